Context: an optimization exercise on an open-source flow, tuned for a short achievable clock period and few clock cycles. The choices shown serve that exercise and are no tape-out recipe.
At most, simulation tests tie the RTL to the original design; equivalence was not proved.
The runs stand in the order in which they began. Some may have run side by side, so a run need not build on the results above it, and the first need not be the original design.
Not every run is shown, and edits may drop behaviour that the tests do not exercise.
Function not checked in runs 12 to 15: the RTL went through the layout flow alone.
No driver is modelled on the clock port, so clocking that relies on it looks cheaper here than on a real chip.
Power is estimated from default activity; no workload was simulated.

==> flow/design.v <==
module constant_value #(parameter W=8, V=0) (A);
	output [W-1:0] A;  
	assign A = V;
endmodule
module register_WE #(parameter W = 8) (A,B,clk,rst,enb);
		input [W-1:0] A;
		input clk,rst,enb;
		output reg [W-1:0] B;
		always@(posedge clk)
		begin
		if(rst == 1) begin
			B <= 0;
		end
		else begin
			if(enb == 1) begin
				B <= A;
			end
		end		
		end
endmodule
module my_2mux #(parameter W=4) (A,B,C,D);
	input [W-1:0] A,B;
	input C;
	output reg [W-1:0] D;
	always@* 
	begin
		if ( C == 0 )
			D = A;
		else
			D = B;
	end
endmodule
module my_4mux #(parameter W=4) (A,B,C,D,E,F);
	input [W-1:0] A,B,C,D;
	input [1:0] E;
	output reg [W-1:0] F;
	always@* 
	begin
		if ( E == 2'b00  )
			F = A;
		else if ( E == 2'b01 )
			F = B;
		else if ( E == 2'b10  )
			F = C;
		else
			F = D;
	end
endmodule
module shifter #(parameter W=8) (data, sh, sh_data);
input [W-1:0] data;  
input [2:0] sh;  
output reg [W-1:0] sh_data;  
always@* begin
	case(sh)
		3'b001: sh_data = 0;  
		3'b010: sh_data = {data[W-2:0],data[W-1]};  
		3'b011: sh_data = {data[0],data[W-1:1]};  
		3'b100: sh_data = {data[W-2:0],1'b0};  
		3'b101: sh_data = {data[W-1],data[W-1:1]};  
		3'b110: sh_data = {1'b0,data[W-1:1]};  
		default: sh_data = data;  
	endcase
end
endmodule
module register_file #(parameter W=8) (din1,Rn,Rm,Rd,wrt,R7Write,rst,clk,dout1,dout2);
	input [W-1:0] din1;
	input [2:0] Rn,Rm,Rd;
	input rst,wrt,R7Write,clk;
	output [W-1:0] dout1,dout2;
	reg [W-1:0] regs [0:7];
	integer i;
	always@(posedge clk)
	begin
		if(rst == 1) begin
			for(i=0;i<8;i=i+1) regs[i] <= 0;
		end
		else begin
			if(wrt == 1) regs[Rd] <= din1;
			if(R7Write == 1) regs[7] <= din1;
		end
	end
	assign dout1 = (R7Write && Rn == 3'd7) ? din1 : regs[Rn];
	assign dout2 = (R7Write && Rm == 3'd7) ? din1 : regs[Rm];
endmodule
module alu #(parameter W=4) (clk,rst,enb,updateFlags,A,B,C,CONTROL,CO,OVF,N,Z);
	input clk,rst,enb;
	input updateFlags;
	input [W-1:0] A,B;
	input [2:0] CONTROL;
	output reg CO,OVF,N,Z;  
	output reg [W-1:0] C;
	reg nCO,nOVF,nN,nZ;  
	reg setFlags;  
	always@*
	begin
	nCO = 0;
	nOVF = 0;
	setFlags = 0;
	C = 0;
	if ( CONTROL == 3'b000)
	begin
		{nCO,C} = A + B;  
		if ( (A[W-1] == B[W-1] ) && (A[W-1] != C[W-1] ))  
			nOVF = 1;  
		setFlags = 1;
	end
	else if ( CONTROL == 3'b001)
	begin
		{nCO,C} = A + {1'b0,~B} + 1'b1;  
		if ( (A[W-1] != B[W-1] ) && (A[W-1] != C[W-1] ))  
			nOVF = 1;
		setFlags = 1;
	end
	else if ( CONTROL == 3'b010)
	begin
		{nCO,C} = B + {1'b0,~A} + 1'b1;  
		if ( (A[W-1] != B[W-1] ) && (B[W-1] != C[W-1] ))  
			nOVF = 1;
		setFlags = 1;
	end
	else if ( CONTROL == 3'b011)
	begin
		C = A ^ B; 			 
		setFlags = 1;
	end
	else if ( CONTROL == 3'b100)
	begin
		C = A & B; 			 
		setFlags = 1;
	end
	else if ( CONTROL == 3'b101)
	begin
		C = A | B;			 
		setFlags = 1;
	end
	else if ( CONTROL == 3'b110)
	begin
		C = B; 			 
	end
	else
	begin
		C = A;			 
	end
	nN = C[W-1];  
	nZ = ( C == 0);  
	end
	always@(posedge clk)
	begin
		if(rst == 1) begin
			CO <= 0;
			OVF <= 0;
			N <= 0;
			Z <= 0;
		end
		else if(enb && updateFlags && setFlags) begin
			CO <= nCO;
			OVF <= nOVF;
			N <= nN;
			Z <= nZ;
		end
	end
endmodule
module datapath(
	PCWrite,
	CLK,
	RST,
	AdrSrc,
	MemW,
	IRWrite,
	RA1Src,
	RegWrite,
	R7Write,
	ALUSrcA,
	updateFlags,
	reg_enb,
	ALUControl,
	ALUSrcB,
	RA2Src,
	RA3Src,
	ResultSrc,
	shift,
	WD3Src,
	C,
	V,
	N,
	Z,
	ALUA,
	ALUB,
	alures,
	counter,
	instruction,
	mem,
	rd2,
	result,
	shiftd,
	mem_addr,
	mem_rdata,
	mem_wdata,
	mem_we
);
input wire	PCWrite;
input wire	CLK;
input wire	RST;
input wire	AdrSrc;
input wire	MemW;
input wire	IRWrite;
input wire	RA1Src;
input wire	RegWrite;
input wire	R7Write;
input wire	ALUSrcA;
input wire	updateFlags;
input wire	reg_enb;
input wire	[2:0] ALUControl;
input wire	[1:0] ALUSrcB;
input wire	[1:0] RA2Src;
input wire	[1:0] RA3Src;
input wire	[1:0] ResultSrc;
input wire	[2:0] shift;
input wire	[1:0] WD3Src;
output wire	C;
output wire	V;
output wire	N;
output wire	Z;
output wire	[7:0] ALUA;
output wire	[7:0] ALUB;
output wire	[7:0] alures;
output wire	[7:0] counter;
output wire	[15:0] instruction;
output wire	[15:0] mem;
output wire	[7:0] rd2;
output wire	[7:0] result;
output wire	[7:0] shiftd;
output wire	[7:0] mem_addr;
input wire	[15:0] mem_rdata;
output wire	[7:0] mem_wdata;
output wire	mem_we;
wire	[7:0] ALUOut;
wire	[7:0] ALUResult;
wire	[7:0] DATA;
wire	enb;
wire	[15:0] INSTR;
wire	[15:0] MEM_ALTERA_SYNTHESIZED;
wire	[7:0] ONE;
wire	[7:0] PC;
wire	[2:0] RA1;
wire	[2:0] RA2;
wire	[2:0] RA3;
wire	[7:0] RD_ALTERA_SYNTHESIZED2;
wire	[7:0] Result_ALTERA_SYNTHESIZED;
wire	[2:0] SEVEN;
wire	[7:0] shifted;
wire	[2:0] SIX;
wire	[7:0] WD3;
wire	[7:0] SYNTHESIZED_WIRE_0;
wire	[7:0] SYNTHESIZED_WIRE_1;
wire	[7:0] SYNTHESIZED_WIRE_2;
wire	[7:0] SYNTHESIZED_WIRE_3;
wire	[7:0] SYNTHESIZED_WIRE_4;
wire	SYNTHESIZED_WIRE_5;
wire	[7:0] SYNTHESIZED_WIRE_6;
assign	ALUA = SYNTHESIZED_WIRE_0;
assign	ALUB = SYNTHESIZED_WIRE_1;
assign	SYNTHESIZED_WIRE_5 = 1;
register_WE	b2v_inst(
	.clk(CLK),
	.rst(RST),
	.enb(PCWrite),
	.A(Result_ALTERA_SYNTHESIZED),
	.B(PC));
	defparam	b2v_inst.W = 8;
alu	b2v_inst1(
	.clk(CLK),
	.rst(RST),
	.enb(enb),
	.updateFlags(updateFlags),
	.A(SYNTHESIZED_WIRE_0),
	.B(SYNTHESIZED_WIRE_1),
	.CONTROL(ALUControl),
	.CO(C),
	.OVF(V),
	.N(N),
	.Z(Z),
	.C(ALUResult));
	defparam	b2v_inst1.W = 8;
constant_value	b2v_inst10(
	.A(SIX));
	defparam	b2v_inst10.V = 6;
	defparam	b2v_inst10.W = 3;
my_2mux	b2v_inst11(
	.C(RA1Src),
	.A(INSTR[5:3]),
	.B(SEVEN),
	.D(RA1));
	defparam	b2v_inst11.W = 3;
constant_value	b2v_inst12(
	.A(SEVEN));
	defparam	b2v_inst12.V = 7;
	defparam	b2v_inst12.W = 3;
register_file	b2v_inst13(
	.wrt(RegWrite),
	.rst(RST),
	.clk(CLK),
	.R7Write(R7Write),
	.din1(WD3),
	.Rd(RA3),
	.Rm(RA2),
	.Rn(RA1),
	.dout1(SYNTHESIZED_WIRE_2),
	.dout2(SYNTHESIZED_WIRE_3));
	defparam	b2v_inst13.W = 8;
register_WE	b2v_inst14(
	.clk(CLK),
	.rst(RST),
	.enb(enb),
	.A(SYNTHESIZED_WIRE_2),
	.B(SYNTHESIZED_WIRE_4));
	defparam	b2v_inst14.W = 8;
register_WE	b2v_inst15(
	.clk(CLK),
	.rst(RST),
	.enb(enb),
	.A(SYNTHESIZED_WIRE_3),
	.B(RD_ALTERA_SYNTHESIZED2));
	defparam	b2v_inst15.W = 8;
shifter	b2v_inst19(
	.data(RD_ALTERA_SYNTHESIZED2),
	.sh(shift),
	.sh_data(shifted));
	defparam	b2v_inst19.W = 8;
my_2mux	b2v_inst2(
	.C(AdrSrc),
	.A(PC),
	.B(Result_ALTERA_SYNTHESIZED),
	.D(SYNTHESIZED_WIRE_6));
	defparam	b2v_inst2.W = 8;
my_2mux	b2v_inst20(
	.C(ALUSrcA),
	.A(SYNTHESIZED_WIRE_4),
	.B(PC),
	.D(SYNTHESIZED_WIRE_0));
	defparam	b2v_inst20.W = 8;
my_4mux	b2v_inst21(
	.A(shifted),
	.B(INSTR[7:0]),
	.C(ONE),
	.D(8'b0),
	.E(ALUSrcB),
	.F(SYNTHESIZED_WIRE_1));
	defparam	b2v_inst21.W = 8;
constant_value	b2v_inst22(
	.A(ONE));
	defparam	b2v_inst22.V = 1;
	defparam	b2v_inst22.W = 8;
register_WE	b2v_inst28(
	.clk(CLK),
	.rst(RST),
	.enb(enb),
	.A(ALUResult),
	.B(ALUOut));
	defparam	b2v_inst28.W = 8;
my_4mux	b2v_inst31(
	.A(ALUOut),
	.B(DATA),
	.C(ALUResult),
	.D(8'b0),
	.E(ResultSrc),
	.F(Result_ALTERA_SYNTHESIZED));
	defparam	b2v_inst31.W = 8;
assign	mem_addr = SYNTHESIZED_WIRE_6;
assign	mem_we = MemW;
assign	mem_wdata = RD_ALTERA_SYNTHESIZED2;
assign	MEM_ALTERA_SYNTHESIZED = mem_rdata;
register_WE	b2v_inst4(
	.clk(CLK),
	.rst(RST),
	.enb(IRWrite),
	.A(MEM_ALTERA_SYNTHESIZED),
	.B(INSTR));
	defparam	b2v_inst4.W = 16;
register_WE	b2v_inst5(
	.clk(CLK),
	.rst(RST),
	.enb(enb),
	.A(MEM_ALTERA_SYNTHESIZED[7:0]),
	.B(DATA));
	defparam	b2v_inst5.W = 8;
my_4mux	b2v_inst7(
	.A(DATA),
	.B(Result_ALTERA_SYNTHESIZED),
	.C(PC),
	.D(8'b0),
	.E(WD3Src),
	.F(WD3));
	defparam	b2v_inst7.W = 8;
my_4mux	b2v_inst8(
	.A(INSTR[8:6]),
	.B(INSTR[10:8]),
	.C(SIX),
	.D(3'b0),
	.E(RA3Src),
	.F(RA3));
	defparam	b2v_inst8.W = 3;
my_4mux	b2v_inst9(
	.A(INSTR[2:0]),
	.B(INSTR[8:6]),
	.C(SIX),
	.D(INSTR[10:8]),
	.E(RA2Src),
	.F(RA2));
	defparam	b2v_inst9.W = 3;
assign	enb = reg_enb;
assign	alures = ALUResult;
assign	counter = PC;
assign	instruction = INSTR;
assign	mem = MEM_ALTERA_SYNTHESIZED;
assign	rd2 = RD_ALTERA_SYNTHESIZED2;
assign	result = Result_ALTERA_SYNTHESIZED;
assign	shiftd = shifted;
endmodule
module controller(rst,instr,clk,PCWrite,AdrSrc,MemW,IRWrite,RA1Src,RA2Src,RA3Src,WD3Src,RegWrite,R7Write,Shift,ALUSrcA,ALUSrcB,ALUControl,ResultSrc,updateFlags,Z,N,V,C,RUN);
input [15:0] instr;
input clk,rst,RUN;
input Z,N,V,C;
output reg PCWrite,AdrSrc,MemW,IRWrite,RA1Src,RegWrite,R7Write,ALUSrcA,updateFlags;
output reg [1:0] RA2Src,RA3Src,WD3Src,ALUSrcB,ResultSrc;
output reg [2:0] Shift,ALUControl;
reg [3:0] state;
reg dRA1Src;
reg [1:0] dRA2Src,dRA3Src;
always@(posedge clk)
begin
	if(rst == 1) state <= 4'b0000;  
	else if (RUN == 1) begin
		if(state == 4'b0000) state <= 4'b0001;  
		else if(state == 4'b0001) begin
			if(instr[15:14] == 2'b00) begin
				state <= 4'b0010 ; 
			end
			else if(instr[15:14] == 2'b01) begin
				if(instr[13:12] == 2'b00) begin
					state <= 4'b0011 ; 
				end
				else if(instr[13:12] == 2'b01) begin
					state <= 4'b1011 ; 
				end
				else if(instr[13:12] == 2'b10) begin
					state <= 4'b0011 ; 
				end
			end
			else if(instr[15:14] == 2'b10) begin
				if(instr[13:11] == 3'b000) begin
					state <= 4'b1000 ; 
				end
				else if(instr[13:11] == 3'b001) begin
					state <= 4'b1010 ; 
				end
				else if(instr[13:11] == 3'b010) begin
					state <= 4'b1001 ; 
				end
				else if(instr[13:11] == 3'b011) begin
					if(Z == 1) state <= 4'b1000 ; 
					else state <= 4'b0000;  
				end
				else if(instr[13:11] == 3'b100) begin
					if(Z == 0) state <= 4'b1000 ; 
					else state <= 4'b0000;  
				end
				else if(instr[13:11] == 3'b101) begin
					if(C == 1) state <= 4'b1000 ; 
					else state <= 4'b0000;  
				end
				else if(instr[13:11] == 3'b110) begin
					if(C == 0) state <= 4'b1000 ; 
					else state <= 4'b0000;  
				end
			end
		end
		else if(state == 4'b0011) begin
			if(instr[13:12] == 2'b00) state <= 4'b0101;  
			else if(instr[13:12] == 2'b10) state <= 4'b0100;  
		end
		else if(state == 4'b0010) state <= 4'b0111;  
		else if(state == 4'b1011) state <= 4'b0000;  
		else if(state == 4'b0111) state <= 4'b0000;  
		else if(state == 4'b0100) state <= 4'b0000;  
		else if(state == 4'b0101) state <= 4'b0110;  
		else if(state == 4'b0110) state <= 4'b0000;  
		else if(state == 4'b1000) state <= 4'b0000;  
		else if(state == 4'b1001) state <= 4'b0000;  
		else if(state == 4'b1010) state <= 4'b0000;  
	end
end
always@(*)
	begin
	if(instr[15:14] == 2'b10) dRA1Src = 1;  
	else dRA1Src = 0;
	if(instr[15:9] == 7'b00000 || instr[15:9] == 7'b00001 || instr[15:9] == 7'b00010 
			|| instr[15:9] == 7'b00011 || instr[15:9] == 7'b00100)  dRA2Src = 2'b00;  
	else if(instr[15:9] == 7'b00101 || instr[15:9] == 7'b00110 || instr[15:9] == 7'b00111 
			|| instr[15:9] == 7'b01000 || instr[15:9] == 7'b01001 || instr[15:9] == 7'b01010) dRA2Src = 2'b01;  
	else if(instr[15:14] == 2'b01 && instr[13:12] == 2'b10) dRA2Src = 2'b01;  
	else if(instr[15:14] == 2'b10 && instr[13:11] == 3'b010) dRA2Src = 2'b11;  
	else dRA2Src = 2'b00;
	if(instr[15:14] == 2'b00 || (instr[15:14] == 2'b01 && instr[13:12] == 2'b00)) dRA3Src = 2'b00;  
	else if(instr[15:14] == 2'b01 && instr[13:12] == 2'b01) dRA3Src = 2'b01;  
	else if(instr[15:14] == 2'b10 && instr[13:11] == 3'b001) dRA3Src = 2'b10;  
	else dRA3Src = 2'b00;
	end
always@(*)
	begin
	PCWrite = 0;
	AdrSrc = 0;
	MemW = 0;
	IRWrite = 0;
	RegWrite = 0;
	R7Write = 0;
	Shift = 3'b000;
	ALUSrcA = 0;
	ALUSrcB = 2'b00;
	ALUControl = 3'b000;
	ResultSrc = 2'b00;
	updateFlags = 0;
	RA1Src = dRA1Src;
	RA2Src = dRA2Src;
	RA3Src = dRA3Src;
	WD3Src = 2'b01;
	if(state == 4'b0000) begin
		PCWrite = 1;
		AdrSrc = 0;
		MemW = 0;
		IRWrite = 1;
		RegWrite = 0;
		R7Write = 0;
		Shift = 3'b000;
		ALUSrcA = 1;
		ALUSrcB = 2'b10;
		ALUControl = 3'b000;
		ResultSrc = 2'b10;
		updateFlags = 0;
	end
	else if(state == 4'b0001) begin
		PCWrite = 0;
		AdrSrc = 0;
		MemW = 0;
		IRWrite = 0;
		WD3Src = 2'b01;
		RegWrite = 0;
		R7Write = 1;
		Shift = 3'b000;
		ALUSrcA = 1;
		ALUSrcB = 2'b10;
		ALUControl = 3'b000;
		ResultSrc = 2'b10;
		updateFlags = 0;
	end
	else if(state == 4'b0101) begin
		PCWrite = 0;
		AdrSrc = 1;
		MemW = 0;
		IRWrite = 0;
		RegWrite = 0;
		R7Write = 0;
		Shift = 3'b000;
		ALUSrcA = 0;
		ALUSrcB = 2'b00;
		ALUControl = 3'b000;
		ResultSrc = 2'b00;
		updateFlags = 0;
	end
	else if(state == 4'b1011) begin
		PCWrite = 0;
		AdrSrc = 0;
		MemW = 0;
		IRWrite = 0;
		RegWrite = 1;
		R7Write = 0;
		Shift = 3'b000;
		ALUSrcA = 0;
		ALUSrcB = 2'b01;
		ALUControl = 3'b110;
		ResultSrc = 2'b10;
		updateFlags = 0;
	end
	else if(state == 4'b0010) begin
		PCWrite = 0;
		AdrSrc = 0;
		MemW = 0;
		IRWrite = 0;
		RegWrite = 0;
		R7Write = 0;
		if(instr[13:9] == 5'b00101) 		Shift = 3'b001;  
		else if(instr[13:9] == 5'b00110) Shift = 3'b010;  
		else if(instr[13:9] == 5'b00111) Shift = 3'b011;  
		else if(instr[13:9] == 5'b01000)	Shift = 3'b100;  
		else if(instr[13:9] == 5'b01001)	Shift = 3'b101;  
		else if(instr[13:9] == 5'b01010) Shift = 3'b110;  
		ALUSrcA = 0;
		ALUSrcB = 2'b00;
		if(instr[13:9] == 5'b00000) ALUControl = 3'b000;  
		else if(instr[13:9] == 5'b00001) ALUControl = 3'b001;  
		else if(instr[13:9] == 5'b00010) ALUControl = 3'b100;  
		else if(instr[13:9] == 5'b00011) ALUControl = 3'b101;  
		else if(instr[13:9] == 5'b00100) ALUControl = 3'b011;  
		else if(instr[13:9] == 5'b00101) ALUControl = 3'b110;  
		else if(instr[13:9] == 5'b00110) ALUControl = 3'b110;  
		else if(instr[13:9] == 5'b00111) ALUControl = 3'b110;  
		else if(instr[13:9] == 5'b01000) ALUControl = 3'b110;  
		else if(instr[13:9] == 5'b01001) ALUControl = 3'b110;  
		else if(instr[13:9] == 5'b01010) ALUControl = 3'b110;  
		ResultSrc = 2'b00;
		updateFlags = 1;
	end
	else if(state == 4'b0011) begin
		PCWrite = 0;
		AdrSrc = 0;
		MemW = 0;
		IRWrite = 0;
		RegWrite = 0;
		R7Write = 0;
		Shift = 3'b000;
		ALUSrcA = 0;
		ALUSrcB = 2'b00;
		ALUControl = 3'b111;
		ResultSrc = 2'b00;
		updateFlags = 0;
	end
	else if(state == 4'b0100) begin
		PCWrite = 0;
		AdrSrc = 1;
		MemW = 1;
		IRWrite = 0;
		RegWrite = 0;
		R7Write = 0;
		Shift = 3'b000;
		ALUSrcA = 0;
		ALUSrcB = 2'b00;
		ALUControl = 3'b000;
		ResultSrc = 2'b00;
		updateFlags = 0;
	end
	else if(state == 4'b1000) begin
		WD3Src = 2'b01;
		PCWrite = 1;
		AdrSrc = 0;
		MemW = 0;
		IRWrite = 0;
		RegWrite = 0;
		R7Write = 1;
		Shift = 3'b000;
		ALUSrcA = 0;
		ALUSrcB = 2'b01;
		ALUControl = 3'b000;
		ResultSrc = 2'b10;
		updateFlags = 0;
	end
	else if(state == 4'b1010) begin
		WD3Src = 2'b10;
		PCWrite = 1;
		AdrSrc = 0;
		MemW = 0;
		IRWrite = 0;
		RegWrite = 1;
		R7Write = 1;
		Shift = 3'b000;
		ALUSrcA = 0;
		ALUSrcB = 2'b01;
		ALUControl = 3'b000;
		ResultSrc = 2'b10;
		updateFlags = 0;
	end
	else if(state == 4'b1001) begin
		WD3Src = 2'b01;
		PCWrite = 1;
		AdrSrc = 0;
		MemW = 0;
		IRWrite = 0;
		RegWrite = 0;
		R7Write = 1;
		Shift = 3'b000;
		ALUSrcA = 0;
		ALUSrcB = 2'b00;
		ALUControl = 3'b110;
		ResultSrc = 2'b10;
		updateFlags = 0;
	end
	else if(state == 4'b0110) begin
		WD3Src = 2'b00;
		PCWrite = 0;
		AdrSrc = 0;
		MemW = 0;
		IRWrite = 0;
		RegWrite = 1;
		R7Write = 0;
		Shift = 3'b000;
		ALUSrcA = 0;
		ALUSrcB = 2'b00;
		ALUControl = 3'b000;
		ResultSrc = 2'b00;
		updateFlags = 0;
	end
	else if(state == 4'b0111) begin
		RA3Src = 2'b00;
		WD3Src = 2'b01;
		PCWrite = 0;
		AdrSrc = 0;
		MemW = 0;
		IRWrite = 0;
		RegWrite = 1;
		R7Write = 0;
		Shift = 3'b000;
		ALUSrcA = 0;
		ALUSrcB = 2'b00;
		ALUControl = 3'b000;
		ResultSrc = 2'b00;
		updateFlags = 0;
	end
end
endmodule
module msprocessor(clk,RESET,RUN,MemAddr,MemRData,MemWE,MemWData);
input clk, RESET, RUN;
output [7:0] MemAddr;     
input [15:0] MemRData;    
output MemWE;             
output [7:0] MemWData;
wire [15:0] inst;
wire C,Z,N,V;
wire PCWrite,AdrSrc,MemW,IRWrite,RA1Src,RegWrite,R7Write,ALUSrcA,updateFlags;
wire [1:0] RA2Src,RA3Src,WD3Src,ALUSrcB,ResultSrc;
wire [2:0] Shift,ALUControl;
datapath dpt(.CLK(clk),.RST(RESET),.PCWrite(PCWrite&RUN),.AdrSrc(AdrSrc),.MemW(MemW&RUN),.IRWrite(IRWrite&RUN),
				.RA1Src(RA1Src),.RA2Src(RA2Src),.RA3Src(RA3Src),.WD3Src(WD3Src),
					.RegWrite(RegWrite&RUN),.R7Write(R7Write&RUN),.shift(Shift),.ALUSrcA(ALUSrcA),
						.ALUSrcB(ALUSrcB),.ALUControl(ALUControl),.ResultSrc(ResultSrc),.C(C),.Z(Z),
							.N(N),.V(V),.counter(),.alures(),.result(),.shiftd(),
								.mem(),.updateFlags(updateFlags),.ALUB(),.ALUA(),.reg_enb(RUN),.instruction(inst),.rd2(),
									.mem_addr(MemAddr),.mem_rdata(MemRData),.mem_wdata(MemWData),.mem_we(MemWE));
controller cont(.rst(RESET),.clk(clk),.PCWrite(PCWrite),.AdrSrc(AdrSrc),.MemW(MemW),.IRWrite(IRWrite),
				.RA1Src(RA1Src),.RA2Src(RA2Src),.RA3Src(RA3Src),.WD3Src(WD3Src),
					.RegWrite(RegWrite),.R7Write(R7Write),.Shift(Shift),.ALUSrcA(ALUSrcA),
						.ALUSrcB(ALUSrcB),.ALUControl(ALUControl),.ResultSrc(ResultSrc),.updateFlags(updateFlags),.instr(inst),
							.C(C),.Z(Z),.N(N),.V(V),.RUN(RUN));
endmodule
==> flow/run.sh <==
#!/bin/bash
# synth_recipe.tcl (not shown) runs the flow's synth.tcl, then flattens the netlist and writes it again
# the make line also repeats each setting of config.mk as NAME=value (left out here)
make -C /OpenROAD-flow-scripts/flow DESIGN_CONFIG=/design/flow/config.mk WORK_HOME=/design/flow/orfs CLKGATE_MAP_FILE= SYNTH_SCRIPT=/design/flow/synth_recipe.tcl finish
==> flow/config.mk <==
export PLATFORM = sky130hd
export DESIGN_NAME = msprocessor
export DESIGN_NICKNAME = msprocessor
export VERILOG_FILES = /design/flow/design.v
export SDC_FILE = /design/flow/constraint.sdc
export NUM_CORES = 4
export LEC_CHECK = 0
export CAP_MARGIN = 20
export CORE_MARGIN = 2
export CORE_UTILIZATION = 40
export PLACE_DENSITY = 0.6
export SLEW_MARGIN = 20
==> flow/constraint.sdc <==
create_clock -name core_clock -period 7.5 [get_ports {clk}]
set_input_delay 1.5000 -clock core_clock [delete_from_list [all_inputs] [get_ports {clk}]]
set_output_delay 1.5000 -clock core_clock [all_outputs]
set_load 0.01 [all_outputs]
==> flow_metrics.py, run 1 <==
metrics = {
    "place": {
        "gp_congestion": 0.9336,
        "io_buffers": 35,
        "dp_hpwl_um": 21570,
        "pre_cts_ws_ns": 2.253,
    },
    "power": {
        "p_per_area_nw_per_um2": 215.1,
        "p_int_mw": 1.441,
        "combPwrFrac": 0.274,
        "swShare": 0.3423,
        "vdd_ir_drop_max_uv": 160.4,
        "clkPwrFrac": 0.350,
        "p_leak_nw": 3.981,
        "pwr-share-seq": 0.376,
        "power_switching_uw": 749.9,
    },
    "layout": {
        "layout_common_cells": "157 x nor2_1, 114 x nand2_1, 72 x a21oi_1",
        "final_common_cell": "nor2_1",
        "areaGrowthSynthToFinish_pct": 11.42,
        "regArea_um2": 3163,
        "n_antenna_cell": 0,
        "multiInputGateArea_um2": 5527,
        "final_nets": 1121,
        "drive_gt1_frac": 0.1066,
        "fillers": 2185,
    },
    "critical_path": {
        "crit_path_start_kind": "flip-flop",
        "end_kind": "flip-flop",
        "crit_slowest_cell": "a31oi_2",
        "path_class": "flip-flop to flip-flop",
        "critical_path.cell_chain": "buf_4 -> nor2b_1 -> nor2b_1 -> a2111oi_0 -> o21ai_1 -> ha_1 -> inv_1 -> fa_1 -> o21bai_1 -> a21oi_1 -> o31a_1 -> nand2_1 -> nand2_1 -> a22oi_1 -> a22oi_1 -> a31oi_2 -> nor2_1",
        "worstPathRequired_ns": 7.64,
        "crit_fanout": 19,
        "cp_num_buf_inv": 2,
        "critPathMaxStageDelay_ns": 0.63,
        "cpLargestDelayFamily": "compound AO/OA/AOI/OAI gates",
        "cp.arrival_ns": 5.53,
    },
    "global_route": {
        "antenna_found_initial": 0,
        "grt_usage": 0.2532,
        "grt_pass1_vias": 8184,
        "grt.overflow.total": 0,
        "grt_max_degree": 75,
        "grt_pass1_wl_um": 47000,
    },
    "clock_network": {
        "worstSkewPairLatency_ns": 0.42,
        "cts_buffers": 17,
        "cts_tree": "yes",
        "cts_sinks": 126,
        "cts_root_buffer": "clkbuf_16",
        "post-cts-setup-buffers": 0,
        "cts_buffer_depth": 2,
        "cts_hold_buf": 0,
        "clkSlewWorstSetupHoldPaths_ns": 0.06,
        "h-tree-depth": 4,
        "post_cts_resized": 0,
    },
    "run_status": {
        "outcome": "timing/DRC/antenna clean",
    },
    "drt": {
        "vias": 8348,
        "routed_via_density": 6.120,
        "dr.pass1.iters": 5,
        "routed_wl_um": 29940,
        "drtIter0Drc": 797,
        "routedWlPerCell_um": 21.95,
        "post-route-drc-count": 0,
        "drtAntennaViolNets": 0,
    },
    "die": {
        "dieArea_um2": 24070,
        "start_util": 0.4062,
        "core_um2": 22500,
        "fp-row-count": 55,
        "die-width_um": 155.2,
        "die_y_um": 155.2,
        "io_pins": 36,
    },
    "timing": {
        "tightest_slew_ns": 1.057,
        "grt_setup_unrepaired": "false",
        "slew_headroom": 0.2925,
        "skew_ns": 0.01177,
        "fin_crit_ns": 5.389,
        "tns_ns": 0,
        "hold_viol": 0,
        "setup_viol": 0,
        "postLayoutSetupSlackWorst_ns": 2.111,
        "timing.fmax_ghz": 0.1856,
        "drv_slew": 0,
        "min_period_over_period": 0.7185,
    },
    "logic_synthesis": {
        "synthesis.area_um2": 9140,
        "synth_edf_count": 64,
        "synth_top_family_by_area": "compound AO/OA/AOI/OAI gates",
        "synth_mux_area_frac": 0.1068,
        "yosys-top-cells-area": "edfxtp_1 21%, dfxtp_1 14%, nor2_1 6.4%",
        "synth_area_per_cell_um2": 8.542,
        "synth_warnings": 10,
        "ys_seq_area_frac": 0.3461,
        "synth_compound_area_frac": 0.2449,
        "synth.ff_latch_count": 126,
        "yosysUniqueCellTypes": 89,
        "yosys.area_share.simple": 0.1958,
        "ys_async_sr_fraction": 0,
        "synthXorXnorAreaFrac": 0.003833,
        "synth_top_area_cell": "edfxtp_1",
        "synth_top_area_share": 0.2103,
        "yosys.area_share.adder": 0.05092,
        "synth_nets": 1125,
        "synth_top_flop_cell": "edfxtp_1",
        "netlist_instances": 1070,
    },
    "job": {
        "drv_cap": 0,
    },
    "worst_hold_path": {
        "hp-class": "flip-flop to flip-flop",
    },
}
-- layer usage --
layer	vias to the layer above	global-route usage	part of all wire
li1	3926	-	-
met1	4035	0.3306	0.43
met2	309	0.4193	0.47
met3	78	0.02869	0.054
met4	0	0.1217	0.045
met5	-	0	0
-- synthesized netlist by cell type, types with 4 or more instances --
master	count
o211a_1	5
a31oi_1	7
nand3_1	16
o22ai_1	18
a221o_1	4
or3_1	5
o21ai_1	5
nand2b_1	16
buf_2	18
inv_1	37
ha_1	34
dfxtp_1	62
nor3b_1	7
o22a_1	4
nand2_1	114
mux2_2	28
mux2i_1	57
a21oi_1	72
a221oi_1	9
mux4_2	4
a2bb2oi_1	5
a21o_1	6
a22oi_1	17
buf_1	6
and3_1	7
edfxtp_1	64
o211ai_1	13
o21ai_0	60
o21bai_1	7
or2_2	5
o221ai_1	8
a22o_1	5
nor3_1	21
a211oi_1	16
o31ai_1	5
clkbuf_1	43
nor2_1	157
nor2b_1	17
-- registers in the layout, summed over array words and instances (netlist names) --
name,flops
cont.state,4
dpt.b2v_inst.B,8
dpt.b2v_inst1.CO,1
dpt.b2v_inst1.Z,1
dpt.b2v_inst13.regs,64
dpt.b2v_inst14.B,8
dpt.b2v_inst15.B,8
dpt.b2v_inst28.B,8
dpt.b2v_inst4.B,16
dpt.b2v_inst5.B,8
-- metrics by stage --
stage          total power, mW  cell area [um2]  instances  hold slack (ns)  utilization
2_1_floorplan            1.228             9140       1070           0.4286            -
3_3_place_gp             1.425             9635       1332           0.4761       0.4282
3_5_place_dp             1.427             9635       1332           0.4889       0.4282
4_1_cts                  2.192            10180       1364           0.4965       0.4523
5_1_grt                  2.289            10180       1364           0.5279       0.4525
6_report                 2.190            10180       1364           0.4928       0.4525
-- path summary, 6_finish.rpt --
check / from / end / slack, ns / depth (start not counted)
hold / removal: dpt.b2v_inst14.B[3] / dpt.b2v_inst14.B[3] / 0.49 / 2
setup reg to reg: cont.state[3] / dpt.b2v_inst13.regs[7][6] / 2.11 / 17
setup / recovery: cont.state[3] / dpt.b2v_inst13.regs[7][6] / 2.11 / 17
hold reg to reg: dpt.b2v_inst14.B[3] / dpt.b2v_inst14.B[3] / 0.49 / 2
-- cells by family (layout without fill, tap and decap cells) --
logic type               after synthesis  after routing
AND/OR/NAND/NOR                      388            388
XOR/XNOR                               4              4
multiplexers                          89             89
adder cells (fa/ha/maj)               36             36
AO/OA/AOI/OAI                        315            315
flip-flops                           126            126
buffers and inverters                112            121
-- worst register-to-register path: stages (launching register included) --
cell and delay [ns]:
dfxtp_1 0.52, buf_4 0.30, nor2b_1 0.49, nor2b_1 0.61, a2111oi_0 0.14, o21ai_1 0.33, ha_1 0.27, inv_1 0.07
fa_1 0.41, o21bai_1 0.19, a21oi_1 0.15, o31a_1 0.34, nand2_1 0.09, nand2_1 0.06, a22oi_1 0.18, a22oi_1 0.21
a31oi_2 0.63, nor2_1 0.12
-- cell type report --
class	instances	share of cell area
clock inverter	10	0.006143
inverter	40	0.01474
timing repair buffer	49	0.04374
multi-input combinational	832	0.5427
clock buffer	22	0.04706
sequential	126	0.3106
tap	285	0.03502
-- power by group through the flow --
stage	clock, mW	sequential, mW	combinational (mW)
2_1_floorplan	0	0.804	0.424
3_3_place_gp	0	0.836	0.589
3_5_place_dp	0	0.837	0.590
4_1_cts	0.776	0.823	0.593
5_1_grt	0.803	0.830	0.656
6_report	0.767	0.824	0.599
Testbench counts, summed over its fixed seeds: cycles 44,472.
==> inputs of run 2 (changes only) <==
--- a/flow/design.v
+++ b/flow/design.v
@@ -723,20 +723,138 @@
 output MemWE;             
 output [7:0] MemWData;
-wire [15:0] inst;
-wire C,Z,N,V;
-wire PCWrite,AdrSrc,MemW,IRWrite,RA1Src,RegWrite,R7Write,ALUSrcA,updateFlags;
-wire [1:0] RA2Src,RA3Src,WD3Src,ALUSrcB,ResultSrc;
-wire [2:0] Shift,ALUControl;
-datapath dpt(.CLK(clk),.RST(RESET),.PCWrite(PCWrite&RUN),.AdrSrc(AdrSrc),.MemW(MemW&RUN),.IRWrite(IRWrite&RUN),
-				.RA1Src(RA1Src),.RA2Src(RA2Src),.RA3Src(RA3Src),.WD3Src(WD3Src),
-					.RegWrite(RegWrite&RUN),.R7Write(R7Write&RUN),.shift(Shift),.ALUSrcA(ALUSrcA),
-						.ALUSrcB(ALUSrcB),.ALUControl(ALUControl),.ResultSrc(ResultSrc),.C(C),.Z(Z),
-							.N(N),.V(V),.counter(),.alures(),.result(),.shiftd(),
-								.mem(),.updateFlags(updateFlags),.ALUB(),.ALUA(),.reg_enb(RUN),.instruction(inst),.rd2(),
-									.mem_addr(MemAddr),.mem_rdata(MemRData),.mem_wdata(MemWData),.mem_we(MemWE));
-controller cont(.rst(RESET),.clk(clk),.PCWrite(PCWrite),.AdrSrc(AdrSrc),.MemW(MemW),.IRWrite(IRWrite),
-				.RA1Src(RA1Src),.RA2Src(RA2Src),.RA3Src(RA3Src),.WD3Src(WD3Src),
-					.RegWrite(RegWrite),.R7Write(R7Write),.Shift(Shift),.ALUSrcA(ALUSrcA),
-						.ALUSrcB(ALUSrcB),.ALUControl(ALUControl),.ResultSrc(ResultSrc),.updateFlags(updateFlags),.instr(inst),
-							.C(C),.Z(Z),.N(N),.V(V),.RUN(RUN));
+reg [7:0] A;         
+reg [7:0] pc;        
+reg dmode;           
+reg st;              
+reg ld_we;           
+reg [2:0] ld_rd;     
+reg [7:0] wd;        
+reg halted;
+reg Zf, Cf;
+reg [7:0] R [0:6];   
+reg ev;              
+reg [15:0] eir;      
+reg [7:0] epc2;      
+reg [7:0] elink;     
+assign MemAddr = A;
+assign MemWData = wd;
+assign MemWE = st & RUN;
+wire [4:0] e_op = eir[13:9];
+wire [2:0] e_rd = eir[8:6];
+wire [2:0] e_rn = eir[5:3];
+wire [2:0] e_rm = eir[2:0];
+wire e_isdp  = ev && eir[15:14] == 2'b00 && e_op <= 5'd10;
+wire e_isldi = ev && eir[15:12] == 4'b0101;
+wire e_isbl  = ev && eir[15:11] == 5'b10001;
+wire e_setf  = e_isdp && e_op <= 5'd4;
+wire [7:0] ea = (e_rn == 3'd7) ? epc2 : R[e_rn];
+wire [7:0] eb = (e_rm == 3'd7) ? epc2 : R[e_rm];
+wire [7:0] es = (e_rd == 3'd7) ? epc2 : R[e_rd];
+reg [7:0] e_res;
+reg e_c;
+always @* begin
+	e_c = 1'b0;
+	case (e_op)
+		5'd0: {e_c, e_res} = {1'b0, ea} + {1'b0, eb};
+		5'd1: {e_c, e_res} = {1'b0, ea} + {1'b0, ~eb} + 9'd1;
+		5'd2: e_res = ea & eb;
+		5'd3: e_res = ea | eb;
+		5'd4: e_res = ea ^ eb;
+		5'd6: e_res = {es[6:0], es[7]};
+		5'd7: e_res = {es[0], es[7:1]};
+		5'd8: e_res = {es[6:0], 1'b0};
+		5'd9: e_res = {es[7], es[7:1]};
+		5'd10: e_res = {1'b0, es[7:1]};
+		default: e_res = 8'h00;
+	endcase
+end
+wire [2:0] e_wreg = e_isldi ? eir[10:8] : e_isbl ? 3'd6 : e_rd;
+wire e_we = (e_isdp || e_isldi || e_isbl) && e_wreg != 3'd7;
+wire [7:0] e_wshort = e_isldi ? eir[7:0] : elink;
+wire [7:0] e_wdata = e_isdp ? e_res : e_wshort;
+wire Zn = e_setf ? (e_res == 8'h00) : Zf;
+wire Cn = e_setf ? e_c : Cf;
+wire [15:0] I = MemRData;
+wire f_dp   = I[15:14] == 2'b00;
+wire f_mem  = I[15:14] == 2'b01;
+wire f_br   = I[15:14] == 2'b10;
+wire f_halt = I[15:14] == 2'b11;
+wire f_ldr  = f_mem && I[13:12] == 2'b00;
+wire f_ldi  = f_mem && I[13:12] == 2'b01;
+wire f_str  = f_mem && I[13:12] == 2'b10;
+wire [2:0] cond = I[13:11];
+wire f_bl   = f_br && cond == 3'b001;
+wire f_bx   = f_br && cond == 3'b010;
+wire [7:0] pc1 = pc + 8'd1;
+wire [7:0] pc2 = pc + 8'd2;
+wire [2:0] f_in = I[5:3];    
+wire [2:0] f_im = I[8:6];    
+wire [2:0] f_ix = I[10:8];   
+wire e_fwd = e_we && !e_isdp;
+wire [7:0] f_rn = (f_in == 3'd7) ? pc2 : (e_fwd && e_wreg == f_in) ? e_wshort : R[f_in];
+wire [7:0] f_rm = (f_im == 3'd7) ? pc2 : (e_fwd && e_wreg == f_im) ? e_wshort : R[f_im];
+wire [7:0] f_rx = (f_ix == 3'd7) ? pc2 : (e_fwd && e_wreg == f_ix) ? e_wshort : R[f_ix];
+wire hazard = e_isdp && e_we &&
+	(((f_ldr || f_str) && e_rd == I[5:3]) || (f_str && e_rd == I[8:6]) || (f_bx && e_rd == I[10:8]));
+reg taken;
+always @* begin
+	case (cond)
+		3'b000: taken = 1'b1;
+		3'b001: taken = 1'b1;
+		3'b011: taken = Zn;
+		3'b100: taken = !Zn;
+		3'b101: taken = Cn;
+		3'b110: taken = !Cn;
+		default: taken = 1'b0;
+	endcase
+end
+wire [7:0] target = pc2 + I[7:0];
+wire [7:0] nxt = f_bx ? f_rx : (f_br && taken) ? target : pc1;
+integer i;
+always @(posedge clk) begin
+	if (RESET) begin
+		A <= 8'h00;
+		pc <= 8'h00;
+		dmode <= 1'b0;
+		st <= 1'b0;
+		halted <= 1'b0;
+		ev <= 1'b0;
+		Zf <= 1'b0;
+		Cf <= 1'b0;
+		for (i = 0; i < 7; i = i + 1) R[i] <= 8'h00;
+	end else if (RUN) begin
+		if (dmode) begin
+			if (ld_we) R[ld_rd] <= MemRData[7:0];
+			dmode <= 1'b0;
+			st <= 1'b0;
+			A <= pc;
+		end else begin
+			if (e_we) R[e_wreg] <= e_wdata;
+			if (e_setf) begin
+				Zf <= Zn;
+				Cf <= Cn;
+			end
+			ev <= 1'b0;
+			if (halted || hazard) begin
+			end else if (f_halt) begin
+				halted <= 1'b1;
+			end else if (f_ldr || f_str) begin
+				dmode <= 1'b1;
+				st <= f_str;
+				ld_we <= f_ldr && I[8:6] != 3'd7;
+				ld_rd <= I[8:6];
+				wd <= f_rm;
+				A <= f_rn;
+				pc <= pc1;
+			end else begin
+				ev <= f_dp || f_ldi || f_bl;
+				eir <= I;
+				epc2 <= pc2;
+				elink <= pc1;
+				A <= nxt;
+				pc <= nxt;
+			end
+		end
+	end
+end
 endmodule
==> run 2 against run 1 <==
Effect of this change: still clean; register-to-register slack better by 0.12 ns; worst hold slack got worse by 0.023 ns; final cell count grew 13%; fmax increased by 2.4%; count of clock-buffer cells in the layout decreased by 4; critical path type unchanged; largest cell class unchanged.
==> flow_metrics.py, run 2 <==
metrics = {
    "timing": {
        "timing.fmax_ghz": 0.1899,
        "hold_viol": 0,
        "tns_ns": 0,
        "min_period_over_period": 0.7020,
        "finalHoldWorstSlack_ns": 0.4696,
        "slew_headroom": 0.2481,
        "drv_slew": 0,
        "setup_viol": 0,
        "tightest_slew_ns": 1.128,
        "fin_crit_ns": 5.265,
        "postLayoutSetupSlackWorst_ns": 2.235,
        "skew_ns": 0.01152,
        "grt_setup_unrepaired": "false",
    },
    "drt": {
        "drtAntennaViolNets": 0,
        "routedWlPerCell_um": 26.50,
        "post-route-drc-count": 0,
        "routed.top_layer": "met4",
        "vias": 10140,
        "routed_via_density": 6.607,
        "routed_wl_um": 40680,
        "dr_wl_met3_um": 4430,
        "dr.pass1.iters": 8,
        "met2_length_um": 17250,
        "drtIter0Drc": 1586,
        "met1_length_um": 17410,
    },
    "clock_network": {
        "h-tree-depth": 4,
        "cts_buffers": 17,
        "cts_sinks": 139,
        "cts_root_buffer": "clkbuf_16",
        "clkSlewWorstSetupHoldPaths_ns": 0.07,
        "cts_hold_buf": 0,
        "cts_tree": "yes",
        "worstSkewPairLatency_ns": 0.44,
        "cts_buffer_depth": 2,
        "post_cts_resized": 0,
        "post-cts-setup-buffers": 0,
    },
    "global_route": {
        "grt_max_degree": 43,
        "antenna_found_initial": 0,
        "grt.overflow.total": 0,
        "grt_pass1_vias": 9537,
        "grt_pass1_wl_um": 61510,
        "grt_usage": 0.2678,
    },
    "layout": {
        "areaGrowthSynthToFinish_pct": 9.683,
        "final_nets": 1194,
        "layout_common_cells": "121 x nand2_1, 116 x nor2_1, 100 x edfxtp_1",
        "n_antenna_cell": 0,
        "largest_reg_flops": 64,
        "drive_gt1_frac": 0.1564,
        "final_cell_area_um2": 12770,
        "fillers": 2785,
        "final_common_cell": "nand2_1",
    },
    "place": {
        "gp_congestion": 0.9881,
        "io_buffers": 35,
        "dp_hpwl_um": 29640,
        "placed_area_um2": 12180,
        "pre_cts_ws_ns": 1.906,
    },
    "die": {
        "die_y_um": 174.6,
        "dieArea_um2": 30490,
        "fp-row-count": 62,
        "io_pins": 36,
        "die-width_um": 174.6,
        "core_um2": 28700,
        "start_util": 0.4056,
    },
    "logic_synthesis": {
        "synth.most_common_cell": "nand2_1",
        "yosys-top-cells-area": "edfxtp_1 26%, mux4_2 16%, dfxtp_1 6.7%",
        "synth_top_area_share": 0.2579,
        "synth_edf_count": 100,
        "synth.ff_latch_count": 139,
        "yosysUniqueCellTypes": 91,
        "synthesis.area_um2": 11640,
        "synth_top_area_cell": "edfxtp_1",
        "synth_nets": 1209,
        "ys_seq_area_frac": 0.3250,
        "ys_async_sr_fraction": 0,
        "synth_area_per_cell_um2": 10.10,
        "synth_top_flop_cell": "edfxtp_1",
        "synth_commonest_cells": "121 x nand2_1, 116 x nor2_1, 100 x edfxtp_1",
        "synth_warnings": 1,
        "netlist_instances": 1153,
    },
    "power": {
        "p_total_mw": 2.326,
        "vdd_ir_drop_max_uv": 146.2,
        "p_leak_nw": 4.866,
        "p_per_area_nw_per_um2": 182.1,
    },
    "critical_path": {
        "crit_path_start_kind": "flip-flop",
        "worstPathRequired_ns": 7.88,
        "rrSetupSlack_ns": 2.24,
        "crit_slowest_cell": "dfxtp_2",
        "timing.rr.end": "A[1]",
        "critPathMaxStageDelay_ns": 0.69,
        "rr_worst_depth": 17,
        "cp.arrival_ns": 5.65,
        "crit_fanout": 16,
        "critical_path.cell_chain": "mux4_2 -> mux2i_1 -> a21o_1 -> inv_1 -> ha_1 -> fa_1 -> a21o_1 -> a31o_1 -> a21oi_1 -> xnor2_1 -> a221oi_2 -> nand4b_4 -> o311ai_2 -> nand3_1 -> mux2i_1 -> a2111oi_0 -> a221o_1",
        "path_class": "flip-flop to flip-flop",
        "end_kind": "flip-flop",
    },
    "worst_hold_path": {
        "min_from": "A[3]",
        "whs_endpoint": "A[3]",
        "hp-class": "flip-flop to flip-flop",
        "hold_depth": 2,
    },
    "run_status": {
        "outcome": "timing/DRC/antenna clean",
    },
    "job": {
        "drv_cap": 0,
    },
}
## run 2: cell types whose count changed after synthesis, moves of 17 or more
cell,change
a21oi_1,-27
nand3_1,+17
dfxtp_1,-23
mux4_2,+79
nand4_1,+17
xnor2_1,+23
edfxtp_1,+36
nor2_1,-41
## run 2: worst max-delay path, delay by kind of cell, from the launching register on
family                   cells  cell delay, ns
buffers and inverters        1            0.07
multiplexers                 3            0.92
flip-flops                   1            0.69
XOR/XNOR                     1            0.12
AND/OR/NAND/NOR              2            0.45
AO/OA/AOI/OAI                8            2.22
adder cells (fa/ha/maj)      2            0.72
## run 2: how the worst max path moves through the flow
| stage | to | startpoint | depth (start not counted) | slack, ns |
|---|---|---|---|---|
| after global placement | A[3] | flip-flop | 17 | 2.00 |
| final | A[1] | flip-flop | 17 | 2.24 |
| after global routing | A[1] | flip-flop | 17 | 1.83 |
| after floorplan | A[4] | flip-flop | 19 | 2.33 |
| after detailed placement | A[1] | flip-flop | 17 | 1.91 |
| after CTS | A[1] | flip-flop | 17 | 1.88 |
## run 2: area by class of cell
cell class,instances,area (um2),share of cell area
Sequential cell,139,3785,0.2964
Multi-Input combinational cell,882,7276,0.5698
Clock inverter,14,161.4,0.01264
Timing Repair Buffer,50,457.9,0.03586
Inverter,48,180.2,0.01411
Clock buffer,18,429.2,0.03361
Tap cell,384,480.5,0.03763
## run 2: logic make-up after synthesis
logic type	share of synthesized area
simple gates	0.1609
compound gates	0.1500
mux	0.2452
flops	0.3250
buf+inv	0.05008
fa+ha+maj	0.04170
xor+xnor	0.02708
## run 2: power by group
group | leakage (nW) | internal, mW | total [mW] | switching (mW)
Sequential | 1.29 | 0.851 | 0.908 | 0.0568
Combinational | 3.29 | 0.232 | 0.533 | 0.302
Clock | 0.284 | 0.498 | 0.884 | 0.386
## run 2: metrics by stage
step	instances	util
floorplan	1153	-
global placement	1503	0.4243
detailed placement	1503	0.4243
CTS	1535	0.4449
global route	1535	0.4449
finish	1535	0.4449
## run 2: per-layer routing
layer / global-route usage / vias to the layer above
met5: 0 / -
met1: 0.4008 / 4975
met2: 0.3841 / 722
met3: 0.04743 / 91
li1: - / 4354
met4: 0.1049 / 0
Testbench counts for the RTL of run 2, summed over its fixed seeds: cycles 14,335.
==> inputs of run 3 (changes only) <==
--- a/flow/design.v
+++ b/flow/design.v
@@ -733,46 +733,31 @@
 reg Zf, Cf;
 reg [7:0] R [0:6];   
-reg ev;              
-reg [15:0] eir;      
-reg [7:0] epc2;      
-reg [7:0] elink;     
+reg [7:0] opA;       
+reg [7:0] opB;       
+reg [7:0] opS;       
+reg e_cin;           
+reg e_we;            
+reg [2:0] e_wreg;
+reg e_setf;          
+reg e_arith, e_and, e_or, e_xor, e_rol, e_ror, e_shl, e_asr, e_lsr, e_pass;
 assign MemAddr = A;
 assign MemWData = wd;
 assign MemWE = st & RUN;
-wire [4:0] e_op = eir[13:9];
-wire [2:0] e_rd = eir[8:6];
-wire [2:0] e_rn = eir[5:3];
-wire [2:0] e_rm = eir[2:0];
-wire e_isdp  = ev && eir[15:14] == 2'b00 && e_op <= 5'd10;
-wire e_isldi = ev && eir[15:12] == 4'b0101;
-wire e_isbl  = ev && eir[15:11] == 5'b10001;
-wire e_setf  = e_isdp && e_op <= 5'd4;
-wire [7:0] ea = (e_rn == 3'd7) ? epc2 : R[e_rn];
-wire [7:0] eb = (e_rm == 3'd7) ? epc2 : R[e_rm];
-wire [7:0] es = (e_rd == 3'd7) ? epc2 : R[e_rd];
-reg [7:0] e_res;
-reg e_c;
-always @* begin
-	e_c = 1'b0;
-	case (e_op)
-		5'd0: {e_c, e_res} = {1'b0, ea} + {1'b0, eb};
-		5'd1: {e_c, e_res} = {1'b0, ea} + {1'b0, ~eb} + 9'd1;
-		5'd2: e_res = ea & eb;
-		5'd3: e_res = ea | eb;
-		5'd4: e_res = ea ^ eb;
-		5'd6: e_res = {es[6:0], es[7]};
-		5'd7: e_res = {es[0], es[7:1]};
-		5'd8: e_res = {es[6:0], 1'b0};
-		5'd9: e_res = {es[7], es[7:1]};
-		5'd10: e_res = {1'b0, es[7:1]};
-		default: e_res = 8'h00;
-	endcase
-end
-wire [2:0] e_wreg = e_isldi ? eir[10:8] : e_isbl ? 3'd6 : e_rd;
-wire e_we = (e_isdp || e_isldi || e_isbl) && e_wreg != 3'd7;
-wire [7:0] e_wshort = e_isldi ? eir[7:0] : elink;
-wire [7:0] e_wdata = e_isdp ? e_res : e_wshort;
-wire Zn = e_setf ? (e_res == 8'h00) : Zf;
-wire Cn = e_setf ? e_c : Cf;
+wire [8:0] e_sum = {1'b0, opA} + {1'b0, opB} + {8'b0, e_cin};
+wire [7:0] e_res =
+	  ({8{e_arith}} & e_sum[7:0])
+	| ({8{e_and}} & (opA & opB))
+	| ({8{e_or}}  & (opA | opB))
+	| ({8{e_xor}} & (opA ^ opB))
+	| ({8{e_rol}} & {opS[6:0], opS[7]})
+	| ({8{e_ror}} & {opS[0], opS[7:1]})
+	| ({8{e_shl}} & {opS[6:0], 1'b0})
+	| ({8{e_asr}} & {opS[7], opS[7:1]})
+	| ({8{e_lsr}} & {1'b0, opS[7:1]})
+	| ({8{e_pass}} & opB);
+wire e_zarith = &(~((opA ^ opB) ^ {opA[6:0] | opB[6:0], e_cin}));
+wire e_zlogic = ~|(({8{e_and}} & (opA & opB)) | ({8{e_or}} & (opA | opB)) | ({8{e_xor}} & (opA ^ opB)));
+wire Zn = e_setf ? (e_arith ? e_zarith : e_zlogic) : Zf;
+wire Cn = e_setf ? (e_arith & e_sum[8]) : Cf;
 wire [15:0] I = MemRData;
 wire f_dp   = I[15:14] == 2'b00;
@@ -786,15 +771,16 @@
 wire f_bl   = f_br && cond == 3'b001;
 wire f_bx   = f_br && cond == 3'b010;
+wire [4:0] op = I[13:9];
+wire f_dpv  = f_dp && op <= 5'd10;
 wire [7:0] pc1 = pc + 8'd1;
 wire [7:0] pc2 = pc + 8'd2;
-wire [2:0] f_in = I[5:3];    
-wire [2:0] f_im = I[8:6];    
-wire [2:0] f_ix = I[10:8];   
-wire e_fwd = e_we && !e_isdp;
-wire [7:0] f_rn = (f_in == 3'd7) ? pc2 : (e_fwd && e_wreg == f_in) ? e_wshort : R[f_in];
-wire [7:0] f_rm = (f_im == 3'd7) ? pc2 : (e_fwd && e_wreg == f_im) ? e_wshort : R[f_im];
-wire [7:0] f_rx = (f_ix == 3'd7) ? pc2 : (e_fwd && e_wreg == f_ix) ? e_wshort : R[f_ix];
-wire hazard = e_isdp && e_we &&
-	(((f_ldr || f_str) && e_rd == I[5:3]) || (f_str && e_rd == I[8:6]) || (f_bx && e_rd == I[10:8]));
+wire [2:0] i_n = I[5:3];
+wire [2:0] i_m = I[2:0];
+wire [2:0] i_d = I[8:6];
+wire [2:0] i_x = I[10:8];
+wire [7:0] r_n = (i_n == 3'd7) ? pc2 : (e_we && e_wreg == i_n) ? e_res : R[i_n];
+wire [7:0] r_m = (i_m == 3'd7) ? pc2 : (e_we && e_wreg == i_m) ? e_res : R[i_m];
+wire [7:0] r_d = (i_d == 3'd7) ? pc2 : (e_we && e_wreg == i_d) ? e_res : R[i_d];
+wire [7:0] r_x = (i_x == 3'd7) ? pc2 : (e_we && e_wreg == i_x) ? e_res : R[i_x];
 reg taken;
 always @* begin
@@ -810,5 +796,6 @@
 end
 wire [7:0] target = pc2 + I[7:0];
-wire [7:0] nxt = f_bx ? f_rx : (f_br && taken) ? target : pc1;
+wire [7:0] nxt = f_bx ? r_x : (f_br && taken) ? target : pc1;
+wire f_sub = op == 5'd1;
 integer i;
 always @(posedge clk) begin
@@ -819,5 +806,6 @@
 		st <= 1'b0;
 		halted <= 1'b0;
-		ev <= 1'b0;
+		e_we <= 1'b0;
+		e_setf <= 1'b0;
 		Zf <= 1'b0;
 		Cf <= 1'b0;
@@ -830,11 +818,12 @@
 			A <= pc;
 		end else begin
-			if (e_we) R[e_wreg] <= e_wdata;
+			if (e_we) R[e_wreg] <= e_res;
 			if (e_setf) begin
 				Zf <= Zn;
 				Cf <= Cn;
 			end
-			ev <= 1'b0;
-			if (halted || hazard) begin
+			e_we <= 1'b0;
+			e_setf <= 1'b0;
+			if (halted) begin
 			end else if (f_halt) begin
 				halted <= 1'b1;
@@ -842,14 +831,27 @@
 				dmode <= 1'b1;
 				st <= f_str;
-				ld_we <= f_ldr && I[8:6] != 3'd7;
-				ld_rd <= I[8:6];
-				wd <= f_rm;
-				A <= f_rn;
+				ld_we <= f_ldr && i_d != 3'd7;
+				ld_rd <= i_d;
+				wd <= r_d;
+				A <= r_n;
 				pc <= pc1;
 			end else begin
-				ev <= f_dp || f_ldi || f_bl;
-				eir <= I;
-				epc2 <= pc2;
-				elink <= pc1;
+				e_we <= (f_dpv && i_d != 3'd7) || (f_ldi && i_x != 3'd7) || f_bl;
+				e_setf <= f_dp && op <= 5'd4;
+				e_wreg <= f_ldi ? i_x : f_bl ? 3'd6 : i_d;
+				opA <= r_n;
+				opB <= f_ldi ? I[7:0] : f_bl ? pc1 : f_sub ? ~r_m : r_m;
+				opS <= r_d;
+				e_cin <= f_sub;
+				e_arith <= f_dp && (op == 5'd0 || op == 5'd1);
+				e_and <= f_dp && op == 5'd2;
+				e_or  <= f_dp && op == 5'd3;
+				e_xor <= f_dp && op == 5'd4;
+				e_rol <= f_dp && op == 5'd6;
+				e_ror <= f_dp && op == 5'd7;
+				e_shl <= f_dp && op == 5'd8;
+				e_asr <= f_dp && op == 5'd9;
+				e_lsr <= f_dp && op == 5'd10;
+				e_pass <= f_ldi || f_bl;
 				A <= nxt;
 				pc <= nxt;
==> run 3 against run 2 <==
Effect of this change: still clean on timing, DRC and antenna; synthesized cell count shrank 16%; utilization grew 0.67 points; non-clock buffer count shrank 2; total power shrank 9.9%.
==> flow_metrics.py, run 3 <==
metrics = {
    "place": {
        "pre_cts_ws_ns": 2.543,
        "gp_congestion": 0.9602,
        "placed_area_um2": 10340,
        "dp_hpwl_um": 23410,
        "io_buffers": 35,
    },
    "drt": {
        "vias": 8231,
        "routed_wl_um": 32420,
        "routedWlPerCell_um": 24.92,
        "drtAntennaViolNets": 0,
        "drtIter0Drc": 1017,
        "routed_via_density": 6.327,
        "dr.pass1.iters": 6,
        "post-route-drc-count": 0,
    },
    "layout": {
        "fillers": 2282,
        "final_nets": 1011,
        "final_cell_area_um2": 10920,
        "final_util": 0.4516,
        "final_common_cell": "nor2_1",
        "drive_gt1_frac": 0.1320,
        "areaGrowthSynthToFinish_pct": 11.29,
        "layout_common_cells": "108 x nor2_1, 106 x edfxtp_1, 84 x nand2_1",
        "largest_reg_flops": 64,
        "n_antenna_cell": 0,
    },
    "critical_path": {
        "cp_num_buf_inv": 3,
        "timing.rr.end": "A[3]",
        "cp.depth": 7,
        "rr_worst_depth": 10,
        "critical_path.cell_chain": "clkdlybuf4s50_1 -> nand3_1 -> nor2_1 -> a22oi_1 -> inv_1 -> nor3_1 -> buf_4",
        "path_class": "input pin to flip-flop",
        "rrSetupSlack_ns": 3.68,
        "cp.arrival_ns": 4.61,
        "crit_slowest_cell": "nor3_1",
        "r2r_start": "opA[0]",
        "end_kind": "flip-flop",
        "cpLargestDelayFamily": "simple AND/OR/NAND/NOR gates",
        "critPathMaxStageDelay_ns": 0.95,
        "crit_fanout": 9,
        "crit_path_start_kind": "input pin",
        "worstPathRequired_ns": 7.64,
    },
    "timing": {
        "tns_ns": 0,
        "grt_setup_unrepaired": "false",
        "hold_viol": 0,
        "slew_headroom": 0.2325,
        "skew_ns": 0.01118,
        "tightest_slew_ns": 1.142,
        "postLayoutSetupSlackWorst_ns": 3.021,
        "min_period_over_period": 0.5972,
        "fin_crit_ns": 4.479,
        "timing.fmax_ghz": 0.2233,
        "drv_slew": 0,
        "setup_viol": 0,
    },
    "worst_hold_path": {
        "min_from": "st",
        "whs_endpoint": "st",
        "hp-class": "flip-flop to flip-flop",
        "hold_depth": 2,
    },
    "logic_synthesis": {
        "synthesis.area_um2": 9811,
        "synth.most_common_cell": "nor2_1",
        "synth_area_per_cell_um2": 10.13,
        "synth_top_flop_cell": "edfxtp_1",
        "netlist_instances": 968,
        "ys_seq_area_frac": 0.3877,
        "synth.ff_latch_count": 137,
        "yosysUniqueCellTypes": 69,
        "yosys-top-cells-area": "edfxtp_1 32%, mux4_2 14%, dfxtp_1 6.3%",
        "synth_edf_count": 106,
        "synth_top_area_cell": "edfxtp_1",
        "synth_commonest_cells": "109 x nor2_1, 106 x edfxtp_1, 84 x nand2_1",
        "synth_warnings": 1,
        "synth_nets": 1015,
        "synth_top_area_share": 0.3244,
        "ys_async_sr_fraction": 0,
    },
    "power": {
        "p_leak_nw": 3.909,
        "p_per_area_nw_per_um2": 192.0,
        "vdd_ir_drop_max_uv": 123.6,
        "p_total_mw": 2.096,
    },
    "global_route": {
        "grt_pass1_vias": 7849,
        "grt_max_degree": 39,
        "antenna_found_initial": 0,
        "grt_usage": 0.2552,
        "grt_pass1_wl_um": 49420,
        "grt.overflow.total": 0,
    },
    "die": {
        "fp-row-count": 57,
        "io_pins": 36,
        "die-width_um": 160.6,
        "core_um2": 24180,
        "die_y_um": 160.6,
        "start_util": 0.4058,
        "dieArea_um2": 25800,
    },
    "clock_network": {
        "cts_buffer_depth": 2,
        "cts_sinks": 137,
        "cts_buffers": 17,
        "clkSlewWorstSetupHoldPaths_ns": 0.07,
        "cts_hold_buf": 0,
        "cts_root_buffer": "clkbuf_16",
        "cts_tree": "yes",
        "post_cts_resized": 0,
        "h-tree-depth": 4,
        "worstSkewPairLatency_ns": 0.44,
        "post-cts-setup-buffers": 0,
    },
    "run_status": {
        "outcome": "timing/DRC/antenna clean",
    },
    "job": {
        "drv_cap": 0,
    },
}
run 3: changes by cell type after synthesis, sizes merged, moves of 10 or more:
cell	previous run	this run
a21o	22	8
o211ai	8	32
mux2i	70	22
nand4	18	6
o22ai	4	14
mux4	83	60
mux2	25	10
nand2	121	85
run 3: report_power, final:
group / switching [mW] / leakage, nW / internal [mW]
Clock: 0.347 / 0.286 / 0.462
Combinational: 0.237 / 2.33 / 0.165
Sequential: 0.0356 / 1.29 / 0.850
Total: 0.619 / 3.91 / 1.48
run 3: worst min-delay path, cell delays in order (launching register included):
cell and delay [ns]:
dfxtp_1 0.31, o21ai_0 0.06, a21oi_1 0.06
run 3: cell type report:
cell class | instances | area [um2] | share of cell area
Multi-Input combinational cell | 717 | 5545 | 0.5079
Timing Repair Buffer | 48 | 450.4 | 0.04126
Clock inverter | 11 | 66.31 | 0.006074
Sequential cell | 137 | 3804 | 0.3484
Inverter | 43 | 161.4 | 0.01478
Clock buffer | 21 | 485.5 | 0.04446
Tap cell | 324 | 405.4 | 0.03713
run 3: worst max-delay path by stage:
stage / start / to / slack [ns]
after floorplan: MemRData[12] / e_and / 3.40
after detailed placement: MemRData[3] / A[2] / 2.54
after global routing: MemRData[3] / A[2] / 2.67
after global placement: MemRData[3] / A[2] / 2.55
after CTS: MemRData[3] / A[2] / 2.99
final: RUN / R[5][2] / 3.02
run 3: logic make-up after synthesis:
kind of cell / Yosys count / synth area share
and+or+nand+nor: 305 / 0.1435
AOI/OAI and AO/OA: 248 / 0.1704
DFF: 137 / 0.3877
buffers and inverters: 114 / 0.04948
muxes: 92 / 0.1717
xor gates and xnor gates: 44 / 0.03928
adders and majority gates: 28 / 0.03801
run 3: per-stage QoR:
stage | hold WS (ns) | std cells
finish | 0.4803 | 1301
global route | 0.5395 | 1301
CTS | 0.4871 | 1300
detailed placement | 0.4769 | 1268
global placement | 0.4667 | 1268
floorplan | 0.4489 | 968
run 3: routing by layer:
metal	global-route usage	vias up	part of all wire
met5	0	-	0
met4	0.1061	0	0.041
met3	0.04545	85	0.085
met2	0.4001	439	0.46
met1	0.3510	4031	0.41
li1	-	3676	-
Testbench counts for the RTL of run 3, summed over its fixed seeds: cycles 14,335.
==> inputs of run 4 (changes only) <==
--- a/flow/config.mk
+++ b/flow/config.mk
@@ -6,7 +6,9 @@
 export NUM_CORES = 4
 export LEC_CHECK = 0
+export ABC_CLOCK_PERIOD_IN_PS = 3000
 export CAP_MARGIN = 20
 export CORE_MARGIN = 2
 export CORE_UTILIZATION = 40
 export PLACE_DENSITY = 0.6
+export SETUP_SLACK_MARGIN = 4.4
 export SLEW_MARGIN = 20
==> run 4 against run 3 <==
Effect of this change: first-iteration DRC count rose by 9.9%; largest power group unchanged; largest cell class unchanged; non-clock buffer count rose by 113; clock skew rose by 0.0027 ns.
==> flow_metrics.py, run 4 <==
metrics = {
    "power": {
        "power_switching_uw": 704.9,
        "vdd_ir_drop_max_uv": 111.1,
        "p_leak_nw": 4.816,
        "pwr-share-seq": 0.390,
        "p_per_area_nw_per_um2": 174.3,
        "clkPwrFrac": 0.365,
        "combPwrFrac": 0.246,
        "p_int_mw": 1.572,
        "swShare": 0.3095,
    },
    "job": {
        "drv_cap": 0,
    },
    "logic_synthesis": {
        "synth_nets": 1015,
        "synth.most_common_cell": "nor2_1",
        "synth_edf_count": 106,
        "netlist_instances": 968,
        "synth_warnings": 1,
        "yosysUniqueCellTypes": 69,
        "ys_seq_area_frac": 0.3877,
        "synth_top_flop_cell": "edfxtp_1",
        "synth_top_area_cell": "edfxtp_1",
        "synth.ff_latch_count": 137,
        "ys_async_sr_fraction": 0,
        "synth_top_area_share": 0.3244,
        "synth_area_per_cell_um2": 10.13,
        "yosys-top-cells-area": "edfxtp_1 32%, mux4_2 14%, dfxtp_1 6.3%",
        "synthesis.area_um2": 9811,
        "synth_commonest_cells": "109 x nor2_1, 106 x edfxtp_1, 84 x nand2_1",
    },
    "worst_hold_path": {
        "hp-class": "flip-flop to flip-flop",
        "min_from": "st",
    },
    "global_route": {
        "grt.overflow.total": 0,
        "grt_usage": 0.2830,
        "grt_pass1_wl_um": 54810,
        "grt_pass1_vias": 8783,
        "grt_max_degree": 28,
        "antenna_found_initial": 0,
    },
    "layout": {
        "final_nets": 1125,
        "fillers": 2019,
        "drive_gt1_frac": 0.3382,
        "largest_reg_flops": 64,
        "layout_common_cells": "106 x edfxtp_1, 104 x nor2_1, 89 x buf_4",
        "areaGrowthSynthToFinish_pct": 33.15,
        "n_antenna_cell": 0,
        "final_common_cell": "edfxtp_1",
    },
    "drt": {
        "routed_via_density": 6.563,
        "dr.pass1.iters": 6,
        "vias": 9286,
        "drtAntennaViolNets": 0,
        "post-route-drc-count": 0,
        "routed_wl_um": 37690,
        "routedWlPerCell_um": 26.63,
        "drtIter0Drc": 1118,
    },
    "place": {
        "pre_cts_ws_ns": 2.891,
        "io_buffers": 35,
        "dp_hpwl_um": 24150,
        "gp_congestion": 0.9301,
    },
    "timing": {
        "tns_ns": 0,
        "drv_slew": 0,
        "slew_headroom": 0.3052,
        "setup_viol": 0,
        "grt_setup_unrepaired": "true",
        "fin_crit_ns": 3.326,
        "hold_viol": 0,
        "tightest_slew_ns": 1.035,
        "timing.fmax_ghz": 0.3007,
        "min_period_over_period": 0.4435,
        "postLayoutSetupSlackWorst_ns": 4.174,
        "skew_ns": 0.01390,
    },
    "critical_path": {
        "cp.arrival_ns": 1.83,
        "worstPathRequired_ns": 6.00,
        "end_kind": "output port",
        "rr_worst_depth": 10,
        "path_class": "input pin to output port",
        "r2r_start": "opB[0]",
        "timing.rr.end": "A[3]",
        "critPathLaunch": "RUN",
        "crit_fanout": 2,
        "endpoint": "MemWE",
        "rrSetupSlack_ns": 4.33,
        "crit_path_start_kind": "input pin",
    },
    "clock_network": {
        "cts_sinks": 137,
        "h-tree-depth": 4,
        "cts_hold_buf": 0,
        "cts_tree": "yes",
        "cts_buffers": 17,
        "worstSkewPairLatency_ns": 0.44,
        "cts_root_buffer": "clkbuf_16",
        "cts_buffer_depth": 2,
        "clkSlewWorstSetupHoldPaths_ns": 0.07,
    },
    "die": {
        "io_pins": 36,
        "dieArea_um2": 25800,
        "start_util": 0.4058,
        "die-width_um": 160.6,
        "die_y_um": 160.6,
        "fp-row-count": 57,
        "core_um2": 24180,
    },
    "run_status": {
        "outcome": "timing/DRC/antenna clean",
    },
}
## run 4: cell counts after synthesis
No cell type changed its count.
## run 4: cell type report
| class | instances | area [um2] | area share |
|---|---|---|---|
| clock inverter | 15 | 143.9 | 0.01102 |
| tap | 324 | 405.4 | 0.03103 |
| clock buffer | 17 | 425.4 | 0.03257 |
| inverter | 43 | 161.4 | 0.01236 |
| multi-input combinational | 718 | 6350 | 0.4861 |
| timing repair buffer | 161 | 1772 | 0.1356 |
| sequential | 137 | 3805 | 0.2913 |
## run 4: worst min path at each step
stage	depth (start not counted)	endpoint	slack [ns]
6_report	2	st	0.50
5_1_grt	2	st	0.53
4_1_cts	2	A[1]	0.51
3_5_place_dp	2	st	0.49
3_3_place_gp	2	st	0.49
2_1_floorplan	2	st	0.45
## run 4: logic make-up after synthesis
logic type / after synthesis / synth area share
flops: 137 / 0.3877
buf+inv: 114 / 0.04948
xor+xnor: 44 / 0.03928
compound gates: 248 / 0.1704
mux: 92 / 0.1717
fa+ha+maj: 28 / 0.03801
simple gates: 305 / 0.1435
## run 4: power by group through the flow
| stage | Sequential (mW) | Clock, mW | Combinational (mW) |
|---|---|---|---|
| floorplan | 0.883 | 0 | 0.291 |
| global placement | 0.901 | 0 | 0.402 |
| detailed placement | 0.901 | 0 | 0.402 |
| CTS | 0.885 | 0.831 | 0.496 |
| global route | 0.890 | 0.865 | 0.584 |
| finish | 0.887 | 0.831 | 0.559 |
## run 4: layer usage
layer | routed length (um) | track usage
met5 | 0 | 0
met4 | 2323 | 0.1314
met2 | 17490 | 0.4579
met3 | 3789 | 0.06173
met1 | 14090 | 0.3639
## run 4: timing repair
| item | in CTS | in global routing |
|---|---|---|
| endpoints found under the setup margin | 209 | 156 |
| gates cloned | 8 | 2 |
| resized for setup | 189 | 77 |
| buffers inserted | 72 | 30 |
| pin swaps | 48 | 43 |
## run 4: worst max-delay path, stage by stage
cell and delay [ns]:
buf_8 0.09, and2_4 0.12, buf_6 0.11
## run 4: through the flow
stage	hold WS [ns]	utilization	instance area [um2]	total power [mW]	std cells
3_3_place_gp	0.4941	0.4343	10500	1.303	1271
4_1_cts	0.5110	0.5148	12450	2.212	1383
3_5_place_dp	0.4901	0.4343	10500	1.303	1271
5_1_grt	0.5275	0.5403	13060	2.339	1415
6_report	0.5039	0.5403	13060	2.277	1415
2_1_floorplan	0.4543	-	10110	1.175	968
==> inputs of run 5 (changes only) <==
--- a/flow/design.v
+++ b/flow/design.v
@@ -727,6 +727,4 @@
 reg dmode;           
 reg st;              
-reg ld_we;           
-reg [2:0] ld_rd;     
 reg [7:0] wd;        
 reg halted;
@@ -741,4 +739,10 @@
 reg e_setf;          
 reg e_arith, e_and, e_or, e_xor, e_rol, e_ror, e_shl, e_asr, e_lsr, e_pass;
+reg [15:0] cdat [0:3];
+reg [5:0] ctag [0:3];
+reg [3:0] cv;
+reg fill;            
+reg [15:0] cw;       
+reg chit;            
 assign MemAddr = A;
 assign MemWData = wd;
@@ -760,5 +764,6 @@
 wire Zn = e_setf ? (e_arith ? e_zarith : e_zlogic) : Zf;
 wire Cn = e_setf ? (e_arith & e_sum[8]) : Cf;
-wire [15:0] I = MemRData;
+wire f_go = !dmode || chit;
+wire [15:0] I = dmode ? cw : MemRData;
 wire f_dp   = I[15:14] == 2'b00;
 wire f_mem  = I[15:14] == 2'b01;
@@ -775,12 +780,13 @@
 wire [7:0] pc1 = pc + 8'd1;
 wire [7:0] pc2 = pc + 8'd2;
+wire [7:0] w_data = dmode ? MemRData[7:0] : e_res;
 wire [2:0] i_n = I[5:3];
 wire [2:0] i_m = I[2:0];
 wire [2:0] i_d = I[8:6];
 wire [2:0] i_x = I[10:8];
-wire [7:0] r_n = (i_n == 3'd7) ? pc2 : (e_we && e_wreg == i_n) ? e_res : R[i_n];
-wire [7:0] r_m = (i_m == 3'd7) ? pc2 : (e_we && e_wreg == i_m) ? e_res : R[i_m];
-wire [7:0] r_d = (i_d == 3'd7) ? pc2 : (e_we && e_wreg == i_d) ? e_res : R[i_d];
-wire [7:0] r_x = (i_x == 3'd7) ? pc2 : (e_we && e_wreg == i_x) ? e_res : R[i_x];
+wire [7:0] r_n = (i_n == 3'd7) ? pc2 : (e_we && e_wreg == i_n) ? w_data : R[i_n];
+wire [7:0] r_m = (i_m == 3'd7) ? pc2 : (e_we && e_wreg == i_m) ? w_data : R[i_m];
+wire [7:0] r_d = (i_d == 3'd7) ? pc2 : (e_we && e_wreg == i_d) ? w_data : R[i_d];
+wire [7:0] r_x = (i_x == 3'd7) ? pc2 : (e_we && e_wreg == i_x) ? w_data : R[i_x];
 reg taken;
 always @* begin
@@ -798,4 +804,6 @@
 wire [7:0] nxt = f_bx ? r_x : (f_br && taken) ? target : pc1;
 wire f_sub = op == 5'd1;
+wire [1:0] lk = pc1[1:0];
+wire lhit = cv[lk] && ctag[lk] == pc1[7:2] && !(dmode && st && A == pc1);
 integer i;
 always @(posedge clk) begin
@@ -810,51 +818,60 @@
 		Zf <= 1'b0;
 		Cf <= 1'b0;
+		fill <= 1'b0;
+		cv <= 4'b0000;
 		for (i = 0; i < 7; i = i + 1) R[i] <= 8'h00;
 	end else if (RUN) begin
-		if (dmode) begin
-			if (ld_we) R[ld_rd] <= MemRData[7:0];
-			dmode <= 1'b0;
-			st <= 1'b0;
+		if (e_we) R[e_wreg] <= w_data;
+		if (e_setf) begin
+			Zf <= Zn;
+			Cf <= Cn;
+		end
+		if (fill) begin
+			cdat[pc[1:0]] <= MemRData;
+			ctag[pc[1:0]] <= pc[7:2];
+			cv[pc[1:0]] <= 1'b1;
+		end
+		if (dmode && st && ctag[A[1:0]] == A[7:2]) cv[A[1:0]] <= 1'b0;
+		e_we <= 1'b0;
+		e_setf <= 1'b0;
+		dmode <= 1'b0;
+		st <= 1'b0;
+		fill <= 1'b0;
+		if (halted) begin
+		end else if (!f_go) begin
 			A <= pc;
+			fill <= 1'b1;
+		end else if (f_halt) begin
+			halted <= 1'b1;
+		end else if (f_ldr || f_str) begin
+			dmode <= 1'b1;
+			st <= f_str;
+			e_we <= f_ldr && i_d != 3'd7;
+			e_wreg <= i_d;
+			wd <= r_d;
+			A <= r_n;
+			pc <= pc1;
+			cw <= cdat[lk];
+			chit <= lhit;
 		end else begin
-			if (e_we) R[e_wreg] <= e_res;
-			if (e_setf) begin
-				Zf <= Zn;
-				Cf <= Cn;
-			end
-			e_we <= 1'b0;
-			e_setf <= 1'b0;
-			if (halted) begin
-			end else if (f_halt) begin
-				halted <= 1'b1;
-			end else if (f_ldr || f_str) begin
-				dmode <= 1'b1;
-				st <= f_str;
-				ld_we <= f_ldr && i_d != 3'd7;
-				ld_rd <= i_d;
-				wd <= r_d;
-				A <= r_n;
-				pc <= pc1;
-			end else begin
-				e_we <= (f_dpv && i_d != 3'd7) || (f_ldi && i_x != 3'd7) || f_bl;
-				e_setf <= f_dp && op <= 5'd4;
-				e_wreg <= f_ldi ? i_x : f_bl ? 3'd6 : i_d;
-				opA <= r_n;
-				opB <= f_ldi ? I[7:0] : f_bl ? pc1 : f_sub ? ~r_m : r_m;
-				opS <= r_d;
-				e_cin <= f_sub;
-				e_arith <= f_dp && (op == 5'd0 || op == 5'd1);
-				e_and <= f_dp && op == 5'd2;
-				e_or  <= f_dp && op == 5'd3;
-				e_xor <= f_dp && op == 5'd4;
-				e_rol <= f_dp && op == 5'd6;
-				e_ror <= f_dp && op == 5'd7;
-				e_shl <= f_dp && op == 5'd8;
-				e_asr <= f_dp && op == 5'd9;
-				e_lsr <= f_dp && op == 5'd10;
-				e_pass <= f_ldi || f_bl;
-				A <= nxt;
-				pc <= nxt;
-			end
+			e_we <= (f_dpv && i_d != 3'd7) || (f_ldi && i_x != 3'd7) || f_bl;
+			e_setf <= f_dp && op <= 5'd4;
+			e_wreg <= f_ldi ? i_x : f_bl ? 3'd6 : i_d;
+			opA <= r_n;
+			opB <= f_ldi ? I[7:0] : f_bl ? pc1 : f_sub ? ~r_m : r_m;
+			opS <= r_d;
+			e_cin <= f_sub;
+			e_arith <= f_dp && (op == 5'd0 || op == 5'd1);
+			e_and <= f_dp && op == 5'd2;
+			e_or  <= f_dp && op == 5'd3;
+			e_xor <= f_dp && op == 5'd4;
+			e_rol <= f_dp && op == 5'd6;
+			e_ror <= f_dp && op == 5'd7;
+			e_shl <= f_dp && op == 5'd8;
+			e_asr <= f_dp && op == 5'd9;
+			e_lsr <= f_dp && op == 5'd10;
+			e_pass <= f_ldi || f_bl;
+			A <= nxt;
+			pc <= nxt;
 		end
 	end
==> run 5 against run 4 <==
Effect of this change: final area is 44% higher; sequential share of layout area is 8.0 points higher; utilization is 1.4 points lower; still clean on timing, DRC and antenna; non-clock buffer count is 25 higher; clock skew is 0.0042 ns higher; via count is 39% higher; sequential power is 77% higher.
==> flow_metrics.py, run 5 <==
metrics = {
    "critical_path": {
        "cpLargestDelayFamily": "compound AO/OA/AOI/OAI gates",
        "crit_path_start_kind": "flip-flop",
        "critical_path.cell_chain": "buf_4 -> inv_1 -> ha_1 -> o211ai_1 -> nor4_2 -> a21oi_2 -> mux2i_2 -> a21o_4 -> o22ai_2 -> o311ai_2 -> a221oi_2",
        "critPathMaxStageDelay_ns": 0.65,
        "path_class": "flip-flop to flip-flop",
        "crit_fanout": 8,
        "rrSetupSlack_ns": 4.11,
        "timing.rr.end": "A[6]",
        "rr_worst_depth": 11,
        "r2r_start": "opA[0]",
        "end_kind": "flip-flop",
        "critPathLaunch": "opA[0]",
        "cp.arrival_ns": 3.83,
        "cp_num_buf_inv": 2,
        "worstPathRequired_ns": 7.94,
        "cp.depth": 11,
        "crit_slowest_cell": "o211ai_1",
    },
    "timing": {
        "timing.fmax_ghz": 0.2954,
        "drv_slew": 0,
        "setup_viol": 0,
        "grt_setup_unrepaired": "true",
        "fin_crit_ns": 3.386,
        "postLayoutSetupSlackWorst_ns": 4.114,
        "min_period_over_period": 0.4514,
        "slew_headroom": 0.3970,
        "skew_ns": 0.01813,
        "hold_viol": 0,
        "tns_ns": 0,
        "tightest_slew_ns": 0.8980,
    },
    "drt": {
        "routedWlPerCell_um": 27.03,
        "routed_wl_um": 54880,
        "drtIter0Drc": 1555,
        "post-route-drc-count": 0,
        "routed_via_density": 6.339,
        "drtAntennaViolNets": 0,
        "vias": 12870,
        "dr.pass1.iters": 7,
    },
    "layout": {
        "multiInputGateArea_um2": 8055,
        "final_common_cell": "edfxtp_1",
        "fillers": 3111,
        "drive_gt1_frac": 0.2734,
        "final_cell_area_um2": 18820,
        "n_antenna_cell": 0,
        "layout_common_cells": "207 x edfxtp_1, 205 x nand2_1, 108 x buf_4",
        "regArea_um2": 6990,
        "final_nets": 1598,
        "areaGrowthSynthToFinish_pct": 28.99,
        "final_util": 0.5266,
    },
    "die": {
        "start_util": 0.4083,
        "die_y_um": 195,
        "die-width_um": 195,
        "io_pins": 36,
        "core_um2": 35740,
        "fp-row-count": 69,
        "dieArea_um2": 38030,
    },
    "power": {
        "swShare": 0.2760,
        "power_switching_mw": 1.047,
        "pwr-share-seq": 0.413,
        "p_int_mw": 2.746,
        "p_per_area_nw_per_um2": 201.5,
        "clkPwrFrac": 0.389,
        "p_leak_nw": 6.809,
        "vdd_ir_drop_max_uv": 204.2,
        "combPwrFrac": 0.197,
    },
    "logic_synthesis": {
        "synth.most_common_cell": "nand2_1",
        "synth_top_family_by_area": "simple AND/OR/NAND/NOR gates",
        "synth_commonest_cells": "216 x nand2_1, 207 x edfxtp_1, 110 x nor2_1",
        "synth_top_area_share": 0.4260,
        "synth_compound_area_frac": 0.1374,
        "yosys-top-cells-area": "edfxtp_1 43%, nand2_1 5.6%, mux4_2 5.4%",
        "synth.ff_latch_count": 245,
        "synth_top_flop_cell": "edfxtp_1",
        "synth_top_area_cell": "edfxtp_1",
        "synth_area_per_cell_um2": 10.29,
        "synthXorXnorAreaFrac": 0.03721,
        "synth_warnings": 1,
        "synth_nets": 1468,
        "yosysUniqueCellTypes": 73,
        "ys_async_sr_fraction": 0,
        "netlist_instances": 1418,
        "yosys.area_share.simple": 0.1657,
        "synth_mux_area_frac": 0.1135,
        "ys_seq_area_frac": 0.4781,
        "yosys.area_share.adder": 0.02812,
        "synthesis.area_um2": 14590,
        "synth_edf_count": 207,
    },
    "clock_network": {
        "clkSlewWorstSetupHoldPaths_ns": 0.07,
        "cts_sinks": 245,
        "h-tree-depth": 1,
        "cts_root_buffer": "clkbuf_16",
        "worstSkewPairLatency_ns": 0.57,
        "cts_buffers": 27,
        "cts_tree": "yes",
        "cts_buffer_depth": 3,
    },
    "place": {
        "pre_cts_ws_ns": 2.077,
        "placed_area_um2": 15470,
        "gp_congestion": 0.9488,
        "io_buffers": 35,
        "dp_hpwl_um": 34100,
    },
    "worst_hold_path": {
        "whs_endpoint": "halted",
        "hold_depth": 2,
        "min_from": "halted",
        "hp-class": "flip-flop to flip-flop",
    },
    "global_route": {
        "grt_usage": 0.2825,
        "grt_pass1_vias": 12500,
        "grt_pass1_wl_um": 80560,
        "antenna_found_initial": 0,
        "grt.overflow.total": 0,
        "grt_max_degree": 36,
    },
    "run_status": {
        "outcome": "timing/DRC/antenna clean",
    },
    "job": {
        "drv_cap": 0,
    },
}
==> run 5: cell count changes after synthesis, sizes merged, moves of 11 or more <==
cell,before,now
a211oi,24,36
a21oi,37,63
a311oi,5,23
a31oi,8,19
and3,7,35
clkbuf,42,55
edfxtp,106,207
mux2i,22,69
mux4,60,35
nand2,85,216
nand3,29,50
o211ai,32,8
o21ai,57,69
xor2,15,29
==> run 5: worst max-delay path by stage <==
stage,endpoint
6_report,A[6]
5_1_grt,A[6]
4_1_cts,MemWE
3_5_place_dp,A[7]
3_3_place_gp,A[7]
2_1_floorplan,A[6]
==> run 5: metal layers <==
metal | up-vias | share of wire | global-route usage
li1 | 5542 | - | -
met1 | 6235 | 0.39 | 0.3832
met2 | 859 | 0.43 | 0.4257
met3 | 232 | 0.12 | 0.06200
met4 | 0 | 0.060 | 0.1465
met5 | - | 0 | 0
==> run 5: cells by family after synthesis <==
group	count (synthesis)
compound gates	298
fa+ha+maj	31
flops	245
buf+inv	143
mux	115
simple gates	524
xor+xnor	62
==> run 5: metrics by stage <==
step,hold slack (ns),total power [mW],cells
6_report,0.4778,3.793,2030
5_1_grt,0.5299,3.891,2030
4_1_cts,0.4719,3.726,2001
3_5_place_dp,0.4570,2.138,1852
3_3_place_gp,0.4413,2.136,1852
2_1_floorplan,0.4280,1.953,1418
==> run 5: final cells by class <==
| type | instances | area share |
|---|---|---|
| repair buffers | 186 | 0.1048 |
| flip-flops and latches | 245 | 0.3714 |
| clock buffers | 31 | 0.03669 |
| inverters | 53 | 0.01243 |
| well taps | 461 | 0.03064 |
| multi-input cells | 1033 | 0.4279 |
| clock inverters | 19 | 0.01529 |
| repair inverters | 2 | 0.0007977 |
==> run 5: what timing repair did <==
action                     in CTS  in global routing
pin swaps                      58                 51
gates cloned                   13                  0
setup endpoints to repair     338                 94
gates resized for setup       228                 84
hold buffers                    0                  0
buffers inserted               86                 29
==> run 5: worst min-delay path, cell delays in order (launching register included) <==
cell	delay, ns
dfxtp_1	0.32
a21oi_1	0.04
nor2_1	0.08
==> run 5: power by group through the flow <==
stage          combinational, mW  sequential (mW)  clock (mW)
3_3_place_gp               0.543             1.59           0
2_1_floorplan              0.385             1.57           0
6_report                   0.749             1.57        1.48
5_1_grt                    0.784             1.57        1.54
3_5_place_dp               0.544             1.59           0
4_1_cts                    0.676             1.56        1.49
Testbench counts for the RTL of run 5, summed over its fixed seeds: cycles 13,870.
==> inputs of run 6 (changes only) <==
--- a/flow/design.v
+++ b/flow/design.v
@@ -748,5 +748,6 @@
 assign MemWData = wd;
 assign MemWE = st & RUN;
-wire [8:0] e_sum = {1'b0, opA} + {1'b0, opB} + {8'b0, e_cin};
+wire [8:0] e_sum;
+ks_add8 e_add(.a(opA), .b(opB), .cin(e_cin), .s(e_sum[7:0]), .cout(e_sum[8]));
 wire [7:0] e_res =
 	  ({8{e_arith}} & e_sum[7:0])
@@ -778,6 +779,12 @@
 wire [4:0] op = I[13:9];
 wire f_dpv  = f_dp && op <= 5'd10;
-wire [7:0] pc1 = pc + 8'd1;
-wire [7:0] pc2 = pc + 8'd2;
+reg [7:0] pc1, pc2;
+integer b;
+always @* begin
+	for (b = 0; b < 8; b = b + 1) begin
+		pc1[b] = pc[b] ^ ((pc & ((8'd1 << b) - 8'd1)) == ((8'd1 << b) - 8'd1));
+		pc2[b] = (b == 0) ? pc[0] : pc[b] ^ ((pc & ((8'd1 << b) - 8'd2)) == ((8'd1 << b) - 8'd2));
+	end
+end
 wire [7:0] w_data = dmode ? MemRData[7:0] : e_res;
 wire [2:0] i_n = I[5:3];
@@ -801,5 +808,6 @@
 	endcase
 end
-wire [7:0] target = pc2 + I[7:0];
+wire [7:0] target;
+ks_add8 t_add(.a(pc2), .b(I[7:0]), .cin(1'b0), .s(target), .cout());
 wire [7:0] nxt = f_bx ? r_x : (f_br && taken) ? target : pc1;
 wire f_sub = op == 5'd1;
@@ -878,2 +886,44 @@
 end
 endmodule
+module ks_add8(a, b, cin, s, cout);
+input [7:0] a, b;
+input cin;
+output [7:0] s;
+output cout;
+wire [8:0] g0 = {a & b, cin};
+wire [8:0] p0 = {a ^ b, 1'b0};
+wire [8:0] g1, p1, g2, p2, g3, p3, g4;
+genvar j;
+generate
+	for (j = 0; j < 9; j = j + 1) begin : pre
+		if (j >= 1) begin
+			assign g1[j] = g0[j] | (p0[j] & g0[j-1]);
+			assign p1[j] = p0[j] & p0[j-1];
+		end else begin
+			assign g1[j] = g0[j];
+			assign p1[j] = p0[j];
+		end
+		if (j >= 2) begin
+			assign g2[j] = g1[j] | (p1[j] & g1[j-2]);
+			assign p2[j] = p1[j] & p1[j-2];
+		end else begin
+			assign g2[j] = g1[j];
+			assign p2[j] = p1[j];
+		end
+		if (j >= 4) begin
+			assign g3[j] = g2[j] | (p2[j] & g2[j-4]);
+			assign p3[j] = p2[j] & p2[j-4];
+		end else begin
+			assign g3[j] = g2[j];
+			assign p3[j] = p2[j];
+		end
+		if (j >= 8) begin
+			assign g4[j] = g3[j] | (p3[j] & g3[j-8]);
+		end else begin
+			assign g4[j] = g3[j];
+		end
+	end
+endgenerate
+assign s = p0[8:1] ^ g4[7:0];
+assign cout = g4[8];
+endmodule
==> run 6 against run 5 <==
Effect of this change: setup slack got worse by 0.046 ns; fmax fell by 1.4%; clock skew rose by 0.034 ns; utilization fell by 1.6 points; critical path type is now input pin to output port; highest routed layer unchanged.
==> flow_metrics.py, run 6 <==
metrics = {
    "job": {
        "drv_cap": 0,
    },
    "logic_synthesis": {
        "yosys-top-cells-area": "edfxtp_1 41%, mux2i_1 6.5%, dfxtp_1 5.0%",
        "synthesis.area_um2": 15330,
        "synth_top_area_cell": "edfxtp_1",
        "synth_warnings": 1,
        "synth_area_per_cell_um2": 10.61,
        "synth_commonest_cells": "207 x edfxtp_1, 167 x nand2_1, 103 x nor2_1",
        "synth_top_flop_cell": "edfxtp_1",
        "netlist_instances": 1445,
        "yosysUniqueCellTypes": 99,
        "synth.most_common_cell": "edfxtp_1",
        "ys_async_sr_fraction": 0,
        "synth_top_area_share": 0.4055,
        "synth_nets": 1498,
        "synth.ff_latch_count": 245,
        "synth_edf_count": 207,
        "ys_seq_area_frac": 0.4551,
    },
    "global_route": {
        "grt_pass1_wl_um": 82590,
        "antenna_found_initial": 0,
        "grt_max_degree": 37,
        "grt_pass1_vias": 12590,
        "grt_usage": 0.2818,
        "grt.overflow.total": 0,
    },
    "die": {
        "fp-row-count": 71,
        "die_y_um": 199.8,
        "core_um2": 37670,
        "die-width_um": 199.8,
        "start_util": 0.4070,
        "io_pins": 36,
        "dieArea_um2": 39910,
    },
    "power": {
        "p_leak_nw": 7.071,
        "vdd_ir_drop_max_uv": 182.3,
        "p_per_area_nw_per_um2": 189.9,
    },
    "drt": {
        "routedWlPerCell_um": 27.35,
        "routed_wl_um": 57220,
        "routed_via_density": 6.399,
        "drtIter0Drc": 1890,
        "post-route-drc-count": 0,
        "dr.pass1.iters": 8,
        "vias": 13390,
        "drtAntennaViolNets": 0,
    },
    "critical_path": {
        "cp.arrival_ns": 1.93,
        "path_class": "input pin to output port",
        "cpLargestDelayFamily": "buffers and inverters",
        "critical_path.cell_chain": "buf_6 -> buf_6 -> and2_4 -> buf_6",
        "crit_top_cell": "buf_6",
        "cp_num_buf_inv": 3,
        "crit_slowest_cell": "and2_4",
        "crit_path_start_kind": "input pin",
        "worstPathRequired_ns": 6.00,
        "crit_fanout": 2,
        "end_kind": "output port",
        "critPathMaxStageDelay_ns": 0.13,
    },
    "place": {
        "io_buffers": 35,
        "gp_congestion": 0.9878,
        "dp_hpwl_um": 36330,
    },
    "timing": {
        "tns_ns": 0,
        "timing.fmax_ghz": 0.2914,
        "slew_headroom": 0.2656,
        "setup_viol": 0,
        "finalHoldWorstSlack_ns": 0.4714,
        "skew_ns": 0.05258,
        "hold_viol": 0,
        "drv_slew": 0,
        "min_period_over_period": 0.4576,
        "tightest_slew_ns": 1.094,
        "fin_crit_ns": 3.432,
        "grt_setup_unrepaired": "true",
    },
    "clock_network": {
        "h-tree-depth": 1,
        "cts_tree": "yes",
        "cts_hold_buf": 0,
        "worstSkewPairLatency_ns": 0.60,
        "clkSlewWorstSetupHoldPaths_ns": 0.06,
        "cts_sinks": 245,
        "cts_root_buffer": "clkbuf_16",
        "cts_buffer_depth": 3,
        "cts_buffers": 28,
    },
    "run_status": {
        "outcome": "timing/DRC/antenna clean",
    },
    "layout": {
        "areaGrowthSynthToFinish_pct": 25.52,
        "final_common_cell": "edfxtp_1",
        "n_antenna_cell": 0,
        "final_nets": 1614,
        "fillers": 3296,
        "drive_gt1_frac": 0.2758,
        "layout_common_cells": "207 x edfxtp_1, 159 x nand2_1, 98 x nor2_1",
    },
    "worst_hold_path": {
        "hp-class": "flip-flop to flip-flop",
    },
}
run 6: cell families (layout without fill, tap and decap cells):
family                     Yosys count  in the layout  share of synthesized area
and+or+nand+nor                    478            479                     0.1484
AOI/OAI and AO/OA                  325            325                     0.1534
DFF                                245            245                     0.4551
buffers and inverters              156            288                    0.05175
muxes                              154            157                     0.1324
xor gates and xnor gates            53             53                    0.03028
adders and majority gates           34             34                    0.02873
run 6: stage by stage:
stage / worst slack (ns) / total power [mW] / cells / area, um2 / utilization
finish: 4.068 / 3.653 / 2092 / 19240 / 0.5109
global route: 4.064 / 3.746 / 2092 / 19240 / 0.5109
CTS: 4.073 / 3.579 / 2068 / 18560 / 0.4928
detailed placement: 2.412 / 2.153 / 1922 / 16220 / 0.4305
global placement: 2.385 / 2.146 / 1920 / 16150 / 0.4287
floorplan: 3.789 / 1.971 / 1445 / 15610 / -
run 6: where the power goes:
group	internal [mW]	leakage [nW]	total (mW)	switching, mW
registers	1.51	2.27	1.56	0.0481
logic	0.320	4.39	0.748	0.429
clock network	0.753	0.418	1.35	0.594
total	2.58	7.07	3.65	1.07
run 6: path summary, 6_finish.rpt:
path         startpoint      to  slack, ns  cells after the start
max                 RUN   MemWE       4.07                      4
min              halted  halted       0.47                      2
max reg2reg      opB[0]  opB[1]       4.39                      9
min reg2reg      halted  halted       0.47                      2
run 6: cell type report:
cell class | count | area (um2) | share of cell area
Timing Repair Buffer | 177 | 1917 | 0.09962
Inverter | 61 | 256.5 | 0.01333
Clock inverter | 21 | 190.2 | 0.009884
Sequential cell | 245 | 7002 | 0.3639
Clock buffer | 29 | 704.4 | 0.03661
Tap cell | 511 | 639.4 | 0.03323
Multi-Input combinational cell | 1048 | 8533 | 0.4435
run 6: timing repair:
item | CTS | global route
setup buffers | 86 | 22
pin swaps | 35 | 43
gates resized for setup | 176 | 110
setup endpoints to repair | 329 | 148
cloned | 10 | 2
run 6: layer usage:
| layer | share of wire | track usage | vias to the layer above |
|---|---|---|---|
| li1 | - | - | 5668 |
| met1 | 0.39 | 0.3842 | 6543 |
| met2 | 0.44 | 0.4306 | 931 |
| met3 | 0.12 | 0.06200 | 245 |
| met4 | 0.055 | 0.1273 | 0 |
| met5 | 0 | 0 | - |
run 6: worst register-to-register path, cell delays in order, from the launching register on:
cell and delay (ns):
edfxtp_1 0.40, inv_1 0.09, fa_1 0.42, nor2b_1 0.26
nor3_1 0.12, o32ai_2 0.88, mux2i_2 0.18, mux2i_1 0.19
a22oi_1 0.20, mux2i_1 0.11
Testbench counts for the RTL of run 6, summed over its fixed seeds: cycles 13,870.
==> inputs of run 7 (changes only) <==
--- a/flow/config.mk
+++ b/flow/config.mk
@@ -6,5 +6,5 @@
 export NUM_CORES = 4
 export LEC_CHECK = 0
-export ABC_CLOCK_PERIOD_IN_PS = 3000
+export ABC_CLOCK_PERIOD_IN_PS = 1000
 export CAP_MARGIN = 20
 export CORE_MARGIN = 2
==> run 7 against run 6 <==
Effect of this change: critical path depth did not move; setup slack did not move; non-clock buffer count did not move; final cell count did not move; utilization did not move; first-iteration DRC count did not move; sequential share of layout area did not move; flip-flop and latch count did not move; total power did not move; sequential power barely moved; combinational power barely moved; clock skew did not move; critical endpoint unchanged.
==> flow_metrics.py, run 7 <==
metrics = {
    "run_status": {
        "outcome": "timing/DRC/antenna clean",
    },
    "place": {
        "dp_cells": 1922,
        "gp_congestion": 0.9878,
        "io_buffers": 35,
        "dp_hpwl_um": 36330,
    },
    "layout": {
        "areaGrowthSynthToFinish_pct": 25.52,
        "final_nets": 1614,
        "fillers": 3296,
        "final_util": 0.5109,
        "layout_common_cells": "207 x edfxtp_1, 159 x nand2_1, 98 x nor2_1",
        "n_antenna_cell": 0,
        "drive_gt1_frac": 0.2758,
        "fin_cells": 2092,
        "final_common_cell": "edfxtp_1",
    },
    "clock_network": {
        "worstSkewPairLatency_ns": 0.60,
        "cts_buffers": 28,
        "cts_buffer_depth": 3,
        "h-tree-depth": 1,
        "clkSlewWorstSetupHoldPaths_ns": 0.06,
        "cts_root_buffer": "clkbuf_16",
        "cts_tree": "yes",
        "cts_sinks": 245,
    },
    "critical_path": {
        "crit_slowest_cell": "and2_4",
        "cp_num_buf_inv": 3,
        "crit_fanout": 2,
        "cp.arrival_ns": 1.93,
        "end_kind": "output port",
        "crit_top_cell": "buf_6",
        "worstPathRequired_ns": 6.00,
        "cpLargestDelayFamily": "buffers and inverters",
        "crit_path_start_kind": "input pin",
        "critical_path.cell_chain": "buf_6 -> buf_6 -> and2_4 -> buf_6",
        "path_class": "input pin to output port",
        "critPathMaxStageDelay_ns": 0.13,
    },
    "power": {
        "p_per_area_nw_per_um2": 189.9,
        "p_leak_nw": 7.071,
        "vdd_ir_drop_max_uv": 182.3,
    },
    "logic_synthesis": {
        "synth.most_common_cell": "edfxtp_1",
        "ys_seq_area_frac": 0.4551,
        "synth_edf_count": 207,
        "synth.ff_latch_count": 245,
        "netlist_instances": 1445,
        "synth_top_area_cell": "edfxtp_1",
        "synth_top_flop_cell": "edfxtp_1",
        "yosysUniqueCellTypes": 99,
        "ys_async_sr_fraction": 0,
        "synth_area_per_cell_um2": 10.61,
        "synth_top_area_share": 0.4055,
        "synth_warnings": 1,
        "synth_nets": 1498,
        "synth_commonest_cells": "207 x edfxtp_1, 167 x nand2_1, 103 x nor2_1",
        "synthesis.area_um2": 15330,
        "yosys-top-cells-area": "edfxtp_1 41%, mux2i_1 6.5%, dfxtp_1 5.0%",
    },
    "timing": {
        "grt_setup_unrepaired": "true",
        "tns_ns": 0,
        "timing.fmax_ghz": 0.2914,
        "min_period_over_period": 0.4576,
        "slew_headroom": 0.2656,
        "drv_slew": 0,
        "setup_viol": 0,
        "tightest_slew_ns": 1.094,
        "fin_crit_ns": 3.432,
        "hold_viol": 0,
        "skew_ns": 0.05258,
    },
    "drt": {
        "routedWlPerCell_um": 27.35,
        "routed_wl_um": 57220,
        "drtIter0Drc": 1890,
        "dr.pass1.iters": 8,
        "post-route-drc-count": 0,
        "drtAntennaViolNets": 0,
        "routed_via_density": 6.399,
        "vias": 13390,
    },
    "global_route": {
        "grt_pass1_wl_um": 82590,
        "grt_usage": 0.2818,
        "antenna_found_initial": 0,
        "grt.overflow.total": 0,
        "grt_max_degree": 37,
        "grt_pass1_vias": 12590,
    },
    "die": {
        "dieArea_um2": 39910,
        "io_pins": 36,
        "start_util": 0.4070,
        "fp-row-count": 71,
        "die-width_um": 199.8,
        "core_um2": 37670,
        "die_y_um": 199.8,
    },
    "worst_hold_path": {
        "hp-class": "flip-flop to flip-flop",
    },
    "job": {
        "drv_cap": 0,
    },
}
-- run 7: final cells by class --
| type | count | area [um2] | share of cell area |
|---|---|---|---|
| clock buffer | 29 | 704.4 | 0.03661 |
| inverter | 61 | 256.5 | 0.01333 |
| clock inverter | 21 | 190.2 | 0.009884 |
| sequential | 245 | 7002 | 0.3639 |
| multi-input combinational | 1048 | 8533 | 0.4435 |
| tap | 511 | 639.4 | 0.03323 |
| timing repair buffer | 177 | 1917 | 0.09962 |
-- run 7: timing repair --
item                       4_1_cts  5_1_grt
hold endpoints to repair         0        0
resized for setup              176      110
setup endpoints to repair      329      148
buffers inserted                86       22
hold buffers                     0        0
cloned                          10        2
pin swaps                       35       43
-- run 7: path summary, 6_finish.rpt --
check                              end   start  slack (ns)  cells after the start
worst min register to register  halted  halted        0.47                      2
worst max register to register  opB[1]  opB[0]        4.39                      9
worst min-delay path            halted  halted        0.47                      2
worst max-delay path             MemWE     RUN        4.07                      4
-- run 7: cells by family after synthesis --
logic type               count (synthesis)  share of synthesized area
AO/OA/AOI/OAI                          325                     0.1534
XOR/XNOR                                53                    0.03028
adder cells (fa/ha/maj)                 34                    0.02873
buffers and inverters                  156                    0.05175
flip-flops                             245                     0.4551
multiplexers                           154                     0.1324
AND/OR/NAND/NOR                        478                     0.1484
-- run 7: power by group --
| group | switching (mW) | internal [mW] |
|---|---|---|
| clock | 0.594 | 0.753 |
| combinational | 0.429 | 0.320 |
| sequential | 0.0481 | 1.51 |
-- run 7: metal layers --
metal / share of wire / track usage
met3: 0.12 / 0.06200
met2: 0.44 / 0.4306
met4: 0.055 / 0.1273
met1: 0.39 / 0.3842
met5: 0 / 0
-- run 7: worst register-to-register path, delay by kind of cell, from the launching register on --
| kind | cells | cell delay, ns |
|---|---|---|
| flip-flops | 1 | 0.40 |
| buffers and inverters | 1 | 0.09 |
| AO/OA/AOI/OAI | 2 | 1.08 |
| adder cells (fa/ha/maj) | 1 | 0.42 |
| AND/OR/NAND/NOR | 2 | 0.38 |
| multiplexers | 3 | 0.48 |
-- run 7: metrics by stage --
step | total power, mW | hold slack (ns) | area (um2) | setup slack (ns)
6_report | 3.653 | 0.4714 | 19240 | 4.068
3_3_place_gp | 2.146 | 0.4418 | 16150 | 2.385
3_5_place_dp | 2.153 | 0.4526 | 16220 | 2.412
5_1_grt | 3.746 | 0.5225 | 19240 | 4.064
4_1_cts | 3.579 | 0.4778 | 18560 | 4.073
2_1_floorplan | 1.971 | 0.4280 | 15610 | 3.789
==> inputs of run 8 (changes only) <==
--- a/flow/config.mk
+++ b/flow/config.mk
@@ -6,8 +6,8 @@
 export NUM_CORES = 4
 export LEC_CHECK = 0
-export ABC_CLOCK_PERIOD_IN_PS = 1000
 export CAP_MARGIN = 20
 export CORE_MARGIN = 2
 export CORE_UTILIZATION = 40
+export GPL_TIMING_DRIVEN = 0
 export PLACE_DENSITY = 0.6
 export SETUP_SLACK_MARGIN = 4.4
==> run 8 against run 7 <==
Effect of this change: still clean; setup slack got worse by 0.036 ns; fmax decreased by 1.0%; non-clock buffer count increased by 52; total power decreased by 0.70%; routed wire length decreased by 0.72%; synthesized cell count unchanged; sequential power about the same; register-to-register slack got worse by 0.11 ns; combinational power increased by 4.0%; utilization increased by 0.55 points; highest routed layer unchanged.
==> flow_metrics.py, run 8 <==
metrics = {
    "logic_synthesis": {
        "yosysUniqueCellTypes": 99,
        "synth_edf_count": 207,
        "synthesis.area_um2": 15330,
        "netlist_instances": 1445,
        "synth_top_area_share": 0.4055,
        "ys_async_sr_fraction": 0,
        "synth.most_common_cell": "edfxtp_1",
        "synth_nets": 1498,
        "ys_seq_area_frac": 0.4551,
        "synth_top_flop_cell": "edfxtp_1",
        "synth_warnings": 1,
        "synth.ff_latch_count": 245,
        "synth_top_area_cell": "edfxtp_1",
        "yosys-top-cells-area": "edfxtp_1 41%, mux2i_1 6.5%, dfxtp_1 5.0%",
        "synth_area_per_cell_um2": 10.61,
        "synth_commonest_cells": "207 x edfxtp_1, 167 x nand2_1, 103 x nor2_1",
    },
    "critical_path": {
        "crit_path_start_kind": "input pin",
        "cp.arrival_ns": 1.97,
        "critical_path.cell_chain": "buf_12 -> clkbuf_16 -> and2_4 -> buf_6",
        "worstPathRequired_ns": 6.00,
        "rrSetupSlack_ns": 4.28,
        "crit_slowest_cell": "clkbuf_16",
        "end_kind": "output port",
        "timing.rr.end": "A[5]",
        "crit_fanout": 2,
        "critPathMaxStageDelay_ns": 0.13,
        "path_class": "input pin to output port",
        "r2r_start": "opB[4]",
        "rr_worst_depth": 10,
        "cp_num_buf_inv": 3,
        "cpLargestDelayFamily": "buffers and inverters",
    },
    "layout": {
        "final_util": 0.5164,
        "final_common_cell": "edfxtp_1",
        "fin_cells": 2142,
        "regArea_um2": 6995,
        "areaGrowthSynthToFinish_pct": 26.89,
        "fillers": 3343,
        "n_antenna_cell": 0,
        "final_nets": 1662,
        "multiInputGateArea_um2": 8531,
        "drive_gt1_frac": 0.2992,
        "final_cell_area_um2": 19450,
        "layout_common_cells": "207 x edfxtp_1, 162 x nand2_1, 99 x nor2_1",
    },
    "die": {
        "dieArea_um2": 39910,
        "core_um2": 37670,
        "io_pins": 36,
        "start_util": 0.4070,
        "die-width_um": 199.8,
        "die_y_um": 199.8,
        "fp-row-count": 71,
    },
    "drt": {
        "routed_via_density": 6.151,
        "routedWlPerCell_um": 26.52,
        "post-route-drc-count": 0,
        "drtIter0Drc": 1599,
        "routed_wl_um": 56810,
        "vias": 13180,
        "dr.pass1.iters": 6,
        "drtAntennaViolNets": 0,
    },
    "timing": {
        "tightest_slew_ns": 0.9821,
        "hold_viol": 0,
        "drv_slew": 0,
        "timing.fmax_ghz": 0.2883,
        "skew_ns": 0.03397,
        "slew_headroom": 0.3406,
        "min_period_over_period": 0.4624,
        "grt_setup_unrepaired": "true",
        "setup_viol": 0,
        "fin_crit_ns": 3.468,
        "tns_ns": 0,
    },
    "power": {
        "combPwrFrac": 0.214,
        "p_per_area_nw_per_um2": 186.5,
        "swShare": 0.3012,
        "p_leak_nw": 7.164,
        "p_int_mw": 2.535,
        "vdd_ir_drop_max_uv": 190.5,
        "power_switching_mw": 1.093,
        "clkPwrFrac": 0.359,
        "pwr-share-seq": 0.426,
    },
    "global_route": {
        "grt_pass1_vias": 12540,
        "grt.overflow.total": 0,
        "grt_max_degree": 23,
        "grt_pass1_wl_um": 82190,
        "grt_usage": 0.2841,
        "antenna_found_initial": 0,
    },
    "run_status": {
        "outcome": "timing/DRC/antenna clean",
    },
    "clock_network": {
        "cts_sinks": 245,
        "cts_root_buffer": "clkbuf_16",
        "cts_tree": "yes",
        "clkSlewWorstSetupHoldPaths_ns": 0.07,
        "cts_buffers": 28,
        "cts_buffer_depth": 3,
        "h-tree-depth": 1,
        "worstSkewPairLatency_ns": 0.60,
    },
    "worst_hold_path": {
        "hold_depth": 2,
        "min_from": "halted",
        "whs_endpoint": "halted",
        "hp-class": "flip-flop to flip-flop",
    },
    "place": {
        "gp_congestion": 1.007,
        "io_buffers": 34,
        "placed_area_um2": 16650,
        "dp_cells": 1994,
        "dp_hpwl_um": 40930,
    },
    "job": {
        "drv_cap": 0,
    },
}
-- run 8: repair_timing --
item                                    CTS  global route
pin swaps                                46            47
gates resized for setup                 232           109
buffers inserted                         58            36
endpoints found under the setup margin  241           121
cloned                                    0             2
hold buffers                              0             0
-- run 8: per-stage QoR --
stage	setup WS [ns]	hold slack (ns)	power, mW
3_3_place_gp	2.626	0.4437	2.175
2_1_floorplan	3.789	0.4280	1.971
6_report	4.032	0.4724	3.628
3_5_place_dp	2.613	0.4634	2.182
4_1_cts	4.033	0.4793	3.560
5_1_grt	4.028	0.5378	3.732
-- run 8: power by group through the flow --
stage                     Clock [mW]  Sequential [mW]  Combinational, mW
after detailed placement           0             1.57              0.608
after floorplan                    0             1.56              0.412
after global placement             0             1.57              0.602
after global routing            1.37             1.55              0.811
after CTS                       1.32             1.55              0.695
final                           1.30             1.55              0.778
-- run 8: kinds of logic after synthesis --
logic type | Yosys count | share of synthesized area
compound gates | 325 | 0.1534
xor+xnor | 53 | 0.03028
fa+ha+maj | 34 | 0.02873
buf+inv | 156 | 0.05175
flops | 245 | 0.4551
mux | 154 | 0.1324
simple gates | 478 | 0.1484
-- run 8: final cells by class --
class | count | share of cell area
tap | 511 | 0.03287
inverter | 61 | 0.01248
clock inverter | 24 | 0.008877
buffer | 95 | 0.04393
clock buffer | 28 | 0.03602
multi-input combinational | 1044 | 0.4386
sequential | 245 | 0.3596
timing repair buffer | 134 | 0.06761
-- run 8: how the worst max path moves through the flow --
stage,startpoint,endpoint,cells past startpoint
finish,RUN,MemWE,4
global route,RUN,MemWE,4
CTS,RUN,MemWE,4
detailed placement,MemRData[0],pc[6],14
global placement,MemRData[0],pc[6],14
floorplan,MemRData[0],pc[6],13
-- run 8: tightest hold or removal path, delay by kind of cell, from the launching register on --
family	cells	cell delay, ns
AND/OR/NAND/NOR	1	0.07
flip-flops	1	0.32
AO/OA/AOI/OAI	1	0.04
-- run 8: per-layer routing --
metal / up-vias / part of all wire / GRT usage
li1: 5779 / - / -
met1: 6498 / 0.41 / 0.3836
met2: 742 / 0.45 / 0.4402
met3: 156 / 0.10 / 0.06418
met4: 0 / 0.043 / 0.1218
met5: - / 0 / 0
==> inputs of run 9 (changes only) <==
==> flow/flow/run.sh (new file) <==
#!/bin/bash
# The standard layout, with one step added after clock tree synthesis:
# flow/fix_io.tcl removes the buffers that placement left on the RUN -> MemWE
# path (between the port buffers). Everything else is the standard flow.
set -euo pipefail
export POST_CTS_TCL="$PWD/flow/fix_io.tcl"
bash standard.sh > standard.log 2>&1
==> flow/flow/fix_io.tcl (new file) <==
# Run after clock tree synthesis (POST_CTS_TCL). The only path from an input
# port to an output port is RUN -> MemWE (MemWE = store & RUN). Buffers that
# placement put between RUN's input buffer and the AND gate only add delay on
# it; remove them, keeping the port buffers at both ends.
set pe [find_timing_paths -from [get_ports RUN] -to [get_ports MemWE] -path_delay max]
set insts {}
foreach pt [get_property $pe points] {
  set pin [get_property $pt pin]
  set inst [get_cells -quiet -of_objects $pin]
  if { $inst eq "" } { continue }
  set name [get_full_name $inst]
  if { [lsearch -exact $insts $name] < 0 } { lappend insts $name }
}
puts "fix_io: RUN -> MemWE goes through $insts"
set extra {}
foreach name [lrange $insts 1 end-1] {
  set ref [get_property [get_cells $name] ref_name]
  if { [regexp {__(buf|clkbuf|dlygate|clkdlybuf)} $ref] } { lappend extra $name }
}
if { [llength $extra] > 0 } {
  puts "fix_io: removing $extra"
  remove_buffers [get_cells $extra]
}
report_checks -from [get_ports RUN] -to [get_ports MemWE]
==> flow/standard.sh (new file) <==
#!/bin/bash
# synth_recipe.tcl (not shown) runs the flow's synth.tcl, then flattens the netlist and writes it again
# the make line also repeats each setting of config.mk as NAME=value (left out here)
make -C /OpenROAD-flow-scripts/flow DESIGN_CONFIG=/design/flow/config.mk WORK_HOME=/design/flow/orfs CLKGATE_MAP_FILE= SYNTH_SCRIPT=/design/flow/synth_recipe.tcl "${@:-finish}"
--- a/flow/config.mk
+++ b/flow/config.mk
@@ -6,8 +6,8 @@
 export NUM_CORES = 4
 export LEC_CHECK = 0
+export ABC_CLOCK_PERIOD_IN_PS = 3000
 export CAP_MARGIN = 20
 export CORE_MARGIN = 2
 export CORE_UTILIZATION = 40
-export GPL_TIMING_DRIVEN = 0
 export PLACE_DENSITY = 0.6
 export SETUP_SLACK_MARGIN = 4.4
removed: flow/run.sh
==> run 9 against run 8 <==
Effect of this change: still clean; fmax increased by 4.3%; flip-flop and latch count unchanged; sequential power barely moved; die area unchanged; utilization is 0.70 points lower.
==> flow_metrics.py, run 9 <==
metrics = {
    "run_status": {
        "outcome": "timing/DRC/antenna clean",
    },
    "clock_network": {
        "cts_tree": "yes",
        "cts_sinks": 245,
        "worstSkewPairLatency_ns": 0.60,
        "clkSlewWorstSetupHoldPaths_ns": 0.06,
    },
    "global_route": {
        "use_met2": 0.4306,
        "grt_pass1_wl_um": 82590,
        "gr-max-usage-layer": "met2",
        "gr-usage-met1": 0.3842,
        "grt_pass1_vias": 12590,
        "grt.overflow.total": 0,
        "grt_use_met3": 0.06200,
        "grt_max_degree": 37,
        "grt_usage": 0.2818,
        "antenna_found_initial": 0,
    },
    "drt": {
        "vias": 13300,
        "drtIter0Drc": 1665,
        "routed_wl_um": 57010,
        "routed_via_density": 6.370,
        "routedWlPerCell_um": 27.30,
        "post-route-drc-count": 0,
        "drtAntennaViolNets": 0,
        "dr.pass1.iters": 10,
    },
    "critical_path": {
        "worstPathRequired_ns": 6.00,
        "end_kind": "output port",
        "cp.arrival_ns": 1.83,
        "crit_path_start_kind": "input pin",
        "crit_fanout": 2,
        "path_class": "input pin to output port",
    },
    "layout": {
        "final_common_cell": "edfxtp_1",
        "final_util": 0.5094,
        "final_nets": 1610,
        "n_antenna_cell": 0,
        "drive_gt1_frac": 0.2727,
        "layout_common_cells": "207 x edfxtp_1, 159 x nand2_1, 99 x nor2_1",
        "fin_cells": 2088,
        "fillers": 3307,
        "regArea_um2": 7002,
        "areaGrowthSynthToFinish_pct": 25.16,
        "multiInputGateArea_um2": 8531,
    },
    "timing": {
        "tightest_slew_ns": 1.117,
        "grt_setup_unrepaired": "true",
        "fin_crit_ns": 3.326,
        "setup_viol": 0,
        "hold_viol": 0,
        "timing.fmax_ghz": 0.3006,
        "tns_ns": 0,
        "postLayoutSetupSlackWorst_ns": 4.174,
        "slew_headroom": 0.2501,
        "drv_slew": 0,
        "skew_ns": 0.05192,
        "min_period_over_period": 0.4435,
    },
    "logic_synthesis": {
        "synth_top_area_share": 0.4055,
        "ys_async_sr_fraction": 0,
        "ys_seq_area_frac": 0.4551,
        "synth_edf_count": 207,
        "synth_top_area_cell": "edfxtp_1",
        "synth_area_per_cell_um2": 10.61,
        "synth.ff_latch_count": 245,
        "synth_commonest_cells": "207 x edfxtp_1, 167 x nand2_1, 103 x nor2_1",
        "synth_warnings": 1,
        "synth.most_common_cell": "edfxtp_1",
        "synth_nets": 1498,
        "yosys-top-cells-area": "edfxtp_1 41%, mux2i_1 6.5%, dfxtp_1 5.0%",
        "yosysUniqueCellTypes": 99,
        "synthesis.area_um2": 15330,
        "synth_top_flop_cell": "edfxtp_1",
        "netlist_instances": 1445,
    },
    "power": {
        "p_total_mw": 3.648,
        "vdd_ir_drop_max_uv": 184.2,
        "p_leak_nw": 7.046,
        "p_per_area_nw_per_um2": 190.2,
    },
    "place": {
        "gp_congestion": 0.9878,
        "dp_hpwl_um": 36330,
        "pre_cts_ws_ns": 2.412,
        "io_buffers": 35,
        "dp_cells": 1922,
    },
    "die": {
        "dieArea_um2": 39910,
        "io_pins": 36,
        "core_um2": 37670,
        "start_util": 0.4070,
        "die_y_um": 199.8,
        "fp-row-count": 71,
        "die-width_um": 199.8,
    },
    "worst_hold_path": {
        "hp-class": "flip-flop to flip-flop",
    },
    "job": {
        "drv_cap": 0,
    },
}
==> run 9: critical path, cell delays in order <==
cell,delay (ns)
buf_6,0.09
and2_4,0.12
buf_6,0.11
==> run 9: layer usage <==
| metal | vias to the layer above | part of all wire |
|---|---|---|
| met4 | 0 | 0.059 |
| li1 | 5671 | - |
| met5 | - | 0 |
| met1 | 6515 | 0.40 |
| met2 | 875 | 0.43 |
| met3 | 240 | 0.11 |
==> run 9: final cells by class <==
class	instances	area share
Clock inverter	21	0.009913
Tap cell	511	0.03332
Multi-Input combinational cell	1049	0.4446
Clock buffer	29	0.03672
Sequential cell	245	0.3649
Inverter	61	0.01337
Timing Repair Buffer	172	0.09710
==> run 9: power by group <==
group	switching, mW	internal [mW]	total (mW)
Clock	0.594	0.753	1.35
Combinational	0.426	0.317	0.743
Sequential	0.0480	1.51	1.56
Total	1.07	2.58	3.65
==> run 9: per-stage QoR <==
stage,instance area [um2],hold slack [ns]
6_report,19190,0.4710
5_1_grt,19190,0.5225
3_5_place_dp,16220,0.4526
3_3_place_gp,16150,0.4418
2_1_floorplan,15610,0.4280
==> run 9: path summary, 6_finish.rpt <==
path,start,endpoint,slack (ns),cells past startpoint
min reg2reg,halted,halted,0.47,2
min,halted,halted,0.47,2
max,RUN,MemWE,4.17,3
max reg2reg,pc[1],A[7],4.34,11
==> run 9: kinds of logic (layout without fill, tap and decap cells) <==
family / after synthesis / in the layout / share of synthesized area
AO/OA/AOI/OAI: 325 / 325 / 0.1534
XOR/XNOR: 53 / 53 / 0.03028
adder cells (fa/ha/maj): 34 / 34 / 0.02873
buffers and inverters: 156 / 283 / 0.05175
flip-flops: 245 / 245 / 0.4551
multiplexers: 154 / 157 / 0.1324
AND/OR/NAND/NOR: 478 / 480 / 0.1484
==> inputs of run 10 (changes only) <==
--- a/flow/design.v
+++ b/flow/design.v
@@ -739,10 +739,13 @@
 reg e_setf;          
 reg e_arith, e_and, e_or, e_xor, e_rol, e_ror, e_shl, e_asr, e_lsr, e_pass;
-reg [15:0] cdat [0:3];
-reg [5:0] ctag [0:3];
-reg [3:0] cv;
-reg fill;            
+localparam CB = 6;
+localparam NE = 1 << CB;
+localparam DIST = 32;            
+reg [15:0] cdat [0:NE-1];
+reg [7-CB:0] ctag [0:NE-1];
+reg [NE-1:0] cv;
 reg [15:0] cw;       
 reg chit;            
+reg [7:0] ppf;       
 assign MemAddr = A;
 assign MemWData = wd;
@@ -765,6 +768,6 @@
 wire Zn = e_setf ? (e_arith ? e_zarith : e_zlogic) : Zf;
 wire Cn = e_setf ? (e_arith & e_sum[8]) : Cf;
-wire f_go = !dmode || chit;
-wire [15:0] I = dmode ? cw : MemRData;
+wire f_go = chit || !dmode;
+wire [15:0] I = chit ? cw : MemRData;
 wire f_dp   = I[15:14] == 2'b00;
 wire f_mem  = I[15:14] == 2'b01;
@@ -812,6 +815,14 @@
 wire [7:0] nxt = f_bx ? r_x : (f_br && taken) ? target : pc1;
 wire f_sub = op == 5'd1;
-wire [1:0] lk = pc1[1:0];
-wire lhit = cv[lk] && ctag[lk] == pc1[7:2] && !(dmode && st && A == pc1);
+wire [CB-1:0] lk = pc1[CB-1:0];
+wire lhit = cv[lk] && ctag[lk] == pc1[7:CB] && !(dmode && st && A == pc1);
+wire [7:0] pc3 = pc2 + 8'd1;
+wire [7:0] ppf1 = ppf + 8'd1;
+wire [7:0] pd = ppf - pc1;
+wire prst = pd == 8'd0 || pd > DIST;
+wire h_pc2 = cv[pc2[CB-1:0]] && ctag[pc2[CB-1:0]] == pc2[7:CB];
+wire h_ppf = cv[ppf[CB-1:0]] && ctag[ppf[CB-1:0]] == ppf[7:CB];
+wire [7:0] pfa = prst ? (h_pc2 ? pc3 : pc2) : (h_ppf ? ppf1 : ppf);
+wire seq = !f_bx && !(f_br && taken);
 integer i;
 always @(posedge clk) begin
@@ -826,6 +837,7 @@
 		Zf <= 1'b0;
 		Cf <= 1'b0;
-		fill <= 1'b0;
-		cv <= 4'b0000;
+		chit <= 1'b0;
+		cv <= {NE{1'b0}};
+		ppf <= 8'h00;
 		for (i = 0; i < 7; i = i + 1) R[i] <= 8'h00;
 	end else if (RUN) begin
@@ -835,19 +847,18 @@
 			Cf <= Cn;
 		end
-		if (fill) begin
-			cdat[pc[1:0]] <= MemRData;
-			ctag[pc[1:0]] <= pc[7:2];
-			cv[pc[1:0]] <= 1'b1;
+		if (!dmode) begin
+			cdat[A[CB-1:0]] <= MemRData;
+			ctag[A[CB-1:0]] <= A[7:CB];
+			cv[A[CB-1:0]] <= 1'b1;
 		end
-		if (dmode && st && ctag[A[1:0]] == A[7:2]) cv[A[1:0]] <= 1'b0;
+		if (dmode && st && ctag[A[CB-1:0]] == A[7:CB]) cv[A[CB-1:0]] <= 1'b0;
 		e_we <= 1'b0;
 		e_setf <= 1'b0;
 		dmode <= 1'b0;
 		st <= 1'b0;
-		fill <= 1'b0;
 		if (halted) begin
 		end else if (!f_go) begin
 			A <= pc;
-			fill <= 1'b1;
+			chit <= 1'b0;
 		end else if (f_halt) begin
 			halted <= 1'b1;
@@ -880,6 +891,14 @@
 			e_lsr <= f_dp && op == 5'd10;
 			e_pass <= f_ldi || f_bl;
-			A <= nxt;
 			pc <= nxt;
+			cw <= cdat[lk];
+			if (seq && lhit) begin
+				chit <= 1'b1;
+				A <= pfa;
+				ppf <= pfa + 8'd1;
+			end else begin
+				chit <= 1'b0;
+				A <= nxt;
+			end
 		end
 	end
==> run 10 against run 9 <==
Effect of this change: global-route usage is 2.4 points lower; sequential power grew to 5.5 times the previous value; non-clock buffer count is 300 higher; final cell count grew to 3.1 times the previous value; synthesized cell count grew to 2.7 times the previous value; critical endpoint is now ppf[6].
==> flow_metrics.py, run 10 <==
metrics = {
    "critical_path": {
        "cpLargestDelayFamily": "multiplexers",
        "end_kind": "flip-flop",
        "rr_worst_depth": 13,
        "cp.arrival_ns": 4.90,
        "crit_slowest_cell": "mux4_2",
        "cp.depth": 13,
        "crit_path_start_kind": "flip-flop",
        "critPathLaunch": "pc[0]",
        "worstPathRequired_ns": 8.19,
        "critical_path.cell_chain": "buf_6 -> ha_4 -> buf_4 -> mux4_2 -> mux4_2 -> mux4_2 -> xnor2_1 -> a2111o_1 -> a21o_4 -> or3_4 -> inv_4 -> nand3_1 -> o311ai_1",
        "path_class": "flip-flop to flip-flop",
        "crit_fanout": 8,
        "cp_num_buf_inv": 3,
        "crit_top_cell": "mux4_2",
        "timing.rr.end": "ppf[6]",
        "r2r_start": "pc[0]",
        "rrSetupSlack_ns": 3.29,
        "critPathMaxStageDelay_ns": 0.54,
    },
    "clock_network": {
        "cts_sinks": 1386,
        "clkSlewWorstSetupHoldPaths_ns": 0.06,
        "cts_tree": "yes",
        "worstSkewPairLatency_ns": 0.79,
    },
    "timing": {
        "min_period_over_period": 0.5610,
        "fin_crit_ns": 4.208,
        "timing.fmax_ghz": 0.2377,
        "setup_viol": 0,
        "tns_ns": 0,
        "skew_ns": 0.03148,
        "slew_headroom": 0.2222,
        "postLayoutSetupSlackWorst_ns": 3.292,
        "drv_slew": 0,
        "grt_setup_unrepaired": "true",
        "tightest_slew_ns": 1.155,
        "hold_viol": 0,
    },
    "drt": {
        "vias": 41190,
        "routedWlPerCell_um": 32.98,
        "post-route-drc-count": 0,
        "drtIter0Drc": 5758,
        "routed_wl_um": 212300,
        "drtAntennaViolNets": 0,
        "dr.pass1.iters": 6,
        "routed_via_density": 6.398,
    },
    "logic_synthesis": {
        "ys_seq_area_frac": 0.6350,
        "yosysUniqueCellTypes": 81,
        "synth_warnings": 1,
        "synth_nets": 3939,
        "ys_async_sr_fraction": 0,
        "synth_top_flop_cell": "edfxtp_1",
        "synth_commonest_cells": "1,270 x edfxtp_1, 543 x mux4_2, 278 x nor2_1",
        "synth.ff_latch_count": 1386,
        "synth_top_area_cell": "edfxtp_1",
        "synth_edf_count": 1270,
        "synthesis.area_um2": 63720,
        "synth.most_common_cell": "edfxtp_1",
        "synth_top_area_share": 0.5985,
        "netlist_instances": 3874,
        "synth_area_per_cell_um2": 16.45,
        "yosys-top-cells-area": "edfxtp_1 60%, mux4_2 19%, dfxtp_1 3.6%",
    },
    "die": {
        "die-width_um": 403.1,
        "dieArea_um2": 162500,
        "fp-row-count": 146,
        "core_um2": 158400,
        "start_util": 0.4023,
        "die_y_um": 403.1,
        "io_pins": 36,
    },
    "place": {
        "gp_congestion": 0.9464,
        "pre_cts_ws_ns": 2.182,
        "io_buffers": 35,
        "placed_area_um2": 67160,
        "dp_hpwl_um": 120000,
    },
    "power": {
        "p_per_area_nw_per_um2": 241.6,
        "p_total_mw": 19.11,
        "clkPwrFrac": 0.385,
        "pwr-share-seq": 0.452,
        "combPwrFrac": 0.163,
        "p_int_mw": 14.19,
        "swShare": 0.2572,
        "power_switching_mw": 4.915,
        "p_leak_nw": 25.34,
        "vdd_ir_drop_max_uv": 258.1,
    },
    "global_route": {
        "antenna_found_initial": 5,
        "grt_max_degree": 88,
        "grt.overflow.total": 0,
        "grt_pass1_vias": 39310,
        "grt_usage": 0.2577,
        "grt_pass1_wl_um": 299100,
    },
    "layout": {
        "areaGrowthSynthToFinish_pct": 24.13,
        "final_cell_area_um2": 79090,
        "drive_gt1_frac": 0.3629,
        "final_common_cell": "edfxtp_1",
        "layout_common_cells": "1,270 x edfxtp_1, 543 x mux4_2, 263 x nand2_1",
        "largest_reg_flops": 1024,
        "final_nets": 4317,
    },
    "worst_hold_path": {
        "hold_depth": 2,
        "hp-class": "flip-flop to flip-flop",
        "whs_endpoint": "Cf",
        "min_from": "Cf",
    },
    "run_status": {
        "outcome": "timing/DRC/antenna clean",
    },
    "job": {
        "drv_cap": 0,
    },
}
==> run 10: cell types whose count changed in the layout (fill, tap and decap cells not counted), moves of 81 or more <==
cell       before   now
buf_12         16   110
nor2_4          1    82
edfxtp_1      207  1270
clkbuf_16      30   154
nand2_1       159   263
mux4_2         29   543
nor2_1         99   186
buf_4          90   203
==> run 10: cell type report <==
cell class,count,area (um2)
diodes,4,10.01
clock buffers,186,3920
clock inverters,74,899.6
fillers,12770,79290
inverters,70,361.6
multi-input cells,2172,24210
flip-flops and latches,1386,40510
well taps,2072,2592
repair buffers,472,6573
repair inverters,2,20.02
==> run 10: power by group through the flow <==
stage | combinational, mW | sequential (mW) | clock, mW
after floorplan | 1.64 | 8.74 | 0
after global placement | 2.28 | 8.80 | 0
after detailed placement | 2.29 | 8.80 | 0
after global routing | 3.22 | 8.63 | 7.77
final | 3.11 | 8.63 | 7.36
==> run 10: per-layer routing <==
metal	track usage	wire [um]	vias to the layer above
li1	-	-	16580
met5	0	10	-
met3	0.05436	22280	444
met4	0.07924	7405	2
met1	0.3672	84190	21550
met2	0.3989	98410	2611
==> run 10: cell families after synthesis <==
group	count (synthesis)	synth area share
simple gates	862	0.06152
xor+xnor	76	0.01045
fa+ha+maj	46	0.009268
mux	633	0.2063
flops	1386	0.6350
compound gates	552	0.05687
buf+inv	319	0.02062
==> run 10: tightest hold or removal path, cell delays in order, from the launching register on <==
cell and delay, ns:
dfxtp_1 0.31, nand2_1 0.05, a21oi_1 0.05
==> run 10: how the worst max path moves through the flow <==
stage | to
after global routing | ppf[2]
after floorplan | A[4]
after global placement | flip-flop
final | ppf[6]
after detailed placement | flip-flop
==> run 10: through the flow <==
step	cells	util	hold WS, ns
finish	6438	0.4994	0.4504
detailed placement	5805	0.4240	0.4456
floorplan	3874	-	0.4280
global placement	5804	0.4239	0.4391
global route	6434	0.4993	0.4850
Testbench counts for the RTL of run 10, summed over its fixed seeds: cycles 13,219.
==> inputs of run 11 (changes only) <==
--- a/flow/design.v
+++ b/flow/design.v
@@ -731,12 +731,12 @@
 reg Zf, Cf;
 reg [7:0] R [0:6];   
-reg [7:0] opA;       
-reg [7:0] opB;       
-reg [7:0] opS;       
-reg e_cin;           
-reg e_we;            
+reg [7:0] opA, opB, opS;         
+reg e_cin, e_we, e_setf;         
 reg [2:0] e_wreg;
-reg e_setf;          
-reg e_arith, e_and, e_or, e_xor, e_rol, e_ror, e_shl, e_asr, e_lsr, e_pass;
+reg [9:0] e_ctl;                 
+reg [7:0] opA2, opB2, opS2;
+reg e2_cin, e2_we, e2_setf;
+reg [2:0] e2_wreg;
+reg [9:0] e2_ctl;
 localparam CB = 6;
 localparam NE = 1 << CB;
@@ -745,27 +745,18 @@
 reg [7-CB:0] ctag [0:NE-1];
 reg [NE-1:0] cv;
-reg [15:0] cw;       
+reg [15:0] cw, cw2;  
 reg chit;            
+reg chit2;           
 reg [7:0] ppf;       
 assign MemAddr = A;
 assign MemWData = wd;
 assign MemWE = st & RUN;
-wire [8:0] e_sum;
-ks_add8 e_add(.a(opA), .b(opB), .cin(e_cin), .s(e_sum[7:0]), .cout(e_sum[8]));
-wire [7:0] e_res =
-	  ({8{e_arith}} & e_sum[7:0])
-	| ({8{e_and}} & (opA & opB))
-	| ({8{e_or}}  & (opA | opB))
-	| ({8{e_xor}} & (opA ^ opB))
-	| ({8{e_rol}} & {opS[6:0], opS[7]})
-	| ({8{e_ror}} & {opS[0], opS[7:1]})
-	| ({8{e_shl}} & {opS[6:0], 1'b0})
-	| ({8{e_asr}} & {opS[7], opS[7:1]})
-	| ({8{e_lsr}} & {1'b0, opS[7:1]})
-	| ({8{e_pass}} & opB);
-wire e_zarith = &(~((opA ^ opB) ^ {opA[6:0] | opB[6:0], e_cin}));
-wire e_zlogic = ~|(({8{e_and}} & (opA & opB)) | ({8{e_or}} & (opA | opB)) | ({8{e_xor}} & (opA ^ opB)));
-wire Zn = e_setf ? (e_arith ? e_zarith : e_zlogic) : Zf;
-wire Cn = e_setf ? (e_arith & e_sum[8]) : Cf;
+wire [7:0] e_res, e2_res;
+wire e_z, e_c, e2_z, e2_c;
+exu x1(.a(opA), .b(opB), .s(opS), .cin(e_cin), .ctl(e_ctl), .res(e_res), .z(e_z), .c(e_c));
+exu x2(.a(opA2), .b(opB2), .s(opS2), .cin(e2_cin), .ctl(e2_ctl), .res(e2_res), .z(e2_z), .c(e2_c));
+wire Zn = e2_setf ? e2_z : e_setf ? e_z : Zf;
+wire Cn = e2_setf ? e2_c : e_setf ? e_c : Cf;
+wire [7:0] w_data = dmode ? MemRData[7:0] : e_res;
 wire f_go = chit || !dmode;
 wire [15:0] I = chit ? cw : MemRData;
@@ -775,28 +766,27 @@
 wire f_halt = I[15:14] == 2'b11;
 wire f_ldr  = f_mem && I[13:12] == 2'b00;
-wire f_ldi  = f_mem && I[13:12] == 2'b01;
 wire f_str  = f_mem && I[13:12] == 2'b10;
 wire [2:0] cond = I[13:11];
-wire f_bl   = f_br && cond == 3'b001;
 wire f_bx   = f_br && cond == 3'b010;
-wire [4:0] op = I[13:9];
-wire f_dpv  = f_dp && op <= 5'd10;
-reg [7:0] pc1, pc2;
-integer b;
-always @* begin
-	for (b = 0; b < 8; b = b + 1) begin
-		pc1[b] = pc[b] ^ ((pc & ((8'd1 << b) - 8'd1)) == ((8'd1 << b) - 8'd1));
-		pc2[b] = (b == 0) ? pc[0] : pc[b] ^ ((pc & ((8'd1 << b) - 8'd2)) == ((8'd1 << b) - 8'd2));
-	end
-end
-wire [7:0] w_data = dmode ? MemRData[7:0] : e_res;
-wire [2:0] i_n = I[5:3];
-wire [2:0] i_m = I[2:0];
-wire [2:0] i_d = I[8:6];
-wire [2:0] i_x = I[10:8];
-wire [7:0] r_n = (i_n == 3'd7) ? pc2 : (e_we && e_wreg == i_n) ? w_data : R[i_n];
-wire [7:0] r_m = (i_m == 3'd7) ? pc2 : (e_we && e_wreg == i_m) ? w_data : R[i_m];
-wire [7:0] r_d = (i_d == 3'd7) ? pc2 : (e_we && e_wreg == i_d) ? w_data : R[i_d];
-wire [7:0] r_x = (i_x == 3'd7) ? pc2 : (e_we && e_wreg == i_x) ? w_data : R[i_x];
+wire [7:0] pc1, pc2, pc3, pc4;
+ks_add8 a1(.a(pc), .b(8'd1), .cin(1'b0), .s(pc1), .cout());
+ks_add8 a2(.a(pc), .b(8'd2), .cin(1'b0), .s(pc2), .cout());
+ks_add8 a3(.a(pc), .b(8'd3), .cin(1'b0), .s(pc3), .cout());
+ks_add8 a4(.a(pc), .b(8'd4), .cin(1'b0), .s(pc4), .cout());
+wire [55:0] rf = {R[6], R[5], R[4], R[3], R[2], R[1], R[0]};
+wire [7:0] r_n, r_m, r_d, r_x, r2_n, r2_m, r2_d;
+rsel s_n(.idx(I[5:3]),  .rf(rf), .r7(pc2), .we1(e_we), .wr1(e_wreg), .v1(w_data), .we2(e2_we), .wr2(e2_wreg), .v2(e2_res), .q(r_n));
+rsel s_m(.idx(I[2:0]),  .rf(rf), .r7(pc2), .we1(e_we), .wr1(e_wreg), .v1(w_data), .we2(e2_we), .wr2(e2_wreg), .v2(e2_res), .q(r_m));
+rsel s_d(.idx(I[8:6]),  .rf(rf), .r7(pc2), .we1(e_we), .wr1(e_wreg), .v1(w_data), .we2(e2_we), .wr2(e2_wreg), .v2(e2_res), .q(r_d));
+rsel s_x(.idx(I[10:8]), .rf(rf), .r7(pc2), .we1(e_we), .wr1(e_wreg), .v1(w_data), .we2(e2_we), .wr2(e2_wreg), .v2(e2_res), .q(r_x));
+rsel t_n(.idx(cw2[5:3]), .rf(rf), .r7(pc3), .we1(e_we), .wr1(e_wreg), .v1(w_data), .we2(e2_we), .wr2(e2_wreg), .v2(e2_res), .q(r2_n));
+rsel t_m(.idx(cw2[2:0]), .rf(rf), .r7(pc3), .we1(e_we), .wr1(e_wreg), .v1(w_data), .we2(e2_we), .wr2(e2_wreg), .v2(e2_res), .q(r2_m));
+rsel t_d(.idx(cw2[8:6]), .rf(rf), .r7(pc3), .we1(e_we), .wr1(e_wreg), .v1(w_data), .we2(e2_we), .wr2(e2_wreg), .v2(e2_res), .q(r2_d));
+wire d_we, d_setf, d_cin, d2_we, d2_setf, d2_cin;
+wire [2:0] d_wreg, d2_wreg;
+wire [9:0] d_ctl, d2_ctl;
+wire [7:0] d_b, d2_b;
+edec dc1(.w(I), .rm(r_m), .link(pc1), .we(d_we), .wreg(d_wreg), .setf(d_setf), .ctl(d_ctl), .b(d_b), .cin(d_cin));
+edec dc2(.w(cw2), .rm(r2_m), .link(pc2), .we(d2_we), .wreg(d2_wreg), .setf(d2_setf), .ctl(d2_ctl), .b(d2_b), .cin(d2_cin));
 reg taken;
 always @* begin
@@ -814,15 +804,25 @@
 ks_add8 t_add(.a(pc2), .b(I[7:0]), .cin(1'b0), .s(target), .cout());
 wire [7:0] nxt = f_bx ? r_x : (f_br && taken) ? target : pc1;
-wire f_sub = op == 5'd1;
-wire [CB-1:0] lk = pc1[CB-1:0];
-wire lhit = cv[lk] && ctag[lk] == pc1[7:CB] && !(dmode && st && A == pc1);
-wire [7:0] pc3 = pc2 + 8'd1;
+wire seq = !f_bx && !(f_br && taken);
+wire x_ok = (cw[15:14] == 2'b00 && cw[13:9] <= 5'd10) || cw[15:12] == 4'b0101;
+wire y_dp = cw2[15:14] == 2'b00 && cw2[13:9] <= 5'd10;
+wire y_ok = y_dp || cw2[15:12] == 4'b0101;
+wire [2:0] x_dst = cw[15:14] == 2'b00 ? cw[8:6] : cw[10:8];
+wire y_rnm = y_dp && cw2[13:9] <= 5'd4;      
+wire y_rd  = y_dp && cw2[13:9] >= 5'd6;      
+wire dep = x_dst != 3'd7 &&
+	((y_rnm && (cw2[5:3] == x_dst || cw2[2:0] == x_dst)) || (y_rd && cw2[8:6] == x_dst));
+wire pair = chit && chit2 && x_ok && y_ok && !dep;
+wire [7:0] np  = pair ? pc2 : pc1;
+wire [7:0] np1 = pair ? pc3 : pc2;
+wire [7:0] np2 = pair ? pc4 : pc3;
+wire stw = dmode && st;      
+wire h_np  = cv[np[CB-1:0]]  && ctag[np[CB-1:0]]  == np[7:CB]  && !(stw && A == np);
+wire h_np1 = cv[np1[CB-1:0]] && ctag[np1[CB-1:0]] == np1[7:CB] && !(stw && A == np1);
+wire h_ppf = cv[ppf[CB-1:0]] && ctag[ppf[CB-1:0]] == ppf[7:CB];
 wire [7:0] ppf1 = ppf + 8'd1;
-wire [7:0] pd = ppf - pc1;
+wire [7:0] pd = ppf - np;
 wire prst = pd == 8'd0 || pd > DIST;
-wire h_pc2 = cv[pc2[CB-1:0]] && ctag[pc2[CB-1:0]] == pc2[7:CB];
-wire h_ppf = cv[ppf[CB-1:0]] && ctag[ppf[CB-1:0]] == ppf[7:CB];
-wire [7:0] pfa = prst ? (h_pc2 ? pc3 : pc2) : (h_ppf ? ppf1 : ppf);
-wire seq = !f_bx && !(f_br && taken);
+wire [7:0] pfa = prst ? (h_np1 ? np2 : np1) : (h_ppf ? ppf1 : ppf);
 integer i;
 always @(posedge clk) begin
@@ -835,7 +835,10 @@
 		e_we <= 1'b0;
 		e_setf <= 1'b0;
+		e2_we <= 1'b0;
+		e2_setf <= 1'b0;
 		Zf <= 1'b0;
 		Cf <= 1'b0;
 		chit <= 1'b0;
+		chit2 <= 1'b0;
 		cv <= {NE{1'b0}};
 		ppf <= 8'h00;
@@ -843,5 +846,6 @@
 	end else if (RUN) begin
 		if (e_we) R[e_wreg] <= w_data;
-		if (e_setf) begin
+		if (e2_we) R[e2_wreg] <= e2_res;
+		if (e_setf || e2_setf) begin
 			Zf <= Zn;
 			Cf <= Cn;
@@ -852,7 +856,9 @@
 			cv[A[CB-1:0]] <= 1'b1;
 		end
-		if (dmode && st && ctag[A[CB-1:0]] == A[7:CB]) cv[A[CB-1:0]] <= 1'b0;
+		if (stw && ctag[A[CB-1:0]] == A[7:CB]) cv[A[CB-1:0]] <= 1'b0;
 		e_we <= 1'b0;
 		e_setf <= 1'b0;
+		e2_we <= 1'b0;
+		e2_setf <= 1'b0;
 		dmode <= 1'b0;
 		st <= 1'b0;
@@ -861,4 +867,5 @@
 			A <= pc;
 			chit <= 1'b0;
+			chit2 <= 1'b0;
 		end else if (f_halt) begin
 			halted <= 1'b1;
@@ -866,32 +873,37 @@
 			dmode <= 1'b1;
 			st <= f_str;
-			e_we <= f_ldr && i_d != 3'd7;
-			e_wreg <= i_d;
+			e_we <= f_ldr && I[8:6] != 3'd7;
+			e_wreg <= I[8:6];
 			wd <= r_d;
 			A <= r_n;
 			pc <= pc1;
-			cw <= cdat[lk];
-			chit <= lhit;
+			cw <= cdat[np[CB-1:0]];
+			cw2 <= cdat[np1[CB-1:0]];
+			chit <= h_np;
+			chit2 <= h_np1;
 		end else begin
-			e_we <= (f_dpv && i_d != 3'd7) || (f_ldi && i_x != 3'd7) || f_bl;
-			e_setf <= f_dp && op <= 5'd4;
-			e_wreg <= f_ldi ? i_x : f_bl ? 3'd6 : i_d;
+			e_we <= d_we;
+			e_setf <= d_setf;
+			e_wreg <= d_wreg;
+			e_ctl <= d_ctl;
+			e_cin <= d_cin;
 			opA <= r_n;
-			opB <= f_ldi ? I[7:0] : f_bl ? pc1 : f_sub ? ~r_m : r_m;
+			opB <= d_b;
 			opS <= r_d;
-			e_cin <= f_sub;
-			e_arith <= f_dp && (op == 5'd0 || op == 5'd1);
-			e_and <= f_dp && op == 5'd2;
-			e_or  <= f_dp && op == 5'd3;
-			e_xor <= f_dp && op == 5'd4;
-			e_rol <= f_dp && op == 5'd6;
-			e_ror <= f_dp && op == 5'd7;
-			e_shl <= f_dp && op == 5'd8;
-			e_asr <= f_dp && op == 5'd9;
-			e_lsr <= f_dp && op == 5'd10;
-			e_pass <= f_ldi || f_bl;
-			pc <= nxt;
-			cw <= cdat[lk];
-			if (seq && lhit) begin
+			if (pair) begin
+				e2_we <= d2_we;
+				e2_setf <= d2_setf;
+				e2_wreg <= d2_wreg;
+				e2_ctl <= d2_ctl;
+				e2_cin <= d2_cin;
+				opA2 <= r2_n;
+				opB2 <= d2_b;
+				opS2 <= r2_d;
+			end
+			pc <= pair ? pc2 : nxt;
+			cw <= cdat[np[CB-1:0]];
+			cw2 <= cdat[np1[CB-1:0]];
+			chit2 <= h_np1;
+			if (seq && h_np) begin
 				chit <= 1'b1;
 				A <= pfa;
@@ -899,5 +911,5 @@
 			end else begin
 				chit <= 1'b0;
-				A <= nxt;
+				A <= pair ? pc2 : nxt;
 			end
 		end
@@ -905,4 +917,62 @@
 end
 endmodule
+module exu(a, b, s, cin, ctl, res, z, c);
+input [7:0] a, b, s;
+input cin;
+input [9:0] ctl;     
+output [7:0] res;
+output z;            
+output c;
+wire [8:0] sum;
+ks_add8 add(.a(a), .b(b), .cin(cin), .s(sum[7:0]), .cout(sum[8]));
+wire [7:0] lg = ({8{ctl[1]}} & (a & b)) | ({8{ctl[2]}} & (a | b)) | ({8{ctl[3]}} & (a ^ b));
+assign res =
+	  ({8{ctl[0]}} & sum[7:0])
+	| lg
+	| ({8{ctl[4]}} & {s[6:0], s[7]})
+	| ({8{ctl[5]}} & {s[0], s[7:1]})
+	| ({8{ctl[6]}} & {s[6:0], 1'b0})
+	| ({8{ctl[7]}} & {s[7], s[7:1]})
+	| ({8{ctl[8]}} & {1'b0, s[7:1]})
+	| ({8{ctl[9]}} & b);
+wire zarith = &(~((a ^ b) ^ {a[6:0] | b[6:0], cin}));
+assign z = ctl[0] ? zarith : ~|lg;
+assign c = ctl[0] & sum[8];
+endmodule
+module edec(w, rm, link, we, wreg, setf, ctl, b, cin);
+input [15:0] w;
+input [7:0] rm;      
+input [7:0] link;    
+output we;
+output [2:0] wreg;
+output setf;
+output [9:0] ctl;
+output [7:0] b;
+output cin;
+wire [4:0] op = w[13:9];
+wire dp = w[15:14] == 2'b00;
+wire dpv = dp && op <= 5'd10;
+wire ldi = w[15:12] == 4'b0101;
+wire bl = w[15:11] == 5'b10001;
+wire sub = op == 5'd1;
+assign wreg = ldi ? w[10:8] : bl ? 3'd6 : w[8:6];
+assign we = (dpv || ldi || bl) && wreg != 3'd7;
+assign setf = dp && op <= 5'd4;
+assign cin = dp && sub;
+assign b = ldi ? w[7:0] : bl ? link : sub ? ~rm : rm;
+assign ctl = {ldi || bl, dp && op == 5'd10, dp && op == 5'd9, dp && op == 5'd8, dp && op == 5'd7,
+	dp && op == 5'd6, dp && op == 5'd4, dp && op == 5'd3, dp && op == 5'd2, dp && (op == 5'd0 || op == 5'd1)};
+endmodule
+module rsel(idx, rf, r7, we1, wr1, v1, we2, wr2, v2, q);
+input [2:0] idx;
+input [55:0] rf;     
+input [7:0] r7;      
+input we1, we2;
+input [2:0] wr1, wr2;
+input [7:0] v1, v2;
+output [7:0] q;
+wire [7:0] rv = rf[idx*8 +: 8];
+assign q = (idx == 3'd7) ? r7 : (we2 && wr2 == idx) ? v2 : (we1 && wr1 == idx) ? v1 : rv;
+endmodule
 module ks_add8(a, b, cin, s, cout);
 input [7:0] a, b;
==> run 11 against run 10 <==
Effect of this change: routed wire length increased by 88%; clock power up 8.3%; area after synthesis increased by 32%; flip-flop and latch count is 49 higher; die area grew 32%; synthesized cell count grew 130%; setup slack worse by 1.4 ns; sequential share of layout area shrank 11 points; count of clock-buffer cells in the layout rose by 22; utilization is 0.14 points higher; via count grew 97%; register-to-register slack worse by 1.4 ns; critical path type unchanged; critical endpoint is now ppf[7]; largest cell class is now multi-input gates.
==> flow_metrics.py, run 11 <==
metrics = {
    "worst_hold_path": {
        "hp-class": "flip-flop to flip-flop",
        "hold_depth": 2,
        "min_from": "chit2",
        "whs_endpoint": "chit2",
    },
    "timing": {
        "slew_headroom": 0.1498,
        "drv_slew": 0,
        "skew_ns": 0.08181,
        "tns_ns": 0,
        "timing.fmax_ghz": 0.1791,
        "min_period_over_period": 0.7443,
        "hold_viol": 0,
        "finalHoldWorstSlack_ns": 0.4917,
        "setup_viol": 0,
        "tightest_slew_ns": 1.275,
        "fin_crit_ns": 5.582,
        "grt_setup_unrepaired": "true",
    },
    "layout": {
        "final_cell_area_um2": 104900,
        "fin_cells": 12080,
        "final_nets": 9216,
        "areaGrowthSynthToFinish_pct": 24.48,
        "layout_common_cells": "2,495 x nand2_1, 1,324 x edfxtp_1, 1,188 x nand3_1",
        "final_common_cell": "nand2_1",
        "largest_reg_flops": 1024,
        "drive_gt1_frac": 0.2240,
    },
    "power": {
        "combPwrFrac": 0.310,
        "p_int_mw": 16.13,
        "clkPwrFrac": 0.322,
        "p_per_area_nw_per_um2": 235.7,
        "p_leak_nw": 36.96,
        "swShare": 0.3475,
        "p_total_mw": 24.72,
        "pwr-share-seq": 0.368,
        "vdd_ir_drop_max_uv": 238.2,
        "power_switching_mw": 8.589,
    },
    "logic_synthesis": {
        "synth_top_area_cell": "edfxtp_1",
        "synth_commonest_cells": "2,545 x nand2_1, 1,324 x edfxtp_1, 1,206 x nand3_1",
        "netlist_instances": 8924,
        "synth_area_per_cell_um2": 9.439,
        "synth.ff_latch_count": 1435,
        "synthesis.area_um2": 84240,
        "ys_seq_area_frac": 0.4984,
        "yosysUniqueCellTypes": 102,
        "synth_top_flop_cell": "edfxtp_1",
        "yosys-top-cells-area": "edfxtp_1 47%, nand2_1 11%, nand3_1 7.2%",
        "synth_edf_count": 1324,
        "synth.most_common_cell": "nand2_1",
        "ys_async_sr_fraction": 0,
        "synth_top_area_share": 0.4720,
        "synth_nets": 9003,
        "synth_warnings": 1,
    },
    "place": {
        "io_buffers": 35,
        "dp_cells": 11280,
        "placed_area_um2": 88010,
        "gp_congestion": 1.019,
        "dp_hpwl_um": 227700,
    },
    "critical_path": {
        "end_kind": "flip-flop",
        "cpLargestDelayFamily": "compound AO/OA/AOI/OAI gates",
        "path_class": "flip-flop to flip-flop",
        "crit_fanout": 6,
        "cp.arrival_ns": 6.27,
        "timing.rr.end": "ppf[7]",
        "r2r_start": "cw[6]",
        "rrSetupSlack_ns": 1.92,
        "cp_num_buf_inv": 6,
        "crit_top_cell": "buf_6",
        "critPathMaxStageDelay_ns": 0.52,
        "crit_path_start_kind": "flip-flop",
        "crit_slowest_cell": "o41ai_4",
        "rr_worst_depth": 26,
        "worstPathRequired_ns": 8.19,
    },
    "drt": {
        "vias": 81110,
        "drtAntennaViolNets": 0,
        "routed_via_density": 6.712,
        "dr.pass1.iters": 9,
        "post-route-drc-count": 0,
        "drtIter0Drc": 13410,
        "routed_wl_um": 399700,
        "routedWlPerCell_um": 33.08,
    },
    "die": {
        "dieArea_um2": 214300,
        "die-width_um": 462.9,
        "fp-row-count": 168,
        "start_util": 0.4023,
        "io_pins": 36,
        "core_um2": 209400,
        "die_y_um": 462.9,
    },
    "run_status": {
        "outcome": "timing/DRC/antenna clean",
    },
    "clock_network": {
        "cts_sinks": 1435,
        "clkSlewWorstSetupHoldPaths_ns": 0.06,
        "cts_tree": "yes",
        "worstSkewPairLatency_ns": 0.86,
    },
    "global_route": {
        "grt.overflow.total": 0,
        "grt_pass1_wl_um": 554100,
        "antenna_found_initial": 20,
        "grt_usage": 0.3561,
        "grt_max_degree": 99,
        "grt_pass1_vias": 75100,
    },
    "job": {
        "drv_cap": 0,
    },
}
## run 11: changes by cell type after synthesis, moves of 165 or more
| cell | previous run | this run |
|---|---|---|
| mux4_2 | 543 | 212 |
| a21oi_1 | 168 | 348 |
| clkbuf_1 | 186 | 579 |
| a311oi_1 | 39 | 261 |
| nand3_1 | 65 | 1206 |
| and3_1 | 41 | 206 |
| nand2_1 | 276 | 2545 |
## run 11: logic make-up after synthesis
| kind of cell | count (synthesis) | synth area share |
|---|---|---|
| multiplexers | 402 | 0.07979 |
| XOR/XNOR | 169 | 0.01757 |
| adder cells (fa/ha/maj) | 60 | 0.009179 |
| flip-flops | 1435 | 0.4984 |
| buffers and inverters | 857 | 0.04009 |
| AO/OA/AOI/OAI | 1425 | 0.1183 |
| AND/OR/NAND/NOR | 4576 | 0.2367 |
## run 11: per-stage QoR
step	utilization	setup slack (ns)
after floorplan	-	1.411
after global placement	0.4202	0.8222
after detailed placement	0.4204	0.8125
after global routing	0.5007	1.787
final	0.5008	1.918
## run 11: worst max-delay path by stage
stage	slack [ns]	startpoint	endpoint	cells after the start
final	1.92	cw[6]	ppf[7]	26
after global routing	1.79	cw[6]	ppf[7]	26
after detailed placement	0.81	cw[8]	cw2[3]	17
after global placement	0.82	cw[8]	cw2[3]	17
after floorplan	1.41	cw[14]	ppf[7]	29
## run 11: routing by layer
layer	routed length (um)	track usage
met5	449	0.005793
met4	30940	0.2222
met3	58760	0.1170
met2	170100	0.5282
met1	139400	0.4478
## run 11: worst reg2reg max path, cell delays in order, from the launching register on
cell	delay, ns
edfxtp_1	0.51
buf_6	0.18
nand2_1	0.09
mux2i_2	0.11
a21o_1	0.21
o41ai_4	0.52
buf_6	0.21
o21ai_1	0.08
and2_4	0.20
inv_6	0.06
ha_4	0.19
or4_4	0.49
nor2_4	0.12
o211ai_1	0.15
mux2_4	0.29
a221o_1	0.31
xnor2_1	0.15
o31ai_2	0.09
buf_6	0.20
inv_8	0.05
buf_6	0.12
a31o_4	0.20
o22ai_4	0.12
o211ai_1	0.15
or4_1	0.52
nand3_1	0.09
a21oi_1	0.06
## run 11: power by group through the flow
stage / logic (mW) / registers, mW / clock network, mW
after detailed placement: 5.43 / 9.28 / 0
after global routing: 7.83 / 9.10 / 8.29
after global placement: 5.38 / 9.28 / 0
final: 7.65 / 9.10 / 7.97
after floorplan: 3.48 / 9.15 / 0
## run 11: layout make-up
| class | instances | area (um2) |
|---|---|---|
| tap | 2805 | 3510 |
| clock inverter | 86 | 917.1 |
| antenna | 11 | 27.53 |
| clock buffer | 208 | 4318 |
| sequential | 1435 | 42020 |
| multi-input combinational | 6640 | 43640 |
| inverter | 94 | 467.9 |
| timing repair buffer | 801 | 9893 |
| timing repair inverter | 4 | 56.30 |
| fill | 18620 | 104500 |
Testbench counts for the RTL of run 11, summed over its fixed seeds: cycles 11,940.
==> inputs of run 12 (changes only) <==
--- a/flow/design.v
+++ b/flow/design.v
@@ -748,4 +748,7 @@
 reg chit;            
 reg chit2;           
+reg fh2, fh3;        
+reg seqd;            
+reg pmode;           
 reg [7:0] ppf;       
 assign MemAddr = A;
@@ -759,5 +762,5 @@
 wire Cn = e2_setf ? e2_c : e_setf ? e_c : Cf;
 wire [7:0] w_data = dmode ? MemRData[7:0] : e_res;
-wire f_go = chit || !dmode;
+wire f_go = chit || (!dmode && !pmode);
 wire [15:0] I = chit ? cw : MemRData;
 wire f_dp   = I[15:14] == 2'b00;
@@ -775,5 +778,5 @@
 ks_add8 a4(.a(pc), .b(8'd4), .cin(1'b0), .s(pc4), .cout());
 wire [55:0] rf = {R[6], R[5], R[4], R[3], R[2], R[1], R[0]};
-wire [7:0] r_n, r_m, r_d, r_x, r2_n, r2_m, r2_d;
+wire [7:0] r_n, r_m, r_d, r_x, r2_n, r2_m, r2_d, r2_x;
 rsel s_n(.idx(I[5:3]),  .rf(rf), .r7(pc2), .we1(e_we), .wr1(e_wreg), .v1(w_data), .we2(e2_we), .wr2(e2_wreg), .v2(e2_res), .q(r_n));
 rsel s_m(.idx(I[2:0]),  .rf(rf), .r7(pc2), .we1(e_we), .wr1(e_wreg), .v1(w_data), .we2(e2_we), .wr2(e2_wreg), .v2(e2_res), .q(r_m));
@@ -783,4 +786,5 @@
 rsel t_m(.idx(cw2[2:0]), .rf(rf), .r7(pc3), .we1(e_we), .wr1(e_wreg), .v1(w_data), .we2(e2_we), .wr2(e2_wreg), .v2(e2_res), .q(r2_m));
 rsel t_d(.idx(cw2[8:6]), .rf(rf), .r7(pc3), .we1(e_we), .wr1(e_wreg), .v1(w_data), .we2(e2_we), .wr2(e2_wreg), .v2(e2_res), .q(r2_d));
+rsel t_x(.idx(cw2[10:8]), .rf(rf), .r7(pc3), .we1(e_we), .wr1(e_wreg), .v1(w_data), .we2(e2_we), .wr2(e2_wreg), .v2(e2_res), .q(r2_x));
 wire d_we, d_setf, d_cin, d2_we, d2_setf, d2_cin;
 wire [2:0] d_wreg, d2_wreg;
@@ -789,16 +793,7 @@
 edec dc1(.w(I), .rm(r_m), .link(pc1), .we(d_we), .wreg(d_wreg), .setf(d_setf), .ctl(d_ctl), .b(d_b), .cin(d_cin));
 edec dc2(.w(cw2), .rm(r2_m), .link(pc2), .we(d2_we), .wreg(d2_wreg), .setf(d2_setf), .ctl(d2_ctl), .b(d2_b), .cin(d2_cin));
-reg taken;
-always @* begin
-	case (cond)
-		3'b000: taken = 1'b1;
-		3'b001: taken = 1'b1;
-		3'b011: taken = Zn;
-		3'b100: taken = !Zn;
-		3'b101: taken = Cn;
-		3'b110: taken = !Cn;
-		default: taken = 1'b0;
-	endcase
-end
+wire taken, y_taken;
+brc b1(.cond(cond), .z(Zn), .c(Cn), .taken(taken));
+brc b2(.cond(cw2[13:11]), .z(Zn), .c(Cn), .taken(y_taken));
 wire [7:0] target;
 ks_add8 t_add(.a(pc2), .b(I[7:0]), .cin(1'b0), .s(target), .cout());
@@ -806,23 +801,52 @@
 wire seq = !f_bx && !(f_br && taken);
 wire x_ok = (cw[15:14] == 2'b00 && cw[13:9] <= 5'd10) || cw[15:12] == 4'b0101;
+wire x_setf = cw[15:14] == 2'b00 && cw[13:9] <= 5'd4;
 wire y_dp = cw2[15:14] == 2'b00 && cw2[13:9] <= 5'd10;
-wire y_ok = y_dp || cw2[15:12] == 4'b0101;
+wire y_br = cw2[15:14] == 2'b10 && cw2[13:11] != 3'b111;
+wire y_bx = cw2[15:14] == 2'b10 && cw2[13:11] == 3'b010;
+wire y_bc = cw2[15:14] == 2'b10 && cw2[13:11] >= 3'b011;
+wire y_ok = y_dp || cw2[15:12] == 4'b0101 || (y_br && !(y_bc && x_setf));
 wire [2:0] x_dst = cw[15:14] == 2'b00 ? cw[8:6] : cw[10:8];
 wire y_rnm = y_dp && cw2[13:9] <= 5'd4;      
 wire y_rd  = y_dp && cw2[13:9] >= 5'd6;      
 wire dep = x_dst != 3'd7 &&
-	((y_rnm && (cw2[5:3] == x_dst || cw2[2:0] == x_dst)) || (y_rd && cw2[8:6] == x_dst));
-wire pair = chit && chit2 && x_ok && y_ok && !dep;
+	((y_rnm && (cw2[5:3] == x_dst || cw2[2:0] == x_dst)) || (y_rd && cw2[8:6] == x_dst) ||
+	 (y_bx && cw2[10:8] == x_dst));
+localparam DUAL = 0;        
+wire pair = DUAL && chit && chit2 && x_ok && y_ok && !dep;
+wire [7:0] y_target;
+ks_add8 y_add(.a(pc3), .b(cw2[7:0]), .cin(1'b0), .s(y_target), .cout());
+wire y_jump = y_br && y_taken;
+wire [7:0] y_nxt = y_bx ? r2_x : y_jump ? y_target : pc2;
 wire [7:0] np  = pair ? pc2 : pc1;
 wire [7:0] np1 = pair ? pc3 : pc2;
-wire [7:0] np2 = pair ? pc4 : pc3;
 wire stw = dmode && st;      
-wire h_np  = cv[np[CB-1:0]]  && ctag[np[CB-1:0]]  == np[7:CB]  && !(stw && A == np);
-wire h_np1 = cv[np1[CB-1:0]] && ctag[np1[CB-1:0]] == np1[7:CB] && !(stw && A == np1);
-wire h_ppf = cv[ppf[CB-1:0]] && ctag[ppf[CB-1:0]] == ppf[7:CB];
-wire [7:0] ppf1 = ppf + 8'd1;
-wire [7:0] pd = ppf - np;
-wire prst = pd == 8'd0 || pd > DIST;
-wire [7:0] pfa = prst ? (h_np1 ? np2 : np1) : (h_ppf ? ppf1 : ppf);
+wire fillw = !dmode;         
+wire [7:0] pk [1:4];
+assign pk[1] = pc1;
+assign pk[2] = pc2;
+assign pk[3] = pc3;
+assign pk[4] = pc4;
+wire [4:1] c_k, f_k, k_k;
+wire [15:0] w_k [1:4];
+genvar g;
+generate
+	for (g = 1; g <= 4; g = g + 1) begin : lk
+		assign c_k[g] = cv[pk[g][CB-1:0]] && ctag[pk[g][CB-1:0]] == pk[g][7:CB] && !(stw && A == pk[g]);
+		assign f_k[g] = fillw && A == pk[g];
+		assign k_k[g] = (c_k[g] && !(fillw && A[CB-1:0] == pk[g][CB-1:0])) || f_k[g];
+		assign w_k[g] = f_k[g] ? MemRData : cdat[pk[g][CB-1:0]];
+	end
+endgenerate
+wire h_np  = pair ? (c_k[2] || f_k[2]) : (c_k[1] || f_k[1]);
+wire h_np1 = pair ? (c_k[3] || f_k[3]) : (c_k[2] || f_k[2]);
+wire [15:0] w_np  = pair ? w_k[2] : w_k[1];
+wire [15:0] w_np1 = pair ? w_k[3] : w_k[2];
+wire k_np1 = pair ? k_k[3] : k_k[2];
+wire k_np2 = pair ? k_k[4] : k_k[3];
+wire h_fast = seqd && (pair ? fh3 && !(stw && A == pc2) : fh2 && !(stw && A == pc1));
+wire [7:0] pd = ppf - pc;
+wire prst = pd < 8'd2 || pd > DIST;
+wire [7:0] pfa = prst ? np1 : ppf;
 integer i;
 always @(posedge clk) begin
@@ -841,4 +865,8 @@
 		chit <= 1'b0;
 		chit2 <= 1'b0;
+		fh2 <= 1'b0;
+		fh3 <= 1'b0;
+		seqd <= 1'b0;
+		pmode <= 1'b0;
 		cv <= {NE{1'b0}};
 		ppf <= 8'h00;
@@ -863,4 +891,5 @@
 		dmode <= 1'b0;
 		st <= 1'b0;
+		pmode <= 1'b0;
 		if (halted) begin
 		end else if (!f_go) begin
@@ -868,4 +897,5 @@
 			chit <= 1'b0;
 			chit2 <= 1'b0;
+			seqd <= 1'b0;
 		end else if (f_halt) begin
 			halted <= 1'b1;
@@ -878,8 +908,11 @@
 			A <= r_n;
 			pc <= pc1;
-			cw <= cdat[np[CB-1:0]];
-			cw2 <= cdat[np1[CB-1:0]];
+			cw <= w_np;
+			cw2 <= w_np1;
 			chit <= h_np;
 			chit2 <= h_np1;
+			fh2 <= k_np1;
+			fh3 <= k_np2;
+			seqd <= 1'b1;
 		end else begin
 			e_we <= d_we;
@@ -901,15 +934,18 @@
 				opS2 <= r2_d;
 			end
-			pc <= pair ? pc2 : nxt;
-			cw <= cdat[np[CB-1:0]];
-			cw2 <= cdat[np1[CB-1:0]];
+			pc <= pair ? y_nxt : nxt;
+			cw <= w_np;
+			cw2 <= w_np1;
 			chit2 <= h_np1;
-			if (seq && h_np) begin
-				chit <= 1'b1;
+			fh2 <= k_np1;
+			fh3 <= k_np2;
+			chit <= (pair ? !y_jump : seq) && h_np;
+			seqd <= pair ? !y_jump : seq;
+			if ((pair ? !y_jump : seq) && h_fast) begin
+				pmode <= 1'b1;
 				A <= pfa;
 				ppf <= pfa + 8'd1;
 			end else begin
-				chit <= 1'b0;
-				A <= pair ? pc2 : nxt;
+				A <= pair ? y_nxt : nxt;
 			end
 		end
@@ -917,4 +953,21 @@
 end
 endmodule
+module brc(cond, z, c, taken);
+input [2:0] cond;
+input z, c;
+output reg taken;
+always @* begin
+	case (cond)
+		3'b000: taken = 1'b1;
+		3'b001: taken = 1'b1;
+		3'b010: taken = 1'b1;
+		3'b011: taken = z;
+		3'b100: taken = !z;
+		3'b101: taken = c;
+		3'b110: taken = !c;
+		default: taken = 1'b0;
+	endcase
+end
+endmodule
 module exu(a, b, s, cin, ctl, res, z, c);
 input [7:0] a, b, s;
==> run 12 against run 11 <==
Effect of this change: fmax increased by 57%; area after synthesis decreased by 27%; final area decreased by 26%; via count decreased by 51%; largest power group unchanged; synthesized cell count decreased by 58%.
==> flow_metrics.py, run 12 <==
metrics = {
    "layout": {
        "largest_reg_flops": 1024,
        "final_common_cell": "edfxtp_1",
        "layout_common_cells": "1,270 x edfxtp_1, 489 x mux4_2, 273 x nand2_1",
        "drive_gt1_frac": 0.3807,
        "areaGrowthSynthToFinish_pct": 25.54,
        "final_cell_area_um2": 77630,
        "final_nets": 4172,
    },
    "logic_synthesis": {
        "synth_commonest_cells": "1,270 x edfxtp_1, 489 x mux4_2, 284 x nand2_1",
        "synth_nets": 3785,
        "synth_warnings": 2,
        "synth_area_per_cell_um2": 16.60,
        "synthesis.area_um2": 61840,
        "ys_async_sr_fraction": 0,
        "synth.most_common_cell": "edfxtp_1",
        "netlist_instances": 3726,
        "ys_seq_area_frac": 0.6507,
        "synth_top_flop_cell": "edfxtp_1",
        "synth.ff_latch_count": 1375,
        "synth_top_area_share": 0.6167,
        "synth_top_area_cell": "edfxtp_1",
        "yosysUniqueCellTypes": 82,
        "yosys-top-cells-area": "edfxtp_1 62%, mux4_2 18%, dfxtp_1 3.4%",
        "synth_edf_count": 1270,
    },
    "global_route": {
        "grt_usage": 0.2608,
        "grt_max_degree": 72,
        "grt_pass1_wl_um": 291800,
        "antenna_found_initial": 9,
        "grt_pass1_vias": 38040,
        "grt.overflow.total": 0,
    },
    "die": {
        "core_um2": 153900,
        "fp-row-count": 144,
        "dieArea_um2": 157800,
        "io_pins": 36,
        "start_util": 0.4019,
        "die-width_um": 397.2,
        "die_y_um": 397.2,
    },
    "power": {
        "p_leak_nw": 24.77,
        "p_per_area_nw_per_um2": 254.0,
        "vdd_ir_drop_max_uv": 231.4,
    },
    "clock_network": {
        "cts_sinks": 1375,
        "worstSkewPairLatency_ns": 0.80,
        "clkSlewWorstSetupHoldPaths_ns": 0.07,
        "cts_tree": "yes",
    },
    "critical_path": {
        "critPathMaxStageDelay_ns": 0.60,
        "worstPathRequired_ns": 8.03,
        "rr_worst_depth": 12,
        "crit_path_start_kind": "flip-flop",
        "critical_path.cell_chain": "buf_4 -> buf_12 -> buf_8 -> ha_4 -> buf_12 -> buf_16 -> buf_12 -> buf_16 -> mux4_2 -> mux4_2 -> mux4_2 -> mux2_2",
        "crit_slowest_cell": "mux4_2",
        "end_kind": "flip-flop",
        "cp.arrival_ns": 4.09,
        "path_class": "flip-flop to flip-flop",
        "crit_fanout": 8,
        "rrSetupSlack_ns": 3.94,
    },
    "place": {
        "placed_area_um2": 65280,
        "dp_hpwl_um": 112200,
        "gp_congestion": 0.9661,
        "io_buffers": 35,
    },
    "drt": {
        "post-route-drc-count": 0,
        "met1_length_um": 82030,
        "routed.top_layer": "met5",
        "met2_length_um": 94310,
        "dr_wl_met3_um": 22080,
        "routed_wl_um": 207800,
        "dr.pass1.iters": 6,
        "vias": 39740,
        "drtAntennaViolNets": 0,
        "routedWlPerCell_um": 33.15,
        "routed_via_density": 6.339,
        "drtIter0Drc": 5706,
    },
    "worst_hold_path": {
        "hold_depth": 2,
        "hp-class": "flip-flop to flip-flop",
    },
    "timing": {
        "min_period_over_period": 0.4747,
        "setup_viol": 0,
        "hold_viol": 0,
        "slew_headroom": 0.2532,
        "finalHoldWorstSlack_ns": 0.4827,
        "drv_slew": 0,
        "skew_ns": 0.03548,
        "grt_setup_unrepaired": "true",
        "timing.fmax_ghz": 0.2809,
        "tns_ns": 0,
        "fin_crit_ns": 3.560,
        "tightest_slew_ns": 1.120,
    },
    "run_status": {
        "outcome": "timing/DRC/antenna clean",
    },
    "job": {
        "drv_cap": 0,
    },
}
[run 12: logic make-up after synthesis]
family | after synthesis | share of synthesized area
flip-flops | 1375 | 0.6507
AND/OR/NAND/NOR | 812 | 0.06024
multiplexers | 588 | 0.1950
AO/OA/AOI/OAI | 511 | 0.05400
buffers and inverters | 321 | 0.02015
XOR/XNOR | 79 | 0.01143
adder cells (fa/ha/maj) | 40 | 0.008458
[run 12: worst max-delay path, delay by kind of cell (launching register included)]
kind                       cells  cell delay [ns]
muxes                          4             1.68
buffers and inverters          7             0.92
adders and majority gates      1             0.31
DFF                            1             0.35
[run 12: worst paths after layout]
kind              startpoint      to
setup / recovery       pc[0]  cw[13]
hold / removal        halted  halted
setup reg to reg       pc[0]  cw[13]
hold reg to reg       halted  halted
[run 12: layer usage]
layer	vias to the layer above	track usage
li1	15890	-
met1	20850	0.3699
met2	2515	0.3943
met3	481	0.05455
met4	6	0.1046
met5	-	0
[run 12: where the power goes]
part / switching (mW) / total [mW] / internal (mW)
clock: 3.06 / 6.91 / 3.85
sequential: 0.115 / 8.60 / 8.49
combinational: 2.21 / 4.21 / 2.00
[run 12: layout make-up]
cell class                      instances  area [um2]
Tap cell                             2044        2557
Timing Repair Buffer                  478        6845
Timing Repair inverter                  2       13.76
Clock inverter                         81       784.5
Fill cell                           12410       76240
Clock buffer                          174        3726
Sequential cell                      1375       40290
Antenna cell                            1       2.502
Inverter                               80       371.6
Multi-Input combinational cell       2034       23030
[run 12: stage by stage]
| step | power (mW) | std cells | util | worst slack, ns |
|---|---|---|---|---|
| floorplan | 10.77 | 3726 | - | 3.709 |
| global placement | 11.75 | 5638 | 0.4242 | 2.482 |
| detailed placement | 11.76 | 5639 | 0.4242 | 2.517 |
| global route | 20.26 | 6268 | 0.5045 | 3.909 |
| finish | 19.72 | 6269 | 0.5045 | 3.940 |
==> inputs of run 13 (changes only) <==
--- a/flow/design.v
+++ b/flow/design.v
@@ -813,5 +813,5 @@
 	((y_rnm && (cw2[5:3] == x_dst || cw2[2:0] == x_dst)) || (y_rd && cw2[8:6] == x_dst) ||
 	 (y_bx && cw2[10:8] == x_dst));
-localparam DUAL = 0;        
+localparam DUAL = 1;        
 wire pair = DUAL && chit && chit2 && x_ok && y_ok && !dep;
 wire [7:0] y_target;
==> run 13 against run 12 <==
Effect of this change: sequential share of layout area decreased by 16 points; die area is 45% higher; combinational power grew 130%; critical path type unchanged; critical endpoint is now ppf[6]; first-iteration DRC count up 130%; worst hold slack lost 0.032 ns; via count rose by 89%; non-clock buffer count rose by 548; highest routed layer unchanged; clock skew grew 0.074 ns; largest power group is now combinational cells; utilization grew 1.4 points; fmax fell by 7.6%.
==> flow_metrics.py, run 13 <==
metrics = {
    "run_status": {
        "outcome": "timing/DRC/antenna clean",
    },
    "layout": {
        "largest_reg_flops": 1024,
        "fin_cells": 10130,
        "regArea_um2": 41990,
        "final_common_cell": "edfxtp_1",
        "fillers": 17780,
        "drive_gt1_frac": 0.4549,
        "layout_common_cells": "1,324 x edfxtp_1, 1,202 x mux4_2, 731 x nand2_1",
        "multiInputGateArea_um2": 50190,
        "areaGrowthSynthToFinish_pct": 29.16,
        "final_util": 0.5184,
        "final_nets": 7067,
    },
    "timing": {
        "hold_viol": 0,
        "postLayoutSetupSlackWorst_ns": 3.647,
        "grt_setup_unrepaired": "true",
        "timing.fmax_ghz": 0.2595,
        "slew_headroom": 0.1794,
        "tightest_slew_ns": 1.231,
        "min_period_over_period": 0.5137,
        "skew_ns": 0.1097,
        "fin_crit_ns": 3.853,
        "tns_ns": 0,
        "drv_slew": 0,
        "setup_viol": 0,
    },
    "logic_synthesis": {
        "synth.most_common_cell": "edfxtp_1",
        "synth_nets": 6460,
        "synth_edf_count": 1324,
        "yosys-top-cells-area": "edfxtp_1 44%, mux4_2 30%, nand2_1 3.3%",
        "netlist_instances": 6373,
        "synth.ff_latch_count": 1433,
        "synth_top_flop_cell": "edfxtp_1",
        "synth_top_area_cell": "edfxtp_1",
        "yosysUniqueCellTypes": 93,
        "synth_area_per_cell_um2": 14.14,
        "ys_async_sr_fraction": 0,
        "synth_warnings": 2,
        "synth_commonest_cells": "1,324 x edfxtp_1, 1,202 x mux4_2, 795 x nand2_1",
        "ys_seq_area_frac": 0.4656,
        "synthesis.area_um2": 90090,
        "synth_top_area_share": 0.4413,
    },
    "power": {
        "power_switching_mw": 8.866,
        "pwr-share-seq": 0.340,
        "p_int_mw": 17.79,
        "p_total_mw": 26.66,
        "vdd_ir_drop_max_uv": 183.1,
        "swShare": 0.3326,
        "clkPwrFrac": 0.305,
        "combPwrFrac": 0.356,
        "p_leak_nw": 37.95,
        "p_per_area_nw_per_um2": 229.1,
    },
    "critical_path": {
        "rrSetupSlack_ns": 3.65,
        "end_kind": "flip-flop",
        "r2r_start": "cw2[10]",
        "endpoint": "ppf[6]",
        "crit_path_start_kind": "flip-flop",
        "crit_fanout": 14,
        "rr_worst_depth": 14,
        "worstPathRequired_ns": 8.18,
        "timing.rr.end": "ppf[6]",
        "cp.arrival_ns": 4.54,
        "path_class": "flip-flop to flip-flop",
        "critPathLaunch": "cw2[10]",
    },
    "global_route": {
        "grt_usage": 0.3436,
        "antenna_found_initial": 22,
        "grt_max_degree": 119,
        "grt_pass1_wl_um": 554800,
        "grt.overflow.total": 0,
        "grt_pass1_vias": 70020,
    },
    "clock_network": {
        "clkSlewWorstSetupHoldPaths_ns": 0.07,
        "cts_sinks": 1433,
        "worstSkewPairLatency_ns": 0.88,
        "cts_tree": "yes",
    },
    "worst_hold_path": {
        "hp-class": "flip-flop to flip-flop",
        "hold_depth": 2,
    },
    "place": {
        "pre_cts_ws_ns": 1.702,
        "io_buffers": 35,
        "gp_congestion": 0.9871,
        "dp_cells": 8977,
        "dp_hpwl_um": 219200,
    },
    "drt": {
        "drtIter0Drc": 13040,
        "routed_via_density": 7.409,
        "routed_wl_um": 412700,
        "dr.pass1.iters": 9,
        "routedWlPerCell_um": 40.76,
        "post-route-drc-count": 0,
        "vias": 75010,
        "drtAntennaViolNets": 0,
    },
    "die": {
        "io_pins": 36,
        "start_util": 0.4013,
        "dieArea_um2": 229000,
        "die_y_um": 478.6,
        "core_um2": 224500,
        "fp-row-count": 174,
        "die-width_um": 478.6,
    },
    "job": {
        "drv_cap": 0,
    },
}
[run 13: cell type report]
cell class | count | area share
multi-input combinational | 4248 | 0.4313
sequential | 1433 | 0.3609
timing repair buffer | 1026 | 0.1229
clock buffer | 185 | 0.03474
tap | 2992 | 0.03217
clock inverter | 101 | 0.01060
inverter | 104 | 0.004839
timing repair inverter | 12 | 0.001957
antenna | 24 | 0.0005161
[run 13: worst max-delay path, cell delays in order, from the launching register on]
cell and delay, ns:
edfxtp_1 0.43, buf_12 0.21, and2_1 0.28, a21oi_1 0.12
o31ai_2 0.55, a211oi_4 0.19, buf_4 0.20, buf_4 0.14
a21oi_1 0.36, o31a_1 0.29, ha_4 0.16, inv_4 0.03
or4_1 0.50, nand3_1 0.08, a21oi_1 0.07
[run 13: how the worst min path moves through the flow]
stage | from | to | slack, ns
finish | chit2 | chit2 | 0.45
global route | chit2 | chit2 | 0.48
detailed placement | chit2 | chit2 | 0.43
global placement | Cf | Cf | 0.46
floorplan | chit2 | chit2 | 0.42
[run 13: cells by family (layout without fill, tap and decap cells)]
kind of cell,count (synthesis),count (layout),share of synthesized area
and+or+nand+nor,1569,1576,0.07785
DFF,1433,1433,0.4656
muxes,1375,1375,0.3203
AOI/OAI and AO/OA,1052,1052,0.07793
buffers and inverters,699,1428,0.03119
xor gates and xnor gates,177,177,0.01729
adders and majority gates,68,68,0.009861
other,0,24,0
[run 13: through the flow]
| stage | hold slack [ns] | instance area (um2) |
|---|---|---|
| after detailed placement | 0.4305 | 94550 |
| after floorplan | 0.4154 | 92170 |
| final | 0.4505 | 116400 |
| after global placement | 0.4563 | 94440 |
| after global routing | 0.4839 | 116300 |
[run 13: metal layers]
layer	wire length (um)	global-route usage	part of all wire	up-vias
met3	70610	0.1577	0.17	2061
met2	171200	0.4886	0.41	7871
met1	131000	0.4139	0.32	37520
li1	-	-	-	27540
met5	320	0	0.00078	-
met4	39580	0.2394	0.096	20
[run 13: power groups by stage]
| stage | registers (mW) | clock network (mW) | logic [mW] |
|---|---|---|---|
| 2_1_floorplan | 9.11 | 0 | 4.61 |
| 3_3_place_gp | 9.27 | 0 | 6.19 |
| 3_5_place_dp | 9.27 | 0 | 6.23 |
| 5_1_grt | 9.05 | 8.44 | 9.58 |
| 6_report | 9.05 | 8.12 | 9.49 |
==> inputs of run 14 (changes only) <==
--- a/flow/design.v
+++ b/flow/design.v
@@ -739,7 +739,7 @@
 reg [2:0] e2_wreg;
 reg [9:0] e2_ctl;
-localparam CB = 6;
+localparam CB = 5;
 localparam NE = 1 << CB;
-localparam DIST = 32;            
+localparam DIST = 16;            
 reg [15:0] cdat [0:NE-1];
 reg [7-CB:0] ctag [0:NE-1];
@@ -751,5 +751,7 @@
 reg seqd;            
 reg pmode;           
-reg [7:0] ppf;       
+reg [7:0] ppf;
+reg stq;             
+reg [7:0] saq;       
 assign MemAddr = A;
 assign MemWData = wd;
@@ -833,5 +835,5 @@
 generate
 	for (g = 1; g <= 4; g = g + 1) begin : lk
-		assign c_k[g] = cv[pk[g][CB-1:0]] && ctag[pk[g][CB-1:0]] == pk[g][7:CB] && !(stw && A == pk[g]);
+		assign c_k[g] = cv[pk[g][CB-1:0]] && ctag[pk[g][CB-1:0]] == pk[g][7:CB] && !(stw && A == pk[g]) && !(stq && saq == pk[g]);
 		assign f_k[g] = fillw && A == pk[g];
 		assign k_k[g] = (c_k[g] && !(fillw && A[CB-1:0] == pk[g][CB-1:0])) || f_k[g];
@@ -849,4 +851,6 @@
 wire prst = pd < 8'd2 || pd > DIST;
 wire [7:0] pfa = prst ? np1 : ppf;
+wire [7:0] ppf1 = ppf + 8'd1;
+wire [7:0] pfa1 = prst ? (pair ? pc4 : pc3) : ppf1;    
 integer i;
 always @(posedge clk) begin
@@ -871,4 +875,5 @@
 		cv <= {NE{1'b0}};
 		ppf <= 8'h00;
+		stq <= 1'b0;
 		for (i = 0; i < 7; i = i + 1) R[i] <= 8'h00;
 	end else if (RUN) begin
@@ -879,4 +884,7 @@
 			Cf <= Cn;
 		end
+		stq <= stw;
+		saq <= A;
+		if (stq && ctag[saq[CB-1:0]] == saq[7:CB]) cv[saq[CB-1:0]] <= 1'b0;
 		if (!dmode) begin
 			cdat[A[CB-1:0]] <= MemRData;
@@ -884,5 +892,4 @@
 			cv[A[CB-1:0]] <= 1'b1;
 		end
-		if (stw && ctag[A[CB-1:0]] == A[7:CB]) cv[A[CB-1:0]] <= 1'b0;
 		e_we <= 1'b0;
 		e_setf <= 1'b0;
@@ -945,5 +952,5 @@
 				pmode <= 1'b1;
 				A <= pfa;
-				ppf <= pfa + 8'd1;
+				ppf <= pfa1;
 			end else begin
 				A <= pair ? y_nxt : nxt;
==> run 14 against run 13 <==
Effect of this change: worst hold slack improved by 0.039 ns; critical path type unchanged; global-route usage down 1.0 points; critical path depth is 1 lower; highest routed layer unchanged.
==> flow_metrics.py, run 14 <==
metrics = {
    "logic_synthesis": {
        "synth_top_area_cell": "edfxtp_1",
        "synthesis.area_um2": 58340,
        "synth.most_common_cell": "edfxtp_1",
        "synth_area_per_cell_um2": 12.47,
        "synth_nets": 4770,
        "synth.ff_latch_count": 865,
        "synth_warnings": 2,
        "netlist_instances": 4679,
        "ys_async_sr_fraction": 0,
        "yosysUniqueCellTypes": 91,
        "yosys-top-cells-area": "edfxtp_1 41%, mux4_2 25%, nand2_1 3.9%",
        "synth_commonest_cells": "788 x edfxtp_1, 660 x mux4_2, 608 x nand2_1",
        "synth_top_area_share": 0.4056,
        "ys_seq_area_frac": 0.4320,
        "synth_edf_count": 788,
        "synth_top_flop_cell": "edfxtp_1",
    },
    "timing": {
        "fin_crit_ns": 4.013,
        "setup_viol": 0,
        "skew_ns": 0.05207,
        "drv_slew": 0,
        "timing.fmax_ghz": 0.2492,
        "grt_setup_unrepaired": "true",
        "tns_ns": 0,
        "min_period_over_period": 0.5350,
        "slew_headroom": 0.2176,
        "tightest_slew_ns": 1.169,
        "hold_viol": 0,
    },
    "global_route": {
        "grt_pass1_wl_um": 349700,
        "grt.overflow.total": 0,
        "antenna_found_initial": 11,
        "grt_pass1_vias": 46370,
        "grt_max_degree": 70,
        "grt_usage": 0.3331,
    },
    "power": {
        "p_leak_nw": 24.52,
        "vdd_ir_drop_max_uv": 220.8,
        "p_total_mw": 15.91,
        "p_per_area_nw_per_um2": 214.9,
    },
    "critical_path": {
        "cp.depth": 13,
        "timing.rr.end": "ppf[5]",
        "r2r_start": "opB2[0]",
        "rrSetupSlack_ns": 3.49,
        "critical_path.cell_chain": "buf_4 -> fa_1 -> nor3b_1 -> nand4_1 -> a311oi_4 -> buf_12 -> mux2i_4 -> o2111a_1 -> a41oi_4 -> buf_12 -> or3_4 -> o21ai_2 -> a21oi_1",
        "cp.arrival_ns": 4.57,
        "endpoint": "ppf[5]",
        "crit_fanout": 7,
        "critPathLaunch": "opB2[0]",
        "end_kind": "flip-flop",
        "path_class": "flip-flop to flip-flop",
        "critPathMaxStageDelay_ns": 0.51,
        "crit_top_cell": "buf_12",
        "crit_path_start_kind": "flip-flop",
        "crit_slowest_cell": "fa_1",
        "cpLargestDelayFamily": "simple AND/OR/NAND/NOR gates",
        "rr_worst_depth": 13,
        "cp_num_buf_inv": 3,
        "worstPathRequired_ns": 8.06,
    },
    "place": {
        "io_buffers": 35,
        "dp_hpwl_um": 146000,
        "gp_congestion": 1.023,
    },
    "drt": {
        "routedWlPerCell_um": 36.45,
        "post-route-drc-count": 0,
        "routed_via_density": 7.038,
        "drtIter0Drc": 8766,
        "dr.pass1.iters": 8,
        "routed_wl_um": 255900,
        "drtAntennaViolNets": 0,
        "vias": 49400,
    },
    "layout": {
        "final_common_cell": "edfxtp_1",
        "layout_common_cells": "788 x edfxtp_1, 660 x mux4_2, 565 x nand2_1",
        "largest_reg_flops": 512,
        "drive_gt1_frac": 0.3922,
        "fillers": 11960,
        "areaGrowthSynthToFinish_pct": 26.87,
        "final_nets": 5104,
    },
    "clock_network": {
        "cts_sinks": 865,
        "worstSkewPairLatency_ns": 0.75,
        "cts_tree": "yes",
        "clkSlewWorstSetupHoldPaths_ns": 0.07,
    },
    "die": {
        "core_um2": 145200,
        "dieArea_um2": 148900,
        "die_y_um": 385.9,
        "fp-row-count": 140,
        "die-width_um": 385.9,
        "start_util": 0.4018,
        "io_pins": 36,
    },
    "run_status": {
        "outcome": "timing/DRC/antenna clean",
    },
    "worst_hold_path": {
        "hp-class": "flip-flop to flip-flop",
    },
    "job": {
        "drv_cap": 0,
    },
}
==> run 14: changes by cell type after synthesis, sizes merged, moves of 23 or more <==
cell / change
dfxtp: -32
buf: -63
clkbuf: -118
a211oi: -31
and3: -55
nand3: -23
nand2: -187
edfxtp: -536
a22oi: -24
a311oi: -66
mux4: -542
o21ai: +47
nor2: -23
==> run 14: worst reg2reg max path, stage by stage, from the launching register on <==
cell	delay, ns
edfxtp_1	0.48
buf_4	0.19
fa_1	0.51
nor3b_1	0.30
nand4_1	0.29
a311oi_4	0.41
buf_12	0.19
mux2i_4	0.29
o2111a_1	0.28
a41oi_4	0.06
buf_12	0.17
or3_4	0.46
o21ai_2	0.16
a21oi_1	0.07
==> run 14: per-layer routing <==
layer,global-route usage,vias up,wire length [um]
li1,-,19360,-
met1,0.4183,24800,87280
met2,0.4990,4177,111600
met3,0.1126,1050,36980
met4,0.1984,8,19980
met5,0,-,61
==> run 14: worst min path at each step <==
stage | startpoint | endpoint | slack [ns] | cells after the start
after floorplan | halted | halted | 0.43 | 2
final | Zf | Zf | 0.49 | 2
after global placement | halted | halted | 0.44 | 2
after detailed placement | halted | halted | 0.48 | 2
after global routing | cv[22] | cv[22] | 0.53 | 2
==> run 14: metrics by stage <==
stage                     setup slack [ns]  hold slack (ns)  instance area [um2]  utilization  std cells
after floorplan                      3.299           0.4280                59380            -       4679
after global placement               1.698           0.4410                61480       0.4234       6373
after detailed placement             1.676           0.4848                61620       0.4243       6379
after global routing                 3.348           0.5303                74000       0.5096       7011
final                                3.487           0.4895                74020       0.5097       7019
==> run 14: cell families after synthesis <==
logic type | Yosys count | synth area share
and+or+nand+nor | 1249 | 0.09561
AOI/OAI and AO/OA | 942 | 0.1037
xor gates and xnor gates | 207 | 0.03146
DFF | 865 | 0.4320
buffers and inverters | 512 | 0.03584
muxes | 832 | 0.2853
adders and majority gates | 72 | 0.01608
==> run 14: final cells by class <==
cell class                 instances  area (um2)  area share
timing repair buffer             640        8569      0.1158
clock inverter                    70       713.2    0.009635
antenna                            8       20.02   0.0002705
tap                             1917        2399     0.03240
multi-input combinational       3310       34050      0.4601
inverter                          98       466.7    0.006305
sequential                       865       25250      0.3411
timing repair inverter             2       16.27   0.0002197
clock buffer                     109        2535     0.03425
==> run 14: power by group <==
part           internal [mW]  switching (mW)  leakage (nW)
registers               5.39           0.168          7.91
logic                   2.55            2.86          15.0
clock network           2.79            2.15          1.57
total                   10.7            5.18          24.5
==> inputs of run 15 (changes only) <==
--- a/flow/config.mk
+++ b/flow/config.mk
@@ -6,9 +6,8 @@
 export NUM_CORES = 4
 export LEC_CHECK = 0
-export ABC_CLOCK_PERIOD_IN_PS = 3000
 export CAP_MARGIN = 20
 export CORE_MARGIN = 2
-export CORE_UTILIZATION = 40
-export PLACE_DENSITY = 0.6
+export CORE_UTILIZATION = 55
+export PLACE_DENSITY = 0.7
 export SETUP_SLACK_MARGIN = 4.4
 export SLEW_MARGIN = 20
==> run 15 against run 14 <==
Effect of this change: flip-flop and latch count is the same; area after synthesis unchanged; total power increased by 1.4%; combinational power grew 3.9%; register-to-register slack improved by 0.05 ns; utilization rose by 19 points; via count increased by 7.0%; synthesized cell count did not move; count of clock-buffer cells in the layout up 6; clock skew is 0.015 ns lower; largest cell class unchanged.
==> flow_metrics.py, run 15 <==
metrics = {
    "logic_synthesis": {
        "netlist_instances": 4679,
        "synth_warnings": 2,
        "synth_commonest_cells": "788 x edfxtp_1, 660 x mux4_2, 608 x nand2_1",
        "ys_async_sr_fraction": 0,
        "synthesis.area_um2": 58340,
        "yosysUniqueCellTypes": 91,
        "synth_edf_count": 788,
        "synth_area_per_cell_um2": 12.47,
        "ys_seq_area_frac": 0.4320,
        "synth.most_common_cell": "edfxtp_1",
        "synth_top_area_share": 0.4056,
        "synth.ff_latch_count": 865,
        "synth_top_area_cell": "edfxtp_1",
        "synth_top_flop_cell": "edfxtp_1",
        "synth_nets": 4770,
        "yosys-top-cells-area": "edfxtp_1 41%, mux4_2 25%, nand2_1 3.9%",
    },
    "global_route": {
        "grt_use_met3": 0.2557,
        "gr-max-usage-layer": "met2",
        "grt.overflow.total": 0,
        "grt_pass1_vias": 49320,
        "grt_pass1_wl_um": 366800,
        "antenna_found_initial": 23,
        "grt_max_degree": 70,
        "use_met2": 0.6661,
        "gr-usage-met1": 0.5521,
        "grt_usage": 0.4833,
    },
    "layout": {
        "multiInputGateArea_um2": 34190,
        "areaGrowthSynthToFinish_pct": 25.82,
        "final_common_cell": "edfxtp_1",
        "drive_gt1_frac": 0.3935,
        "final_cell_area_um2": 73410,
        "fillers": 6616,
        "final_nets": 5113,
        "regArea_um2": 25250,
        "layout_common_cells": "788 x edfxtp_1, 660 x mux4_2, 577 x nand2_1",
        "largest_reg_flops": 512,
    },
    "place": {
        "pre_cts_ws_ns": 2.025,
        "io_buffers": 35,
        "placed_area_um2": 60880,
        "dp_hpwl_um": 135600,
        "gp_congestion": 1.047,
    },
    "drt": {
        "routedWlPerCell_um": 41.75,
        "drtIter0Drc": 11090,
        "drtAntennaViolNets": 0,
        "routed_wl_um": 271800,
        "post-route-drc-count": 0,
        "dr.pass1.iters": 9,
        "routed_via_density": 8.114,
        "vias": 52830,
    },
    "timing": {
        "fin_crit_ns": 3.962,
        "drv_slew": 0,
        "timing.fmax_ghz": 0.2524,
        "grt_setup_unrepaired": "true",
        "hold_viol": 0,
        "postLayoutSetupSlackWorst_ns": 3.538,
        "slew_headroom": 0.2088,
        "tightest_slew_ns": 1.183,
        "skew_ns": 0.03699,
        "min_period_over_period": 0.5283,
        "tns_ns": 0,
        "setup_viol": 0,
    },
    "run_status": {
        "outcome": "timing/DRC/antenna clean",
    },
    "critical_path": {
        "worstPathRequired_ns": 8.05,
        "end_kind": "flip-flop",
        "path_class": "flip-flop to flip-flop",
        "timing.rr.end": "A[6]",
        "rrSetupSlack_ns": 3.54,
        "crit_path_start_kind": "flip-flop",
        "critPathLaunch": "opA[7]",
        "crit_fanout": 6,
        "rr_worst_depth": 16,
        "r2r_start": "opA[7]",
        "cp.arrival_ns": 4.52,
    },
    "worst_hold_path": {
        "whs_endpoint": "halted",
        "hold_depth": 2,
        "min_from": "halted",
        "hp-class": "flip-flop to flip-flop",
    },
    "die": {
        "die_y_um": 329.7,
        "io_pins": 36,
        "dieArea_um2": 108700,
        "fp-row-count": 119,
        "core_um2": 105300,
        "start_util": 0.5542,
        "die-width_um": 329.7,
    },
    "power": {
        "p_per_area_nw_per_um2": 219.7,
        "vdd_ir_drop_max_uv": 224.1,
        "p_total_mw": 16.13,
        "p_leak_nw": 24.50,
    },
    "clock_network": {
        "clkSlewWorstSetupHoldPaths_ns": 0.07,
        "cts_sinks": 865,
        "cts_tree": "yes",
        "worstSkewPairLatency_ns": 0.74,
    },
    "job": {
        "drv_cap": 0,
    },
}
## run 15: metrics by stage
stage / std cells / utilization / hold slack [ns]
after floorplan: 4679 / - / 0.4280
after global placement: 5844 / 0.5780 / 0.4479
after detailed placement: 5845 / 0.5783 / 0.4544
after global routing: 6495 / 0.6970 / 0.5130
final: 6511 / 0.6973 / 0.4751
## run 15: logic make-up after synthesis
family / Yosys count / share of synthesized area
compound gates: 942 / 0.1037
xor+xnor: 207 / 0.03146
fa+ha+maj: 72 / 0.01608
buf+inv: 512 / 0.03584
flops: 865 / 0.4320
mux: 832 / 0.2853
simple gates: 1249 / 0.09561
## run 15: worst max-delay path: stages, from the launching register on
cell      delay, ns
edfxtp_1       0.46
inv_1          0.07
ha_2           0.40
xor2_1         0.25
nand4_1        0.21
o311ai_4       0.32
a31oi_4        0.08
a311oi_4       0.27
buf_12         0.18
buf_6          0.10
buf_12         0.09
mux2i_4        0.38
nor3_2         0.07
o311ai_2       0.31
nand3_1        0.18
a22oi_1        0.22
o221ai_1       0.18
## run 15: where the power goes
| group | total, mW | leakage, nW | switching [mW] | internal, mW |
|---|---|---|---|---|
| combinational | 5.62 | 15.1 | 3.09 | 2.53 |
| clock | 4.94 | 1.53 | 2.17 | 2.77 |
| sequential | 5.57 | 7.92 | 0.177 | 5.39 |
| total | 16.1 | 24.5 | 5.43 | 10.7 |
## run 15: worst max path at each step
stage | to | slack, ns
5_1_grt | A[6] | 3.49
3_5_place_dp | A[6] | 2.02
2_1_floorplan | A[6] | 3.30
3_3_place_gp | A[6] | 2.01
6_report | A[6] | 3.54
## run 15: routing by layer
| layer | up-vias | wire, um |
|---|---|---|
| li1 | 19410 | - |
| met1 | 25140 | 77940 |
| met2 | 6183 | 109300 |
| met3 | 2084 | 52740 |
| met4 | 16 | 31610 |
| met5 | - | 250 |
## run 15: cell type report
| class | instances | share of cell area |
|---|---|---|
| diodes | 22 | 0.0007500 |
| clock buffers | 115 | 0.03470 |
| clock inverters | 56 | 0.008437 |
| inverters | 98 | 0.006375 |
| multi-input cells | 3312 | 0.4657 |
| flip-flops and latches | 865 | 0.3440 |
| well taps | 1391 | 0.02371 |
| repair buffers | 650 | 0.1161 |
| repair inverters | 2 | 0.0002045 |
==> inputs of run 16 (changes only) <==
--- a/flow/design.v
+++ b/flow/design.v
@@ -795,7 +795,6 @@
 edec dc1(.w(I), .rm(r_m), .link(pc1), .we(d_we), .wreg(d_wreg), .setf(d_setf), .ctl(d_ctl), .b(d_b), .cin(d_cin));
 edec dc2(.w(cw2), .rm(r2_m), .link(pc2), .we(d2_we), .wreg(d2_wreg), .setf(d2_setf), .ctl(d2_ctl), .b(d2_b), .cin(d2_cin));
-wire taken, y_taken;
+wire taken;
 brc b1(.cond(cond), .z(Zn), .c(Cn), .taken(taken));
-brc b2(.cond(cw2[13:11]), .z(Zn), .c(Cn), .taken(y_taken));
 wire [7:0] target;
 ks_add8 t_add(.a(pc2), .b(I[7:0]), .cin(1'b0), .s(target), .cout());
@@ -803,10 +802,9 @@
 wire seq = !f_bx && !(f_br && taken);
 wire x_ok = (cw[15:14] == 2'b00 && cw[13:9] <= 5'd10) || cw[15:12] == 4'b0101;
-wire x_setf = cw[15:14] == 2'b00 && cw[13:9] <= 5'd4;
 wire y_dp = cw2[15:14] == 2'b00 && cw2[13:9] <= 5'd10;
 wire y_br = cw2[15:14] == 2'b10 && cw2[13:11] != 3'b111;
 wire y_bx = cw2[15:14] == 2'b10 && cw2[13:11] == 3'b010;
 wire y_bc = cw2[15:14] == 2'b10 && cw2[13:11] >= 3'b011;
-wire y_ok = y_dp || cw2[15:12] == 4'b0101 || (y_br && !(y_bc && x_setf));
+wire y_ok = y_dp || cw2[15:12] == 4'b0101 || (y_br && !y_bc);
 wire [2:0] x_dst = cw[15:14] == 2'b00 ? cw[8:6] : cw[10:8];
 wire y_rnm = y_dp && cw2[13:9] <= 5'd4;      
@@ -819,6 +817,6 @@
 wire [7:0] y_target;
 ks_add8 y_add(.a(pc3), .b(cw2[7:0]), .cin(1'b0), .s(y_target), .cout());
-wire y_jump = y_br && y_taken;
-wire [7:0] y_nxt = y_bx ? r2_x : y_jump ? y_target : pc2;
+wire jump = pair ? y_br : !seq;
+wire [7:0] jaddr = pair ? (y_bx ? r2_x : y_target) : (f_bx ? r_x : target);
 wire [7:0] np  = pair ? pc2 : pc1;
 wire [7:0] np1 = pair ? pc3 : pc2;
@@ -941,5 +939,5 @@
 				opS2 <= r2_d;
 			end
-			pc <= pair ? y_nxt : nxt;
+			pc <= jump ? jaddr : np;
 			cw <= w_np;
 			cw2 <= w_np1;
@@ -947,13 +945,9 @@
 			fh2 <= k_np1;
 			fh3 <= k_np2;
-			chit <= (pair ? !y_jump : seq) && h_np;
-			seqd <= pair ? !y_jump : seq;
-			if ((pair ? !y_jump : seq) && h_fast) begin
-				pmode <= 1'b1;
-				A <= pfa;
-				ppf <= pfa1;
-			end else begin
-				A <= pair ? y_nxt : nxt;
-			end
+			chit <= !jump && h_np;
+			seqd <= !jump;
+			pmode <= !jump && h_fast;
+			if (!jump && h_fast) ppf <= pfa1;
+			A <= jump ? jaddr : (h_fast ? pfa : np);
 		end
 	end
--- a/flow/config.mk
+++ b/flow/config.mk
@@ -6,8 +6,9 @@
 export NUM_CORES = 4
 export LEC_CHECK = 0
+export ABC_CLOCK_PERIOD_IN_PS = 3000
 export CAP_MARGIN = 20
 export CORE_MARGIN = 2
-export CORE_UTILIZATION = 55
-export PLACE_DENSITY = 0.7
+export CORE_UTILIZATION = 40
+export PLACE_DENSITY = 0.6
 export SETUP_SLACK_MARGIN = 4.4
 export SLEW_MARGIN = 20
==> run 16 against run 15 <==
Effect of this change: worst hold slack better by 0.0040 ns; routed wire length is 3.3% lower; setup slack better by 0.21 ns; synthesized cell count is 1.3% higher; final cell count is 10% higher; utilization is 17 points lower; non-clock buffer count is 87 higher; total power is 1.9% higher; combinational power hardly changed; flip-flop and latch count stayed put; clock skew is 0.039 ns higher; critical path depth is 3 lower.
==> flow_metrics.py, run 16 <==
metrics = {
    "logic_synthesis": {
        "synthesis.area_um2": 58640,
        "synth_nets": 4833,
        "synth_mux_area_frac": 0.2841,
        "synth_top_area_cell": "edfxtp_1",
        "synth_top_flop_cell": "edfxtp_1",
        "netlist_instances": 4742,
        "ys_async_sr_fraction": 0,
        "synth.ff_latch_count": 865,
        "synth_area_per_cell_um2": 12.37,
        "ys_seq_area_frac": 0.4298,
        "synth_top_family_by_area": "multiplexers",
        "synth_warnings": 2,
        "yosys-top-cells-area": "edfxtp_1 40%, mux4_2 25%, nand2_1 3.8%",
        "synthXorXnorAreaFrac": 0.03111,
        "synth_top_area_share": 0.4035,
        "synth.most_common_cell": "edfxtp_1",
        "yosysUniqueCellTypes": 92,
        "yosys.area_share.adder": 0.01600,
        "synth_commonest_cells": "788 x edfxtp_1, 644 x mux4_2, 594 x nand2_1",
        "synth_edf_count": 788,
        "yosys.area_share.simple": 0.09956,
        "synth_compound_area_frac": 0.1046,
    },
    "drt": {
        "drtIter0Drc": 8412,
        "routedWlPerCell_um": 36.61,
        "routed_wl_um": 262900,
        "routed_via_density": 7.160,
        "post-route-drc-count": 0,
        "drtAntennaViolNets": 0,
        "vias": 51430,
        "dr.pass1.iters": 8,
    },
    "critical_path": {
        "timing.rr.end": "ppf[0]",
        "critical_path.cell_chain": "inv_1 -> ha_4 -> xor2_1 -> nand4_1 -> o41ai_4 -> a211oi_4 -> or3_1 -> nand4b_1 -> a31oi_2 -> buf_6 -> or4_4 -> or3_4 -> a21oi_2",
        "cp.arrival_ns": 4.44,
        "cp.depth": 13,
        "crit_slowest_cell": "or4_4",
        "rrSetupSlack_ns": 3.75,
        "worstPathRequired_ns": 8.19,
        "critPathMaxStageDelay_ns": 0.54,
        "end_kind": "flip-flop",
        "cpLargestDelayFamily": "simple AND/OR/NAND/NOR gates",
        "rr_worst_depth": 13,
        "cp_num_buf_inv": 2,
        "crit_path_start_kind": "flip-flop",
        "r2r_start": "opA[6]",
        "crit_fanout": 8,
        "path_class": "flip-flop to flip-flop",
        "endpoint": "ppf[0]",
        "critPathLaunch": "opA[6]",
    },
    "global_route": {
        "grt.overflow.total": 0,
        "antenna_found_initial": 8,
        "grt_usage": 0.3355,
        "grt_max_degree": 73,
        "grt_pass1_wl_um": 360100,
        "grt_pass1_vias": 48130,
    },
    "die": {
        "core_um2": 145600,
        "die_y_um": 386.9,
        "fp-row-count": 140,
        "io_pins": 36,
        "die-width_um": 386.9,
        "dieArea_um2": 149700,
        "start_util": 0.4028,
    },
    "power": {
        "p_leak_nw": 25.57,
        "p_per_area_nw_per_um2": 214.8,
        "vdd_ir_drop_max_uv": 203.5,
    },
    "job": {
        "drv_cap": 0,
    },
    "run_status": {
        "outcome": "timing/DRC/antenna clean",
    },
    "layout": {
        "layout_common_cells": "788 x edfxtp_1, 644 x mux4_2, 549 x nand2_1",
        "final_common_cell": "edfxtp_1",
        "final_nets": 5270,
        "areaGrowthSynthToFinish_pct": 30.45,
        "fin_cells": 7183,
        "fillers": 11800,
        "largest_reg_flops": 512,
        "drive_gt1_frac": 0.4098,
    },
    "place": {
        "gp_congestion": 1.008,
        "io_buffers": 35,
        "dp_cells": 6401,
        "dp_hpwl_um": 145400,
        "pre_cts_ws_ns": 1.877,
    },
    "clock_network": {
        "cts_tree": "yes",
        "clkSlewWorstSetupHoldPaths_ns": 0.07,
        "cts_sinks": 865,
        "worstSkewPairLatency_ns": 0.76,
    },
    "timing": {
        "min_period_over_period": 0.4997,
        "fin_crit_ns": 3.748,
        "timing.fmax_ghz": 0.2668,
        "finalHoldWorstSlack_ns": 0.4791,
        "tns_ns": 0,
        "setup_viol": 0,
        "postLayoutSetupSlackWorst_ns": 3.752,
        "drv_slew": 0,
        "slew_headroom": 0.2272,
        "hold_viol": 0,
        "skew_ns": 0.07633,
        "grt_setup_unrepaired": "true",
        "tightest_slew_ns": 1.151,
    },
    "worst_hold_path": {
        "hp-class": "flip-flop to flip-flop",
    },
}
==> run 16: changes by cell type in the layout (fill, tap and decap cells not counted), moves of 25 or more <==
| cell | before | now |
|---|---|---|
| buf_12 | 97 | 134 |
| nand2_1 | 577 | 549 |
| o21ai_0 | 87 | 118 |
| mux2i_1 | 112 | 139 |
| a21oi_1 | 207 | 176 |
| buf_4 | 331 | 376 |
| buf_16 | 45 | 70 |
==> run 16: cell families after synthesis <==
logic type / Yosys count
AO/OA/AOI/OAI: 948
XOR/XNOR: 205
buffers and inverters: 515
flip-flops: 865
adder cells (fa/ha/maj): 72
AND/OR/NAND/NOR: 1284
multiplexers: 853
==> run 16: layer usage <==
layer	routed length, um	part of all wire	GRT usage	up-vias
met2	116000	0.44	0.5162	4676
met1	88650	0.34	0.4260	25640
met3	36460	0.14	0.08481	1241
met5	50	0.00019	0	-
li1	-	-	-	19860
met4	21770	0.083	0.2071	8
==> run 16: worst reg2reg max path: stages, from the launching register on <==
cell and delay (ns):
edfxtp_1 0.50, inv_1 0.13, ha_4 0.32, xor2_1 0.17, nand4_1 0.16, o41ai_4 0.43, a211oi_4 0.13, or3_1 0.38
nand4b_1 0.14, a31oi_2 0.10, buf_6 0.15, or4_4 0.54, or3_4 0.42, a21oi_2 0.12
==> run 16: worst min path at each step <==
stage,startpoint,endpoint,depth (start not counted)
floorplan,halted,halted,2
detailed placement,halted,halted,2
global placement,halted,halted,2
finish,fh3,fh3,2
global route,halted,halted,2
==> run 16: final cells by class <==
type,instances,area [um2],area share
clock buffer,116,2562,0.03350
inverter,101,511.7,0.006690
timing repair inverter,3,25.02,0.0003272
multi-input combinational,3372,34990,0.4575
tap,1917,2399,0.03136
timing repair buffer,737,9809,0.1282
clock inverter,70,930.9,0.01217
antenna,2,5.005,0.00006543
sequential,865,25260,0.3302
==> run 16: power by group <==
part           switching [mW]  total [mW]  internal (mW)
logic                    2.97        5.60           2.63
clock network            2.19        5.25           3.06
registers               0.180        5.58           5.40
total                    5.34        16.4           11.1
==> run 16: stage by stage <==
stage | utilization | cell area, um2 | power [mW]
after global routing | 0.5254 | 76490 | 16.77
after detailed placement | 0.4241 | 61730 | 9.514
after global placement | 0.4234 | 61640 | 9.491
final | 0.5255 | 76490 | 16.43
after floorplan | - | 60070 | 8.452
Testbench counts for the RTL of run 16, summed over its fixed seeds: cycles 12,422.

afterwards: timing with drivers on the ports:
The results above use ideal ports. As a check the final layouts listed here were re-extracted and re-timed, cells and wires unchanged.
Step 1: set_driving_cell puts a clkbuf_16 on clk and a buf_2 on each other input, an assumption about the parent block.
Step 2, shift: input delay + t, output delay - t, t = (earliest + latest rising clock arrival at the registers) / 2. This alone moves slack from input paths to output paths.
Three values: ideal, step 1, step 2; two values: the first two.
run | t, ns | setup slack, ns | hold WS [ns] | worst register clock-pin slew, ns | pins driven straight from the clock port
run 1 | 0.456 | 2.111 / 2.111 / 2.111 | 0.493 / 0.493 / 0.493 | 0.06 / 0.06 | 1
run 2 | 0.479 | 2.235 / 2.235 / 2.087 | 0.470 / 0.470 / 0.470 | 0.07 / 0.07 | 1
run 3 | 0.477 | 3.021 / 3.049 / 2.572 | 0.480 / 0.480 / 0.480 | 0.07 / 0.07 | 1
run 4 | 0.478 | 4.174 / 4.133 / 3.866 | 0.504 / 0.504 / 0.504 | 0.07 / 0.07 | 1
run 5 | 0.617 | 4.114 / 4.112 / 3.531 | 0.478 / 0.478 / 0.478 | 0.07 / 0.07 | 1
run 6 | 0.629 | 4.068 / 4.037 / 3.650 | 0.471 / 0.471 / 0.471 | 0.07 / 0.07 | 1
run 7 | 0.629 | 4.068 / 4.037 / 3.650 | 0.471 / 0.471 / 0.471 | 0.07 / 0.07 | 1
run 8 | 0.636 | 4.032 / 3.987 / 3.528 | 0.472 / 0.472 / 0.472 | 0.07 / 0.07 | 1
run 9 | 0.627 | 4.174 / 4.143 / 3.665 | 0.471 / 0.471 / 0.471 | 0.07 / 0.07 | 1
run 10 | 0.857 | 3.292 / 3.292 / 3.049 | 0.450 / 0.450 / 0.450 | 0.07 / 0.07 | 1
run 11 | 0.910 | 1.918 / 1.918 / 1.918 | 0.492 / 0.492 / 0.492 | 0.08 / 0.08 | 1
run 12 | 0.863 | 3.940 / 3.940 / 3.258 | 0.483 / 0.483 / 0.483 | 0.07 / 0.07 | 1
run 13 | 0.915 | 3.647 / 3.647 / 3.034 | 0.450 / 0.450 / 0.450 | 0.07 / 0.07 | 1
run 14 | 0.813 | 3.487 / 3.487 / 2.976 | 0.489 / 0.489 / 0.489 | 0.07 / 0.07 | 1
run 15 | 0.794 | 3.538 / 3.538 / 2.897 | 0.475 / 0.475 / 0.475 | 0.07 / 0.07 | 1
run 16 | 0.803 | 3.752 / 3.752 / 3.082 | 0.479 / 0.479 / 0.479 | 0.07 / 0.07 | 1
After both steps every run listed still meets setup and hold. The setup slack of run 12, which loses most, moves by 0.000 ns with the drivers and by -0.682 ns with both steps.
